This is an optimization exercise on Yosys and OpenROAD, whose aim is small area, not a production implementation.
Function was checked by simulation only, so behaviour that the tests miss may differ from the original.
Order is by start time. A run may have started before the one above it ended, and the first run may already hold edits.
The series may have gaps, and a smaller design here may also do less where the tests do not look.
Power figures rest on the tool's default switching activity, not on a simulated workload.

<file path="design/flow/config.mk">
export PLATFORM = sky130hd
export DESIGN_NAME = solver
export DESIGN_NICKNAME = solver
export VERILOG_FILES = /design/flow/design.v
export SDC_FILE = /design/flow/constraint.sdc
export NUM_CORES = 4
export LEC_CHECK = 0
export CAP_MARGIN = 20
export CORE_MARGIN = 2
export CORE_UTILIZATION = 40
export SLEW_MARGIN = 20
</file>
<file path="design/flow/constraint.sdc">
create_clock -name core_clock -period 9.0 [get_ports {clk}]
set_input_delay 1.8000 -clock core_clock [delete_from_list [all_inputs] [get_ports {clk}]]
set_output_delay 1.8000 -clock core_clock [all_outputs]
set_load 0.01 [all_outputs]
</file>
<file path="design/flow/design.v">
module solver (
    input clk,
    input reset,
    input insert,
    input advance,
    input [3:0] value,
    output [40:0] solution
);
(* mem2reg *)
reg [40:0] counts [9];
assign solution =
    counts[0] + counts[1] + counts[2]
    + counts[3] + counts[4] + counts[5]
    + counts[6] + counts[7] + counts[8];
always @(posedge clk) begin
    if (reset) begin
        for (integer i = 0; i < 9; i = i + 1) begin
            counts[i] <= 0;
        end
    end if (insert) begin
        counts[value] <= counts[value] + 1;
    end if (advance) begin
        for (integer i = 1; i < 7; i = i + 1) begin
            counts[i - 1] <= counts[i];
        end
        counts[6] <= counts[7] + counts[0];
        counts[7] <= counts[8];
        counts[8] <= counts[0];
    end
end
endmodule
</file>
<file path="design/flow/run.sh">
#!/bin/bash
# synth_recipe.tcl (not shown) runs the flow's synth.tcl, then flattens the netlist and writes it again
# the make line also repeats each setting of config.mk as NAME=value (left out here)
make -C /OpenROAD-flow-scripts/flow DESIGN_CONFIG=/design/flow/config.mk WORK_HOME=/design/flow/orfs CLKGATE_MAP_FILE= SYNTH_SCRIPT=/design/flow/synth_recipe.tcl finish
</file>
==> results of run 1 <==
[cells by family (layout without fill, tap and decap cells)]
kind of cell,count (synthesis),after routing
and+or+nand+nor,816,816
muxes,50,50
DFF,369,369
buffers and inverters,624,581
AOI/OAI and AO/OA,1140,1140
adders and majority gates,359,359
xor gates and xnor gates,122,122
[power by group through the flow]
stage	Sequential, mW	Clock (mW)	Combinational, mW
after floorplan	1.96	0	5.49
after global placement	2.03	0	10.0
after detailed placement	2.03	0	10.0
after CTS	2.00	1.91	10.1
after global routing	2.03	1.96	10.9
final	2.00	1.90	10.0
[metal layers]
metal	track usage, %	up-vias	share of wire, %
met2	44.8	1525	43
met5	0	-	0
li1	-	12216	-
met4	12.9	0	4.8
met3	6.31	305	11
met1	40.9	13323	41
[placed cells by master, fill, tap and decap left out, types with 14 or more instances in the layout]
cell / count
a221oi_1: 22
clkbuf_16: 46
nor2b_1: 15
inv_1: 379
dfxtp_1: 369
mux2i_1: 22
nor3_1: 87
nand3_1: 69
o22ai_1: 14
a221o_1: 32
a21oi_1: 261
o211ai_1: 24
o21a_1: 18
nand2_1: 264
o21ai_0: 220
and3_1: 104
ha_1: 82
o21bai_1: 18
nor2_1: 124
o21ai_1: 28
nand2b_1: 16
a22oi_1: 114
a22o_1: 19
fa_1: 277
a31oi_1: 94
a32oi_1: 22
mux2_2: 24
clkdlybuf4s50_1: 42
xnor2_1: 64
a211oi_1: 78
buf_4: 70
xor2_1: 39
a2bb2oi_1: 39
a21o_1: 37
nand4_1: 18
[worst reg2reg max path, stage by stage (launching register included)]
cell and delay [ns]:
dfxtp_1 0.44, ha_1 0.24, inv_1 0.06, fa_1 0.43, nor2b_1 0.19, o211ai_1 0.22, a2111o_1 0.55, a2111o_1 0.54
a21oi_1 0.29, o31ai_1 0.13, buf_4 0.18, o41ai_1 0.46, a221oi_1 0.25, xnor2_1 0.18, a2bb2oi_1 0.14
[cell type report]
cell class / instances / share of cell area, %
clock buffers: 66 / 3.98
clock inverters: 16 / 0.530
inverters: 383 / 4.40
multi-input cells: 2487 / 61.8
flip-flops and latches: 369 / 22.5
well taps: 969 / 3.70
repair buffers: 116 / 3.02
[timing repair]
item,4_1_cts,5_1_grt
setup endpoints to repair,2,3
gates resized for setup,2,4
hold endpoints to repair,0,0
[per-stage QoR]
step                      instances  total power [mW]  cell area (um^2)
after floorplan                3480              7.46             30000
after global placement         4324              12.1             31300
after detailed placement       4324              12.0             31300
after CTS                      4406              14.0             32800
after global routing           4406              14.9             32800
final                          4406              13.9             32800
[worst paths after layout]
check | startpoint | slack (ns) | endpoint | cells after the start
worst max-delay path | counts[0][2] | 0.31 | solution[40] | 23
worst min-delay path | counts[1][7] | 0.48 | counts[0][7] | 2
worst max register to register | counts[0][0] | 4.58 | counts[6][40] | 14
worst min register to register | counts[1][7] | 0.48 | counts[0][7] | 2
==> flow_metrics.env, run 1 <==
export IMPL_pwr_share_comb_pct=71.9
export IMPL_crit_type="flop to output port"
export IMPL_antenna_found_initial=1
export IMPL_netSwitchingFraction_pct=48.2
export IMPL_ys_top_cells_by_count="380 x inv_1, 369 x dfxtp_1, 277 x fa_1, 267 x nand2_1, 261 x a21oi_1"
export IMPL_cts_setup_buffers=0
export IMPL_area_growth_pct=9.16
export IMPL_htree_levels=2
export IMPL_async_flop_share_pct=0
export IMPL_fin_crit_ns=8.69
export IMPL_grt_max_degree=213
export IMPL_synth_ff_latch_count=369
export IMPL_synth_top_area_cell="dfxtp_1"
export IMPL_synth_edf_count=0
export IMPL_cts_sinks=369
export IMPL_clk_pin_slew_ns=0.06
export IMPL_place_congestion=0.965
export IMPL_first_pass_iters=7
export IMPL_vias=27369
export IMPL_syn_instance_count=3480
export IMPL_routedWlPerCell_um=26.4
export IMPL_clk_latency_ns=0.62
export IMPL_synthMostInstantiatedCell="inv_1"
export IMPL_die_width_um=278
export IMPL_worst_slew_pin_slew_ns=1.19
export IMPL_required_ns=7.20
export IMPL_power_share_clock_pct=13.7
export IMPL_cts_tree="yes"
export IMPL_n_antenna_cell=0
export IMPL_fill_cells=7312
export IMPL_postRouteAntennaNets=0
export IMPL_p_switching_mw=6.71
export IMPL_grt_overflow=0
export IMPL_setup_violations=0
export IMPL_cap_violations=0
export IMPL_path_buf_inv=7
export IMPL_wirelength_um=116000
export IMPL_synth_top_area_share_pct=24.6
export IMPL_drv_slew=0
export IMPL_setup_tns_ns=0
export IMPL_register_area_um2=7390
export IMPL_syn_area_per_cell_um2=8.63
export IMPL_max_slew_margin_rel_pct=20.5
export IMPL_cts_made_buffers=46
export IMPL_dp_hpwl_um=80500
export IMPL_end_kind="output port"
export IMPL_vias_per_cell=6.21
export IMPL_cp_common_cell="fa_1"
export IMPL_cts_hold_buffers=0
export IMPL_grt_pass1_wl_um=174000
export IMPL_path_cells="inv_1 > fa_1 > inv_1 > fa_1 > fa_1 > inv_1 > fa_1 > inv_1 > ha_1 > fa_1 > a211oi_1 > o21bai_1 > nor2_1 > o41ai_1 > buf_4 > a31oi_4 > o41ai_1 > buf_4 > a211o_1 > a31o_2 > a31oi_1 > xnor2_1 > clkdlybuf4s50_1"
export IMPL_die_area_um2=77300
export IMPL_synthSimpleGateAreaFrac_pct=13.9
export IMPL_synth_cell_types=108
export IMPL_clockBufferDepth=3
export IMPL_drc_errors=0
export IMPL_dp_slack_ns=0.572
export IMPL_arrival_ns=6.89
export IMPL_synth_xor_area_share_pct=4.07
export IMPL_synthTopCellsByArea="dfxtp_1 25%, fa_1 18%, inv_1 4.7%, a21oi_1 4.3%, o21ai_0 3.7%"
export IMPL_drive_above_1_share_pct=7.68
export IMPL_vdd_ir_drop_max_mv=0.584
export IMPL_ios=49
export IMPL_syn_nets=3847
export IMPL_synth_top_family_by_area="compound AO/OA/AOI/OAI gates"
export IMPL_synth_compound_area_share_pct=25.3
export IMPL_worst_setup_path_start_kind="flop"
export IMPL_final_core_util_pct=44.0
export IMPL_die_h_um=278
export IMPL_start_util_pct=40.3
export IMPL_drt_iter0_drc=3513
export IMPL_final_nets=3770
export IMPL_powerDensity_nw_per_um2=425
export IMPL_slowest_delay_ns=0.55
export IMPL_grt_setup_unrepaired="no"
export IMPL_synth_adder_area_share_pct=21.9
export IMPL_multi_input_area_um2=20300
export IMPL_p_seq_share_pct=14.4
export IMPL_yosysWarnings=1
export IMPL_core_area_um2=74400
export IMPL_grt_pass1_vias=26303
export IMPL_worst_hold_slack_ns=0.479
export IMPL_mappedNetlistArea_um2=30000
export IMPL_worst_path_max_fanout=5
export IMPL_largest_register_ffs=369
export IMPL_clock_root_buffer="clkbuf_16"
export IMPL_yosysSeqAreaShare_pct=24.6
export IMPL_p_leak_nw=13.5
export IMPL_top_regs="counts: 369 flops"
export IMPL_crit_family="adder cells"
export IMPL_internal_power_mw=7.21
export IMPL_cp_slowest_cell="clkdlybuf4s50_1"
export IMPL_max_freq_ghz=0.115
export IMPL_top_register="counts"
export IMPL_ys_flop_type="dfxtp_1"
export IMPL_num_rows=100
export IMPL_finalHoldViolCount=0
export IMPL_finalClockSkew_ns=0.0321
export IMPL_status="finished clean"
export IMPL_grt_usage_pct=29.7
export IMPL_setup_slack_ns=0.308
export IMPL_synth_mux_area_share_pct=1.90
export IMPL_finalCritPeriodShare_pct=96.6
export IMPL_port_buffers=48
export IMPL_hold_path_class="flop to flop"
==> run 2, diff against run 1 <==
==> design/flow/design.v (replaced) <==
module solver (
    input clk,
    input reset,
    input insert,
    input advance,
    input [3:0] value,
    output [40:0] solution
);
reg [40:0] slot [0:6];
reg [6:0]  sv;
reg [40:0] j7, j8;
reg        v7, v8;
reg [2:0]  q;
reg [40:0] total;
assign solution = total;
wire       ins = insert & ~(value[3] & |value[2:0]);
wire [3:0] qv  = {1'b0, q} + {1'b0, value[2:0]};
wire [2:0] tgt = (qv >= 4'd7) ? qv - 4'd7 : qv[2:0];
wire       to_j7 = (value == 4'd7);
wire       to_j8 = (value == 4'd8);
wire       to_adult = ~value[3] & ~to_j7;
reg [6:0] sel;
integer k, m;
always @* begin
    for (k = 0; k < 7; k = k + 1)
        sel[k] = sv[k] & (advance ? (q == k) : (to_adult & (tgt == k)));
end
wire selj7 = v7 & ~advance & to_j7;
wire selj8 = v8 & ~advance & to_j8;
reg [40:0] rd;
always @* begin
    rd = {41{selj7}} & j7 | {41{selj8}} & j8;
    for (m = 0; m < 7; m = m + 1)
        rd = rd | ({41{sel[m]}} & slot[m]);
end
wire [40:0] addend = {41{advance & v7}} & j7;
wire [40:0] sum_a  = rd + addend + {40'd0, ~advance};
wire [40:0] sum_t  = total + ({41{advance}} & rd) + {40'd0, ins & ~advance};
always @(posedge clk) begin
    if (advance) begin
        slot[q] <= sum_a;
        sv[q] <= 1'b1;
        j7 <= j8;
        v7 <= v8;
        j8 <= rd;
        v8 <= 1'b1;
        q <= (q == 3'd6) ? 3'd0 : q + 3'd1;
        total <= sum_t;
    end else begin
        if (reset) begin
            sv <= 7'd0;
            v7 <= 1'b0;
            v8 <= 1'b0;
        end
        if (ins) begin
            if (to_j7) begin
                j7 <= sum_a;
                v7 <= 1'b1;
            end else if (to_j8) begin
                j8 <= sum_a;
                v8 <= 1'b1;
            end else begin
                slot[tgt] <= sum_a;
                sv[tgt] <= 1'b1;
            end
        end
        if (reset & ~ins)
            q <= 3'd0;
        if (reset)
            total <= ins ? sum_a : 41'd0;
        else
            total <= sum_t;
    end
end
endmodule
==> run 2 against run 1 <==
  * Still clean on timing, DRC and antenna
  * Critical path type is now primary input to flop
  * Critical path depth rose by 7
  * Sequential cell count rose by 53
  * Clock power fell by 4%
  * Clock skew fell by 0.0082 ns
  * Cell count fell by 41%
==> flow_metrics.env, run 2 <==
export IMPL_reg2reg_slack_ns=1.49
export IMPL_cts_setup_buffers=0
export IMPL_fin_area_um2=24000
export IMPL_cts_hold_buffers=0
export IMPL_synth_top_area_cell="edfxtp_1"
export IMPL_die_width_um=233
export IMPL_largest_register_ffs=287
export IMPL_final_nets=2013
export IMPL_num_rows=84
export IMPL_register_area_um2=12200
export IMPL_dp_slack_ns=-0.0498
export IMPL_wl_met2_um=29800
export IMPL_ys_flop_type="edfxtp_1"
export IMPL_worst_slew_pin_slew_ns=1.07
export IMPL_core_area_um2=52200
export IMPL_synth_edf_count=372
export IMPL_cp_common_cell="ha_1"
export IMPL_fill_cells=4762
export IMPL_vdd_ir_drop_max_mv=0.129
export IMPL_place_congestion=0.938
export IMPL_rr_worst_depth=29
export IMPL_yosysWarnings=1
export IMPL_start_util_pct=40.3
export IMPL_worst_path_max_fanout=12
export IMPL_synth_ff_latch_count=422
export IMPL_clockBufferDepth=3
export IMPL_clk_pin_slew_ns=0.06
export IMPL_final_common_cell="edfxtp_1"
export IMPL_layout_common_cells="372 x edfxtp_1, 226 x nand2_1, 115 x a21oi_1"
export IMPL_port_buffers=48
export IMPL_clk_latency_ns=0.59
export IMPL_vias=15510
export IMPL_crit_start="value[0]"
export IMPL_mappedNetlistArea_um2=21000
export IMPL_max_slew_margin_rel_pct=28.4
export IMPL_crit_type="primary input to flop"
export IMPL_status="finished clean"
export IMPL_vias_per_cell=5.92
export IMPL_synth_top_area_share_pct=53.1
export IMPL_cts_sinks=422
export IMPL_dp_hpwl_um=40700
export IMPL_grt_pass1_wl_um=93800
export IMPL_synth_cell_types=79
export IMPL_wl_met3_um=3970
export IMPL_routedWlPerCell_um=23.8
export IMPL_ios=49
export IMPL_setup_worst_path_end="total[33]"
export IMPL_end_kind="flop"
export IMPL_fin_crit_ns=8.65
export IMPL_m1WireLength_um=26900
export IMPL_top_register="slot"
export IMPL_wirelength_um=62300
export IMPL_yosysSeqAreaShare_pct=57.9
export IMPL_reg2reg_to="total[33]"
export IMPL_setup_tns_ns=0
export IMPL_setup_slack_ns=0.350
export IMPL_arrival_ns=9.08
export IMPL_cts_resized=0
export IMPL_finalClockSkew_ns=0.0239
export IMPL_reg2reg_from="q[0]"
export IMPL_p_leak_nw=9.72
export IMPL_n_antenna_cell=0
export IMPL_top_layer_used="met4"
export IMPL_setup_violations=0
export IMPL_htree_levels=2
export IMPL_hold_path_class="flop to flop"
export IMPL_async_flop_share_pct=0
export IMPL_drc_errors=0
export IMPL_max_freq_ghz=0.116
export IMPL_grt_overflow=0
export IMPL_clock_root_buffer="clkbuf_16"
export IMPL_ys_top_cells_by_count="372 x edfxtp_1, 228 x nand2_1, 115 x a21oi_1, 105 x inv_1, 101 x nor2_1"
export IMPL_multi_input_area_um2=8230
export IMPL_first_pass_iters=6
export IMPL_syn_instance_count=1838
export IMPL_die_area_um2=54400
export IMPL_cts_tree="yes"
export IMPL_die_h_um=233
export IMPL_synthMostInstantiatedCell="edfxtp_1"
export IMPL_powerDensity_nw_per_um2=250
export IMPL_grt_setup_unrepaired="no"
export IMPL_final_core_util_pct=45.9
export IMPL_required_ns=9.43
export IMPL_cts_made_buffers=44
export IMPL_finalHoldViolCount=0
export IMPL_finalCritPeriodShare_pct=96.1
export IMPL_antenna_found_initial=0
export IMPL_grt_max_degree=76
export IMPL_syn_area_per_cell_um2=11.4
export IMPL_grt_pass1_vias=15200
export IMPL_drt_iter0_drc=1708
export IMPL_worst_setup_path_start_kind="primary input"
export IMPL_area_growth_pct=14.2
export IMPL_drv_slew=0
export IMPL_syn_nets=1951
export IMPL_cap_violations=0
export IMPL_drive_above_1_share_pct=8.34
export IMPL_synthTopCellsByArea="edfxtp_1 53%, ha_1 6.0%, dfxtp_1 4.8%, nand2_1 4.1%, a222oi_1 3.1%"
export IMPL_slowest_delay_ns=0.62
export IMPL_cp_slowest_cell="a311oi_1"
export IMPL_placed_area_um2=22600
export IMPL_postRouteAntennaNets=0
export IMPL_grt_usage_pct=22.9
[run 2: changes by cell type after synthesis, sizes merged, moves of 43 or more]
cell    change
buf        -43
a211oi     -67
nand3      -51
o21ai     -161
clkbuf    -111
edfxtp    +372
a31oi      -79
fa        -272
a22oi      -96
nor3       -84
dfxtp     -319
a21oi     -143
inv       -274
a222oi     +52
[run 2: worst min-delay path by stage]
stage,slack [ns],end,depth (start not counted),start
floorplan,0.44,v7,2,v8
global placement,0.47,v8,1,v8
detailed placement,0.46,v8,1,v8
CTS,0.48,v8,1,v8
global route,0.50,v8,1,v8
finish,0.48,v8,1,v8
[run 2: metal layers]
layer | global-route usage [%] | vias up
met5 | 0 | -
met4 | 7.15 | 0
met3 | 3.54 | 107
met2 | 38.1 | 556
met1 | 30.7 | 7735
li1 | - | 7112
[run 2: power by group]
part           internal (mW)  leakage (nW)  total, mW  switching [mW]
combinational          0.552          5.08       1.47           0.916
clock                   1.06         0.680       1.83           0.772
sequential              2.54          3.96       2.70           0.157
[run 2: metrics by stage]
step                cells  hold slack (ns)  power (mW)
global placement     2540            0.465        4.15
detailed placement   2542            0.463        4.19
floorplan            1838            0.439        3.59
global route         2618            0.500        6.26
CTS                  2618            0.476        6.01
finish               2618            0.476        5.99
[run 2: cells by family after synthesis]
group / Yosys count / synth area share [%]
AND/OR/NAND/NOR: 521 / 11.5
flip-flops: 422 / 57.9
XOR/XNOR: 74 / 3.12
buffers and inverters: 195 / 3.53
adder cells (fa/ha/maj): 105 / 6.43
AO/OA/AOI/OAI: 518 / 17.3
multiplexers: 3 / 0.143
[run 2: final cells by class]
class / count / share of cell area, %
clock buffers: 53 / 4.82
clock inverters: 23 / 1.01
inverters: 108 / 1.69
multi-input cells: 1221 / 34.3
flip-flops and latches: 422 / 50.7
well taps: 688 / 3.59
repair buffers: 103 / 3.90
[run 2: worst max-delay path: cells and delay by family]
kind / cells / cell delay (ns)
XOR/XNOR: 1 / 0.19
AND/OR/NAND/NOR: 6 / 1.18
adder cells (fa/ha/maj): 6 / 1.59
buffers and inverters: 6 / 1.38
multiplexers: 1 / 0.28
AO/OA/AOI/OAI: 10 / 2.63
==> run 3, diff against run 2 <==
--- a/design/flow/config.mk
+++ b/design/flow/config.mk
@@ -9,3 +9,5 @@
 export CORE_MARGIN = 2
 export CORE_UTILIZATION = 40
+export CTS_BUF_LIST = sky130_fd_sc_hd__clkbuf_4
+export CTS_CLUSTER_SIZE = 30
 export SLEW_MARGIN = 20
==> run 3 against run 2 <==
  * Still clean on timing, DRC and antenna
  * Critical path depth unchanged
  * Worst setup slack improved by 0.21 ns
  * Clock skew increased by 0.060 ns
  * Cell count increased by 4.6%
  * Clock-buffer cell count increased by 122
  * Design area increased by 0.17%
  * Clock power decreased by 7%
  * Total power decreased by 2.2%
  * Synthesized area unchanged
  * Routed wire length increased by 0.69%
==> flow_metrics.env, run 3 <==
export IMPL_synth_top_area_share_pct=53.1
export IMPL_pwr_share_comb_pct=25.1
export IMPL_cp_common_cell="ha_1"
export IMPL_mappedNetlistArea_um2=21000
export IMPL_fin_area_um2=24000
export IMPL_netSwitchingFraction_pct=31.9
export IMPL_status="finished clean"
export IMPL_fill_cells=4836
export IMPL_worst_setup_path_start_kind="primary input"
export IMPL_grt_overflow=0
export IMPL_final_common_cell="edfxtp_1"
export IMPL_syn_instance_count=1838
export IMPL_routedWlPerCell_um=22.9
export IMPL_yosysSeqAreaShare_pct=57.9
export IMPL_vdd_ir_drop_max_mv=0.129
export IMPL_cp_slowest_cell="a311oi_1"
export IMPL_grt_max_degree=76
export IMPL_power_share_clock_pct=28.9
export IMPL_postRouteAntennaNets=0
export IMPL_instances_no_fill=2739
export IMPL_wirelength_um=62800
export IMPL_drc_errors=0
export IMPL_internal_power_mw=3.99
export IMPL_cts_made_buffers=106
export IMPL_synth_ff_latch_count=422
export IMPL_grt_pass1_vias=15732
export IMPL_synth_top_area_cell="edfxtp_1"
export IMPL_top_register="slot"
export IMPL_cap_violations=0
export IMPL_hold_depth=1
export IMPL_ys_top_cells_by_count="372 x edfxtp_1, 228 x nand2_1, 115 x a21oi_1, 105 x inv_1, 101 x nor2_1"
export IMPL_grt_setup_unrepaired="no"
export IMPL_crit_family="compound AO/OA/AOI/OAI gates"
export IMPL_finalClockSkew_ns=0.0834
export IMPL_clk_pin_slew_ns=0.06
export IMPL_grt_pass1_wl_um=95000
export IMPL_area_growth_pct=14.3
export IMPL_layout_common_cells="372 x edfxtp_1, 226 x nand2_1, 175 x clkbuf_4"
export IMPL_async_flop_share_pct=0
export IMPL_clk_latency_ns=0.89
export IMPL_wl_met3_um=4150
export IMPL_path_buf_inv=6
export IMPL_max_freq_ghz=0.119
export IMPL_p_switching_mw=1.87
export IMPL_required_ns=9.69
export IMPL_die_h_um=233
export IMPL_clock_root_buffer="clkbuf_4"
export IMPL_start_util_pct=40.3
export IMPL_wl_met2_um=30300
export IMPL_htree_levels=3
export IMPL_cts_resized=0
export IMPL_place_congestion=0.938
export IMPL_rr_worst_depth=29
export IMPL_finalCritPeriodShare_pct=93.7
export IMPL_largest_register_ffs=287
export IMPL_cts_sinks=422
export IMPL_powerDensity_nw_per_um2=244
export IMPL_worstSetupPathDepth=30
export IMPL_die_width_um=233
export IMPL_port_buffers=48
export IMPL_arrival_ns=9.13
export IMPL_drive_above_1_share_pct=13.9
export IMPL_hold_path_class="flop to flop"
export IMPL_register_area_um2=12200
export IMPL_p_seq_share_pct=46.0
export IMPL_first_pass_iters=6
export IMPL_drt_iter0_drc=1478
export IMPL_num_rows=84
export IMPL_max_slew_margin_rel_pct=29.2
export IMPL_synthMostInstantiatedCell="edfxtp_1"
export IMPL_synth_cell_types=79
export IMPL_clockBufferDepth=3
export IMPL_vias=15936
export IMPL_final_nets=2075
export IMPL_grt_usage_pct=23.2
export IMPL_synthTopCellsByArea="edfxtp_1 53%, ha_1 6.0%, dfxtp_1 4.8%, nand2_1 4.1%, a222oi_1 3.1%"
export IMPL_syn_nets=1951
export IMPL_worst_path_max_fanout=12
export IMPL_cts_tree="yes"
export IMPL_placed_area_um2=22600
export IMPL_worst_slew_pin_slew_ns=1.06
export IMPL_m1WireLength_um=26700
export IMPL_fin_crit_ns=8.44
export IMPL_end_kind="flop"
export IMPL_antenna_found_initial=1
export IMPL_cts_hold_buffers=0
export IMPL_crit_type="primary input to flop"
export IMPL_multi_input_area_um2=8230
export IMPL_vias_per_cell=5.82
export IMPL_setup_violations=0
export IMPL_dp_cells=2542
export IMPL_cts_setup_buffers=0
export IMPL_dp_hpwl_um=40700
export IMPL_die_area_um2=54400
export IMPL_p_leak_nw=9.90
export IMPL_drv_slew=0
export IMPL_top_layer_used="met4"
export IMPL_syn_area_per_cell_um2=11.4
export IMPL_ios=49
export IMPL_slowest_delay_ns=0.60
export IMPL_core_area_um2=52200
export IMPL_synth_edf_count=372
export IMPL_yosysWarnings=1
export IMPL_finalHoldViolCount=0
export IMPL_ys_flop_type="edfxtp_1"
[run 3: logic make-up after synthesis]
group / after synthesis / share of synthesized area [%]
buffers and inverters: 195 / 3.53
xor gates and xnor gates: 74 / 3.12
muxes: 3 / 0.143
DFF: 422 / 57.9
adders and majority gates: 105 / 6.43
and+or+nand+nor: 521 / 11.5
AOI/OAI and AO/OA: 518 / 17.3
[run 3: per-stage QoR]
stage	utilization (%)	setup TNS, ns	setup WS (ns)	total power [mW]	hold slack (ns)
final	46.0	0	0.565	5.86	0.473
after detailed placement	43.3	-0.338	-0.0498	4.19	0.463
after CTS	46.0	0	0.877	5.89	0.478
after floorplan	-	0	1.13	3.59	0.439
after global routing	46.0	0	0.355	6.16	0.503
after global placement	43.2	0	0.0454	4.15	0.465
[run 3: power by group through the flow]
| stage | registers, mW | logic (mW) | clock network, mW |
|---|---|---|---|
| floorplan | 2.70 | 0.894 | 0 |
| global placement | 2.73 | 1.42 | 0 |
| detailed placement | 2.74 | 1.45 | 0 |
| CTS | 2.70 | 1.46 | 1.74 |
| global route | 2.72 | 1.61 | 1.84 |
| finish | 2.69 | 1.47 | 1.70 |
[run 3: layout make-up]
cell class	count	area share (%)
flip-flops and latches	422	50.6
multi-input cells	1221	34.2
clock buffers	175	5.46
repair buffers	103	3.89
well taps	688	3.58
inverters	108	1.69
clock inverters	21	0.510
diodes	1	0.0104
[run 3: worst paths after layout]
kind / from / to / slack [ns]
max: value[0] / total[33] / 0.56
min: v8 / v8 / 0.47
max reg2reg: q[0] / total[33] / 1.43
min reg2reg: v8 / v8 / 0.47
[run 3: per-layer routing]
metal  vias to the layer above  global-route usage (%)
met5                         -                       0
met4                         0                    8.50
met3                       101                    3.63
met2                       626                    38.5
met1                      7890                    30.6
li1                       7319                       -
==> run 4, diff against run 3 <==
--- a/design/flow/config.mk
+++ b/design/flow/config.mk
@@ -9,5 +9,6 @@
 export CORE_MARGIN = 2
 export CORE_UTILIZATION = 40
-export CTS_BUF_LIST = sky130_fd_sc_hd__clkbuf_4
-export CTS_CLUSTER_SIZE = 30
+export CTS_BUF_LIST = sky130_fd_sc_hd__clkbuf_8
+export CTS_CLUSTER_DIAMETER = 50
+export CTS_CLUSTER_SIZE = 20
 export SLEW_MARGIN = 20
==> run 4 against run 3 <==
  * Total power fell by 4.0%
  * Sequential power barely moved
  * Via count fell by 2.1%
  * Cell count fell by 4.4%
  * Sequential cell count did not move
  * Largest cell class unchanged
  * Largest power group unchanged
==> flow_metrics.env, run 4 <==
export IMPL_reg2reg_slack_ns=1.44
export IMPL_max_freq_ghz=0.116
export IMPL_core_area_um2=52200
export IMPL_ys_top_cells_by_count="372 x edfxtp_1, 228 x nand2_1, 115 x a21oi_1, 105 x inv_1, 101 x nor2_1"
export IMPL_min_to="v8"
export IMPL_dp_hpwl_um=40700
export IMPL_crit_type="primary input to flop"
export IMPL_reg2reg_to="total[33]"
export IMPL_grt_pass1_wl_um=93800
export IMPL_postRouteAntennaNets=0
export IMPL_die_h_um=233
export IMPL_grt_overflow=0
export IMPL_required_ns=9.50
export IMPL_yosysSeqAreaShare_pct=57.9
export IMPL_end_kind="flop"
export IMPL_drt_iter0_drc=1727
export IMPL_syn_nets=1951
export IMPL_cts_tree="yes"
export IMPL_synth_ff_latch_count=422
export IMPL_clk_latency_ns=0.68
export IMPL_final_common_cell="edfxtp_1"
export IMPL_slowest_delay_ns=0.63
export IMPL_top_register="slot"
export IMPL_finalHoldViolCount=0
export IMPL_ios=49
export IMPL_drc_errors=0
export IMPL_final_nets=2010
export IMPL_setup_violations=0
export IMPL_path_buf_inv=6
export IMPL_synthTopCellsByArea="edfxtp_1 53%, ha_1 6.0%, dfxtp_1 4.8%, nand2_1 4.1%, a222oi_1 3.1%"
export IMPL_place_congestion=0.938
export IMPL_cts_setup_buffers=0
export IMPL_worst_setup_path_start_kind="primary input"
export IMPL_vias_per_cell=5.96
export IMPL_die_width_um=233
export IMPL_clk_pin_slew_ns=0.11
export IMPL_fin_crit_ns=8.63
export IMPL_port_buffers=48
export IMPL_min_from="v8"
export IMPL_num_rows=84
export IMPL_layout_common_cells="372 x edfxtp_1, 226 x nand2_1, 115 x a21oi_1"
export IMPL_grt_pass1_vias=15213
export IMPL_grt_usage_pct=22.8
export IMPL_max_slew_margin_rel_pct=29.0
export IMPL_clock_root_buffer="clkbuf_8"
export IMPL_synth_cell_types=79
export IMPL_syn_area_per_cell_um2=11.4
export IMPL_worst_slew_pin_slew_ns=1.07
export IMPL_cts_hold_buffers=0
export IMPL_mappedNetlistArea_um2=21000
export IMPL_area_growth_pct=12.5
export IMPL_cts_made_buffers=41
export IMPL_synth_top_area_share_pct=53.1
export IMPL_drive_above_1_share_pct=9.07
export IMPL_hold_path_class="flop to flop"
export IMPL_first_pass_iters=5
export IMPL_crit_family="compound AO/OA/AOI/OAI gates"
export IMPL_synthMostInstantiatedCell="edfxtp_1"
export IMPL_start_util_pct=40.3
export IMPL_hold_depth=1
export IMPL_cp_common_cell="ha_1"
export IMPL_powerDensity_nw_per_um2=238
export IMPL_cp_slowest_cell="a311oi_1"
export IMPL_cap_violations=0
export IMPL_largest_register_ffs=287
export IMPL_final_core_util_pct=45.3
export IMPL_die_area_um2=54400
export IMPL_yosysWarnings=1
export IMPL_vias=15599
export IMPL_total_power_mw=5.63
export IMPL_arrival_ns=9.13
export IMPL_antenna_found_initial=1
export IMPL_p_leak_nw=9.55
export IMPL_rr_worst_depth=29
export IMPL_grt_max_degree=76
export IMPL_synth_top_area_cell="edfxtp_1"
export IMPL_cts_resized=0
export IMPL_htree_levels=2
export IMPL_fill_cells=4821
export IMPL_vdd_ir_drop_max_mv=0.162
export IMPL_grt_setup_unrepaired="no"
export IMPL_crit_start="value[0]"
export IMPL_reg2reg_from="q[0]"
export IMPL_synth_edf_count=372
export IMPL_status="finished clean"
export IMPL_wirelength_um=62200
export IMPL_clockBufferDepth=3
export IMPL_finalCritPeriodShare_pct=95.8
export IMPL_finalClockSkew_ns=0.0517
export IMPL_async_flop_share_pct=0
export IMPL_worst_path_max_fanout=12
export IMPL_cts_sinks=422
export IMPL_ys_flop_type="edfxtp_1"
export IMPL_syn_instance_count=1838
export IMPL_drv_slew=0
export IMPL_routedWlPerCell_um=23.8
==> run 4: cell counts after synthesis <==
No cell type changed its count.
==> run 4: cells by family (layout without fill, tap and decap cells) <==
group | Yosys count | in the layout | share of synthesized area (%)
AO/OA/AOI/OAI | 518 | 518 | 17.3
adder cells (fa/ha/maj) | 105 | 105 | 6.43
multiplexers | 3 | 3 | 0.143
XOR/XNOR | 74 | 74 | 3.12
AND/OR/NAND/NOR | 521 | 521 | 11.5
other | 0 | 1 | 0
buffers and inverters | 195 | 287 | 3.53
flip-flops | 422 | 422 | 57.9
==> run 4: power breakdown <==
group / internal, mW / leakage (nW) / switching [mW]
clock: 0.633 / 0.513 / 0.830
combinational: 0.552 / 5.08 / 0.919
sequential: 2.53 / 3.96 / 0.156
==> run 4: routing by layer <==
| layer | up-vias | global-route usage (%) | wire [um] |
|---|---|---|---|
| li1 | 7109 | - | - |
| met1 | 7814 | 30.8 | 26900 |
| met2 | 587 | 38.3 | 29900 |
| met3 | 89 | 3.11 | 3890 |
| met4 | 0 | 6.25 | 1490 |
| met5 | - | 0 | 0 |
==> run 4: final cells by class <==
cell class              instances  area (um^2)  share of cell area [%]
clock inverters                33          457                    1.93
clock buffers                  43          592                    2.50
diodes                          1         2.50                  0.0106
multi-input cells            1221         8230                    34.8
repair buffers                103          936                    3.96
well taps                     688          861                    3.64
inverters                     108          407                    1.72
flip-flops and latches        422        12200                    51.5
==> run 4: worst max path at each step <==
stage,end,slack [ns],depth (start not counted)
floorplan,total[40],1.13,29
global placement,total[33],0.05,30
detailed placement,total[33],-0.05,30
CTS,total[33],0.63,30
global route,total[35],0.16,30
finish,total[33],0.37,30
==> run 4: per-stage QoR <==
| step | setup WS, ns | TNS (ns) | hold WS, ns | instances | cell area [um^2] |
|---|---|---|---|---|---|
| 2_1_floorplan | 1.13 | 0 | 0.439 | 1838 | 21000 |
| 3_3_place_gp | 0.0454 | 0 | 0.465 | 2540 | 22600 |
| 3_5_place_dp | -0.0498 | -0.338 | 0.463 | 2542 | 22600 |
| 4_1_cts | 0.627 | 0 | 0.489 | 2618 | 23700 |
| 5_1_grt | 0.165 | 0 | 0.514 | 2619 | 23700 |
| 6_report | 0.374 | 0 | 0.485 | 2619 | 23700 |
==> run 5, diff against run 4 <==
--- a/design/flow/config.mk
+++ b/design/flow/config.mk
@@ -9,6 +9,6 @@
 export CORE_MARGIN = 2
 export CORE_UTILIZATION = 40
-export CTS_BUF_LIST = sky130_fd_sc_hd__clkbuf_8
-export CTS_CLUSTER_DIAMETER = 50
-export CTS_CLUSTER_SIZE = 20
+export CTS_BUF_LIST = sky130_fd_sc_hd__clkbuf_16
+export CTS_CLUSTER_DIAMETER = 60
+export CTS_CLUSTER_SIZE = 30
 export SLEW_MARGIN = 20
==> run 5 against run 4 <==
  * Fmax shrank 0.86%
  * Largest cell class unchanged
  * Highest routed layer unchanged
  * Total power grew 2.3%
  * First-iteration DRC count increased by 0.87%
  * Design area up 0.50%
  * Critical endpoint unchanged
  * Routed wire length fell by 0.43%
  * Sequential power hardly changed
==> flow_metrics.env, run 5 <==
export IMPL_fin_crit_ns=8.70
export IMPL_die_area_um2=54400
export IMPL_htree_levels=2
export IMPL_vdd_ir_drop_max_mv=0.136
export IMPL_wirelength_um=61900
export IMPL_clk_latency_ns=0.59
export IMPL_syn_area_per_cell_um2=11.4
export IMPL_largest_register_ffs=287
export IMPL_place_congestion=0.938
export IMPL_drv_slew=0
export IMPL_antenna_found_initial=0
export IMPL_routedWlPerCell_um=23.8
export IMPL_synthMostInstantiatedCell="edfxtp_1"
export IMPL_die_width_um=233
export IMPL_end_kind="flop"
export IMPL_finalHoldViolCount=0
export IMPL_grt_max_degree=76
export IMPL_reg2reg_from="q[0]"
export IMPL_total_power_mw=5.76
export IMPL_grt_usage_pct=22.7
export IMPL_cts_setup_buffers=0
export IMPL_powerDensity_nw_per_um2=242
export IMPL_hold_path_class="flop to flop"
export IMPL_arrival_ns=9.15
export IMPL_finalClockSkew_ns=0.0278
export IMPL_async_flop_share_pct=0
export IMPL_worst_slew_pin_slew_ns=1.05
export IMPL_min_from="v8"
export IMPL_grt_overflow=0
export IMPL_reg2reg_slack_ns=1.45
export IMPL_required_ns=9.45
export IMPL_grt_setup_unrepaired="no"
export IMPL_layout_common_cells="372 x edfxtp_1, 226 x nand2_1, 115 x a21oi_1"
export IMPL_ys_flop_type="edfxtp_1"
export IMPL_first_pass_iters=6
export IMPL_clockBufferDepth=3
export IMPL_worst_setup_path_start_kind="primary input"
export IMPL_n_antenna_cell=0
export IMPL_mappedNetlistArea_um2=21000
export IMPL_cap_violations=0
export IMPL_clk_pin_slew_ns=0.09
export IMPL_clock_root_buffer="clkbuf_16"
export IMPL_finalCritPeriodShare_pct=96.7
export IMPL_worst_path_max_fanout=12
export IMPL_vias=15409
export IMPL_yosysSeqAreaShare_pct=57.9
export IMPL_synth_edf_count=372
export IMPL_syn_instance_count=1838
export IMPL_max_slew_margin_rel_pct=30.2
export IMPL_syn_nets=1951
export IMPL_die_h_um=233
export IMPL_synth_top_area_share_pct=53.1
export IMPL_p_leak_nw=9.62
export IMPL_cp_common_cell="ha_1"
export IMPL_final_nets=2003
export IMPL_cts_tree="yes"
export IMPL_cts_sinks=422
export IMPL_drive_above_1_share_pct=8.40
export IMPL_final_common_cell="edfxtp_1"
export IMPL_synth_cell_types=79
export IMPL_status="finished clean"
export IMPL_vias_per_cell=5.92
export IMPL_grt_pass1_wl_um=93500
export IMPL_crit_type="primary input to flop"
export IMPL_cts_made_buffers=34
export IMPL_port_buffers=48
export IMPL_crit_start="value[0]"
export IMPL_dp_slack_ns=-0.0498
export IMPL_synthTopCellsByArea="edfxtp_1 53%, ha_1 6.0%, dfxtp_1 4.8%, nand2_1 4.1%, a222oi_1 3.1%"
export IMPL_area_growth_pct=13.1
export IMPL_max_freq_ghz=0.115
export IMPL_grt_pass1_vias=15061
export IMPL_setup_violations=0
export IMPL_ios=49
export IMPL_postRouteAntennaNets=0
export IMPL_fill_cells=4801
export IMPL_dp_hpwl_um=40700
export IMPL_ys_top_cells_by_count="372 x edfxtp_1, 228 x nand2_1, 115 x a21oi_1, 105 x inv_1, 101 x nor2_1"
export IMPL_num_rows=84
export IMPL_synth_top_area_cell="edfxtp_1"
export IMPL_synth_ff_latch_count=422
export IMPL_setup_slack_ns=0.300
export IMPL_drt_iter0_drc=1742
export IMPL_core_area_um2=52200
export IMPL_drc_errors=0
export IMPL_slowest_delay_ns=0.64
export IMPL_start_util_pct=40.3
export IMPL_yosysWarnings=1
export IMPL_cts_resized=0
export IMPL_top_register="slot"
export IMPL_cts_hold_buffers=0
export IMPL_cp_slowest_cell="a311oi_1"
run 5: cell counts after synthesis:
Identical to the previous run, type by type.
run 5: power breakdown:
group / internal [mW] / switching, mW
clock network: 0.760 / 0.838
registers: 2.53 / 0.156
logic: 0.552 / 0.916
total: 3.85 / 1.91
run 5: through the flow:
| step | utilization, % | hold WS (ns) | cells | area (um^2) | TNS (ns) |
|---|---|---|---|---|---|
| after detailed placement | 43.3 | 0.463 | 2542 | 22600 | -0.338 |
| after floorplan | - | 0.439 | 1838 | 21000 | 0 |
| after global routing | 45.5 | 0.505 | 2604 | 23800 | 0 |
| after CTS | 45.5 | 0.481 | 2604 | 23800 | 0 |
| after global placement | 43.2 | 0.465 | 2540 | 22600 | 0 |
| final | 45.5 | 0.478 | 2604 | 23800 | 0 |
run 5: cell families (layout without fill, tap and decap cells):
family | after synthesis | after routing | share of synthesized area (%)
compound gates | 518 | 518 | 17.3
mux | 3 | 3 | 0.143
flops | 422 | 422 | 57.9
simple gates | 521 | 521 | 11.5
fa+ha+maj | 105 | 105 | 6.43
xor+xnor | 74 | 74 | 3.12
buf+inv | 195 | 273 | 3.53
run 5: final cells by class:
cell class,count,area (um^2),area share (%)
inverter,108,407,1.71
tap,688,861,3.62
timing repair buffer,103,936,3.94
clock inverter,28,319,1.34
clock buffer,34,851,3.58
sequential,422,12200,51.2
multi-input combinational,1221,8230,34.6
run 5: critical path, delay by kind of cell:
| kind | cells | cell delay [ns] |
|---|---|---|
| AOI/OAI and AO/OA | 10 | 2.69 |
| xor gates and xnor gates | 1 | 0.19 |
| adders and majority gates | 6 | 1.59 |
| buffers and inverters | 6 | 1.38 |
| muxes | 1 | 0.28 |
| and+or+nand+nor | 6 | 1.17 |
run 5: metal layers:
layer | wire, um | vias to the layer above | track usage, % | share of wire (%)
met5 | 0 | - | 0 | 0
met3 | 3720 | 87 | 2.47 | 6.0
met2 | 29900 | 540 | 38.1 | 48
li1 | - | 7090 | - | -
met4 | 1520 | 0 | 6.89 | 2.4
met1 | 26800 | 7692 | 31.0 | 43
run 5: path summary, 6_finish.rpt:
kind,cells after the start,endpoint
worst max-delay path,30,total[33]
worst min-delay path,1,v8
worst max register to register,29,total[33]
worst min register to register,1,v8
==> run 6, diff against run 5 <==
==> design/flow/design.v (replaced) <==
module solver (
    input clk,
    input reset,
    input insert,
    input advance,
    input [3:0] value,
    output [40:0] solution
);
reg [40:0] slot [0:6];
reg [6:0]  sv;
reg [40:0] j7, j8;
reg        v7, v8;
reg [2:0]  q;
reg [40:0] total;
assign solution = total;
wire       ins = insert & ~(value[3] & |value[2:0]);
wire       to_j7 = (value == 4'd7);
wire       to_j8 = (value == 4'd8);
reg [6:0] hit, sel;
reg [2:0] e;
integer k;
always @* begin
    for (k = 0; k < 7; k = k + 1) begin
        e = (k + 7 - q) % 7;
        hit[k] = advance ? (q == k) : (ins & (value == {1'b0, e}));
        sel[k] = sv[k] & hit[k];
    end
end
wire selj7 = v7 & ~advance & to_j7;
wire selj8 = v8 & ~advance & to_j8;
reg [40:0] rd;
integer m;
always @* begin
    rd = {41{selj7}} & j7 | {41{selj8}} & j8;
    for (m = 0; m < 7; m = m + 1)
        rd = rd | ({41{sel[m]}} & slot[m]);
end
wire [40:0] sa_a = rd;
wire [40:0] sa_b = {41{advance & v7}} & j7;
wire        sa_ci = ~advance;
wire [40:0] sa_p = sa_a ^ sa_b;
wire [40:0] sa_g0 = sa_a & sa_b;
wire sa_gc0 = sa_g0[0] | sa_p[0] & sa_ci;
wire sa_G0 = sa_g0[1] | sa_p[1] & sa_gc0;
wire sa_G1 = sa_g0[3] | sa_p[3] & sa_g0[2];
wire sa_P1 = sa_p[3] & sa_p[2];
wire sa_G2 = sa_g0[5] | sa_p[5] & sa_g0[4];
wire sa_P2 = sa_p[5] & sa_p[4];
wire sa_G3 = sa_g0[7] | sa_p[7] & sa_g0[6];
wire sa_P3 = sa_p[7] & sa_p[6];
wire sa_G4 = sa_g0[9] | sa_p[9] & sa_g0[8];
wire sa_P4 = sa_p[9] & sa_p[8];
wire sa_G5 = sa_g0[11] | sa_p[11] & sa_g0[10];
wire sa_P5 = sa_p[11] & sa_p[10];
wire sa_G6 = sa_g0[13] | sa_p[13] & sa_g0[12];
wire sa_P6 = sa_p[13] & sa_p[12];
wire sa_G7 = sa_g0[15] | sa_p[15] & sa_g0[14];
wire sa_P7 = sa_p[15] & sa_p[14];
wire sa_G8 = sa_g0[17] | sa_p[17] & sa_g0[16];
wire sa_P8 = sa_p[17] & sa_p[16];
wire sa_G9 = sa_g0[19] | sa_p[19] & sa_g0[18];
wire sa_P9 = sa_p[19] & sa_p[18];
wire sa_G10 = sa_g0[21] | sa_p[21] & sa_g0[20];
wire sa_P10 = sa_p[21] & sa_p[20];
wire sa_G11 = sa_g0[23] | sa_p[23] & sa_g0[22];
wire sa_P11 = sa_p[23] & sa_p[22];
wire sa_G12 = sa_g0[25] | sa_p[25] & sa_g0[24];
wire sa_P12 = sa_p[25] & sa_p[24];
wire sa_G13 = sa_g0[27] | sa_p[27] & sa_g0[26];
wire sa_P13 = sa_p[27] & sa_p[26];
wire sa_G14 = sa_g0[29] | sa_p[29] & sa_g0[28];
wire sa_P14 = sa_p[29] & sa_p[28];
wire sa_G15 = sa_g0[31] | sa_p[31] & sa_g0[30];
wire sa_P15 = sa_p[31] & sa_p[30];
wire sa_G16 = sa_g0[33] | sa_p[33] & sa_g0[32];
wire sa_P16 = sa_p[33] & sa_p[32];
wire sa_G17 = sa_g0[35] | sa_p[35] & sa_g0[34];
wire sa_P17 = sa_p[35] & sa_p[34];
wire sa_G18 = sa_g0[37] | sa_p[37] & sa_g0[36];
wire sa_P18 = sa_p[37] & sa_p[36];
wire sa_G19 = sa_g0[39] | sa_p[39] & sa_g0[38];
wire sa_P19 = sa_p[39] & sa_p[38];
wire sa_G20 = sa_g0[2] | sa_p[2] & sa_G0;
wire sa_P20 = sa_p[2] & sa_p[1];
wire sa_G21 = sa_G1 | sa_P1 & sa_G0;
wire sa_P21 = sa_P1 & sa_p[1];
wire sa_G22 = sa_g0[6] | sa_p[6] & sa_G2;
wire sa_P22 = sa_p[6] & sa_P2;
wire sa_G23 = sa_G3 | sa_P3 & sa_G2;
wire sa_P23 = sa_P3 & sa_P2;
wire sa_G24 = sa_g0[10] | sa_p[10] & sa_G4;
wire sa_P24 = sa_p[10] & sa_P4;
wire sa_G25 = sa_G5 | sa_P5 & sa_G4;
wire sa_P25 = sa_P5 & sa_P4;
wire sa_G26 = sa_g0[14] | sa_p[14] & sa_G6;
wire sa_P26 = sa_p[14] & sa_P6;
wire sa_G27 = sa_G7 | sa_P7 & sa_G6;
wire sa_P27 = sa_P7 & sa_P6;
wire sa_G28 = sa_g0[18] | sa_p[18] & sa_G8;
wire sa_P28 = sa_p[18] & sa_P8;
wire sa_G29 = sa_G9 | sa_P9 & sa_G8;
wire sa_P29 = sa_P9 & sa_P8;
wire sa_G30 = sa_g0[22] | sa_p[22] & sa_G10;
wire sa_P30 = sa_p[22] & sa_P10;
wire sa_G31 = sa_G11 | sa_P11 & sa_G10;
wire sa_P31 = sa_P11 & sa_P10;
wire sa_G32 = sa_g0[26] | sa_p[26] & sa_G12;
wire sa_P32 = sa_p[26] & sa_P12;
wire sa_G33 = sa_G13 | sa_P13 & sa_G12;
wire sa_P33 = sa_P13 & sa_P12;
wire sa_G34 = sa_g0[30] | sa_p[30] & sa_G14;
wire sa_P34 = sa_p[30] & sa_P14;
wire sa_G35 = sa_G15 | sa_P15 & sa_G14;
wire sa_P35 = sa_P15 & sa_P14;
wire sa_G36 = sa_g0[34] | sa_p[34] & sa_G16;
wire sa_P36 = sa_p[34] & sa_P16;
wire sa_G37 = sa_G17 | sa_P17 & sa_G16;
wire sa_P37 = sa_P17 & sa_P16;
wire sa_G38 = sa_g0[38] | sa_p[38] & sa_G18;
wire sa_P38 = sa_p[38] & sa_P18;
wire sa_G39 = sa_G19 | sa_P19 & sa_G18;
wire sa_P39 = sa_P19 & sa_P18;
wire sa_G40 = sa_g0[4] | sa_p[4] & sa_G21;
wire sa_P40 = sa_p[4] & sa_P21;
wire sa_G41 = sa_G2 | sa_P2 & sa_G21;
wire sa_P41 = sa_P2 & sa_P21;
wire sa_G42 = sa_G22 | sa_P22 & sa_G21;
wire sa_P42 = sa_P22 & sa_P21;
wire sa_G43 = sa_G23 | sa_P23 & sa_G21;
wire sa_P43 = sa_P23 & sa_P21;
wire sa_G44 = sa_g0[12] | sa_p[12] & sa_G25;
wire sa_P44 = sa_p[12] & sa_P25;
wire sa_G45 = sa_G6 | sa_P6 & sa_G25;
wire sa_P45 = sa_P6 & sa_P25;
wire sa_G46 = sa_G26 | sa_P26 & sa_G25;
wire sa_P46 = sa_P26 & sa_P25;
wire sa_G47 = sa_G27 | sa_P27 & sa_G25;
wire sa_P47 = sa_P27 & sa_P25;
wire sa_G48 = sa_g0[20] | sa_p[20] & sa_G29;
wire sa_P48 = sa_p[20] & sa_P29;
wire sa_G49 = sa_G10 | sa_P10 & sa_G29;
wire sa_P49 = sa_P10 & sa_P29;
wire sa_G50 = sa_G30 | sa_P30 & sa_G29;
wire sa_P50 = sa_P30 & sa_P29;
wire sa_G51 = sa_G31 | sa_P31 & sa_G29;
wire sa_P51 = sa_P31 & sa_P29;
wire sa_G52 = sa_g0[28] | sa_p[28] & sa_G33;
wire sa_P52 = sa_p[28] & sa_P33;
wire sa_G53 = sa_G14 | sa_P14 & sa_G33;
wire sa_P53 = sa_P14 & sa_P33;
wire sa_G54 = sa_G34 | sa_P34 & sa_G33;
wire sa_P54 = sa_P34 & sa_P33;
wire sa_G55 = sa_G35 | sa_P35 & sa_G33;
wire sa_P55 = sa_P35 & sa_P33;
wire sa_G56 = sa_g0[36] | sa_p[36] & sa_G37;
wire sa_P56 = sa_p[36] & sa_P37;
wire sa_G57 = sa_G18 | sa_P18 & sa_G37;
wire sa_P57 = sa_P18 & sa_P37;
wire sa_G58 = sa_G38 | sa_P38 & sa_G37;
wire sa_P58 = sa_P38 & sa_P37;
wire sa_G59 = sa_G39 | sa_P39 & sa_G37;
wire sa_P59 = sa_P39 & sa_P37;
wire sa_G60 = sa_g0[8] | sa_p[8] & sa_G43;
wire sa_P60 = sa_p[8] & sa_P43;
wire sa_G61 = sa_G4 | sa_P4 & sa_G43;
wire sa_P61 = sa_P4 & sa_P43;
wire sa_G62 = sa_G24 | sa_P24 & sa_G43;
wire sa_P62 = sa_P24 & sa_P43;
wire sa_G63 = sa_G25 | sa_P25 & sa_G43;
wire sa_P63 = sa_P25 & sa_P43;
wire sa_G64 = sa_G44 | sa_P44 & sa_G43;
wire sa_P64 = sa_P44 & sa_P43;
wire sa_G65 = sa_G45 | sa_P45 & sa_G43;
wire sa_P65 = sa_P45 & sa_P43;
wire sa_G66 = sa_G46 | sa_P46 & sa_G43;
wire sa_P66 = sa_P46 & sa_P43;
wire sa_G67 = sa_G47 | sa_P47 & sa_G43;
wire sa_P67 = sa_P47 & sa_P43;
wire sa_G68 = sa_g0[24] | sa_p[24] & sa_G51;
wire sa_P68 = sa_p[24] & sa_P51;
wire sa_G69 = sa_G12 | sa_P12 & sa_G51;
wire sa_P69 = sa_P12 & sa_P51;
wire sa_G70 = sa_G32 | sa_P32 & sa_G51;
wire sa_P70 = sa_P32 & sa_P51;
wire sa_G71 = sa_G33 | sa_P33 & sa_G51;
wire sa_P71 = sa_P33 & sa_P51;
wire sa_G72 = sa_G52 | sa_P52 & sa_G51;
wire sa_P72 = sa_P52 & sa_P51;
wire sa_G73 = sa_G53 | sa_P53 & sa_G51;
wire sa_P73 = sa_P53 & sa_P51;
wire sa_G74 = sa_G54 | sa_P54 & sa_G51;
wire sa_P74 = sa_P54 & sa_P51;
wire sa_G75 = sa_G55 | sa_P55 & sa_G51;
wire sa_P75 = sa_P55 & sa_P51;
wire sa_G76 = sa_g0[40] | sa_p[40] & sa_G59;
wire sa_P76 = sa_p[40] & sa_P59;
wire sa_G77 = sa_g0[16] | sa_p[16] & sa_G67;
wire sa_P77 = sa_p[16] & sa_P67;
wire sa_G78 = sa_G8 | sa_P8 & sa_G67;
wire sa_P78 = sa_P8 & sa_P67;
wire sa_G79 = sa_G28 | sa_P28 & sa_G67;
wire sa_P79 = sa_P28 & sa_P67;
wire sa_G80 = sa_G29 | sa_P29 & sa_G67;
wire sa_P80 = sa_P29 & sa_P67;
wire sa_G81 = sa_G48 | sa_P48 & sa_G67;
wire sa_P81 = sa_P48 & sa_P67;
wire sa_G82 = sa_G49 | sa_P49 & sa_G67;
wire sa_P82 = sa_P49 & sa_P67;
wire sa_G83 = sa_G50 | sa_P50 & sa_G67;
wire sa_P83 = sa_P50 & sa_P67;
wire sa_G84 = sa_G51 | sa_P51 & sa_G67;
wire sa_P84 = sa_P51 & sa_P67;
wire sa_G85 = sa_G68 | sa_P68 & sa_G67;
wire sa_P85 = sa_P68 & sa_P67;
wire sa_G86 = sa_G69 | sa_P69 & sa_G67;
wire sa_P86 = sa_P69 & sa_P67;
wire sa_G87 = sa_G70 | sa_P70 & sa_G67;
wire sa_P87 = sa_P70 & sa_P67;
wire sa_G88 = sa_G71 | sa_P71 & sa_G67;
wire sa_P88 = sa_P71 & sa_P67;
wire sa_G89 = sa_G72 | sa_P72 & sa_G67;
wire sa_P89 = sa_P72 & sa_P67;
wire sa_G90 = sa_G73 | sa_P73 & sa_G67;
wire sa_P90 = sa_P73 & sa_P67;
wire sa_G91 = sa_G74 | sa_P74 & sa_G67;
wire sa_P91 = sa_P74 & sa_P67;
wire sa_G92 = sa_G75 | sa_P75 & sa_G67;
wire sa_P92 = sa_P75 & sa_P67;
wire sa_G93 = sa_g0[32] | sa_p[32] & sa_G92;
wire sa_P93 = sa_p[32] & sa_P92;
wire sa_G94 = sa_G16 | sa_P16 & sa_G92;
wire sa_P94 = sa_P16 & sa_P92;
wire sa_G95 = sa_G36 | sa_P36 & sa_G92;
wire sa_P95 = sa_P36 & sa_P92;
wire sa_G96 = sa_G37 | sa_P37 & sa_G92;
wire sa_P96 = sa_P37 & sa_P92;
wire sa_G97 = sa_G56 | sa_P56 & sa_G92;
wire sa_P97 = sa_P56 & sa_P92;
wire sa_G98 = sa_G57 | sa_P57 & sa_G92;
wire sa_P98 = sa_P57 & sa_P92;
wire sa_G99 = sa_G58 | sa_P58 & sa_G92;
wire sa_P99 = sa_P58 & sa_P92;
wire sa_G100 = sa_G59 | sa_P59 & sa_G92;
wire sa_P100 = sa_P59 & sa_P92;
wire sa_G101 = sa_G76 | sa_P76 & sa_G92;
wire sa_P101 = sa_P76 & sa_P92;
wire [40:0] sa_c = {sa_G100, sa_G99, sa_G98, sa_G97, sa_G96, sa_G95, sa_G94, sa_G93, sa_G92, sa_G91, sa_G90, sa_G89, sa_G88, sa_G87, sa_G86, sa_G85, sa_G84, sa_G83, sa_G82, sa_G81, sa_G80, sa_G79, sa_G78, sa_G77, sa_G67, sa_G66, sa_G65, sa_G64, sa_G63, sa_G62, sa_G61, sa_G60, sa_G43, sa_G42, sa_G41, sa_G40, sa_G21, sa_G20, sa_G0, sa_gc0, sa_ci};
wire [40:0] sa_s = sa_p ^ sa_c;
wire [40:0] st_a = total;
wire [40:0] st_b = {41{advance}} & rd;
wire        st_ci = ins & ~advance;
wire [40:0] st_p = st_a ^ st_b;
wire [40:0] st_g0 = st_a & st_b;
wire st_gc0 = st_g0[0] | st_p[0] & st_ci;
wire st_G0 = st_g0[1] | st_p[1] & st_gc0;
wire st_G1 = st_g0[3] | st_p[3] & st_g0[2];
wire st_P1 = st_p[3] & st_p[2];
wire st_G2 = st_g0[5] | st_p[5] & st_g0[4];
wire st_P2 = st_p[5] & st_p[4];
wire st_G3 = st_g0[7] | st_p[7] & st_g0[6];
wire st_P3 = st_p[7] & st_p[6];
wire st_G4 = st_g0[9] | st_p[9] & st_g0[8];
wire st_P4 = st_p[9] & st_p[8];
wire st_G5 = st_g0[11] | st_p[11] & st_g0[10];
wire st_P5 = st_p[11] & st_p[10];
wire st_G6 = st_g0[13] | st_p[13] & st_g0[12];
wire st_P6 = st_p[13] & st_p[12];
wire st_G7 = st_g0[15] | st_p[15] & st_g0[14];
wire st_P7 = st_p[15] & st_p[14];
wire st_G8 = st_g0[17] | st_p[17] & st_g0[16];
wire st_P8 = st_p[17] & st_p[16];
wire st_G9 = st_g0[19] | st_p[19] & st_g0[18];
wire st_P9 = st_p[19] & st_p[18];
wire st_G10 = st_g0[21] | st_p[21] & st_g0[20];
wire st_P10 = st_p[21] & st_p[20];
wire st_G11 = st_g0[23] | st_p[23] & st_g0[22];
wire st_P11 = st_p[23] & st_p[22];
wire st_G12 = st_g0[25] | st_p[25] & st_g0[24];
wire st_P12 = st_p[25] & st_p[24];
wire st_G13 = st_g0[27] | st_p[27] & st_g0[26];
wire st_P13 = st_p[27] & st_p[26];
wire st_G14 = st_g0[29] | st_p[29] & st_g0[28];
wire st_P14 = st_p[29] & st_p[28];
wire st_G15 = st_g0[31] | st_p[31] & st_g0[30];
wire st_P15 = st_p[31] & st_p[30];
wire st_G16 = st_g0[33] | st_p[33] & st_g0[32];
wire st_P16 = st_p[33] & st_p[32];
wire st_G17 = st_g0[35] | st_p[35] & st_g0[34];
wire st_P17 = st_p[35] & st_p[34];
wire st_G18 = st_g0[37] | st_p[37] & st_g0[36];
wire st_P18 = st_p[37] & st_p[36];
wire st_G19 = st_g0[39] | st_p[39] & st_g0[38];
wire st_P19 = st_p[39] & st_p[38];
wire st_G20 = st_g0[2] | st_p[2] & st_G0;
wire st_P20 = st_p[2] & st_p[1];
wire st_G21 = st_G1 | st_P1 & st_G0;
wire st_P21 = st_P1 & st_p[1];
wire st_G22 = st_g0[6] | st_p[6] & st_G2;
wire st_P22 = st_p[6] & st_P2;
wire st_G23 = st_G3 | st_P3 & st_G2;
wire st_P23 = st_P3 & st_P2;
wire st_G24 = st_g0[10] | st_p[10] & st_G4;
wire st_P24 = st_p[10] & st_P4;
wire st_G25 = st_G5 | st_P5 & st_G4;
wire st_P25 = st_P5 & st_P4;
wire st_G26 = st_g0[14] | st_p[14] & st_G6;
wire st_P26 = st_p[14] & st_P6;
wire st_G27 = st_G7 | st_P7 & st_G6;
wire st_P27 = st_P7 & st_P6;
wire st_G28 = st_g0[18] | st_p[18] & st_G8;
wire st_P28 = st_p[18] & st_P8;
wire st_G29 = st_G9 | st_P9 & st_G8;
wire st_P29 = st_P9 & st_P8;
wire st_G30 = st_g0[22] | st_p[22] & st_G10;
wire st_P30 = st_p[22] & st_P10;
wire st_G31 = st_G11 | st_P11 & st_G10;
wire st_P31 = st_P11 & st_P10;
wire st_G32 = st_g0[26] | st_p[26] & st_G12;
wire st_P32 = st_p[26] & st_P12;
wire st_G33 = st_G13 | st_P13 & st_G12;
wire st_P33 = st_P13 & st_P12;
wire st_G34 = st_g0[30] | st_p[30] & st_G14;
wire st_P34 = st_p[30] & st_P14;
wire st_G35 = st_G15 | st_P15 & st_G14;
wire st_P35 = st_P15 & st_P14;
wire st_G36 = st_g0[34] | st_p[34] & st_G16;
wire st_P36 = st_p[34] & st_P16;
wire st_G37 = st_G17 | st_P17 & st_G16;
wire st_P37 = st_P17 & st_P16;
wire st_G38 = st_g0[38] | st_p[38] & st_G18;
wire st_P38 = st_p[38] & st_P18;
wire st_G39 = st_G19 | st_P19 & st_G18;
wire st_P39 = st_P19 & st_P18;
wire st_G40 = st_g0[4] | st_p[4] & st_G21;
wire st_P40 = st_p[4] & st_P21;
wire st_G41 = st_G2 | st_P2 & st_G21;
wire st_P41 = st_P2 & st_P21;
wire st_G42 = st_G22 | st_P22 & st_G21;
wire st_P42 = st_P22 & st_P21;
wire st_G43 = st_G23 | st_P23 & st_G21;
wire st_P43 = st_P23 & st_P21;
wire st_G44 = st_g0[12] | st_p[12] & st_G25;
wire st_P44 = st_p[12] & st_P25;
wire st_G45 = st_G6 | st_P6 & st_G25;
wire st_P45 = st_P6 & st_P25;
wire st_G46 = st_G26 | st_P26 & st_G25;
wire st_P46 = st_P26 & st_P25;
wire st_G47 = st_G27 | st_P27 & st_G25;
wire st_P47 = st_P27 & st_P25;
wire st_G48 = st_g0[20] | st_p[20] & st_G29;
wire st_P48 = st_p[20] & st_P29;
wire st_G49 = st_G10 | st_P10 & st_G29;
wire st_P49 = st_P10 & st_P29;
wire st_G50 = st_G30 | st_P30 & st_G29;
wire st_P50 = st_P30 & st_P29;
wire st_G51 = st_G31 | st_P31 & st_G29;
wire st_P51 = st_P31 & st_P29;
wire st_G52 = st_g0[28] | st_p[28] & st_G33;
wire st_P52 = st_p[28] & st_P33;
wire st_G53 = st_G14 | st_P14 & st_G33;
wire st_P53 = st_P14 & st_P33;
wire st_G54 = st_G34 | st_P34 & st_G33;
wire st_P54 = st_P34 & st_P33;
wire st_G55 = st_G35 | st_P35 & st_G33;
wire st_P55 = st_P35 & st_P33;
wire st_G56 = st_g0[36] | st_p[36] & st_G37;
wire st_P56 = st_p[36] & st_P37;
wire st_G57 = st_G18 | st_P18 & st_G37;
wire st_P57 = st_P18 & st_P37;
wire st_G58 = st_G38 | st_P38 & st_G37;
wire st_P58 = st_P38 & st_P37;
wire st_G59 = st_G39 | st_P39 & st_G37;
wire st_P59 = st_P39 & st_P37;
wire st_G60 = st_g0[8] | st_p[8] & st_G43;
wire st_P60 = st_p[8] & st_P43;
wire st_G61 = st_G4 | st_P4 & st_G43;
wire st_P61 = st_P4 & st_P43;
wire st_G62 = st_G24 | st_P24 & st_G43;
wire st_P62 = st_P24 & st_P43;
wire st_G63 = st_G25 | st_P25 & st_G43;
wire st_P63 = st_P25 & st_P43;
wire st_G64 = st_G44 | st_P44 & st_G43;
wire st_P64 = st_P44 & st_P43;
wire st_G65 = st_G45 | st_P45 & st_G43;
wire st_P65 = st_P45 & st_P43;
wire st_G66 = st_G46 | st_P46 & st_G43;
wire st_P66 = st_P46 & st_P43;
wire st_G67 = st_G47 | st_P47 & st_G43;
wire st_P67 = st_P47 & st_P43;
wire st_G68 = st_g0[24] | st_p[24] & st_G51;
wire st_P68 = st_p[24] & st_P51;
wire st_G69 = st_G12 | st_P12 & st_G51;
wire st_P69 = st_P12 & st_P51;
wire st_G70 = st_G32 | st_P32 & st_G51;
wire st_P70 = st_P32 & st_P51;
wire st_G71 = st_G33 | st_P33 & st_G51;
wire st_P71 = st_P33 & st_P51;
wire st_G72 = st_G52 | st_P52 & st_G51;
wire st_P72 = st_P52 & st_P51;
wire st_G73 = st_G53 | st_P53 & st_G51;
wire st_P73 = st_P53 & st_P51;
wire st_G74 = st_G54 | st_P54 & st_G51;
wire st_P74 = st_P54 & st_P51;
wire st_G75 = st_G55 | st_P55 & st_G51;
wire st_P75 = st_P55 & st_P51;
wire st_G76 = st_g0[40] | st_p[40] & st_G59;
wire st_P76 = st_p[40] & st_P59;
wire st_G77 = st_g0[16] | st_p[16] & st_G67;
wire st_P77 = st_p[16] & st_P67;
wire st_G78 = st_G8 | st_P8 & st_G67;
wire st_P78 = st_P8 & st_P67;
wire st_G79 = st_G28 | st_P28 & st_G67;
wire st_P79 = st_P28 & st_P67;
wire st_G80 = st_G29 | st_P29 & st_G67;
wire st_P80 = st_P29 & st_P67;
wire st_G81 = st_G48 | st_P48 & st_G67;
wire st_P81 = st_P48 & st_P67;
wire st_G82 = st_G49 | st_P49 & st_G67;
wire st_P82 = st_P49 & st_P67;
wire st_G83 = st_G50 | st_P50 & st_G67;
wire st_P83 = st_P50 & st_P67;
wire st_G84 = st_G51 | st_P51 & st_G67;
wire st_P84 = st_P51 & st_P67;
wire st_G85 = st_G68 | st_P68 & st_G67;
wire st_P85 = st_P68 & st_P67;
wire st_G86 = st_G69 | st_P69 & st_G67;
wire st_P86 = st_P69 & st_P67;
wire st_G87 = st_G70 | st_P70 & st_G67;
wire st_P87 = st_P70 & st_P67;
wire st_G88 = st_G71 | st_P71 & st_G67;
wire st_P88 = st_P71 & st_P67;
wire st_G89 = st_G72 | st_P72 & st_G67;
wire st_P89 = st_P72 & st_P67;
wire st_G90 = st_G73 | st_P73 & st_G67;
wire st_P90 = st_P73 & st_P67;
wire st_G91 = st_G74 | st_P74 & st_G67;
wire st_P91 = st_P74 & st_P67;
wire st_G92 = st_G75 | st_P75 & st_G67;
wire st_P92 = st_P75 & st_P67;
wire st_G93 = st_g0[32] | st_p[32] & st_G92;
wire st_P93 = st_p[32] & st_P92;
wire st_G94 = st_G16 | st_P16 & st_G92;
wire st_P94 = st_P16 & st_P92;
wire st_G95 = st_G36 | st_P36 & st_G92;
wire st_P95 = st_P36 & st_P92;
wire st_G96 = st_G37 | st_P37 & st_G92;
wire st_P96 = st_P37 & st_P92;
wire st_G97 = st_G56 | st_P56 & st_G92;
wire st_P97 = st_P56 & st_P92;
wire st_G98 = st_G57 | st_P57 & st_G92;
wire st_P98 = st_P57 & st_P92;
wire st_G99 = st_G58 | st_P58 & st_G92;
wire st_P99 = st_P58 & st_P92;
wire st_G100 = st_G59 | st_P59 & st_G92;
wire st_P100 = st_P59 & st_P92;
wire st_G101 = st_G76 | st_P76 & st_G92;
wire st_P101 = st_P76 & st_P92;
wire [40:0] st_c = {st_G100, st_G99, st_G98, st_G97, st_G96, st_G95, st_G94, st_G93, st_G92, st_G91, st_G90, st_G89, st_G88, st_G87, st_G86, st_G85, st_G84, st_G83, st_G82, st_G81, st_G80, st_G79, st_G78, st_G77, st_G67, st_G66, st_G65, st_G64, st_G63, st_G62, st_G61, st_G60, st_G43, st_G42, st_G41, st_G40, st_G21, st_G20, st_G0, st_gc0, st_ci};
wire [40:0] st_s = st_p ^ st_c;
integer w;
always @(posedge clk) begin
    for (w = 0; w < 7; w = w + 1)
        if (hit[w])
            slot[w] <= sa_s;
    if (advance) begin
        sv <= sv | hit;
        j7 <= j8;
        v7 <= v8;
        j8 <= rd;
        v8 <= 1'b1;
        q <= (q == 3'd6) ? 3'd0 : q + 3'd1;
        total <= st_s;
    end else begin
        if (reset) begin
            sv <= hit;
            v7 <= ins & to_j7;
            v8 <= ins & to_j8;
        end else begin
            sv <= sv | hit;
            if (ins & to_j7) v7 <= 1'b1;
            if (ins & to_j8) v8 <= 1'b1;
        end
        if (ins & to_j7) j7 <= sa_s;
        if (ins & to_j8) j8 <= sa_s;
        if (reset & ~ins)
            q <= 3'd0;
        if (reset)
            total <= ins ? sa_s : 41'd0;
        else
            total <= st_s;
    end
end
endmodule
--- a/design/flow/config.mk
+++ b/design/flow/config.mk
@@ -9,6 +9,3 @@
 export CORE_MARGIN = 2
 export CORE_UTILIZATION = 40
-export CTS_BUF_LIST = sky130_fd_sc_hd__clkbuf_16
-export CTS_CLUSTER_DIAMETER = 60
-export CTS_CLUSTER_SIZE = 30
 export SLEW_MARGIN = 20
==> run 6 against run 5 <==
  * Still clean on timing, DRC and antenna
  * Synthesized area is 2.2% lower
  * Combinational power hardly changed
  * Total power is 5.8% higher
  * Worst setup slack better by 0.58 ns
  * Utilization is 0.53 points higher
  * Synthesized cell count is 9.6% lower
  * Design area is 1.0% lower
  * Non-clock buffer count is 12 lower
  * Sequential cell count stayed put
  * Via count is 9.2% lower
  * Clock-buffer cell count is 31 higher
  * Sequential share of layout area is 0.57 points higher
  * Highest routed layer unchanged
==> flow_metrics.env, run 6 <==
export IMPL_setup_violations=0
export IMPL_grt_setup_unrepaired="no"
export IMPL_pwr_share_comb_pct=23.9
export IMPL_grt_pass1_vias=14056
export IMPL_dp_hpwl_um=34100
export IMPL_yosysWarnings=2
export IMPL_die_h_um=231
export IMPL_n_antenna_cell=0
export IMPL_largest_register_ffs=287
export IMPL_finalClockSkew_ns=0.0223
export IMPL_die_width_um=231
export IMPL_synth_ff_latch_count=422
export IMPL_die_area_um2=53200
export IMPL_grt_usage_pct=21.4
export IMPL_cp_slowest_cell="a221oi_1"
export IMPL_drt_iter0_drc=1460
export IMPL_max_slew_margin_rel_pct=36.8
export IMPL_hold_depth=1
export IMPL_grtUsageMet2_pct=35.1
export IMPL_p_switching_mw=1.80
export IMPL_port_buffers=48
export IMPL_p_leak_nw=9.29
export IMPL_ios=49
export IMPL_max_freq_ghz=0.123
export IMPL_antenna_found_initial=1
export IMPL_cp_common_cell="ha_1"
export IMPL_clock_root_buffer="clkbuf_16"
export IMPL_top_register="slot"
export IMPL_cts_setup_buffers=0
export IMPL_grt_pass1_wl_um=86000
export IMPL_final_common_cell="edfxtp_1"
export IMPL_htree_levels=2
export IMPL_drv_slew=0
export IMPL_drc_errors=0
export IMPL_ys_flop_type="edfxtp_1"
export IMPL_layout_common_cells="373 x edfxtp_1, 189 x nand2_1, 100 x ha_1"
export IMPL_netSwitchingFraction_pct=29.6
export IMPL_powerDensity_nw_per_um2=259
export IMPL_syn_area_per_cell_um2=12.4
export IMPL_synth_top_area_cell="edfxtp_1"
export IMPL_vias=13988
export IMPL_worst_hold_slack_ns=0.447
export IMPL_async_flop_share_pct=0
export IMPL_synth_cell_types=74
export IMPL_status="finished clean"
export IMPL_area_growth_pct=14.4
export IMPL_mappedNetlistArea_um2=20600
export IMPL_syn_instance_count=1662
export IMPL_grt_busiest_layer="met2"
export IMPL_use_met1_pct=29.4
export IMPL_start_util_pct=40.3
export IMPL_core_area_um2=51100
export IMPL_cap_violations=0
export IMPL_vdd_ir_drop_max_mv=0.126
export IMPL_cts_sinks=422
export IMPL_setup_tns_ns=0
export IMPL_p_seq_share_pct=44.8
export IMPL_clk_pin_slew_ns=0.07
export IMPL_worst_setup_path_start_kind="flop"
export IMPL_vias_per_cell=5.75
export IMPL_grt_max_degree=185
export IMPL_wirelength_um=56400
export IMPL_cts_made_buffers=46
export IMPL_final_nets=1837
export IMPL_required_ns=9.47
export IMPL_clockBufferDepth=3
export IMPL_finalCritPeriodShare_pct=90.2
export IMPL_end_kind="flop"
export IMPL_synthTopCellsByArea="edfxtp_1 54%, ha_1 6.1%, dfxtp_1 4.8%, nand2_1 3.4%, a221o_1 3.0%"
export IMPL_synth_edf_count=373
export IMPL_num_rows=83
export IMPL_cts_hold_buffers=0
export IMPL_postRouteAntennaNets=0
export IMPL_crit_type="flop to flop"
export IMPL_worst_path_max_fanout=23
export IMPL_slowest_delay_ns=0.57
export IMPL_grt_overflow=0
export IMPL_clk_latency_ns=0.58
export IMPL_ys_top_cells_by_count="373 x edfxtp_1, 189 x nand2_1, 100 x ha_1, 97 x inv_1, 67 x clkbuf_1"
export IMPL_arrival_ns=8.59
export IMPL_place_congestion=0.866
export IMPL_finalHoldViolCount=0
export IMPL_syn_nets=1784
export IMPL_first_pass_iters=5
export IMPL_fin_crit_ns=8.12
export IMPL_synth_top_area_share_pct=54.5
export IMPL_synthMostInstantiatedCell="edfxtp_1"
export IMPL_worst_slew_pin_slew_ns=0.941
export IMPL_grtUsageMet3_pct=2.99
export IMPL_cts_tree="yes"
export IMPL_internal_power_mw=4.29
export IMPL_cts_resized=0
export IMPL_rr_worst_depth=30
export IMPL_power_share_clock_pct=31.3
export IMPL_yosysSeqAreaShare_pct=59.2
export IMPL_hold_path_class="flop to flop"
export IMPL_routedWlPerCell_um=23.2
export IMPL_drive_above_1_share_pct=9.14
## run 6: final timing paths
kind / slack [ns] / startpoint / endpoint
setup / recovery: 0.88 / q[1] / total[40]
hold / removal: 0.45 / sv[0] / sv[0]
setup reg to reg: 0.88 / q[1] / total[40]
hold reg to reg: 0.45 / sv[0] / sv[0]
## run 6: area by class of cell
class,instances,area [um^2]
multi-input cells,1057,7780
clock inverters,19,221
clock buffers,65,1280
fillers,4656,27600
well taps,680,851
flip-flops and latches,422,12200
inverters,97,364
repair buffers,91,842
## run 6: logic make-up (layout without fill, tap and decap cells)
group / count (synthesis) / in the layout / synth area share [%]
adder cells (fa/ha/maj): 114 / 114 / 7.45
AND/OR/NAND/NOR: 439 / 439 / 10.4
flip-flops: 422 / 422 / 59.2
buffers and inverters: 183 / 272 / 3.49
AO/OA/AOI/OAI: 402 / 402 / 14.9
XOR/XNOR: 81 / 81 / 3.49
multiplexers: 21 / 21 / 1.07
## run 6: per-layer routing
| layer | wire, um | up-vias |
|---|---|---|
| met5 | 0 | - |
| met1 | 24300 | 6943 |
| met3 | 4280 | 107 |
| met2 | 26400 | 524 |
| met4 | 1420 | 0 |
| li1 | - | 6414 |
## run 6: metrics by stage
step | worst slack [ns] | cells | cell area (um^2) | utilization, % | power (mW)
2_1_floorplan | 0.251 | 1662 | 20600 | - | 3.62
3_3_place_gp | 0.873 | 2347 | 22000 | 43.1 | 4.18
3_5_place_dp | 0.747 | 2347 | 22000 | 43.1 | 4.22
4_1_cts | 0.861 | 2431 | 23500 | 46.0 | 6.13
5_1_grt | 0.243 | 2431 | 23500 | 46.0 | 6.38
6_report | 0.881 | 2431 | 23500 | 46.0 | 6.09
## run 6: critical path: cells and delay by family, from the launching register on
kind	cells	cell delay (ns)
fa+ha+maj	5	1.66
buf+inv	4	0.71
flops	1	0.56
xor+xnor	2	0.33
mux	2	0.46
simple gates	6	0.81
compound gates	11	3.46
## run 6: power by group through the flow
stage / Sequential (mW) / Clock [mW] / Combinational, mW
detailed placement: 2.77 / 0 / 1.45
global route: 2.75 / 2.01 / 1.62
finish: 2.73 / 1.91 / 1.46
CTS: 2.73 / 1.94 / 1.46
global placement: 2.76 / 0 / 1.42
floorplan: 2.74 / 0 / 0.881
==> run 7, diff against run 6 <==
==> design/flow/design.v (replaced) <==
module solver (
    input clk,
    input reset,
    input insert,
    input advance,
    input [3:0] value,
    output [40:0] solution
);
reg [40:0] slot [0:6];
reg [6:0]  sv;
reg [40:0] j7, j8;
reg        v7, v8;
reg [2:0]  q;
reg [40:0] total;
assign solution = total;
wire       ins = insert & ~(value[3] & |value[2:0]);
wire [3:0] qv  = {1'b0, q} + {1'b0, value[2:0]};
wire [2:0] tgt = (qv >= 4'd7) ? qv - 4'd7 : qv[2:0];
wire       to_j7 = (value == 4'd7);
wire       to_j8 = (value == 4'd8);
wire       to_adult = ~value[3] & ~to_j7;
reg [6:0] sel;
integer k, m;
always @* begin
    for (k = 0; k < 7; k = k + 1)
        sel[k] = sv[k] & (advance ? (q == k) : (to_adult & (tgt == k)));
end
wire selj7 = v7 & ~advance & to_j7;
wire selj8 = v8 & ~advance & to_j8;
reg [40:0] rd;
always @* begin
    rd = {41{selj7}} & j7 | {41{selj8}} & j8;
    for (m = 0; m < 7; m = m + 1)
        rd = rd | ({41{sel[m]}} & slot[m]);
end
wire [40:0] addend = {41{advance & v7}} & j7;
wire [40:0] sum_a  = rd + addend + {40'd0, ~advance};
wire [40:0] sum_t  = total + ({41{advance}} & rd) + {40'd0, ins & ~advance};
always @(posedge clk) begin
    if (advance) begin
        slot[q] <= sum_a;
        sv[q] <= 1'b1;
        j7 <= j8;
        v7 <= v8;
        j8 <= rd;
        v8 <= 1'b1;
        q <= (q == 3'd6) ? 3'd0 : q + 3'd1;
        total <= sum_t;
    end else begin
        if (reset) begin
            sv <= 7'd0;
            v7 <= 1'b0;
            v8 <= 1'b0;
        end
        if (ins) begin
            if (to_j7) begin
                j7 <= sum_a;
                v7 <= 1'b1;
            end else if (to_j8) begin
                j8 <= sum_a;
                v8 <= 1'b1;
            end else begin
                slot[tgt] <= sum_a;
                sv[tgt] <= 1'b1;
            end
        end
        if (reset & ~ins)
            q <= 3'd0;
        if (reset)
            total <= ins ? sum_a : 41'd0;
        else
            total <= sum_t;
    end
end
endmodule
==> design/flow/flow/run.sh (new file) <==
#!/bin/bash
# Standard ORFS layout, but clock tree synthesis without dummy loads and with
# a chosen buffer and sink clustering.
set -euo pipefail
export CTS_ARGS="-sink_clustering_enable -repair_clock_nets -dont_use_dummy_load -sink_clustering_size 20 -sink_clustering_max_diameter 50 -buf_list sky130_fd_sc_hd__clkbuf_8"
bash standard.sh > standard_flow.log 2>&1
==> design/flow/standard.sh (new file) <==
#!/bin/bash
# synth_recipe.tcl (not shown) runs the flow's synth.tcl, then flattens the netlist and writes it again
# the make line also repeats each setting of config.mk as NAME=value (left out here)
make -C /OpenROAD-flow-scripts/flow DESIGN_CONFIG=/design/flow/config.mk WORK_HOME=/design/flow/orfs CLKGATE_MAP_FILE= SYNTH_SCRIPT=/design/flow/synth_recipe.tcl "${@:-finish}"
removed: design/flow/run.sh
==> run 7 against run 6 <==
  * Still clean
  * Register-to-register slack better by 0.58 ns
  * Clock skew up 0.087 ns
  * Total power down 15%
  * Synthesized cell count up 11%
  * Non-clock buffer count up 12
  * Design area down 1.5%
  * Fmax down 6.3%
  * Via count up 10%
  * Synthesized area up 2.2%
  * Global-route usage up 1.4 points
  * Clock power down 46%
  * First-iteration DRC count up 16%
  * Critical endpoint is now total[35]
  * Largest cell class unchanged
  * Largest power group unchanged
  * Highest routed layer unchanged
==> flow_metrics.env, run 7 <==
export IMPL_grt_setup_unrepaired="no"
export IMPL_finalClockSkew_ns=0.109
export IMPL_hold_path_class="flop to flop"
export IMPL_p_leak_nw=9.34
export IMPL_ys_top_cells_by_count="372 x edfxtp_1, 228 x nand2_1, 115 x a21oi_1, 105 x inv_1, 101 x nor2_1"
export IMPL_start_util_pct=40.3
export IMPL_worst_slew_pin_slew_ns=1.08
export IMPL_clk_latency_ns=0.66
export IMPL_vias=15403
export IMPL_max_freq_ghz=0.115
export IMPL_area_growth_pct=10.2
export IMPL_synth_top_area_share_pct=53.1
export IMPL_reg2reg_from="q[0]"
export IMPL_yosysSeqAreaShare_pct=57.9
export IMPL_ys_flop_type="edfxtp_1"
export IMPL_finalCritPeriodShare_pct=96.3
export IMPL_cts_made_buffers=41
export IMPL_wirelength_um=62000
export IMPL_die_area_um2=54400
export IMPL_postRouteAntennaNets=0
export IMPL_syn_area_per_cell_um2=11.4
export IMPL_clockBufferDepth=3
export IMPL_vias_per_cell=5.96
export IMPL_grt_max_degree=76
export IMPL_fill_cells=4859
export IMPL_finalHoldViolCount=0
export IMPL_mappedNetlistArea_um2=21000
export IMPL_syn_instance_count=1838
export IMPL_use_met1_pct=30.8
export IMPL_ios=49
export IMPL_cp_slowest_cell="a311oi_1"
export IMPL_slowest_delay_ns=0.63
export IMPL_cp_common_cell="ha_1"
export IMPL_fin_area_um2=23200
export IMPL_routedWlPerCell_um=24.0
export IMPL_die_width_um=233
export IMPL_syn_nets=1951
export IMPL_min_to="v8"
export IMPL_port_buffers=48
export IMPL_pwr_share_comb_pct=28.2
export IMPL_cts_setup_buffers=0
export IMPL_max_slew_margin_rel_pct=28.2
export IMPL_grt_busiest_layer="met2"
export IMPL_die_h_um=233
export IMPL_multi_input_area_um2=8230
export IMPL_drv_slew=0
export IMPL_grt_usage_pct=22.7
export IMPL_grtUsageMet3_pct=3.08
export IMPL_crit_type="primary input to flop"
export IMPL_cts_sinks=422
export IMPL_clock_root_buffer="clkbuf_8"
export IMPL_fin_crit_ns=8.67
export IMPL_synthMostInstantiatedCell="edfxtp_1"
export IMPL_grt_pass1_wl_um=93500
export IMPL_core_area_um2=52200
export IMPL_status="finished clean"
export IMPL_final_nets=2010
export IMPL_antenna_found_initial=1
export IMPL_drc_errors=0
export IMPL_netSwitchingFraction_pct=32.8
export IMPL_drt_iter0_drc=1696
export IMPL_reg2reg_slack_ns=1.46
export IMPL_synth_top_area_cell="edfxtp_1"
export IMPL_place_congestion=0.938
export IMPL_required_ns=9.45
export IMPL_cts_hold_buffers=0
export IMPL_synthTopCellsByArea="edfxtp_1 53%, ha_1 6.0%, dfxtp_1 4.8%, nand2_1 4.1%, a222oi_1 3.1%"
export IMPL_reg2reg_to="total[35]"
export IMPL_grt_pass1_vias=15102
export IMPL_final_common_cell="edfxtp_1"
export IMPL_async_flop_share_pct=0
export IMPL_setup_tns_ns=0
export IMPL_dp_hpwl_um=40700
export IMPL_clk_pin_slew_ns=0.10
export IMPL_layout_common_cells="372 x edfxtp_1, 226 x nand2_1, 115 x a21oi_1"
export IMPL_worst_path_max_fanout=12
export IMPL_largest_register_ffs=287
export IMPL_cts_resized=0
export IMPL_vdd_ir_drop_max_mv=0.139
export IMPL_placed_area_um2=22600
export IMPL_internal_power_mw=3.49
export IMPL_top_register="slot"
export IMPL_register_area_um2=12200
export IMPL_worst_setup_path_start_kind="primary input"
export IMPL_grt_overflow=0
export IMPL_grtUsageMet2_pct=38.1
export IMPL_cap_violations=0
export IMPL_rr_worst_depth=29
export IMPL_setup_violations=0
export IMPL_cts_tree="yes"
export IMPL_arrival_ns=9.12
export IMPL_first_pass_iters=8
export IMPL_p_seq_share_pct=51.8
export IMPL_hold_depth=1
export IMPL_worst_hold_slack_ns=0.482
export IMPL_p_switching_mw=1.70
export IMPL_synth_ff_latch_count=422
export IMPL_powerDensity_nw_per_um2=224
export IMPL_min_from="v8"
export IMPL_synth_edf_count=372
export IMPL_synth_cell_types=79
export IMPL_yosysWarnings=1
export IMPL_drive_above_1_share_pct=7.49
export IMPL_num_rows=84
export IMPL_end_kind="flop"
export IMPL_htree_levels=2
export IMPL_power_share_clock_pct=19.9
-- run 7: worst max-delay path by stage --
stage              from         to  slack [ns]  cells after the start
3_3_place_gp   value[0]  total[33]        0.05                     30
3_5_place_dp   value[0]  total[33]       -0.05                     30
6_report       value[0]  total[35]        0.33                     30
2_1_floorplan  value[0]  total[40]        1.13                     29
5_1_grt        value[0]  total[35]        0.11                     30
4_1_cts        value[0]  total[35]        0.61                     30
-- run 7: layer usage --
metal,wire length [um],part of all wire (%)
met5,0,0
met1,26800,43
met3,3860,6.2
met2,29900,48
met4,1440,2.3
-- run 7: final cells by class --
class | instances | area share (%)
antenna | 1 | 0.0108
inverter | 108 | 1.76
multi-input combinational | 1221 | 35.5
clock buffer | 41 | 2.44
sequential | 422 | 52.5
timing repair buffer | 103 | 4.04
tap | 688 | 3.72
-- run 7: per-stage QoR --
step / util (%) / power [mW] / std cells / worst slack [ns]
after global routing: 44.4 / 5.45 / 2584 / 0.113
after global placement: 43.2 / 4.15 / 2540 / 0.0454
after CTS: 44.4 / 5.22 / 2583 / 0.609
after floorplan: - / 3.59 / 1838 / 1.13
after detailed placement: 43.3 / 4.19 / 2542 / -0.0498
final: 44.4 / 5.20 / 2584 / 0.330
-- run 7: logic make-up (layout without fill, tap and decap cells) --
kind of cell | after synthesis | in the layout | synth area share, %
AO/OA/AOI/OAI | 518 | 518 | 17.3
XOR/XNOR | 74 | 74 | 3.12
adder cells (fa/ha/maj) | 105 | 105 | 6.43
buffers and inverters | 195 | 252 | 3.53
flip-flops | 422 | 422 | 57.9
multiplexers | 3 | 3 | 0.143
other | 0 | 1 | 0
AND/OR/NAND/NOR | 521 | 521 | 11.5
-- run 7: power groups by stage --
stage	clock (mW)	sequential, mW	combinational [mW]
finish	1.04	2.69	1.47
global route	1.13	2.72	1.61
CTS	1.07	2.69	1.46
detailed placement	0	2.74	1.45
global placement	0	2.73	1.42
floorplan	0	2.70	0.894
-- run 7: critical path, delay by kind of cell --
family | cells | cell delay (ns)
AO/OA/AOI/OAI | 10 | 2.69
XOR/XNOR | 1 | 0.18
adder cells (fa/ha/maj) | 6 | 1.59
buffers and inverters | 6 | 1.39
multiplexers | 1 | 0.28
AND/OR/NAND/NOR | 6 | 1.17
==> run 8, diff against run 7 <==
==> design/flow/design.v: back to that of run 6 <==
==> design/flow/flow/run.sh (replaced) <==
#!/bin/bash
# Own layout flow:
#  1. the standard synthesis (bash standard.sh synth), unchanged;
#  2. the logic between the flip-flops re-mapped by ABC for area (flow/remap.tcl):
#     the flip-flops stay the same instances, names and cell types;
#  3. the standard ORFS layout from that netlist, with clock tree synthesis
#     run without dummy loads and with a chosen buffer and sink clustering.
# Each tool's output goes to a log file of its own in this folder.
set -euo pipefail
here=$(pwd)
R=$here/orfs/results/$FLOW_PLATFORM/solver/base
YOSYS=${YOSYS_EXE:-$FLOW_HOME/../tools/install/yosys/bin/yosys}

bash standard.sh synth > log_1_standard_synth.txt 2>&1
cp "$R/1_2_yosys.v" "$R/1_2_yosys_std.v"

export REMAP_LIB=$FLOW_HOME/platforms/$FLOW_PLATFORM/lib/sky130_fd_sc_hd__tt_025C_1v80.lib
export REMAP_IN=$R/1_2_yosys_std.v
export REMAP_OUT=$R/1_2_yosys.v
export REMAP_TOP=$FLOW_TOP
export REMAP_D=$(python3 -c "print(int(float('$FLOW_PERIOD_NS')*1000))")
export REMAP_ABC_SCRIPT=$here/flow/area.abc
export REMAP_DONT_USE="$(sed -n '/DONT_USE_CELLS/,/^$/p' "$FLOW_HOME/platforms/$FLOW_PLATFORM/config.mk" | grep -o 'sky130_fd_sc_hd__[a-z0-9_]*' | tr '\n' ' ')"
"$YOSYS" -c "$here/flow/remap.tcl" > log_2_remap.txt 2>&1
rm -f "$R/1_synth.odb" "$R/1_synth.sdc"

export CTS_ARGS="-sink_clustering_enable -repair_clock_nets -dont_use_dummy_load -sink_clustering_size 16 -sink_clustering_max_diameter 50 -buf_list sky130_fd_sc_hd__clkbuf_8"
bash standard.sh > log_3_layout.txt 2>&1
==> design/flow/flow/area.abc (new file) <==
strash; dc2; dch -f; map -a; strash; dch -f; map -a; topo
==> design/flow/flow/remap.tcl (new file) <==
# Re-map the combinational logic of the standard synthesis netlist for area.
# Flip-flops stay the same instances (same names and cell types); only the
# logic between them is re-mapped by ABC.
yosys -import
set lib $::env(REMAP_LIB)
set in  $::env(REMAP_IN)
set out $::env(REMAP_OUT)
read_liberty -ignore_miss_func -ignore_miss_dir $lib
read_verilog $in
hierarchy -top $::env(REMAP_TOP)
set ffs {}
foreach c [split [exec grep -o {sky130_fd_sc_hd__[a-z0-9_]*} $in | sort -u] "\n"] {
  if {[regexp {__(df|edf|sdf|dl|sedf|conb)} $c]} { lappend ffs $c }
}
blackbox {*}$ffs
flatten
opt -purge
set du {}
foreach c $::env(REMAP_DONT_USE) { lappend du -dont_use $c }
if {[info exists ::env(REMAP_ABC_SCRIPT)] && $::env(REMAP_ABC_SCRIPT) ne ""} {
  abc -liberty $lib {*}$du -D $::env(REMAP_D) -script $::env(REMAP_ABC_SCRIPT)
} else {
  abc -liberty $lib {*}$du -D $::env(REMAP_D)
}
opt_clean -purge
splitnets
opt_clean -purge
hilomap -singleton -hicell sky130_fd_sc_hd__conb_1 HI -locell sky130_fd_sc_hd__conb_1 LO
insbuf -buf sky130_fd_sc_hd__buf_4 A X
opt_clean -purge
read_liberty -lib -ignore_redef $lib
stat -liberty $lib
check -assert
write_verilog -noattr -nohex -nodec $out
==> run 8 against run 7 <==
  * Still clean
  * First-iteration DRC count is 26% lower
  * Fmax up 3.2%
  * Combinational power down 15%
  * Routed wire length fell by 8.3%
  * Worst setup slack gained 0.27 ns
  * Design area shrank 0.51%
  * Via count shrank 2.0%
  * Synthesized cell count is 3.2% higher
  * Critical path type unchanged
  * Highest routed layer unchanged
==> flow_metrics.env, run 8 <==
export IMPL_grt_pass1_wl_um=85900
export IMPL_grtUsageMet2_pct=37.9
export IMPL_crit_type="primary input to flop"
export IMPL_die_width_um=224
export IMPL_syn_area_per_cell_um2=10.2
export IMPL_slowest_delay_ns=0.26
export IMPL_routedWlPerCell_um=20.7
export IMPL_vdd_ir_drop_max_mv=0.0997
export IMPL_worst_hold_slack_ns=0.476
export IMPL_arrival_ns=8.90
export IMPL_cts_hold_buffers=0
export IMPL_place_congestion=0.886
export IMPL_p_leak_nw=8.31
export IMPL_crit_family="simple AND/OR/NAND/NOR gates"
export IMPL_vias_per_cell=5.48
export IMPL_vias=15091
export IMPL_drt_iter0_drc=1253
export IMPL_drv_slew=0
export IMPL_n_antenna_cell=0
export IMPL_max_freq_ghz=0.119
export IMPL_syn_instance_count=1897
export IMPL_num_rows=80
export IMPL_status="finished clean"
export IMPL_reg2reg_to="total[40]"
export IMPL_htree_levels=2
export IMPL_hold_path_class="flop to flop"
export IMPL_port_buffers=48
export IMPL_grt_max_degree=62
export IMPL_start_util_pct=40.6
export IMPL_clk_pin_slew_ns=0.09
export IMPL_path_buf_inv=16
export IMPL_cp_common_cell="nand2_2"
export IMPL_worst_path_max_fanout=4
export IMPL_core_area_um2=47800
export IMPL_finalClockSkew_ns=0.0554
export IMPL_reg2reg_from="q[2]"
export IMPL_grt_pass1_vias=14655
export IMPL_rr_worst_depth=66
export IMPL_dp_hpwl_um=34200
export IMPL_required_ns=9.50
export IMPL_final_core_util_pct=48.2
export IMPL_finalHoldViolCount=0
export IMPL_cts_sinks=422
export IMPL_drc_errors=0
export IMPL_cp_slowest_cell="dlygate4sd2_1"
export IMPL_worst_slew_pin_slew_ns=0.880
export IMPL_yosysWarnings=2
export IMPL_max_slew_margin_rel_pct=41.4
export IMPL_worst_setup_path_start_kind="primary input"
export IMPL_die_h_um=224
export IMPL_clockBufferDepth=3
export IMPL_wirelength_um=56900
export IMPL_final_common_cell="edfxtp_1"
export IMPL_die_area_um2=50300
export IMPL_reg2reg_slack_ns=0.70
export IMPL_largest_register_ffs=287
export IMPL_top_register="slot"
export IMPL_grt_overflow=0
export IMPL_syn_nets=1905
export IMPL_finalCritPeriodShare_pct=93.3
export IMPL_hold_depth=2
export IMPL_cts_made_buffers=44
export IMPL_grt_busiest_layer="met2"
export IMPL_clk_latency_ns=0.65
export IMPL_clock_root_buffer="clkbuf_8"
export IMPL_mappedNetlistArea_um2=19400
export IMPL_ios=49
export IMPL_area_growth_pct=18.8
export IMPL_grtUsageMet3_pct=3.00
export IMPL_setup_violations=0
export IMPL_powerDensity_nw_per_um2=215
export IMPL_min_to="v8"
export IMPL_grt_usage_pct=22.6
export IMPL_antenna_found_initial=0
export IMPL_min_from="v8"
export IMPL_final_nets=2150
export IMPL_fin_crit_ns=8.40
export IMPL_first_pass_iters=5
export IMPL_end_kind="flop"
export IMPL_layout_common_cells="373 x edfxtp_1, 342 x nand2_1, 225 x nor2_1"
export IMPL_use_met1_pct=30.5
export IMPL_drive_above_1_share_pct=18.6
export IMPL_postRouteAntennaNets=0
export IMPL_cap_violations=0
export IMPL_cts_tree="yes"
-- run 8: cell types whose count changed in the layout (fill, tap and decap cells not counted), moves of 29 or more --
cell      change
o21ai_1      -29
a21o_1       -70
a222oi_1     -65
nor2_1      +129
a22oi_1      +71
nand2_1     +116
a21oi_1      -61
buf_4       +135
inv_1       -105
ha_1        -100
clkinv_1    +198
and3_1       -75
o21ai_0      +57
-- run 8: through the flow --
step / setup slack [ns] / total power, mW / area (um^2) / TNS (ns) / std cells
floorplan: -0.360 / 3.41 / 19700 / -0.607 / 1897
global placement: -0.797 / 3.85 / 22000 / -16.67 / 2695
detailed placement: -1.01 / 3.88 / 22000 / -23.48 / 2695
CTS: 0.0309 / 4.95 / 22700 / 0 / 2744
global route: -0.0381 / 5.20 / 23100 / -0.0381 / 2755
finish: 0.603 / 4.95 / 23100 / 0 / 2755
-- run 8: final cells by class --
cell class / count / area, um^2
Clock buffer: 44 / 606
Multi-Input combinational cell: 1205 / 6640
Inverter: 229 / 928
Fill cell: 4382 / 24800
Sequential cell: 422 / 12200
Tap cell: 615 / 769
Timing Repair Buffer: 240 / 1930
-- run 8: power by group --
| group | switching, mW | leakage (nW) | internal, mW |
|---|---|---|---|
| clock | 0.632 | 0.316 | 0.435 |
| sequential | 0.139 | 3.95 | 2.49 |
| combinational | 0.764 | 4.04 | 0.489 |
-- run 8: how the worst max path moves through the flow --
stage               cells after the start  startpoint        end  slack (ns)
CTS                                    67    value[2]  total[40]        0.03
detailed placement                     67    value[1]  total[40]       -1.01
finish                                 74    value[1]  total[40]        0.60
global route                           73    value[1]  total[40]       -0.04
floorplan                              65     advance  total[40]       -0.36
global placement                       67    value[1]  total[40]       -0.80
-- run 8: repair_timing --
action,CTS,global route
setup endpoints to repair,3,41
gates resized for setup,41,72
buffers inserted,5,11
pin swaps,18,35
gates cloned,0,0
-- run 8: worst reg2reg max path, delay by kind of cell, from the launching register on --
| kind | cells | cell delay, ns |
|---|---|---|
| DFF | 1 | 0.69 |
| and+or+nand+nor | 37 | 4.07 |
| buffers and inverters | 14 | 1.58 |
| AOI/OAI and AO/OA | 12 | 1.45 |
| xor gates and xnor gates | 3 | 0.41 |
-- run 8: routing by layer --
metal	wire, um	vias to the layer above
met3	3670	98
met4	1540	0
met1	24600	7373
met2	27100	476
li1	-	7144
met5	0	-
==> run 9, diff against run 8 <==
==> design/flow/flow/run.sh (replaced) <==
#!/bin/bash
# Own layout flow: the standard ORFS layout (bash standard.sh), with clock tree
# synthesis run without dummy loads and with a chosen buffer and sink clustering.
# The flow's output goes to log_layout.txt in this folder; ORFS's own logs are
# under orfs/logs/.
set -euo pipefail
export CTS_ARGS="-sink_clustering_enable -repair_clock_nets -dont_use_dummy_load -sink_clustering_size 16 -sink_clustering_max_diameter 50 -buf_list sky130_fd_sc_hd__clkbuf_8"
bash standard.sh > log_layout.txt 2>&1
removed: design/flow/flow/area.abc
removed: design/flow/flow/remap.tcl
==> run 9 against run 8 <==
  * Worst setup slack improved by 0.29 ns
  * First-iteration DRC count increased by 16%
  * Sequential share of layout area increased by 1.0 points
  * Utilization decreased by 3.9 points
  * Clock power about the same
==> flow_metrics.env, run 9 <==
export IMPL_status="finished clean"
export IMPL_max_freq_ghz=0.123
export IMPL_vdd_ir_drop_max_mv=0.0809
export IMPL_instances_no_fill=2390
export IMPL_cts_sinks=422
export IMPL_grt_setup_unrepaired="no"
export IMPL_die_h_um=231
export IMPL_cts_made_buffers=43
export IMPL_finalHoldViolCount=0
export IMPL_postRouteAntennaNets=0
export IMPL_finalCritPeriodShare_pct=90.1
export IMPL_drive_above_1_share_pct=8.19
export IMPL_max_slew_margin_rel_pct=38.7
export IMPL_cap_violations=0
export IMPL_synth_cell_types=74
export IMPL_first_pass_iters=8
export IMPL_syn_area_per_cell_um2=12.4
export IMPL_setup_slack_ns=0.888
export IMPL_drt_iter0_drc=1456
export IMPL_grt_busiest_layer="met2"
export IMPL_dp_hpwl_um=34100
export IMPL_num_rows=83
export IMPL_grtUsageMet3_pct=3.19
export IMPL_finalClockSkew_ns=0.0663
export IMPL_antenna_found_initial=1
export IMPL_grtUsageMet2_pct=35.4
export IMPL_powerDensity_nw_per_um2=231
export IMPL_ios=49
export IMPL_wirelength_um=56200
export IMPL_setup_violations=0
export IMPL_clk_pin_slew_ns=0.07
export IMPL_clockBufferDepth=3
export IMPL_cts_resized=0
export IMPL_crit_type="flop to flop"
export IMPL_grt_usage_pct=21.3
export IMPL_mappedNetlistArea_um2=20600
export IMPL_final_core_util_pct=44.3
export IMPL_die_area_um2=53200
export IMPL_place_congestion=0.866
export IMPL_worst_setup_path_start_kind="flop"
export IMPL_drv_slew=0
export IMPL_setup_tns_ns=0
export IMPL_htree_levels=2
export IMPL_n_antenna_cell=0
export IMPL_start_util_pct=40.3
export IMPL_synth_top_area_share_pct=54.5
export IMPL_synthMostInstantiatedCell="edfxtp_1"
export IMPL_clk_latency_ns=0.64
export IMPL_yosysWarnings=2
export IMPL_async_flop_share_pct=0
export IMPL_ys_flop_type="edfxtp_1"
export IMPL_cts_tree="yes"
export IMPL_grt_pass1_wl_um=85600
export IMPL_grt_pass1_vias=13867
export IMPL_synth_edf_count=373
export IMPL_yosysSeqAreaShare_pct=59.2
export IMPL_vias_per_cell=5.82
export IMPL_required_ns=9.49
export IMPL_area_growth_pct=9.95
export IMPL_top_register="slot"
export IMPL_port_buffers=48
export IMPL_final_common_cell="edfxtp_1"
export IMPL_synth_top_area_cell="edfxtp_1"
export IMPL_p_leak_nw=8.87
export IMPL_cp_common_cell="ha_1"
export IMPL_vias=13904
export IMPL_dp_slack_ns=0.747
export IMPL_hold_path_class="flop to flop"
export IMPL_cp_slowest_cell="a221oi_1"
export IMPL_cts_hold_buffers=0
export IMPL_worst_path_max_fanout=23
export IMPL_cts_setup_buffers=0
export IMPL_ys_top_cells_by_count="373 x edfxtp_1, 189 x nand2_1, 100 x ha_1, 97 x inv_1, 67 x clkbuf_1"
export IMPL_die_width_um=231
export IMPL_synthTopCellsByArea="edfxtp_1 54%, ha_1 6.1%, dfxtp_1 4.8%, nand2_1 3.4%, a221o_1 3.0%"
export IMPL_largest_register_ffs=287
export IMPL_worst_slew_pin_slew_ns=0.913
export IMPL_syn_nets=1784
export IMPL_slowest_delay_ns=0.57
export IMPL_core_area_um2=51100
export IMPL_grt_max_degree=185
export IMPL_routedWlPerCell_um=23.5
export IMPL_syn_instance_count=1662
export IMPL_drc_errors=0
export IMPL_fill_cells=4720
export IMPL_synth_ff_latch_count=422
export IMPL_grt_overflow=0
export IMPL_fin_crit_ns=8.11
export IMPL_final_nets=1834
export IMPL_layout_common_cells="373 x edfxtp_1, 189 x nand2_1, 100 x ha_1"
export IMPL_dp_cells=2347
export IMPL_clock_root_buffer="clkbuf_8"
export IMPL_arrival_ns=8.60
export IMPL_end_kind="flop"
export IMPL_use_met1_pct=29.3
run 9: metal layers:
metal	wire (um)	share of wire (%)
met3	3910	7.0
met5	0	0
met2	26600	47
met1	24500	44
met4	1120	2.0
run 9: kinds of logic (layout without fill, tap and decap cells):
logic type / after synthesis / in the layout / synth area share (%)
AND/OR/NAND/NOR: 439 / 439 / 10.4
flip-flops: 422 / 422 / 59.2
AO/OA/AOI/OAI: 402 / 402 / 14.9
buffers and inverters: 183 / 231 / 3.49
adder cells (fa/ha/maj): 114 / 114 / 7.45
XOR/XNOR: 81 / 81 / 3.49
multiplexers: 21 / 21 / 1.07
run 9: area by class of cell:
class | count | area (um^2) | area share, %
inverter | 97 | 364 | 1.61
tap | 680 | 851 | 3.76
multi-input combinational | 1057 | 7780 | 34.4
clock buffer | 43 | 592 | 2.62
timing repair buffer | 91 | 842 | 3.72
sequential | 422 | 12200 | 53.9
run 9: final timing paths:
kind | start | to | slack [ns] | cells after the start
max reg2reg | q[1] | total[40] | 0.89 | 30
min | sv[0] | sv[0] | 0.45 | 1
max | q[1] | total[40] | 0.89 | 30
min reg2reg | sv[0] | sv[0] | 0.45 | 1
run 9: power breakdown:
| part | total [mW] | switching (mW) | internal [mW] |
|---|---|---|---|
| Sequential | 2.72 | 0.174 | 2.55 |
| Clock | 1.05 | 0.621 | 0.425 |
| Combinational | 1.46 | 0.861 | 0.597 |
| Total | 5.23 | 1.66 | 3.57 |
run 9: metrics by stage:
step	instance area [um^2]	power [mW]	hold WS, ns
floorplan	20600	3.62	0.418
global placement	22000	4.18	0.431
detailed placement	22000	4.22	0.435
CTS	22600	5.27	0.452
global route	22600	5.51	0.478
finish	22600	5.23	0.450
run 9: critical path: cells and delay by family (launching register included):
| kind | cells | cell delay (ns) |
|---|---|---|
| AO/OA/AOI/OAI | 11 | 3.49 |
| XOR/XNOR | 2 | 0.32 |
| adder cells (fa/ha/maj) | 5 | 1.66 |
| buffers and inverters | 4 | 0.72 |
| flip-flops | 1 | 0.56 |
| multiplexers | 2 | 0.46 |
| AND/OR/NAND/NOR | 6 | 0.82 |
==> run 10, diff against run 9 <==
==> design/flow/flow/run.sh (replaced) <==
#!/bin/bash
# Own layout flow: the standard ORFS layout (bash standard.sh), with clock tree
# synthesis run without dummy loads and with a chosen buffer and sink clustering.
# The flow's output goes to log_layout.txt in this folder; ORFS's own logs are
# under orfs/logs/.
set -euo pipefail
export CTS_ARGS="-sink_clustering_enable -repair_clock_nets -dont_use_dummy_load -sink_clustering_size 10 -sink_clustering_max_diameter 40 -buf_list sky130_fd_sc_hd__clkbuf_4"
bash standard.sh > log_layout.txt 2>&1
==> run 10 against run 9 <==
  * Synthesized area is the same
  * Sequential cell count is the same
  * Largest power group unchanged
  * Global-route usage is 0.20 points higher
  * Critical endpoint unchanged
  * Clock power fell by 7%
  * Worst setup slack improved by 0.061 ns
==> flow_metrics.env, run 10 <==
export IMPL_syn_area_per_cell_um2=12.4
export IMPL_synth_ff_latch_count=422
export IMPL_final_core_util_pct=44.1
export IMPL_routedWlPerCell_um=23.3
export IMPL_drv_slew=0
export IMPL_synthTopCellsByArea="edfxtp_1 54%, ha_1 6.1%, dfxtp_1 4.8%, nand2_1 3.4%, a221o_1 3.0%"
export IMPL_drive_above_1_share_pct=9.51
export IMPL_cap_violations=0
export IMPL_mappedNetlistArea_um2=20600
export IMPL_status="finished clean"
export IMPL_clockBufferDepth=3
export IMPL_cts_made_buffers=68
export IMPL_postRouteAntennaNets=0
export IMPL_placed_area_um2=22000
export IMPL_cts_hold_buffers=0
export IMPL_powerDensity_nw_per_um2=229
export IMPL_cts_sinks=422
export IMPL_hold_path_class="flop to flop"
export IMPL_ios=49
export IMPL_vias_per_cell=5.79
export IMPL_die_width_um=231
export IMPL_core_area_um2=51100
export IMPL_grt_overflow=0
export IMPL_cts_setup_buffers=0
export IMPL_worst_hold_slack_ns=0.456
export IMPL_clk_pin_slew_ns=0.09
export IMPL_cts_resized=0
export IMPL_clk_latency_ns=0.82
export IMPL_die_h_um=231
export IMPL_start_util_pct=40.3
export IMPL_area_growth_pct=9.59
export IMPL_fin_area_um2=22500
export IMPL_syn_instance_count=1662
export IMPL_finalCritPeriodShare_pct=89.4
export IMPL_arrival_ns=8.70
export IMPL_first_pass_iters=8
export IMPL_port_buffers=48
export IMPL_crit_type="flop to flop"
export IMPL_wirelength_um=56400
export IMPL_cp_common_cell="ha_1"
export IMPL_fin_crit_ns=8.05
export IMPL_synth_top_area_cell="edfxtp_1"
export IMPL_grt_usage_pct=21.5
export IMPL_clock_root_buffer="clkbuf_4"
export IMPL_num_rows=83
export IMPL_final_common_cell="edfxtp_1"
export IMPL_largest_register_ffs=287
export IMPL_vdd_ir_drop_max_mv=0.0908
export IMPL_required_ns=9.65
export IMPL_die_area_um2=53200
export IMPL_setup_tns_ns=0
export IMPL_fill_cells=4746
export IMPL_setup_violations=0
export IMPL_finalClockSkew_ns=0.114
export IMPL_final_nets=1859
export IMPL_top_register="slot"
export IMPL_worst_path_max_fanout=23
export IMPL_yosysWarnings=2
export IMPL_synth_edf_count=373
export IMPL_drc_errors=0
export IMPL_finalHoldViolCount=0
export IMPL_end_kind="flop"
export IMPL_cp_slowest_cell="a221oi_1"
export IMPL_synth_top_area_share_pct=54.5
export IMPL_slowest_delay_ns=0.57
export IMPL_synth_cell_types=74
export IMPL_cts_tree="yes"
export IMPL_instances_no_fill=2418
export IMPL_drt_iter0_drc=1385
export IMPL_yosysSeqAreaShare_pct=59.2
export IMPL_grt_pass1_vias=14120
export IMPL_dp_hpwl_um=34100
export IMPL_grt_max_degree=185
export IMPL_layout_common_cells="373 x edfxtp_1, 189 x nand2_1, 100 x ha_1"
export IMPL_grt_pass1_wl_um=86000
export IMPL_dp_cells=2347
export IMPL_async_flop_share_pct=0
export IMPL_synthMostInstantiatedCell="edfxtp_1"
export IMPL_max_slew_margin_rel_pct=39.1
export IMPL_grt_setup_unrepaired="no"
export IMPL_antenna_found_initial=3
export IMPL_worst_setup_path_start_kind="flop"
export IMPL_worst_slew_pin_slew_ns=0.907
export IMPL_syn_nets=1784
export IMPL_ys_top_cells_by_count="373 x edfxtp_1, 189 x nand2_1, 100 x ha_1, 97 x inv_1, 67 x clkbuf_1"
export IMPL_place_congestion=0.866
export IMPL_p_leak_nw=8.87
export IMPL_ys_flop_type="edfxtp_1"
export IMPL_max_freq_ghz=0.124
export IMPL_htree_levels=3
export IMPL_vias=14006
-- run 10: cell counts after synthesis --
Identical to the previous run, type by type.
-- run 10: through the flow --
step	power, mW	worst slack (ns)
after global placement	4.18	0.873
after floorplan	3.62	0.251
after detailed placement	4.22	0.747
final	5.16	0.950
after global routing	5.45	0.287
after CTS	5.21	0.911
-- run 10: report_power, final --
group	switching (mW)	internal [mW]
sequential	0.172	2.55
clock	0.634	0.347
combinational	0.860	0.597
total	1.67	3.49
-- run 10: logic make-up after synthesis --
kind of cell               count (synthesis)  synth area share, %
xor gates and xnor gates                  81                 3.49
buffers and inverters                    183                 3.49
AOI/OAI and AO/OA                        402                 14.9
DFF                                      422                 59.2
muxes                                     21                 1.07
adders and majority gates                114                 7.45
and+or+nand+nor                          439                 10.4
-- run 10: worst paths after layout --
check,start,end,slack (ns),cells past startpoint
worst min register to register,sv[0],sv[0],0.46,1
worst max register to register,q[1],total[40],0.95,30
worst min-delay path,sv[0],sv[0],0.46,1
worst max-delay path,q[1],total[40],0.95,30
-- run 10: worst max-delay path: cells and delay by family (launching register included) --
family                     cells  cell delay, ns
muxes                          2            0.46
AOI/OAI and AO/OA             11            3.47
DFF                            1            0.56
and+or+nand+nor                6            0.81
adders and majority gates      5            1.64
xor gates and xnor gates       2            0.32
buffers and inverters          4            0.71
-- run 10: layer usage --
layer	track usage, %	share of wire [%]	wire [um]	up-vias
met4	6.17	2.3	1310	0
met2	35.3	47	26800	532
li1	-	-	-	6438
met5	0	0	0	-
met3	3.99	7.7	4330	102
met1	29.0	43	24000	6934
-- run 10: cell type report --
class	count	area [um^2]	area share, %
Antenna cell	3	7.51	0.0333
Inverter	97	364	1.62
Sequential cell	422	12200	54.0
Clock buffer	68	510	2.26
Timing Repair Buffer	91	842	3.74
Tap cell	680	851	3.77
Multi-Input combinational cell	1057	7780	34.5
==> run 11, diff against run 10 <==
==> design/flow/flow/run.sh (replaced) <==
#!/bin/bash
# Own layout flow:
#  1. the standard synthesis (bash standard.sh synth), unchanged;
#  2. the logic between the flip-flops re-mapped by ABC for area (flow/remap.tcl):
#     the flip-flops stay the same instances, names and cell types;
#  3. the standard ORFS layout from that netlist, with clock tree synthesis
#     run without dummy loads and with a chosen buffer and sink clustering.
# Each tool's output goes to a log file of its own in this folder.
set -euo pipefail
here=$(pwd)
R=$here/orfs/results/$FLOW_PLATFORM/solver/base
YOSYS=${YOSYS_EXE:-$FLOW_HOME/../tools/install/yosys/bin/yosys}

bash standard.sh synth > log_1_standard_synth.txt 2>&1
cp "$R/1_2_yosys.v" "$R/1_2_yosys_std.v"

export REMAP_LIB=$FLOW_HOME/platforms/$FLOW_PLATFORM/lib/sky130_fd_sc_hd__tt_025C_1v80.lib
export REMAP_IN=$R/1_2_yosys_std.v
export REMAP_OUT=$R/1_2_yosys.v
export REMAP_TOP=$FLOW_TOP
export REMAP_D=$(python3 -c "print(int(float('$FLOW_PERIOD_NS')*1000))")
export REMAP_ABC_SCRIPT=
export REMAP_DONT_USE="$(sed -n '/DONT_USE_CELLS/,/^$/p' "$FLOW_HOME/platforms/$FLOW_PLATFORM/config.mk" | grep -o 'sky130_fd_sc_hd__[a-z0-9_]*' | tr '\n' ' ')"
"$YOSYS" -c "$here/flow/remap.tcl" > log_2_remap.txt 2>&1
rm -f "$R/1_synth.odb" "$R/1_synth.sdc"

export CTS_ARGS="-sink_clustering_enable -repair_clock_nets -dont_use_dummy_load -sink_clustering_size 10 -sink_clustering_max_diameter 40 -buf_list sky130_fd_sc_hd__clkbuf_4"
bash standard.sh > log_3_layout.txt 2>&1
==> design/flow/flow/remap.tcl (new file) <==
# Re-map the combinational logic of the standard synthesis netlist for area.
# Flip-flops stay the same instances (same names and cell types); only the
# logic between them is re-mapped by ABC.
yosys -import
set lib $::env(REMAP_LIB)
set in  $::env(REMAP_IN)
set out $::env(REMAP_OUT)
read_liberty -ignore_miss_func -ignore_miss_dir $lib
read_verilog $in
hierarchy -top $::env(REMAP_TOP)
set ffs {}
foreach c [split [exec grep -o {sky130_fd_sc_hd__[a-z0-9_]*} $in | sort -u] "\n"] {
  if {[regexp {__(df|edf|sdf|dl|sedf|conb)} $c]} { lappend ffs $c }
}
blackbox {*}$ffs
flatten
opt -purge
set du {}
foreach c $::env(REMAP_DONT_USE) { lappend du -dont_use $c }
if {[info exists ::env(REMAP_ABC_SCRIPT)] && $::env(REMAP_ABC_SCRIPT) ne ""} {
  abc -liberty $lib {*}$du -D $::env(REMAP_D) -script $::env(REMAP_ABC_SCRIPT)
} else {
  abc -liberty $lib {*}$du -D $::env(REMAP_D)
}
opt_clean -purge
splitnets
opt_clean -purge
hilomap -singleton -hicell sky130_fd_sc_hd__conb_1 HI -locell sky130_fd_sc_hd__conb_1 LO
insbuf -buf sky130_fd_sc_hd__buf_4 A X
opt_clean -purge
read_liberty -lib -ignore_redef $lib
stat -liberty $lib
check -assert
write_verilog -noattr -nohex -nodec $out
--- a/design/flow/config.mk
+++ b/design/flow/config.mk
@@ -8,4 +8,4 @@
 export CAP_MARGIN = 20
 export CORE_MARGIN = 2
-export CORE_UTILIZATION = 40
+export CORE_UTILIZATION = 70
 export SLEW_MARGIN = 20
==> run 11 against run 10 <==
  * Critical path type is now primary input to flop
  * Still clean on timing, DRC and antenna
  * Design area decreased by 4.8%
  * Critical path depth decreased by 2
  * Global-route usage increased by 15 points
  * Largest power group unchanged
  * Cell count decreased by 11%
  * Register-to-register slack improved by 0.31 ns
  * Die area decreased by 45%
  * Utilization increased by 34 points
  * Hold slack improved by 0.023 ns
  * Non-clock buffer count increased by 67
  * Sequential cell count unchanged
==> flow_metrics.env, run 11 <==
export IMPL_status="finished clean"
export IMPL_vias=14480
export IMPL_syn_area_per_cell_um2=12.2
export IMPL_largest_register_ffs=287
export IMPL_required_ns=9.42
export IMPL_min_to="v8"
export IMPL_finalHoldViolCount=0
export IMPL_drv_slew=0
export IMPL_port_buffers=48
export IMPL_htree_levels=2
export IMPL_total_power_mw=4.77
export IMPL_drive_above_1_share_pct=10.3
export IMPL_clk_pin_slew_ns=0.09
export IMPL_grt_pass1_wl_um=79000
export IMPL_p_seq_share_pct=56.3
export IMPL_worst_setup_path_start_kind="primary input"
export IMPL_hold_depth=2
export IMPL_final_common_cell="edfxtp_1"
export IMPL_syn_nets=1606
export IMPL_fin_crit_ns=8.53
export IMPL_ios=49
export IMPL_syn_instance_count=1598
export IMPL_reg2reg_from="q[1]"
export IMPL_vdd_ir_drop_max_mv=0.148
export IMPL_drc_errors=0
export IMPL_arrival_ns=8.95
export IMPL_cp_common_cell="buf_4"
export IMPL_min_from="v8"
export IMPL_num_rows=61
export IMPL_mappedNetlistArea_um2=19500
export IMPL_finalClockSkew_ns=0.0538
export IMPL_p_switching_mw=1.49
export IMPL_max_slew_margin_rel_pct=38.6
export IMPL_pwr_share_comb_pct=25.5
export IMPL_path_buf_inv=7
export IMPL_area_growth_pct=10.2
export IMPL_die_h_um=171
export IMPL_clock_root_buffer="clkbuf_4"
export IMPL_powerDensity_nw_per_um2=222
export IMPL_routedWlPerCell_um=24.0
export IMPL_die_width_um=171
export IMPL_worst_hold_slack_ns=0.479
export IMPL_rr_worst_depth=27
export IMPL_hold_path_class="flop to flop"
export IMPL_cp_slowest_cell="o311ai_0"
export IMPL_netSwitchingFraction_pct=31.2
export IMPL_cap_violations=0
export IMPL_cts_tree="yes"
export IMPL_grt_overflow=0
export IMPL_worstSetupPathDepth=28
export IMPL_setup_violations=0
export IMPL_first_pass_iters=8
export IMPL_die_area_um2=29200
export IMPL_reg2reg_to="slot[0][40]"
export IMPL_finalCritPeriodShare_pct=94.8
export IMPL_postRouteAntennaNets=0
export IMPL_grt_setup_unrepaired="no"
export IMPL_grt_pass1_vias=14280
export IMPL_dp_hpwl_um=33200
export IMPL_p_leak_nw=7.58
export IMPL_setup_tns_ns=0
export IMPL_top_register="slot"
export IMPL_internal_power_mw=3.28
export IMPL_slowest_delay_ns=0.60
export IMPL_dp_slack_ns=-0.346
export IMPL_grt_max_degree=106
export IMPL_grt_usage_pct=36.0
export IMPL_core_area_um2=27600
export IMPL_wirelength_um=51600
export IMPL_setup_slack_ns=0.465
export IMPL_worst_slew_pin_slew_ns=0.919
export IMPL_max_freq_ghz=0.117
export IMPL_power_share_clock_pct=18.3
export IMPL_place_congestion=0.885
export IMPL_clk_latency_ns=0.73
export IMPL_cts_made_buffers=55
export IMPL_drt_iter0_drc=1866
export IMPL_crit_family="compound AO/OA/AOI/OAI gates"
export IMPL_final_core_util_pct=77.9
export IMPL_crit_type="primary input to flop"
export IMPL_yosysWarnings=2
export IMPL_cts_sinks=422
export IMPL_end_kind="flop"
export IMPL_clockBufferDepth=3
export IMPL_layout_common_cells="373 x edfxtp_1, 197 x nand2_1, 109 x o21ai_0"
export IMPL_antenna_found_initial=1
export IMPL_cts_setup_buffers=0
export IMPL_final_nets=1780
export IMPL_vias_per_cell=6.74
export IMPL_start_util_pct=70.7
export IMPL_cts_hold_buffers=0
export IMPL_reg2reg_slack_ns=1.26
export IMPL_worst_path_max_fanout=7
==> run 11: final cells by class <==
cell class / count / area (um^2)
repair buffers: 158 / 1330
diodes: 1 / 2.50
flip-flops and latches: 422 / 12200
clock buffers: 55 / 413
inverters: 80 / 300
multi-input cells: 1055 / 6750
well taps: 378 / 473
fillers: 1772 / 6100
==> run 11: metal layers <==
| layer | wire, um | track usage (%) | vias to the layer above |
|---|---|---|---|
| li1 | - | - | 6514 |
| met1 | 19700 | 48.4 | 7012 |
| met2 | 24700 | 59.2 | 789 |
| met3 | 5030 | 5.64 | 165 |
| met4 | 2170 | 14.9 | 0 |
| met5 | 0 | 0 | - |
==> run 11: worst max path at each step <==
| stage | to | slack (ns) | startpoint |
|---|---|---|---|
| global route | total[40] | 0.03 | value[1] |
| finish | slot[0][40] | 0.47 | value[1] |
| detailed placement | slot[3][40] | -0.35 | value[1] |
| global placement | slot[6][40] | -0.09 | value[1] |
| floorplan | slot[0][40] | 0.20 | advance |
| CTS | slot[0][40] | 0.39 | value[1] |
==> run 11: stage by stage <==
stage,cell area [um^2],std cells
finish,21500,2149
detailed placement,21000,2093
global placement,21000,2093
floorplan,19500,1598
global route,21500,2149
CTS,21400,2148
==> run 11: what timing repair did <==
item / CTS / global route
resized for setup: 0 / 5
endpoints found under the setup margin: 0 / 9
hold endpoints to repair: 0 / 0
==> run 11: worst register-to-register path: cells and delay by family, from the launching register on <==
family,cells,cell delay [ns]
AO/OA/AOI/OAI,14,3.78
buffers and inverters,6,1.01
flip-flops,1,0.82
AND/OR/NAND/NOR,4,0.75
XOR/XNOR,2,0.71
adder cells (fa/ha/maj),1,0.39
==> run 11: power by group through the flow <==
stage                     combinational [mW]  sequential [mW]  clock [mW]
after floorplan                        0.846             2.66           0
after global placement                  1.16             2.71           0
after detailed placement                1.20             2.72           0
after CTS                               1.21             2.68       0.873
after global routing                    1.32             2.71       0.942
final                                   1.21             2.68       0.872
==> run 12, diff against run 11 <==
--- a/design/flow/flow/run.sh
+++ b/design/flow/flow/run.sh
@@ -4,5 +4,6 @@
 #  2. the logic between the flip-flops re-mapped by ABC for area (flow/remap.tcl):
 #     the flip-flops stay the same instances, names and cell types;
-#  3. the standard ORFS layout from that netlist, with clock tree synthesis
+#  3. the standard ORFS layout from that netlist, with buf_2 as the port buffer
+#     cell and clock tree synthesis
 #     run without dummy loads and with a chosen buffer and sink clustering.
 # Each tool's output goes to a log file of its own in this folder.
@@ -25,4 +26,5 @@
 rm -f "$R/1_synth.odb" "$R/1_synth.sdc"
 
-export CTS_ARGS="-sink_clustering_enable -repair_clock_nets -dont_use_dummy_load -sink_clustering_size 10 -sink_clustering_max_diameter 40 -buf_list sky130_fd_sc_hd__clkbuf_4"
+export BUFFER_PORTS_ARGS="-buffer_cell sky130_fd_sc_hd__buf_2"
+export CTS_ARGS="-sink_clustering_enable -repair_clock_nets -dont_use_dummy_load -sink_clustering_size 9 -sink_clustering_max_diameter 35 -buf_list sky130_fd_sc_hd__clkbuf_4"
 bash standard.sh > log_3_layout.txt 2>&1
==> run 12 against run 11 <==
  * Hold slack gained 0.0055 ns
  * Utilization fell by 1.9 points
  * Critical path type unchanged
  * Synthesized cell count stayed put
  * Clock power rose by 12%
  * Non-clock buffer count decreased by 51
  * Via count is 0.61% lower
  * Sequential share of layout area up 1.4 points
  * Clock skew increased by 0.044 ns
  * Register-to-register slack worse by 0.10 ns
  * Sequential cell count unchanged
  * Routed wire length shrank 2.2%
==> flow_metrics.env, run 12 <==
export IMPL_path_buf_inv=4
export IMPL_layout_common_cells="373 x edfxtp_1, 197 x nand2_1, 110 x o21ai_0"
export IMPL_worst_hold_slack_ns=0.484
export IMPL_register_area_um2=12200
export IMPL_clk_latency_ns=0.71
export IMPL_vdd_ir_drop_max_mv=0.172
export IMPL_area_growth_pct=7.51
export IMPL_syn_area_per_cell_um2=12.2
export IMPL_cts_tree="yes"
export IMPL_slowest_delay_ns=0.50
export IMPL_setup_tns_ns=0
export IMPL_finalHoldViolCount=0
export IMPL_max_freq_ghz=0.121
export IMPL_fill_cells=1809
export IMPL_dp_hpwl_um=31900
export IMPL_end_kind="flop"
export IMPL_grt_pass1_wl_um=77200
export IMPL_worst_setup_path_start_kind="primary input"
export IMPL_finalClockSkew_ns=0.0978
export IMPL_antenna_found_initial=1
export IMPL_powerDensity_nw_per_um2=227
export IMPL_arrival_ns=8.69
export IMPL_die_width_um=171
export IMPL_cts_hold_buffers=0
export IMPL_drc_errors=0
export IMPL_worst_slew_pin_slew_ns=0.939
export IMPL_syn_nets=1606
export IMPL_p_leak_nw=7.45
export IMPL_status="finished clean"
export IMPL_clock_root_buffer="clkbuf_4"
export IMPL_vias_per_cell=6.81
export IMPL_crit_type="primary input to flop"
export IMPL_num_rows=61
export IMPL_syn_instance_count=1598
export IMPL_largest_register_ffs=287
export IMPL_first_pass_iters=7
export IMPL_clockBufferDepth=3
export IMPL_worst_path_max_fanout=7
export IMPL_postRouteAntennaNets=0
export IMPL_drv_slew=0
export IMPL_cts_setup_buffers=0
export IMPL_grt_overflow=0
export IMPL_wirelength_um=50500
export IMPL_ios=49
export IMPL_grt_usage_pct=35.4
export IMPL_setup_violations=0
export IMPL_yosysWarnings=2
export IMPL_cp_slowest_cell="xor3_1"
export IMPL_drive_above_1_share_pct=11.0
export IMPL_die_h_um=171
export IMPL_port_buffers=48
export IMPL_final_common_cell="edfxtp_1"
export IMPL_die_area_um2=29200
export IMPL_final_nets=1744
export IMPL_core_area_um2=27600
export IMPL_drt_iter0_drc=1858
export IMPL_multi_input_area_um2=6740
export IMPL_mappedNetlistArea_um2=19500
export IMPL_required_ns=9.42
export IMPL_clk_pin_slew_ns=0.09
export IMPL_cts_resized=0
export IMPL_cap_violations=0
export IMPL_cts_sinks=422
export IMPL_grt_max_degree=62
export IMPL_routedWlPerCell_um=23.9
export IMPL_place_congestion=0.874
export IMPL_top_register="slot"
export IMPL_crit_family="compound AO/OA/AOI/OAI gates"
export IMPL_vias=14391
export IMPL_start_util_pct=70.7
export IMPL_cts_made_buffers=70
export IMPL_htree_levels=3
export IMPL_finalCritPeriodShare_pct=91.8
export IMPL_max_slew_margin_rel_pct=37.2
export IMPL_grt_setup_unrepaired="no"
export IMPL_grt_pass1_vias=13854
export IMPL_hold_path_class="flop to flop"
export IMPL_fin_crit_ns=8.26
run 12: power breakdown:
part	internal (mW)	switching, mW	leakage [nW]
sequential	2.51	0.167	3.96
combinational	0.386	0.708	3.16
clock	0.357	0.621	0.322
run 12: final cells by class:
type / count / area share, %
Tap cell: 378 / 2.26
Multi-Input combinational cell: 1055 / 32.2
Sequential cell: 422 / 58.2
Antenna cell: 2 / 0.0239
Clock buffer: 70 / 2.51
Timing Repair Buffer: 107 / 3.41
Inverter: 80 / 1.43
run 12: worst min-delay path, cell delays in order, from the launching register on:
cell and delay [ns]:
dfxtp_1 0.32, clkinv_1 0.06, o21bai_1 0.06
run 12: routing by layer:
metal,routed length (um),vias up,GRT usage [%]
met4,1650,0,14.0
met2,23900,837,55.7
met1,19700,6986,49.3
met5,0,-,0
li1,-,6443,-
met3,5200,125,6.52
run 12: final timing paths:
check	slack, ns	to	cells past startpoint	from
worst max-delay path	0.74	slot[4][40]	25	value[1]
worst min-delay path	0.48	v8	2	v8
worst max register to register	1.16	slot[4][40]	24	q[1]
worst min register to register	0.48	v8	2	v8
run 12: per-stage QoR:
stage / power [mW] / area [um^2] / setup WS, ns / util [%] / cells
floorplan: 3.51 / 19500 / 0.202 / - / 1598
global placement: 3.75 / 20400 / 0.118 / 74.1 / 2042
detailed placement: 3.79 / 20400 / 0.0759 / 74.1 / 2042
CTS: 4.74 / 20900 / 0.822 / 76.0 / 2112
global route: 4.96 / 20900 / 0.0948 / 76.0 / 2113
finish: 4.75 / 20900 / 0.736 / 76.0 / 2114
==> run 13, diff against run 12 <==
--- a/design/flow/design.v
+++ b/design/flow/design.v
@@ -247,6 +247,7 @@
 wire [40:0] sa_c = {sa_G100, sa_G99, sa_G98, sa_G97, sa_G96, sa_G95, sa_G94, sa_G93, sa_G92, sa_G91, sa_G90, sa_G89, sa_G88, sa_G87, sa_G86, sa_G85, sa_G84, sa_G83, sa_G82, sa_G81, sa_G80, sa_G79, sa_G78, sa_G77, sa_G67, sa_G66, sa_G65, sa_G64, sa_G63, sa_G62, sa_G61, sa_G60, sa_G43, sa_G42, sa_G41, sa_G40, sa_G21, sa_G20, sa_G0, sa_gc0, sa_ci};
 wire [40:0] sa_s = sa_p ^ sa_c;
-wire [40:0] st_a = total;
-wire [40:0] st_b = {41{advance}} & rd;
+wire        clr = reset & ~advance;
+wire [40:0] st_a = {41{~clr}} & total;
+wire [40:0] st_b = {41{advance | clr & ins}} & rd;
 wire        st_ci = ins & ~advance;
 wire [40:0] st_p = st_a ^ st_b;
@@ -485,8 +486,5 @@
         if (reset & ~ins)
             q <= 3'd0;
-        if (reset)
-            total <= ins ? sa_s : 41'd0;
-        else
-            total <= st_s;
+        total <= st_s;
     end
 end
==> run 13 against run 12 <==
  * Design area fell by 1.2%
  * Cell count fell by 2.4%
  * Routed wire length fell by 2.9%
  * Via count fell by 2.5%
  * Largest cell class unchanged
==> flow_metrics.env, run 13 <==
export IMPL_finalCritPeriodShare_pct=88.2
export IMPL_clock_root_buffer="clkbuf_4"
export IMPL_grt_max_degree=71
export IMPL_slowest_delay_ns=0.65
export IMPL_die_h_um=170
export IMPL_port_buffers=48
export IMPL_reg2reg_to="slot[5][40]"
export IMPL_vias_per_cell=6.80
export IMPL_die_width_um=170
export IMPL_grt_setup_unrepaired="no"
export IMPL_grtUsageMet2_pct=54.9
export IMPL_power_share_clock_pct=19.3
export IMPL_core_area_um2=27100
export IMPL_drc_errors=0
export IMPL_setup_worst_path_end="slot[5][40]"
export IMPL_cts_made_buffers=68
export IMPL_htree_levels=3
export IMPL_grt_busiest_layer="met2"
export IMPL_final_common_cell="edfxtp_1"
export IMPL_mappedNetlistArea_um2=19400
export IMPL_path_buf_inv=2
export IMPL_required_ns=9.42
export IMPL_grt_pass1_vias=13315
export IMPL_area_growth_pct=6.62
export IMPL_grt_pass1_wl_um=74400
export IMPL_p_leak_nw=7.70
export IMPL_cts_tree="yes"
export IMPL_cp_slowest_cell="o311ai_0"
export IMPL_clockBufferDepth=3
export IMPL_p_switching_mw=1.58
export IMPL_start_util_pct=71.6
export IMPL_syn_instance_count=1572
export IMPL_dp_hpwl_um=29600
export IMPL_reg2reg_from="q[2]"
export IMPL_p_seq_share_pct=56.3
export IMPL_grt_overflow=0
export IMPL_final_nets=1701
export IMPL_die_area_um2=29100
export IMPL_cts_resized=0
export IMPL_powerDensity_nw_per_um2=239
export IMPL_worstSetupPathDepth=21
export IMPL_layout_common_cells="373 x edfxtp_1, 230 x nand2_1, 91 x nor2_1"
export IMPL_cts_setup_buffers=0
export IMPL_first_pass_iters=9
export IMPL_internal_power_mw=3.37
export IMPL_clk_latency_ns=0.71
export IMPL_wirelength_um=49000
export IMPL_rr_worst_depth=20
export IMPL_vdd_ir_drop_max_mv=0.163
export IMPL_setup_violations=0
export IMPL_worst_hold_slack_ns=0.473
export IMPL_multi_input_area_um2=6780
export IMPL_crit_type="primary input to flop"
export IMPL_status="finished clean"
export IMPL_max_freq_ghz=0.126
export IMPL_crit_start="value[0]"
export IMPL_place_congestion=0.874
export IMPL_antenna_found_initial=1
export IMPL_worst_path_max_fanout=23
export IMPL_top_register="slot"
export IMPL_largest_register_ffs=287
export IMPL_vias=14031
export IMPL_finalHoldViolCount=0
export IMPL_routedWlPerCell_um=23.8
export IMPL_cts_sinks=422
export IMPL_hold_path_class="flop to flop"
export IMPL_syn_area_per_cell_um2=12.3
export IMPL_ios=49
export IMPL_crit_family="compound AO/OA/AOI/OAI gates"
export IMPL_yosysWarnings=2
export IMPL_worst_setup_path_start_kind="primary input"
export IMPL_dp_slack_ns=0.508
export IMPL_reg2reg_slack_ns=1.57
export IMPL_clk_pin_slew_ns=0.08
export IMPL_grtUsageMet3_pct=6.25
export IMPL_cap_violations=0
export IMPL_path_cells="buf_2 > xor2_1 > mux2_1 > o31ai_4 > buf_4 > and3_1 > a2111oi_0 > and4_1 > and2_0 > o311ai_0 > o311ai_0 > a21o_1 > a31oi_1 > a211o_1 > nand4_1 > o211ai_1 > nand4bb_1 > a311oi_1 > o31ai_1 > xnor2_1 > xor2_1"
export IMPL_fin_crit_ns=7.94
export IMPL_drive_above_1_share_pct=10.6
export IMPL_drt_iter0_drc=1777
export IMPL_finalClockSkew_ns=0.0837
export IMPL_cts_hold_buffers=0
export IMPL_arrival_ns=8.37
export IMPL_grt_usage_pct=34.3
export IMPL_worst_slew_pin_slew_ns=0.967
export IMPL_use_met1_pct=46.9
export IMPL_setup_tns_ns=0
export IMPL_setup_slack_ns=1.06
export IMPL_pwr_share_comb_pct=24.4
export IMPL_netSwitchingFraction_pct=31.9
export IMPL_drv_slew=0
export IMPL_fill_cells=1785
export IMPL_register_area_um2=12200
export IMPL_postRouteAntennaNets=0
export IMPL_max_slew_margin_rel_pct=34.6
export IMPL_end_kind="flop"
export IMPL_num_rows=60
export IMPL_syn_nets=1580
==> run 13: how the worst min path moves through the flow <==
| stage | startpoint | endpoint | slack, ns | depth (start not counted) |
|---|---|---|---|---|
| CTS | v8 | v8 | 0.48 | 2 |
| detailed placement | v8 | v8 | 0.47 | 2 |
| global placement | sv[3] | sv[3] | 0.46 | 1 |
| global route | v8 | v8 | 0.50 | 2 |
| finish | v8 | v8 | 0.47 | 2 |
| floorplan | sv[0] | sv[0] | 0.43 | 1 |
==> run 13: cell type report <==
type | count | area share (%)
multi-input combinational | 1063 | 32.8
tap | 372 | 2.25
sequential | 422 | 58.9
timing repair buffer | 92 | 2.77
antenna | 1 | 0.0121
inverter | 46 | 0.835
clock buffer | 68 | 2.47
==> run 13: layer usage <==
layer | up-vias | routed length (um)
met1 | 6731 | 19000
met4 | 0 | 2030
met2 | 825 | 22700
met5 | - | 0
met3 | 169 | 5280
li1 | 6306 | -
==> run 13: tightest hold or removal path, stage by stage (launching register included) <==
cell and delay [ns]:
dfxtp_1 0.31, clkinv_1 0.05, o21bai_1 0.06
==> run 13: through the flow <==
stage | std cells | power (mW) | cell area [um^2] | utilization, %
after CTS | 2063 | 4.95 | 20700 | 76.3
after global placement | 1995 | 3.98 | 20200 | 74.4
final | 2064 | 4.95 | 20700 | 76.3
after floorplan | 1572 | 3.70 | 19400 | -
after detailed placement | 1995 | 4.02 | 20200 | 74.4
after global routing | 2064 | 5.17 | 20700 | 76.3
==> run 13: power by group through the flow <==
stage / combinational, mW / sequential (mW) / clock, mW
after floorplan: 0.940 / 2.76 / 0
after global placement: 1.16 / 2.81 / 0
after detailed placement: 1.19 / 2.83 / 0
after CTS: 1.20 / 2.78 / 0.964
after global routing: 1.33 / 2.82 / 1.03
final: 1.21 / 2.79 / 0.954
==> run 14, diff against run 13 <==
--- a/design/flow/design.v
+++ b/design/flow/design.v
@@ -293,169 +293,111 @@
 wire st_G19 = st_g0[39] | st_p[39] & st_g0[38];
 wire st_P19 = st_p[39] & st_p[38];
-wire st_G20 = st_g0[2] | st_p[2] & st_G0;
-wire st_P20 = st_p[2] & st_p[1];
-wire st_G21 = st_G1 | st_P1 & st_G0;
-wire st_P21 = st_P1 & st_p[1];
-wire st_G22 = st_g0[6] | st_p[6] & st_G2;
-wire st_P22 = st_p[6] & st_P2;
-wire st_G23 = st_G3 | st_P3 & st_G2;
-wire st_P23 = st_P3 & st_P2;
-wire st_G24 = st_g0[10] | st_p[10] & st_G4;
-wire st_P24 = st_p[10] & st_P4;
-wire st_G25 = st_G5 | st_P5 & st_G4;
-wire st_P25 = st_P5 & st_P4;
-wire st_G26 = st_g0[14] | st_p[14] & st_G6;
-wire st_P26 = st_p[14] & st_P6;
-wire st_G27 = st_G7 | st_P7 & st_G6;
-wire st_P27 = st_P7 & st_P6;
-wire st_G28 = st_g0[18] | st_p[18] & st_G8;
-wire st_P28 = st_p[18] & st_P8;
-wire st_G29 = st_G9 | st_P9 & st_G8;
-wire st_P29 = st_P9 & st_P8;
-wire st_G30 = st_g0[22] | st_p[22] & st_G10;
-wire st_P30 = st_p[22] & st_P10;
-wire st_G31 = st_G11 | st_P11 & st_G10;
-wire st_P31 = st_P11 & st_P10;
-wire st_G32 = st_g0[26] | st_p[26] & st_G12;
-wire st_P32 = st_p[26] & st_P12;
-wire st_G33 = st_G13 | st_P13 & st_G12;
-wire st_P33 = st_P13 & st_P12;
-wire st_G34 = st_g0[30] | st_p[30] & st_G14;
-wire st_P34 = st_p[30] & st_P14;
-wire st_G35 = st_G15 | st_P15 & st_G14;
-wire st_P35 = st_P15 & st_P14;
-wire st_G36 = st_g0[34] | st_p[34] & st_G16;
-wire st_P36 = st_p[34] & st_P16;
-wire st_G37 = st_G17 | st_P17 & st_G16;
-wire st_P37 = st_P17 & st_P16;
-wire st_G38 = st_g0[38] | st_p[38] & st_G18;
-wire st_P38 = st_p[38] & st_P18;
-wire st_G39 = st_G19 | st_P19 & st_G18;
-wire st_P39 = st_P19 & st_P18;
-wire st_G40 = st_g0[4] | st_p[4] & st_G21;
-wire st_P40 = st_p[4] & st_P21;
-wire st_G41 = st_G2 | st_P2 & st_G21;
-wire st_P41 = st_P2 & st_P21;
-wire st_G42 = st_G22 | st_P22 & st_G21;
-wire st_P42 = st_P22 & st_P21;
-wire st_G43 = st_G23 | st_P23 & st_G21;
-wire st_P43 = st_P23 & st_P21;
-wire st_G44 = st_g0[12] | st_p[12] & st_G25;
-wire st_P44 = st_p[12] & st_P25;
-wire st_G45 = st_G6 | st_P6 & st_G25;
-wire st_P45 = st_P6 & st_P25;
-wire st_G46 = st_G26 | st_P26 & st_G25;
-wire st_P46 = st_P26 & st_P25;
-wire st_G47 = st_G27 | st_P27 & st_G25;
-wire st_P47 = st_P27 & st_P25;
-wire st_G48 = st_g0[20] | st_p[20] & st_G29;
-wire st_P48 = st_p[20] & st_P29;
-wire st_G49 = st_G10 | st_P10 & st_G29;
-wire st_P49 = st_P10 & st_P29;
-wire st_G50 = st_G30 | st_P30 & st_G29;
-wire st_P50 = st_P30 & st_P29;
-wire st_G51 = st_G31 | st_P31 & st_G29;
-wire st_P51 = st_P31 & st_P29;
-wire st_G52 = st_g0[28] | st_p[28] & st_G33;
-wire st_P52 = st_p[28] & st_P33;
-wire st_G53 = st_G14 | st_P14 & st_G33;
-wire st_P53 = st_P14 & st_P33;
-wire st_G54 = st_G34 | st_P34 & st_G33;
-wire st_P54 = st_P34 & st_P33;
-wire st_G55 = st_G35 | st_P35 & st_G33;
-wire st_P55 = st_P35 & st_P33;
-wire st_G56 = st_g0[36] | st_p[36] & st_G37;
-wire st_P56 = st_p[36] & st_P37;
-wire st_G57 = st_G18 | st_P18 & st_G37;
-wire st_P57 = st_P18 & st_P37;
-wire st_G58 = st_G38 | st_P38 & st_G37;
-wire st_P58 = st_P38 & st_P37;
-wire st_G59 = st_G39 | st_P39 & st_G37;
-wire st_P59 = st_P39 & st_P37;
-wire st_G60 = st_g0[8] | st_p[8] & st_G43;
-wire st_P60 = st_p[8] & st_P43;
-wire st_G61 = st_G4 | st_P4 & st_G43;
-wire st_P61 = st_P4 & st_P43;
-wire st_G62 = st_G24 | st_P24 & st_G43;
-wire st_P62 = st_P24 & st_P43;
-wire st_G63 = st_G25 | st_P25 & st_G43;
-wire st_P63 = st_P25 & st_P43;
-wire st_G64 = st_G44 | st_P44 & st_G43;
-wire st_P64 = st_P44 & st_P43;
-wire st_G65 = st_G45 | st_P45 & st_G43;
-wire st_P65 = st_P45 & st_P43;
-wire st_G66 = st_G46 | st_P46 & st_G43;
-wire st_P66 = st_P46 & st_P43;
-wire st_G67 = st_G47 | st_P47 & st_G43;
-wire st_P67 = st_P47 & st_P43;
-wire st_G68 = st_g0[24] | st_p[24] & st_G51;
-wire st_P68 = st_p[24] & st_P51;
-wire st_G69 = st_G12 | st_P12 & st_G51;
-wire st_P69 = st_P12 & st_P51;
-wire st_G70 = st_G32 | st_P32 & st_G51;
-wire st_P70 = st_P32 & st_P51;
-wire st_G71 = st_G33 | st_P33 & st_G51;
-wire st_P71 = st_P33 & st_P51;
-wire st_G72 = st_G52 | st_P52 & st_G51;
-wire st_P72 = st_P52 & st_P51;
-wire st_G73 = st_G53 | st_P53 & st_G51;
-wire st_P73 = st_P53 & st_P51;
-wire st_G74 = st_G54 | st_P54 & st_G51;
-wire st_P74 = st_P54 & st_P51;
-wire st_G75 = st_G55 | st_P55 & st_G51;
-wire st_P75 = st_P55 & st_P51;
-wire st_G76 = st_g0[40] | st_p[40] & st_G59;
-wire st_P76 = st_p[40] & st_P59;
-wire st_G77 = st_g0[16] | st_p[16] & st_G67;
-wire st_P77 = st_p[16] & st_P67;
-wire st_G78 = st_G8 | st_P8 & st_G67;
-wire st_P78 = st_P8 & st_P67;
-wire st_G79 = st_G28 | st_P28 & st_G67;
-wire st_P79 = st_P28 & st_P67;
-wire st_G80 = st_G29 | st_P29 & st_G67;
-wire st_P80 = st_P29 & st_P67;
-wire st_G81 = st_G48 | st_P48 & st_G67;
-wire st_P81 = st_P48 & st_P67;
-wire st_G82 = st_G49 | st_P49 & st_G67;
-wire st_P82 = st_P49 & st_P67;
-wire st_G83 = st_G50 | st_P50 & st_G67;
-wire st_P83 = st_P50 & st_P67;
-wire st_G84 = st_G51 | st_P51 & st_G67;
-wire st_P84 = st_P51 & st_P67;
-wire st_G85 = st_G68 | st_P68 & st_G67;
-wire st_P85 = st_P68 & st_P67;
-wire st_G86 = st_G69 | st_P69 & st_G67;
-wire st_P86 = st_P69 & st_P67;
-wire st_G87 = st_G70 | st_P70 & st_G67;
-wire st_P87 = st_P70 & st_P67;
-wire st_G88 = st_G71 | st_P71 & st_G67;
-wire st_P88 = st_P71 & st_P67;
-wire st_G89 = st_G72 | st_P72 & st_G67;
-wire st_P89 = st_P72 & st_P67;
-wire st_G90 = st_G73 | st_P73 & st_G67;
-wire st_P90 = st_P73 & st_P67;
-wire st_G91 = st_G74 | st_P74 & st_G67;
-wire st_P91 = st_P74 & st_P67;
-wire st_G92 = st_G75 | st_P75 & st_G67;
-wire st_P92 = st_P75 & st_P67;
-wire st_G93 = st_g0[32] | st_p[32] & st_G92;
-wire st_P93 = st_p[32] & st_P92;
-wire st_G94 = st_G16 | st_P16 & st_G92;
-wire st_P94 = st_P16 & st_P92;
-wire st_G95 = st_G36 | st_P36 & st_G92;
-wire st_P95 = st_P36 & st_P92;
-wire st_G96 = st_G37 | st_P37 & st_G92;
-wire st_P96 = st_P37 & st_P92;
-wire st_G97 = st_G56 | st_P56 & st_G92;
-wire st_P97 = st_P56 & st_P92;
-wire st_G98 = st_G57 | st_P57 & st_G92;
-wire st_P98 = st_P57 & st_P92;
-wire st_G99 = st_G58 | st_P58 & st_G92;
-wire st_P99 = st_P58 & st_P92;
-wire st_G100 = st_G59 | st_P59 & st_G92;
-wire st_P100 = st_P59 & st_P92;
-wire st_G101 = st_G76 | st_P76 & st_G92;
-wire st_P101 = st_P76 & st_P92;
-wire [40:0] st_c = {st_G100, st_G99, st_G98, st_G97, st_G96, st_G95, st_G94, st_G93, st_G92, st_G91, st_G90, st_G89, st_G88, st_G87, st_G86, st_G85, st_G84, st_G83, st_G82, st_G81, st_G80, st_G79, st_G78, st_G77, st_G67, st_G66, st_G65, st_G64, st_G63, st_G62, st_G61, st_G60, st_G43, st_G42, st_G41, st_G40, st_G21, st_G20, st_G0, st_gc0, st_ci};
+wire st_G20 = st_G1 | st_P1 & st_G0;
+wire st_P20 = st_P1 & st_p[1];
+wire st_G21 = st_G3 | st_P3 & st_G2;
+wire st_P21 = st_P3 & st_P2;
+wire st_G22 = st_G5 | st_P5 & st_G4;
+wire st_P22 = st_P5 & st_P4;
+wire st_G23 = st_G7 | st_P7 & st_G6;
+wire st_P23 = st_P7 & st_P6;
+wire st_G24 = st_G9 | st_P9 & st_G8;
+wire st_P24 = st_P9 & st_P8;
+wire st_G25 = st_G11 | st_P11 & st_G10;
+wire st_P25 = st_P11 & st_P10;
+wire st_G26 = st_G13 | st_P13 & st_G12;
+wire st_P26 = st_P13 & st_P12;
+wire st_G27 = st_G15 | st_P15 & st_G14;
+wire st_P27 = st_P15 & st_P14;
+wire st_G28 = st_G17 | st_P17 & st_G16;
+wire st_P28 = st_P17 & st_P16;
+wire st_G29 = st_G19 | st_P19 & st_G18;
+wire st_P29 = st_P19 & st_P18;
+wire st_G30 = st_G21 | st_P21 & st_G20;
+wire st_P30 = st_P21 & st_P20;
+wire st_G31 = st_G23 | st_P23 & st_G22;
+wire st_P31 = st_P23 & st_P22;
+wire st_G32 = st_G25 | st_P25 & st_G24;
+wire st_P32 = st_P25 & st_P24;
+wire st_G33 = st_G27 | st_P27 & st_G26;
+wire st_P33 = st_P27 & st_P26;
+wire st_G34 = st_G29 | st_P29 & st_G28;
+wire st_P34 = st_P29 & st_P28;
+wire st_G35 = st_G31 | st_P31 & st_G30;
+wire st_P35 = st_P31 & st_P30;
+wire st_G36 = st_G33 | st_P33 & st_G32;
+wire st_P36 = st_P33 & st_P32;
+wire st_G37 = st_G36 | st_P36 & st_G35;
+wire st_P37 = st_P36 & st_P35;
+wire st_G38 = st_G32 | st_P32 & st_G35;
+wire st_P38 = st_P32 & st_P35;
+wire st_G39 = st_G34 | st_P34 & st_G37;
+wire st_P39 = st_P34 & st_P37;
+wire st_G40 = st_G22 | st_P22 & st_G30;
+wire st_P40 = st_P22 & st_P30;
+wire st_G41 = st_G24 | st_P24 & st_G35;
+wire st_P41 = st_P24 & st_P35;
+wire st_G42 = st_G26 | st_P26 & st_G38;
+wire st_P42 = st_P26 & st_P38;
+wire st_G43 = st_G28 | st_P28 & st_G37;
+wire st_P43 = st_P28 & st_P37;
+wire st_G44 = st_G2 | st_P2 & st_G20;
+wire st_P44 = st_P2 & st_P20;
+wire st_G45 = st_G4 | st_P4 & st_G30;
+wire st_P45 = st_P4 & st_P30;
+wire st_G46 = st_G6 | st_P6 & st_G40;
+wire st_P46 = st_P6 & st_P40;
+wire st_G47 = st_G8 | st_P8 & st_G35;
+wire st_P47 = st_P8 & st_P35;
+wire st_G48 = st_G10 | st_P10 & st_G41;
+wire st_P48 = st_P10 & st_P41;
+wire st_G49 = st_G12 | st_P12 & st_G38;
+wire st_P49 = st_P12 & st_P38;
+wire st_G50 = st_G14 | st_P14 & st_G42;
+wire st_P50 = st_P14 & st_P42;
+wire st_G51 = st_G16 | st_P16 & st_G37;
+wire st_P51 = st_P16 & st_P37;
+wire st_G52 = st_G18 | st_P18 & st_G43;
+wire st_P52 = st_P18 & st_P43;
+wire st_G53 = st_g0[2] | st_p[2] & st_G0;
+wire st_P53 = st_p[2] & st_p[1];
+wire st_G54 = st_g0[4] | st_p[4] & st_G20;
+wire st_P54 = st_p[4] & st_P20;
+wire st_G55 = st_g0[6] | st_p[6] & st_G44;
+wire st_P55 = st_p[6] & st_P44;
+wire st_G56 = st_g0[8] | st_p[8] & st_G30;
+wire st_P56 = st_p[8] & st_P30;
+wire st_G57 = st_g0[10] | st_p[10] & st_G45;
+wire st_P57 = st_p[10] & st_P45;
+wire st_G58 = st_g0[12] | st_p[12] & st_G40;
+wire st_P58 = st_p[12] & st_P40;
+wire st_G59 = st_g0[14] | st_p[14] & st_G46;
+wire st_P59 = st_p[14] & st_P46;
+wire st_G60 = st_g0[16] | st_p[16] & st_G35;
+wire st_P60 = st_p[16] & st_P35;
+wire st_G61 = st_g0[18] | st_p[18] & st_G47;
+wire st_P61 = st_p[18] & st_P47;
+wire st_G62 = st_g0[20] | st_p[20] & st_G41;
+wire st_P62 = st_p[20] & st_P41;
+wire st_G63 = st_g0[22] | st_p[22] & st_G48;
+wire st_P63 = st_p[22] & st_P48;
+wire st_G64 = st_g0[24] | st_p[24] & st_G38;
+wire st_P64 = st_p[24] & st_P38;
+wire st_G65 = st_g0[26] | st_p[26] & st_G49;
+wire st_P65 = st_p[26] & st_P49;
+wire st_G66 = st_g0[28] | st_p[28] & st_G42;
+wire st_P66 = st_p[28] & st_P42;
+wire st_G67 = st_g0[30] | st_p[30] & st_G50;
+wire st_P67 = st_p[30] & st_P50;
+wire st_G68 = st_g0[32] | st_p[32] & st_G37;
+wire st_P68 = st_p[32] & st_P37;
+wire st_G69 = st_g0[34] | st_p[34] & st_G51;
+wire st_P69 = st_p[34] & st_P51;
+wire st_G70 = st_g0[36] | st_p[36] & st_G43;
+wire st_P70 = st_p[36] & st_P43;
+wire st_G71 = st_g0[38] | st_p[38] & st_G52;
+wire st_P71 = st_p[38] & st_P52;
+wire st_G72 = st_g0[40] | st_p[40] & st_G39;
+wire st_P72 = st_p[40] & st_P39;
+wire [40:0] st_c = {st_G39, st_G71, st_G52, st_G70, st_G43, st_G69, st_G51, st_G68, st_G37, st_G67, st_G50, st_G66, st_G42, st_G65, st_G49, st_G64, st_G38, st_G63, st_G48, st_G62, st_G41, st_G61, st_G47, st_G60, st_G35, st_G59, st_G46, st_G58, st_G40, st_G57, st_G45, st_G56, st_G30, st_G55, st_G44, st_G54, st_G20, st_G53, st_G0, st_gc0, st_ci};
 wire [40:0] st_s = st_p ^ st_c;
 integer w;
==> run 14 against run 13 <==
  * Utilization decreased by 0.16 points
  * Clock skew increased by 0.033 ns
  * Routed wire length about the same
  * Clock-buffer cell count decreased by 7
  * Synthesized cell count decreased by 2.4%
  * Fmax decreased by 5.2%
  * Worst setup slack got worse by 0.44 ns
  * Critical path type unchanged
  * Critical endpoint is now slot[3][40]
  * Largest cell class unchanged
==> flow_metrics.env, run 14 <==
export IMPL_die_h_um=169
export IMPL_min_from="sv[3]"
export IMPL_vdd_ir_drop_max_mv=0.147
export IMPL_dp_slack_ns=-0.202
export IMPL_max_slew_margin_rel_pct=40.2
export IMPL_cts_sinks=422
export IMPL_worst_hold_slack_ns=0.459
export IMPL_drc_errors=0
export IMPL_clk_latency_ns=0.78
export IMPL_place_congestion=0.842
export IMPL_dp_cells=1929
export IMPL_final_common_cell="edfxtp_1"
export IMPL_top_register="slot"
export IMPL_first_pass_iters=9
export IMPL_max_freq_ghz=0.119
export IMPL_end_kind="flop"
export IMPL_instances_no_fill=1991
export IMPL_syn_instance_count=1535
export IMPL_clock_root_buffer="clkbuf_4"
export IMPL_setup_tns_ns=0
export IMPL_cts_resized=0
export IMPL_fill_cells=1816
export IMPL_grt_usage_pct=34.6
export IMPL_drv_slew=0
export IMPL_grt_pass1_vias=13486
export IMPL_drt_iter0_drc=1851
export IMPL_setup_violations=0
export IMPL_worst_slew_pin_slew_ns=0.897
export IMPL_num_rows=60
export IMPL_hold_depth=1
export IMPL_finalHoldViolCount=0
export IMPL_clk_pin_slew_ns=0.09
export IMPL_min_to="sv[3]"
export IMPL_clockBufferDepth=3
export IMPL_cts_tree="yes"
export IMPL_reg2reg_slack_ns=0.98
export IMPL_area_growth_pct=6.93
export IMPL_grt_overflow=0
export IMPL_worst_setup_path_start_kind="primary input"
export IMPL_start_util_pct=71.2
export IMPL_cts_made_buffers=61
export IMPL_grt_setup_unrepaired="no"
export IMPL_arrival_ns=8.88
export IMPL_hold_path_class="flop to flop"
export IMPL_finalCritPeriodShare_pct=93.1
export IMPL_wirelength_um=49000
export IMPL_required_ns=9.50
export IMPL_htree_levels=2
export IMPL_cts_setup_buffers=0
export IMPL_cts_hold_buffers=0
export IMPL_largest_register_ffs=287
export IMPL_crit_type="primary input to flop"
export IMPL_syn_nets=1543
export IMPL_total_power_mw=4.56
export IMPL_dp_hpwl_um=29500
export IMPL_multi_input_area_um2=6690
export IMPL_antenna_found_initial=1
export IMPL_routedWlPerCell_um=24.6
export IMPL_core_area_um2=26900
export IMPL_layout_common_cells="373 x edfxtp_1, 222 x nand2_1, 90 x nor2_1"
export IMPL_final_nets=1659
export IMPL_die_area_um2=28700
export IMPL_mappedNetlistArea_um2=19100
export IMPL_drive_above_1_share_pct=11.1
export IMPL_setup_slack_ns=0.623
export IMPL_yosysWarnings=2
export IMPL_vias_per_cell=6.92
export IMPL_grt_max_degree=76
export IMPL_cap_violations=0
export IMPL_status="finished clean"
export IMPL_syn_area_per_cell_um2=12.5
export IMPL_postRouteAntennaNets=0
export IMPL_powerDensity_nw_per_um2=223
export IMPL_register_area_um2=12200
export IMPL_rr_worst_depth=25
export IMPL_ios=49
export IMPL_reg2reg_from="q[1]"
export IMPL_port_buffers=48
export IMPL_reg2reg_to="slot[3][40]"
export IMPL_fin_crit_ns=8.38
export IMPL_die_width_um=169
export IMPL_grt_pass1_wl_um=75300
export IMPL_worst_path_max_fanout=7
export IMPL_finalClockSkew_ns=0.117
export IMPL_vias=13778
export IMPL_p_leak_nw=7.70
run 14: layer usage:
| metal | share of wire (%) | global-route usage (%) |
|---|---|---|
| met4 | 2.6 | 11.7 |
| met3 | 11 | 6.30 |
| met5 | 0 | 0 |
| met2 | 47 | 55.7 |
| met1 | 39 | 48.4 |
run 14: worst max-delay path: stages:
cell and delay, ns:
buf_4 0.13, nor3b_2 0.44, o21ai_0 0.16, a2111oi_1 0.49
o21a_2 0.31, nand2_1 0.07, and4_1 0.20, a21oi_1 0.18
a221o_1 0.18, a311oi_1 0.16, o311ai_1 0.38, a311oi_1 0.17
o311ai_1 0.30, a31oi_1 0.20, o21bai_1 0.26, a211oi_1 0.15
o31ai_1 0.29, nand3b_1 0.18, a2111oi_2 0.59, o211ai_1 0.25
a2111o_1 0.50, a311oi_1 0.41, o21bai_1 0.16, a31oi_1 0.22
xor2_1 0.33, xor2_2 0.34
run 14: where the power goes:
group,switching (mW),leakage [nW],internal (mW)
sequential,0.134,3.96,2.50
combinational,0.652,3.46,0.362
clock,0.602,0.281,0.308
run 14: worst max-delay path by stage:
stage / slack, ns / end / startpoint
global placement: -0.01 / slot[1][40] / advance
CTS: 0.53 / slot[5][40] / advance
global route: 0.04 / slot[5][40] / advance
detailed placement: -0.20 / slot[1][40] / advance
finish: 0.62 / slot[3][40] / advance
floorplan: 0.08 / slot[0][40] / value[0]
run 14: final cells by class:
class / instances / area share (%)
timing repair buffer: 94 / 2.87
multi-input combinational: 1038 / 32.7
tap: 341 / 2.08
inverter: 34 / 0.623
clock buffer: 61 / 2.24
sequential: 422 / 59.5
antenna: 1 / 0.0122
run 14: per-stage QoR:
step | util (%) | area [um^2]
after floorplan | - | 19200
after global placement | 74.4 | 20000
after detailed placement | 74.4 | 20000
after CTS | 76.1 | 20500
after global routing | 76.2 | 20500
final | 76.2 | 20500
==> run 15, diff against run 14 <==
--- a/design/flow/design.v
+++ b/design/flow/design.v
@@ -401,6 +401,14 @@
 wire [40:0] st_c = {st_G39, st_G71, st_G52, st_G70, st_G43, st_G69, st_G51, st_G68, st_G37, st_G67, st_G50, st_G66, st_G42, st_G65, st_G49, st_G64, st_G38, st_G63, st_G48, st_G62, st_G41, st_G61, st_G47, st_G60, st_G35, st_G59, st_G46, st_G58, st_G40, st_G57, st_G45, st_G56, st_G30, st_G55, st_G44, st_G54, st_G20, st_G53, st_G0, st_gc0, st_ci};
 wire [40:0] st_s = st_p ^ st_c;
+wire ld7 = ~advance & ins & to_j7;
+wire ld8 = ~advance & ins & to_j8;
+wire hold7 = ~advance & ~ld7;
+wire hold8 = ~advance & ~ld8;
+wire [40:0] j7_d = {41{advance}} & j8 | {41{ld7}} & sa_s | {41{hold7}} & j7;
+wire [40:0] j8_d = {41{advance}} & rd | {41{ld8}} & sa_s | {41{hold8}} & j8;
 integer w;
 always @(posedge clk) begin
+    j7 <= j7_d;
+    j8 <= j8_d;
     for (w = 0; w < 7; w = w + 1)
         if (hit[w])
@@ -408,7 +416,5 @@
     if (advance) begin
         sv <= sv | hit;
-        j7 <= j8;
         v7 <= v8;
-        j8 <= rd;
         v8 <= 1'b1;
         q <= (q == 3'd6) ? 3'd0 : q + 3'd1;
@@ -424,6 +430,4 @@
             if (ins & to_j8) v8 <= 1'b1;
         end
-        if (ins & to_j7) j7 <= sa_s;
-        if (ins & to_j8) j8 <= sa_s;
         if (reset & ~ins)
             q <= 3'd0;
==> run 15 against run 14 <==
  * Still clean on timing, DRC and antenna
  * Design area is 1.9% lower
  * Non-clock buffer count down 2
  * Total power is 0.48% lower
  * Global-route usage grew 1.3 points
  * Worst setup slack got worse by 0.017 ns
  * Sequential power down 2%
  * Clock-buffer cell count increased by 7
  * First-iteration DRC count is 6.6% higher
  * Fmax decreased by 0.21%
  * Cell count up 6.0%
  * Clock skew rose by 0.012 ns
  * Sequential cell count stayed put
  * Critical endpoint is now slot[1][40]
  * Largest cell class unchanged
  * Largest power group unchanged
==> flow_metrics.env, run 15 <==
export IMPL_p_leak_nw=7.06
export IMPL_routedWlPerCell_um=23.6
export IMPL_dp_hpwl_um=30000
export IMPL_grt_max_degree=56
export IMPL_port_buffers=48
export IMPL_grt_setup_unrepaired="no"
export IMPL_mappedNetlistArea_um2=18700
export IMPL_cts_tree="yes"
export IMPL_drive_above_1_share_pct=10.3
export IMPL_vias_per_cell=6.90
export IMPL_yosysWarnings=2
export IMPL_dp_slack_ns=0.135
export IMPL_grt_pass1_vias=14276
export IMPL_first_pass_iters=19
export IMPL_final_nets=1785
export IMPL_die_h_um=168
export IMPL_status="finished clean"
export IMPL_syn_area_per_cell_um2=11.3
export IMPL_hold_depth=1
export IMPL_setup_violations=0
export IMPL_finalClockSkew_ns=0.129
export IMPL_final_core_util_pct=76.9
export IMPL_grt_usage_pct=35.9
export IMPL_register_area_um2=11400
export IMPL_core_area_um2=26100
export IMPL_clock_root_buffer="clkbuf_4"
export IMPL_fin_crit_ns=8.39
export IMPL_place_congestion=0.924
export IMPL_clk_latency_ns=0.73
export IMPL_drv_slew=0
export IMPL_cts_resized=0
export IMPL_required_ns=9.39
export IMPL_die_width_um=168
export IMPL_drt_iter0_drc=1974
export IMPL_setup_slack_ns=0.606
export IMPL_fill_cells=1746
export IMPL_cts_setup_buffers=0
export IMPL_powerDensity_nw_per_um2=226
export IMPL_setup_tns_ns=0
export IMPL_vdd_ir_drop_max_mv=0.162
export IMPL_fin_area_um2=20100
export IMPL_final_common_cell="edfxtp_1"
export IMPL_cap_violations=0
export IMPL_area_growth_pct=7.31
export IMPL_layout_common_cells="291 x edfxtp_1, 251 x nand2_1, 131 x dfxtp_1"
export IMPL_num_rows=59
export IMPL_die_area_um2=28100
export IMPL_worst_path_max_fanout=21
export IMPL_multi_input_area_um2=7090
export IMPL_finalCritPeriodShare_pct=93.3
export IMPL_rr_worst_depth=25
export IMPL_clk_pin_slew_ns=0.09
export IMPL_wirelength_um=49900
export IMPL_hold_path_class="flop to flop"
export IMPL_clockBufferDepth=3
export IMPL_placed_area_um2=19600
export IMPL_crit_start="value[0]"
export IMPL_postRouteAntennaNets=0
export IMPL_reg2reg_from="q[2]"
export IMPL_vias=14564
export IMPL_cts_sinks=422
export IMPL_drc_errors=0
export IMPL_max_freq_ghz=0.119
export IMPL_worst_setup_path_start_kind="primary input"
export IMPL_syn_instance_count=1656
export IMPL_cts_made_buffers=68
export IMPL_min_from="sv[4]"
export IMPL_grt_pass1_wl_um=77400
export IMPL_antenna_found_initial=1
export IMPL_cts_hold_buffers=0
export IMPL_htree_levels=3
export IMPL_max_slew_margin_rel_pct=42.9
export IMPL_top_register="slot"
export IMPL_crit_type="primary input to flop"
export IMPL_worst_slew_pin_slew_ns=0.855
export IMPL_arrival_ns=8.79
export IMPL_start_util_pct=71.6
export IMPL_largest_register_ffs=287
export IMPL_ios=49
export IMPL_finalHoldViolCount=0
export IMPL_grt_overflow=0
export IMPL_syn_nets=1664
export IMPL_end_kind="flop"
## run 15: worst max-delay path: stages
cell      delay (ns)
buf_2           0.15
xnor2_1         0.57
or3_1           0.21
a31oi_1         0.12
o32ai_4         0.40
and2_2          0.26
buf_4           0.33
a22oi_1         0.16
nand4_1         0.12
a21oi_1         0.11
and2_0          0.19
a311oi_1        0.30
o311ai_0        0.22
a311o_1         0.41
a31o_1          0.28
nor4_1          0.46
o311a_1         0.25
a21oi_1         0.17
o31a_1          0.37
o21bai_1        0.27
o211ai_1        0.15
a31oi_1         0.38
o211ai_1        0.18
a31oi_1         0.32
a21oi_1         0.14
xnor2_1         0.47
## run 15: area by class of cell
| class | instances | area share [%] |
|---|---|---|
| repair buffers | 92 | 2.84 |
| well taps | 335 | 2.09 |
| flip-flops and latches | 422 | 56.6 |
| clock buffers | 68 | 2.54 |
| diodes | 1 | 0.0125 |
| multi-input cells | 1156 | 35.3 |
| inverters | 37 | 0.691 |
## run 15: per-layer routing
layer  GRT usage, %  vias to the layer above  routed length (um)
met5              0                        -                   0
met4           14.6                        0                1660
met3           5.70                      154                5590
met2           59.9                      916               23700
met1           47.8                     6912               18900
li1               -                     6582                   -
## run 15: through the flow
stage / hold WS (ns) / power [mW] / cells
CTS: 0.464 / 4.53 / 2110
detailed placement: 0.454 / 3.61 / 2042
finish: 0.461 / 4.54 / 2111
global route: 0.484 / 4.74 / 2111
global placement: 0.446 / 3.56 / 2042
floorplan: 0.420 / 3.36 / 1656
## run 15: where the power goes
| group | total, mW | switching [mW] | internal [mW] |
|---|---|---|---|
| logic | 1.01 | 0.661 | 0.345 |
| clock network | 0.957 | 0.610 | 0.347 |
| registers | 2.58 | 0.146 | 2.43 |
## run 15: worst paths after layout
| check | to | slack [ns] |
|---|---|---|
| setup / recovery | slot[1][40] | 0.61 |
| hold / removal | sv[4] | 0.46 |
| setup reg to reg | total[40] | 0.88 |
| hold reg to reg | sv[4] | 0.46 |
==> run 16, diff against run 15 <==
--- a/design/flow/design.v
+++ b/design/flow/design.v
@@ -10,5 +10,4 @@
 reg [6:0]  sv;
 reg [40:0] j7, j8;
-reg        v7, v8;
 reg [2:0]  q;
 reg [40:0] total;
@@ -27,6 +26,6 @@
     end
 end
-wire selj7 = v7 & ~advance & to_j7;
-wire selj8 = v8 & ~advance & to_j8;
+wire selj7 = ~advance & to_j7;
+wire selj8 = ~advance & to_j8;
 reg [40:0] rd;
 integer m;
@@ -37,5 +36,5 @@
 end
 wire [40:0] sa_a = rd;
-wire [40:0] sa_b = {41{advance & v7}} & j7;
+wire [40:0] sa_b = {41{advance}} & j7;
 wire        sa_ci = ~advance;
 wire [40:0] sa_p = sa_a ^ sa_b;
@@ -403,6 +402,6 @@
 wire ld7 = ~advance & ins & to_j7;
 wire ld8 = ~advance & ins & to_j8;
-wire hold7 = ~advance & ~ld7;
-wire hold8 = ~advance & ~ld8;
+wire hold7 = ~advance & ~ld7 & ~reset;
+wire hold8 = ~advance & ~ld8 & ~reset;
 wire [40:0] j7_d = {41{advance}} & j8 | {41{ld7}} & sa_s | {41{hold7}} & j7;
 wire [40:0] j8_d = {41{advance}} & rd | {41{ld8}} & sa_s | {41{hold8}} & j8;
@@ -416,6 +415,4 @@
     if (advance) begin
         sv <= sv | hit;
-        v7 <= v8;
-        v8 <= 1'b1;
         q <= (q == 3'd6) ? 3'd0 : q + 3'd1;
         total <= st_s;
@@ -423,10 +420,6 @@
         if (reset) begin
             sv <= hit;
-            v7 <= ins & to_j7;
-            v8 <= ins & to_j8;
         end else begin
             sv <= sv | hit;
-            if (ins & to_j7) v7 <= 1'b1;
-            if (ins & to_j8) v8 <= 1'b1;
         end
         if (reset & ~ins)
==> run 16 against run 15 <==
  * Sequential share of layout area increased by 0.34 points
  * Design area decreased by 1.0%
  * Clock power shrank 7.5%
  * Fmax grew 4.3%
  * First-iteration DRC count shrank 5.8%
  * Total power fell by 6.4%
  * Worst setup slack improved by 0.35 ns
  * Via count down 1.7%
  * Sequential cell count down 2
  * Register-to-register slack gained 0.34 ns
  * Utilization is 0.57 points lower
  * Clock-buffer cell count decreased by 8
  * Largest cell class unchanged
==> flow_metrics.env, run 16 <==
export IMPL_status="finished clean"
export IMPL_routedWlPerCell_um=24.3
export IMPL_setup_tns_ns=0
export IMPL_grtUsageMet2_pct=54.8
export IMPL_dp_slack_ns=0.285
export IMPL_min_from="j8[6]"
export IMPL_worst_setup_path_start_kind="primary input"
export IMPL_max_freq_ghz=0.124
export IMPL_yosysWarnings=2
export IMPL_max_slew_margin_rel_pct=25.5
export IMPL_top_register="slot"
export IMPL_p_leak_nw=6.98
export IMPL_start_util_pct=71.5
export IMPL_antenna_found_initial=1
export IMPL_grt_pass1_wl_um=75400
export IMPL_worst_hold_slack_ns=0.463
export IMPL_largest_register_ffs=287
export IMPL_finalCritPeriodShare_pct=89.4
export IMPL_instances_no_fill=2017
export IMPL_setup_violations=0
export IMPL_clock_root_buffer="clkbuf_4"
export IMPL_core_area_um2=26100
export IMPL_final_nets=1691
export IMPL_area_growth_pct=6.74
export IMPL_syn_nets=1582
export IMPL_grt_overflow=0
export IMPL_cts_tree="yes"
export IMPL_die_width_um=167
export IMPL_clk_pin_slew_ns=0.09
export IMPL_mappedNetlistArea_um2=18600
export IMPL_grt_setup_unrepaired="no"
export IMPL_reg2reg_from="q[1]"
export IMPL_worst_slew_pin_slew_ns=1.12
export IMPL_fin_crit_ns=8.05
export IMPL_finalClockSkew_ns=0.132
export IMPL_grt_pass1_vias=13777
export IMPL_rr_worst_depth=23
export IMPL_powerDensity_nw_per_um2=214
export IMPL_drv_slew=0
export IMPL_use_met1_pct=49.0
export IMPL_vias=14311
export IMPL_first_pass_iters=9
export IMPL_reg2reg_slack_ns=1.22
export IMPL_cts_setup_buffers=0
export IMPL_drc_errors=0
export IMPL_cts_resized=0
export IMPL_final_common_cell="edfxtp_1"
export IMPL_port_buffers=48
export IMPL_ios=49
export IMPL_end_kind="flop"
export IMPL_cts_hold_buffers=0
export IMPL_drt_iter0_drc=1859
export IMPL_min_to="j8[6]"
export IMPL_reg2reg_to="slot[5][40]"
export IMPL_cts_made_buffers=60
export IMPL_num_rows=59
export IMPL_crit_type="primary input to flop"
export IMPL_arrival_ns=8.50
export IMPL_setup_slack_ns=0.951
export IMPL_required_ns=9.46
export IMPL_finalHoldViolCount=0
export IMPL_grt_max_degree=72
export IMPL_dp_hpwl_um=29600
export IMPL_grt_busiest_layer="met2"
export IMPL_syn_instance_count=1574
export IMPL_worst_path_max_fanout=9
export IMPL_clk_latency_ns=0.78
export IMPL_drive_above_1_share_pct=10.2
export IMPL_cts_sinks=420
export IMPL_placed_area_um2=19400
export IMPL_dp_cells=1956
export IMPL_grtUsageMet3_pct=6.10
export IMPL_fin_area_um2=19900
export IMPL_hold_path_class="flop to flop"
export IMPL_die_h_um=167
export IMPL_wirelength_um=49100
export IMPL_syn_area_per_cell_um2=11.8
export IMPL_cap_violations=0
export IMPL_die_area_um2=27900
export IMPL_place_congestion=0.863
export IMPL_hold_depth=2
export IMPL_vdd_ir_drop_max_mv=0.181
export IMPL_clockBufferDepth=3
export IMPL_layout_common_cells="290 x edfxtp_1, 204 x nand2_1, 130 x dfxtp_1"
export IMPL_postRouteAntennaNets=0
export IMPL_fill_cells=1738
export IMPL_htree_levels=2
export IMPL_vias_per_cell=7.10
export IMPL_grt_usage_pct=34.9
-- run 16: changes by cell type in the layout (fill, tap and decap cells not counted), sizes merged, moves of 11 or more --
cell    before  now
nand2      254  211
o21ai       99   47
a21oi       92   67
a222oi      54   95
o22ai       34    1
clkinv      37   58
a22o         8   22
a221oi       2   18
a22oi       82   67
or2         20    9
nor2        98   82
-- run 16: cell type report --
| cell class | count | area, um^2 | share of cell area, % |
|---|---|---|---|
| Antenna cell | 1 | 2.50 | 0.0126 |
| Clock buffer | 60 | 450 | 2.27 |
| Sequential cell | 420 | 11300 | 56.9 |
| Tap cell | 335 | 419 | 2.11 |
| Multi-Input combinational cell | 1055 | 6910 | 34.8 |
| Inverter | 58 | 218 | 1.10 |
| Timing Repair Buffer | 88 | 568 | 2.86 |
-- run 16: critical path: stages --
cell and delay [ns]:
buf_2 0.15, xnor3_1 0.32, nor3b_1 0.25, o211ai_1 0.22, a21boi_4 0.47, a221oi_1 0.16, and4_1 0.27, a21o_1 0.21
o21ai_0 0.25, nand2_1 0.12, a311o_1 0.39, a311oi_1 0.45, o311ai_0 0.22, nor4_1 0.39, o311ai_0 0.25, a31oi_1 0.36
o21a_1 0.27, nand3_1 0.13, a311oi_1 0.49, o311ai_0 0.30, a21oi_1 0.35, a221oi_1 0.19, xnor3_1 0.34, clkinv_1 0.15
-- run 16: worst max-delay path by stage --
| stage | startpoint | endpoint | slack, ns | cells after the start |
|---|---|---|---|---|
| 2_1_floorplan | value[2] | total[40] | 0.01 | 23 |
| 3_3_place_gp | value[0] | total[40] | 0.47 | 25 |
| 3_5_place_dp | value[0] | total[40] | 0.29 | 25 |
| 4_1_cts | value[1] | slot[0][40] | 1.04 | 24 |
| 5_1_grt | value[0] | total[40] | 0.35 | 25 |
| 6_report | value[1] | slot[5][40] | 0.95 | 24 |
-- run 16: through the flow --
stage / utilization, % / total power, mW
after floorplan: - / 3.16
after global placement: 74.6 / 3.35
after detailed placement: 74.6 / 3.39
after CTS: 76.3 / 4.24
after global routing: 76.3 / 4.43
final: 76.3 / 4.25
-- run 16: layer usage --
layer	share of wire (%)	routed length, um
met1	39	19000
met2	46	22500
met3	12	5720
met4	3.7	1830
met5	0	0
-- run 16: where the power goes --
group	internal, mW	leakage (nW)	switching (mW)
Sequential	2.36	3.78	0.140
Clock	0.303	0.276	0.582
Combinational	0.311	2.93	0.559
Total	2.97	6.98	1.28
==> run 17, diff against run 16 <==
--- a/design/flow/design.v
+++ b/design/flow/design.v
@@ -8,13 +8,13 @@
 );
 reg [40:0] slot [0:6];
-reg [6:0]  sv;
 reg [40:0] j7, j8;
 reg [2:0]  q;
 reg [40:0] total;
 assign solution = total;
-wire       ins = insert & ~(value[3] & |value[2:0]);
+wire       ins   = insert & ~(value[3] & |value[2:0]);
 wire       to_j7 = (value == 4'd7);
 wire       to_j8 = (value == 4'd8);
-reg [6:0] hit, sel;
+wire       clr   = reset & ~advance;
+reg [6:0] hit;
 reg [2:0] e;
 integer k;
@@ -23,5 +23,4 @@
         e = (k + 7 - q) % 7;
         hit[k] = advance ? (q == k) : (ins & (value == {1'b0, e}));
-        sel[k] = sv[k] & hit[k];
     end
 end
@@ -33,5 +32,5 @@
     rd = {41{selj7}} & j7 | {41{selj8}} & j8;
     for (m = 0; m < 7; m = m + 1)
-        rd = rd | ({41{sel[m]}} & slot[m]);
+        rd = rd | ({41{hit[m]}} & slot[m]);
 end
 wire [40:0] sa_a = rd;
@@ -246,5 +245,4 @@
 wire [40:0] sa_c = {sa_G100, sa_G99, sa_G98, sa_G97, sa_G96, sa_G95, sa_G94, sa_G93, sa_G92, sa_G91, sa_G90, sa_G89, sa_G88, sa_G87, sa_G86, sa_G85, sa_G84, sa_G83, sa_G82, sa_G81, sa_G80, sa_G79, sa_G78, sa_G77, sa_G67, sa_G66, sa_G65, sa_G64, sa_G63, sa_G62, sa_G61, sa_G60, sa_G43, sa_G42, sa_G41, sa_G40, sa_G21, sa_G20, sa_G0, sa_gc0, sa_ci};
 wire [40:0] sa_s = sa_p ^ sa_c;
-wire        clr = reset & ~advance;
 wire [40:0] st_a = {41{~clr}} & total;
 wire [40:0] st_b = {41{advance | clr & ins}} & rd;
@@ -400,31 +398,30 @@
 wire [40:0] st_c = {st_G39, st_G71, st_G52, st_G70, st_G43, st_G69, st_G51, st_G68, st_G37, st_G67, st_G50, st_G66, st_G42, st_G65, st_G49, st_G64, st_G38, st_G63, st_G48, st_G62, st_G41, st_G61, st_G47, st_G60, st_G35, st_G59, st_G46, st_G58, st_G40, st_G57, st_G45, st_G56, st_G30, st_G55, st_G44, st_G54, st_G20, st_G53, st_G0, st_gc0, st_ci};
 wire [40:0] st_s = st_p ^ st_c;
+reg [6:0] keep;
+reg [40:0] slot_d [0:6];
+integer u;
+always @* begin
+    for (u = 0; u < 7; u = u + 1) begin
+        keep[u] = ~hit[u] & ~clr;
+        slot_d[u] = {41{hit[u]}} & sa_s | {41{keep[u]}} & slot[u];
+    end
+end
 wire ld7 = ~advance & ins & to_j7;
 wire ld8 = ~advance & ins & to_j8;
-wire hold7 = ~advance & ~ld7 & ~reset;
-wire hold8 = ~advance & ~ld8 & ~reset;
-wire [40:0] j7_d = {41{advance}} & j8 | {41{ld7}} & sa_s | {41{hold7}} & j7;
-wire [40:0] j8_d = {41{advance}} & rd | {41{ld8}} & sa_s | {41{hold8}} & j8;
+wire keep7 = ~advance & ~ld7 & ~reset;
+wire keep8 = ~advance & ~ld8 & ~reset;
+wire [40:0] j7_d = {41{advance}} & j8 | {41{ld7}} & sa_s | {41{keep7}} & j7;
+wire [40:0] j8_d = {41{advance}} & rd | {41{ld8}} & sa_s | {41{keep8}} & j8;
 integer w;
 always @(posedge clk) begin
+    for (w = 0; w < 7; w = w + 1)
+        slot[w] <= slot_d[w];
     j7 <= j7_d;
     j8 <= j8_d;
-    for (w = 0; w < 7; w = w + 1)
-        if (hit[w])
-            slot[w] <= sa_s;
-    if (advance) begin
-        sv <= sv | hit;
+    total <= st_s;
+    if (advance)
         q <= (q == 3'd6) ? 3'd0 : q + 3'd1;
-        total <= st_s;
-    end else begin
-        if (reset) begin
-            sv <= hit;
-        end else begin
-            sv <= sv | hit;
-        end
-        if (reset & ~ins)
-            q <= 3'd0;
-        total <= st_s;
-    end
+    else if (reset & ~ins)
+        q <= 3'd0;
 end
 endmodule
==> run 17 against run 16 <==
  * Via count grew 23%
  * Cell count up 22%
  * Fmax down 4.3%
  * Clock power down 0.6%
  * Clock skew fell by 0.020 ns
  * Critical endpoint is now total[39]
  * Utilization rose by 0.50 points
==> flow_metrics.env, run 17 <==
export IMPL_status="finished clean"
export IMPL_dp_cells=2411
export IMPL_finalCritPeriodShare_pct=93.5
export IMPL_clockBufferDepth=3
export IMPL_yosysWarnings=3
export IMPL_arrival_ns=9.02
export IMPL_finalClockSkew_ns=0.112
export IMPL_internal_power_mw=2.28
export IMPL_grt_pass1_wl_um=88200
export IMPL_pwr_share_comb_pct=14.1
export IMPL_vdd_ir_drop_max_mv=0.132
export IMPL_cts_made_buffers=58
export IMPL_p_seq_share_pct=58.8
export IMPL_num_rows=58
export IMPL_worst_setup_path_start_kind="primary input"
export IMPL_max_slew_margin_rel_pct=16.7
export IMPL_port_buffers=48
export IMPL_vias=17598
export IMPL_syn_area_per_cell_um2=8.92
export IMPL_rr_worst_depth=25
export IMPL_cts_tree="yes"
export IMPL_reg2reg_to="total[39]"
export IMPL_setup_tns_ns=0
export IMPL_end_kind="flop"
export IMPL_cts_resized=0
export IMPL_clock_root_buffer="clkbuf_4"
export IMPL_drc_errors=0
export IMPL_reg2reg_from="q[1]"
export IMPL_worst_slew_pin_slew_ns=1.25
export IMPL_path_buf_inv=3
export IMPL_p_leak_nw=7.01
export IMPL_required_ns=9.61
export IMPL_core_area_um2=25300
export IMPL_place_congestion=0.930
export IMPL_first_pass_iters=10
export IMPL_layout_common_cells="410 x dfxtp_1, 370 x nand2_1, 242 x o21ai_0"
export IMPL_cp_slowest_cell="o41ai_2"
export IMPL_die_h_um=164
export IMPL_mappedNetlistArea_um2=18000
export IMPL_drive_above_1_share_pct=8.74
export IMPL_antenna_found_initial=1
export IMPL_finalHoldViolCount=0
export IMPL_cts_sinks=413
export IMPL_grt_pass1_vias=16761
export IMPL_grt_usage_pct=41.4
export IMPL_hold_depth=2
export IMPL_fin_crit_ns=8.41
export IMPL_min_from="slot[1][10]"
export IMPL_routedWlPerCell_um=23.1
export IMPL_final_nets=2149
export IMPL_syn_nets=2030
export IMPL_final_common_cell="dfxtp_1"
export IMPL_die_width_um=164
export IMPL_fin_area_um2=19400
export IMPL_crit_type="primary input to flop"
export IMPL_slowest_delay_ns=0.69
export IMPL_syn_instance_count=2022
export IMPL_clk_latency_ns=0.73
export IMPL_htree_levels=2
export IMPL_setup_slack_ns=0.587
export IMPL_fill_cells=1842
export IMPL_drt_iter0_drc=2970
export IMPL_grt_max_degree=78
export IMPL_setup_violations=0
export IMPL_clk_pin_slew_ns=0.08
export IMPL_min_to="slot[1][10]"
export IMPL_ios=49
export IMPL_postRouteAntennaNets=0
export IMPL_vias_per_cell=7.12
export IMPL_grt_overflow=0
export IMPL_worst_path_max_fanout=19
export IMPL_cap_violations=0
export IMPL_power_share_clock_pct=27.1
export IMPL_max_freq_ghz=0.119
export IMPL_dp_slack_ns=0.0335
export IMPL_area_growth_pct=7.57
export IMPL_top_register="slot"
export IMPL_wirelength_um=57000
export IMPL_total_power_mw=3.25
export IMPL_drv_slew=0
export IMPL_reg2reg_slack_ns=0.80
export IMPL_register_area_um2=8300
export IMPL_powerDensity_nw_per_um2=168
export IMPL_p_switching_uw=971
export IMPL_die_area_um2=27100
export IMPL_largest_register_ffs=287
export IMPL_hold_path_class="flop to flop"
export IMPL_instances_no_fill=2470
export IMPL_multi_input_area_um2=9430
export IMPL_crit_family="compound AO/OA/AOI/OAI gates"
export IMPL_start_util_pct=71.4
export IMPL_placed_area_um2=19000
export IMPL_netSwitchingFraction_pct=29.9
export IMPL_grt_setup_unrepaired="no"
export IMPL_cts_hold_buffers=0
export IMPL_cts_setup_buffers=0
export IMPL_dp_hpwl_um=34100
==> run 17: worst max path at each step <==
| stage | startpoint | to | slack, ns | depth (start not counted) |
|---|---|---|---|---|
| after floorplan | advance | total[40] | 0.12 | 22 |
| after global placement | advance | total[39] | 0.09 | 25 |
| after detailed placement | advance | total[39] | 0.03 | 25 |
| after CTS | advance | total[40] | 0.72 | 25 |
| after global routing | advance | total[40] | 0.05 | 25 |
| final | advance | total[39] | 0.59 | 25 |
==> run 17: final cells by class <==
class	instances	area share, %
antenna	1	0.0129
clock buffer	58	2.25
inverter	49	0.948
multi-input combinational	1519	48.6
sequential	413	42.8
tap	330	2.13
timing repair buffer	100	3.26
==> run 17: metal layers <==
metal,wire length [um],vias up,GRT usage (%)
li1,-,7876,-
met3,6730,270,6.83
met2,25300,1212,66.2
met4,3080,0,21.7
met1,21800,8240,54.1
met5,0,-,0
==> run 17: tightest hold or removal path, cell delays in order, from the launching register on <==
cell	delay, ns
dfxtp_1	0.33
nand2_1	0.05
o21ai_0	0.05
==> run 17: through the flow <==
step	hold WS, ns	util [%]
after CTS	0.462	76.8
after global placement	0.432	75.1
after floorplan	0.418	-
after global routing	0.479	76.8
after detailed placement	0.443	75.1
final	0.462	76.8
==> run 17: power groups by stage <==
stage	logic, mW	clock network (mW)	registers (mW)
after floorplan	0.249	0	1.94
after CTS	0.440	0.876	1.91
after global routing	0.474	0.944	1.92
after global placement	0.433	0	1.95
after detailed placement	0.438	0	1.95
final	0.459	0.880	1.91

==> re-timing with driven ports <==
No port has a modelled driver above. Below, the same layouts with a new extraction and two added sets of constraints. Step 1 sets driving cells, clkbuf_16 on the clock port and buf_2 on the other inputs (assumed; they add their load-dependent delay and slew). Step 2 also shifts input and output timing later by t, the mid clock arrival at the registers, as if the neighbouring blocks saw the same clock. Three values: ideal, step 1, step 2; two values: the first two.
run | t (ns) | setup slack, ns | worst data-port slew with drivers (ns)
run 1 | 0.670 | 0.308 / 0.245 / 0.915 | 0.09
run 2 | 0.623 | 0.350 / 0.375 / -0.249 | 0.03
run 3 | 0.896 | 0.565 / 0.591 / -0.305 | 0.03
run 4 | 0.704 | 0.374 / 0.401 / -0.303 | 0.03
run 5 | 0.628 | 0.300 / 0.328 / -0.300 | 0.03
run 6 | 0.625 | 0.881 / 0.881 / 0.701 | 0.04
run 7 | 0.660 | 0.330 / 0.357 / -0.304 | 0.03
run 8 | 0.671 | 0.603 / 0.636 / -0.036 | 0.06
run 9 | 0.665 | 0.888 / 0.888 / 0.666 | 0.04
run 10 | 0.817 | 0.950 / 0.950 / 0.678 | 0.04
run 11 | 0.744 | 0.465 / 0.488 / -0.257 | 0.04
run 12 | 0.717 | 0.736 / 0.769 / 0.052 | 0.06
run 13 | 0.715 | 1.059 / 1.079 / 0.364 | 0.03
run 14 | 0.764 | 0.623 / 0.648 / -0.116 | 0.03
run 15 | 0.714 | 0.606 / 0.632 / -0.082 | 0.05
run 16 | 0.761 | 0.951 / 0.976 / 0.215 | 0.04
run 17 | 0.720 | 0.587 / 0.609 / -0.111 | 0.03
With both steps, setup timing fails in 10 of these runs, where it was met with ideal ports. The setup slack of run 3, which loses most, moves by +0.026 ns with the drivers and by -0.870 ns with both steps.
